Source: an optimization exercise on an open RTL-to-GDS flow (aim: small area). Production flows keep margins and buffers that such runs may drop. Where RTL was checked, it was by simulation tests only, not by an equivalence proof against the original. Order is by start time. A run may have started before the one above it ended, and the first run may already hold edits. Some runs may be left out. An edit can pass the tests and still lose a function that they never use. Only the layout flow was run in runs 3 and 4; the RTL was not checked for function there. The clock port is modelled as an ideal driver, which makes a skipped or thinned clock tree look cheaper than it is; a real chip needs a root buffer or a tree. Power and IR drop assume default switching activity.

--- flow/design.v ---
`timescale 1ns / 1ps
module halfadder(
    input A,
    input B,
    output S,
    output C
    );
	xor x1(S,A,B);
	and a1(C,A,B);
endmodule
`timescale 1ns / 1ps
module fulladder(
    input A,
    input B,
    input Cin,
    output S,
    output Cout
    );
	wire s0, c0, c1;
	halfadder half1(
		.A(A),
		.B(B),
		.S(s0),
		.C(c0)
		);
	halfadder half2(
		s0,
		Cin,
		S,
		c1
		);
	or o1(Cout,c0,c1);
endmodule
`timescale 1ns / 1ps
module LCD_INIT(
	input CLK,
	input RST,
	output reg [11:8] SF_D,
	output reg LCD_E,
	output reg LCD_RS,
	output reg LCD_RW,
	output reg DONE
    );
	reg [3:0] init_stage_counter;
	reg [19:0] init_counter;
	always @(posedge CLK)
	begin
		if (RST)
		begin
			init_stage_counter = 0;
			init_counter = 0;
			LCD_E <= 0;
			SF_D <= 0;
			LCD_RS <= 0;
			LCD_RW <= 0;
			DONE <= 0;
		end
		else
		begin
			if (init_stage_counter == 0 && init_counter >= 750000)
			begin
				init_stage_counter = 1;
				init_counter = 0;
				LCD_E <= 1;
				SF_D <= 4'h3;
			end
			if (init_stage_counter == 1 && init_counter >= 12)
			begin
				init_stage_counter = 2;
				init_counter = 0;
				LCD_E <= 0;
				SF_D <= 4'h0;
			end
			if (init_stage_counter == 2 && init_counter >= 205000)
			begin
				init_stage_counter = 3;
				init_counter = 0;
				LCD_E <= 1;
				SF_D <= 4'h3;
			end
			if (init_stage_counter == 3 && init_counter >= 12)
			begin
				init_stage_counter = 4;
				init_counter = 0;
				LCD_E <= 0;
				SF_D <= 4'h0;
			end
			if (init_stage_counter == 4 && init_counter >= 5000)
			begin
				init_stage_counter = 5;
				init_counter = 0;
				LCD_E <= 1;
				SF_D <= 4'h3;
			end
			if (init_stage_counter == 5 && init_counter >= 12)
			begin
				init_stage_counter = 6;
				init_counter = 0;
				LCD_E <= 0;
				SF_D <= 4'h0;
			end
			if (init_stage_counter == 6 && init_counter >= 2000)
			begin
				init_stage_counter = 7;
				init_counter = 0;
				LCD_E <= 1;
				SF_D <= 4'h2;
			end
			if (init_stage_counter == 7 && init_counter >= 12)
			begin
				init_stage_counter = 8;
				init_counter = 0;
				LCD_E <= 0;
			end
			if (init_stage_counter == 8 && init_counter >= 2000)
			begin
				init_stage_counter = 9;
				init_counter = 0;
			end
			if (init_stage_counter == 9)
			begin
				if (init_counter == 1)
				begin
					LCD_E <= 0;
					SF_D <= 4'b0010;
				end
				if (init_counter == 6)
					LCD_E <= 1;
				if (init_counter == 26)
				begin
					LCD_E <= 0;
					SF_D <= 4'h8;
				end
				if (init_counter == 76)
				begin
					LCD_E <= 1;
				end
				if (init_counter == 101)
				begin
					LCD_E <= 0;
				end
				if (init_counter >= 3005)
				begin
					init_counter = 0;
					init_stage_counter = 10;
				end
			end
			if (init_stage_counter == 10)
			begin
				if (init_counter == 1)
				begin
					LCD_E <= 0;
					SF_D <= 4'h0;
				end
				if (init_counter == 6)
					LCD_E <= 1;
				if (init_counter == 26)
				begin
					LCD_E <= 0;
					SF_D <= 4'h6;
				end
				if (init_counter == 76)
				begin
					LCD_E <= 1;
				end
				if (init_counter == 101)
				begin
					LCD_E <= 0;
				end
				if (init_counter >= 3005)
				begin
					init_counter = 0;
					init_stage_counter = 11;
				end
			end
			if (init_stage_counter == 11)
			begin
				if (init_counter == 1)
				begin
					LCD_E <= 0;
					SF_D <= 4'h0;
				end
				if (init_counter == 6)
					LCD_E <= 1;
				if (init_counter == 26)
				begin
					LCD_E <= 0;
					SF_D <= 4'hc;
				end
				if (init_counter == 76)
				begin
					LCD_E <= 1;
				end
				if (init_counter == 101)
				begin
					LCD_E <= 0;
				end
				if (init_counter >= 3005)
				begin
					init_counter = 0;
					init_stage_counter = 12;
				end
			end
			if (init_stage_counter == 12)
			begin
				if (init_counter == 1)
				begin
					LCD_E <= 0;
					SF_D <= 4'h0;
				end
				if (init_counter == 6)
					LCD_E <= 1;
				if (init_counter == 26)
				begin
					LCD_E <= 0;
					SF_D <= 4'h1;
				end
				if (init_counter == 76)
				begin
					LCD_E <= 1;
				end
				if (init_counter == 101)
				begin
					LCD_E <= 0;
				end
				if (init_counter >= 100000)
				begin
					init_counter = 0;
					init_stage_counter = 15;
					DONE <= 1;
				end
			end
			if (init_stage_counter != 15)
				init_counter = init_counter + 1;
		end
	end	
endmodule
`timescale 1ns / 1ps
module lcd_vala(
	input [2:0] DATA,
	input CLK,
	input RST,
	output tri [11:8] SF_D,
	output tri LCD_E,
	output tri LCD_RS,
	output tri LCD_RW
	);
	reg [3:0] D;
	reg Enable, RS, RW;
	wire [3:0] init_D;
	wire init_E, init_RS, init_RW;
	wire init_done;
	LCD_INIT Init_Module(CLK, RST, init_D, init_E, init_RS, init_RW, init_done);
	assign SF_D[11:8] = (init_done) ? D[3:0] : init_D[3:0];
	assign LCD_E = (init_done) ? Enable : init_E;
	assign LCD_RS = (init_done) ? RS : init_RS;
	assign LCD_RW = (init_done) ? RW : init_RW;
	reg stage_counter;
	reg [11:0] counter;
	always @(posedge CLK)
	begin
		if (RST)
		begin
			D = 4'b0000;
			Enable = 1'b0;
			RS = 1'b0;
			RW = 1'b0;
			stage_counter = 0;
			counter = 0;
		end
		else if (init_done == 1)
		begin
			if (stage_counter == 1'b0)
			begin
				if (counter == 1)
				begin
					RS = 0;
					RW = 0;
					Enable = 0;
					D = 4'h8;
				end
				if (counter == 6)
					Enable = 1;
				if (counter == 26)
				begin
					Enable = 0;
					D = 4'h0;
				end
				if (counter == 76)
				begin
					Enable = 1;
				end
				if (counter == 101)
				begin
					Enable = 0;
				end
				if (counter >= 3005)
				begin
					counter = 0;
					stage_counter = 1'b1;
				end
			end
			if (stage_counter == 1'b1)
			begin
				if (counter == 1)
				begin
					RS = 1;
					RW = 0;
					Enable = 0;
					D = 4'b0011;
				end
				if (counter == 6)
					Enable = 1;
				if (counter == 26)
				begin
					Enable = 0;
					D = {1'b0, DATA};
				end
				if (counter == 76)
				begin
					Enable = 1;
				end
				if (counter == 101)
				begin
					Enable = 0;
				end
				if (counter >= 3005)
				begin
					counter = 0;
					stage_counter = 1'b0;
				end
			end
		counter = counter + 1;
		end
	end
endmodule
`timescale 1ns / 1ps
module main(
    input [1:0] A,
    input [1:0] B,
    output [1:0] S,
    input Cin,
    output Cout,
	 input CLK,
	 input RST,
	 output [11:8] SF_D,
	 output LCD_E,
	 output LCD_RS,
	 output LCD_RW,
	 output LCD_Enable
    );
	assign LCD_Enable = 1'b1;
	wire c0;
	fulladder full1(
		A[0],
		B[0],
		Cin,
		S[0],
		c0
		);
	fulladder full2(
		A[1],
		B[1],
		c0,
		S[1],
		Cout
		);
	lcd_vala yup(
		.DATA({Cout, S[1:0]}),
		.CLK(CLK),
		.RST(RST),
		.SF_D(SF_D),
		.LCD_E(LCD_E),
		.LCD_RS(LCD_RS),
		.LCD_RW(LCD_RW)
	);
endmodule
--- flow/run.sh ---
#!/bin/bash
# synth_recipe.tcl (not shown) runs the flow's synth.tcl, then flattens the netlist and writes it again
# the make line also repeats each setting of config.mk as NAME=value (left out here)
make -C /OpenROAD-flow-scripts/flow DESIGN_CONFIG=/design/flow/config.mk WORK_HOME=/design/flow/orfs CLKGATE_MAP_FILE= SYNTH_SCRIPT=/design/flow/synth_recipe.tcl finish
--- flow/config.mk ---
export PLATFORM = sky130hd
export DESIGN_NAME = main
export DESIGN_NICKNAME = main
export VERILOG_FILES = /design/flow/design.v
export SDC_FILE = /design/flow/constraint.sdc
export NUM_CORES = 4
export LEC_CHECK = 0
export CAP_MARGIN = 20
export CORE_MARGIN = 2
export CORE_UTILIZATION = 35
export SLEW_MARGIN = 20
--- flow/constraint.sdc ---
create_clock -name core_clock -period 20.0 [get_ports {CLK}]
set_input_delay 4.0000 -clock core_clock [delete_from_list [all_inputs] [get_ports {CLK}]]
set_output_delay 4.0000 -clock core_clock [all_outputs]
set_load 0.01 [all_outputs]
==> results of run 1 <==
## cells in the final DEF (no fill, tap or decap), drive strengths merged, types with 4 or more instances in the layout
master         instances
or4                    7
nand2b                 5
clkbuf                 6
inv                   22
or3                   17
nor4b                  5
a31oi                  6
o31ai                  5
nand3                 24
a211oi                 7
o211ai                 4
mux2i                  4
nor4                  20
a31o                   5
o21ai                 30
a21o                   7
nor2                  76
and3                  13
mux2                   5
nand4                 17
xnor2                 11
nor3b                  5
clkdlybuf4s50         16
nor3                  27
o21a                   7
dfxtp                 50
nand2                 63
a21oi                 44
and2                   9
## power by group through the flow
stage | logic (mW) | clock network (mW) | registers [mW]
detailed placement | 0.0144 | 0 | 0.104
floorplan | 0.0106 | 0 | 0.103
global placement | 0.0142 | 0 | 0.104
finish | 0.0145 | 0.0884 | 0.101
CTS | 0.0145 | 0.0910 | 0.101
global route | 0.0161 | 0.0952 | 0.101
## critical path, stage by stage
cell	delay (ns)
clkdlybuf4s50_1	0.45
inv_1	0.06
fa_1	0.43
fa_1	0.44
inv_1	0.08
clkdlybuf4s50_1	0.53
## state kept, by name (all words and copies together) (netlist names), 4 cells and up
signal	cells
yup.Init_Module.init_stage_counter	4
yup.D	4
yup.counter	12
yup.Init_Module.SF_D	4
yup.Init_Module.init_counter	20
## layout make-up
cell class / instances / share of cell area
inverters: 22 / 0.0179
multi-input cells: 488 / 0.651
clock inverters: 2 / 0.00381
well taps: 147 / 0.0400
clock buffers: 6 / 0.0302
repair buffers: 19 / 0.0397
flip-flops and latches: 50 / 0.217
## final timing paths
kind                                                       to  cells after the start                                  startpoint
setup / recovery                                         S[1]                      6                                        A[0]
hold / removal                            yup.RS$_SDFFE_PP0P_                      2                         yup.RS$_SDFFE_PP0P_
setup reg to reg  yup.Init_Module.init_counter[10]$_SDFF_PP0_                     15  yup.Init_Module.init_counter[5]$_SDFF_PP0_
hold reg to reg                           yup.RS$_SDFFE_PP0P_                      2                         yup.RS$_SDFFE_PP0P_
## kinds of logic (layout without fill, tap and decap cells)
family | count (synthesis) | count (layout) | synth area share
compound gates | 152 | 152 | 0.242
xor+xnor | 14 | 14 | 0.0286
fa+ha+maj | 4 | 4 | 0.0152
buf+inv | 61 | 49 | 0.0688
flops | 50 | 50 | 0.233
mux | 9 | 9 | 0.0224
other cells | 1 | 1 | 0.000874
simple gates | 308 | 308 | 0.389
## through the flow
step / power, mW / instances
3_3_place_gp: 0.118 / 726
3_5_place_dp: 0.118 / 726
6_report: 0.204 / 734
5_1_grt: 0.213 / 734
2_1_floorplan: 0.113 / 599
4_1_cts: 0.207 / 734
## per-layer routing
layer  vias to the layer above  share of wire
met2                       173           0.44
met4                         0          0.022
met3                        21          0.067
met5                         -              0
li1                       2186              -
met1                      2142           0.47
==> reports/metrics.yaml, run 1 <==
placement:
  placed_cell_area_sq_um: 4450
  post-dp-hpwl_microns: 9740
  port_buffers: 16
  gp_congestion: 0.940
  dp_worst_setup_slack_ns: 10.00
die:
  io-pin-count: 18
  die_w_microns: 115
  initial_utilization: 0.357
  rows: 40
  die-area_sq_um: 13200
  die_h_microns: 115
  coreArea_sq_um: 12000
global_route:
  grt_pass1_vias: 4219
  grt_max_degree: 38
  grt_use_met3: 0.0316
  met1_usage: 0.287
  track_usage: 0.204
  globalRouteMet2Util: 0.318
  overflow: 0
  grt_pass1_wl_microns: 21900
  top_usage_layer: "met2"
  antenna_found_initial: 0
synthesis:
  yosys.area.top_type_share: 0.233
  synth_top_flop_cell: "dfxtp_1"
  synth-edff-count: 0
  yosysMostFrequentCell: "nor2_1"
  synth_top_area_cell: "dfxtp_1"
  ys_top_cells_by_area: "dfxtp_1 (23%), nor2_1 (6.6%), nand2_1 (5.2%), a21oi_1 (5.0%), nor3_1 (3.0%)"
  syn-cell-area_sq_um: 4290
  syn_area_per_cell_sq_um: 7.17
  syn_inst: 599
  ys_seq_area_frac: 0.233
  async_flop_share: 0
  synth_cell_types: 79
  yosysWarningCount: 2
  synth-seq-cells: 50
  synth_common_cells: "nor2_1 (75), nand2_1 (60), dfxtp_1 (50)"
timing:
  setup_ws_ns: 10.01
  rsz0062_at_grt: "no"
  whs_ns: 0.455
  finalSetupViolations: 0
  tns_ns: 0
  hold_viol_final: 0
  fin_crit_ns: 9.99
  drv_slew: 0
  fin_crit_sh: 0.500
  fmax_mhz: 100
  finClkSkew_ns: 0.00277
  tightest_slew_ns: 0.969
  relSlewSlack: 0.348
final_layout:
  final.fill_count: 1273
  design_area_sq_um: 4600
  final_nets: 597
  final_core_util: 0.383
  antennaDiodeCount: 0
  seq_area_sq_um: 1000
  syn_to_final_growth_pct: 7.23
  layout-drive-gt1-share: 0.0818
  multi_input_area_sq_um: 3000
cts:
  clk_pin_slew_ns: 0.07
  cts_setup_buffers: 0
  clk_latency_ns: 0.29
  cts-resized-gates: 0
  cts_buffer_depth: 2
  clockRootBuffer: "clkbuf_16"
  cts.htree.levels: 2
  cts_made_buffers: 5
  clkSinkCount: 50
  hold_buffers: 0
  cts_tree: "built"
power_and_ir_drop:
  p_int_mw: 0.157
  p_clk_frac: 0.433
  peakVddDrop_v: 0.0000349
  p_sw_mw: 0.0477
  switching_share: 0.234
  p_per_area_nw_per_um2: 44.4
  power_frac_comb: 0.071
  p_seq_frac: 0.496
  leakage_nw: 1.63
setup_path:
  critical_path_class: "in2out"
  arrival_ns: 5.99
  cp-start-kind: "input port"
  endpoint_kind: "output port"
  path_max_fanout: 2
  required_ns: 16.00
  reg2reg_slack_ns: 13.98
detailed_routing:
  firstDrtPassIters: 6
  drc: 0
  via_count: 4522
  ant_nets: 0
  post_drt_wl_per_cell_microns: 18.0
  viasPerCell: 6.16
  drt-total-wl_microns: 13200
  drt_iter0_markers: 334
outcome:
  status: "finished clean"
flow_run:
  drv_cap: 0
worst_hold_path:
  hp-class: "reg2reg"
==> run 2: changes to the inputs <==
==> flow/design.v (replaced) <==
module main(
    input [1:0] A,
    input [1:0] B,
    output [1:0] S,
    input Cin,
    output Cout,
    input CLK,
    input RST,
    output [11:8] SF_D,
    output LCD_E,
    output LCD_RS,
    output LCD_RW,
    output LCD_Enable
    );
  assign LCD_Enable = 1'b1;
  assign LCD_RW = 1'b0;
  assign {Cout, S} = A + B + Cin;
  reg [11:0] h;
  reg [8:0] U;
  reg [2:0] dat;
  wire done = U[8] & U[7];
  wire hw = &h;
  always @(posedge CLK) begin
    if (RST) begin
      h <= 12'd3815;
      U <= 9'd26;
    end else begin
      h <= hw ? 12'd1091 : h + 12'd1;
      if (hw) begin
        U[0] <= ~U[0];
        if (!done) U[8:1] <= U[8:1] + {7'd0, U[0]};
      end
    end
    if (!(U[0] == 1'b1 && h >= 12'd1116)) dat <= {Cout, S};
  end
  assign SF_D[8] = (U >= 9'd351 && U < 9'd383) || (U == 9'd276 && h >= 12'd2566 && h < 12'd2578) || (U == 9'd344 && h >= 12'd3238 && h < 12'd3250) || (U == 9'd346 && h >= 12'd2240 && h < 12'd2252) || (U == 9'd350 && h >= 12'd3285 && h < 12'd3335) || (U == 9'd350 && h >= 12'd3335 && h < 12'd3360) || (U == 9'd350 && h >= 12'd3360) || (U == 9'd383 && h < 12'd4094) || (done && ((U[0] == 1'b1 && h < 12'd1096) || (U[0] == 1'b1 && h >= 12'd1096 && h < 12'd1116) || (U[0] == 1'b1 && h >= 12'd1116 && h < 12'd1166 && dat[0]) || (U[0] == 1'b1 && h >= 12'd1166 && h < 12'd1191 && dat[0]) || (U[0] == 1'b1 && h >= 12'd1191 && dat[0])));
  assign SF_D[9] = (U == 9'd276 && h >= 12'd2566 && h < 12'd2578) || (U == 9'd344 && h >= 12'd3238 && h < 12'd3250) || (U == 9'd346 && h >= 12'd2240 && h < 12'd2252) || (U == 9'd347 && h >= 12'd1247 && h < 12'd1259) || (U == 9'd347 && h >= 12'd1259 && h < 12'd3265) || (U == 9'd347 && h >= 12'd3265 && h < 12'd3285) || (U == 9'd348 && h >= 12'd3285 && h < 12'd3335) || (U == 9'd348 && h >= 12'd3335 && h < 12'd3360) || (U == 9'd348 && h >= 12'd3360) || (U == 9'd349 && h < 12'd3260) || (done && ((U[0] == 1'b1 && h < 12'd1096) || (U[0] == 1'b1 && h >= 12'd1096 && h < 12'd1116) || (U[0] == 1'b1 && h >= 12'd1116 && h < 12'd1166 && dat[1]) || (U[0] == 1'b1 && h >= 12'd1166 && h < 12'd1191 && dat[1]) || (U[0] == 1'b1 && h >= 12'd1191 && dat[1])));
  assign SF_D[10] = (U == 9'd348 && h >= 12'd3285 && h < 12'd3335) || (U == 9'd348 && h >= 12'd3335 && h < 12'd3360) || (U == 9'd348 && h >= 12'd3360) || (U == 9'd349 && h < 12'd3260) || (U == 9'd349 && h >= 12'd3285 && h < 12'd3335) || (U == 9'd349 && h >= 12'd3335 && h < 12'd3360) || (U == 9'd349 && h >= 12'd3360) || (U == 9'd350 && h < 12'd3260) || (done && ((U[0] == 1'b1 && h >= 12'd1116 && h < 12'd1166 && dat[2]) || (U[0] == 1'b1 && h >= 12'd1166 && h < 12'd1191 && dat[2]) || (U[0] == 1'b1 && h >= 12'd1191 && dat[2])));
  assign SF_D[11] = (U == 9'd347 && h >= 12'd3285 && h < 12'd3335) || (U == 9'd347 && h >= 12'd3335 && h < 12'd3360) || (U == 9'd347 && h >= 12'd3360) || (U == 9'd348 && h < 12'd3260) || (U == 9'd349 && h >= 12'd3285 && h < 12'd3335) || (U == 9'd349 && h >= 12'd3335 && h < 12'd3360) || (U == 9'd349 && h >= 12'd3360) || (U == 9'd350 && h < 12'd3260) || (done && ((U[0] == 1'b0 && h < 12'd1096) || (U[0] == 1'b0 && h >= 12'd1096 && h < 12'd1116)));
  assign LCD_E = (U == 9'd276 && h >= 12'd2566 && h < 12'd2578) || (U == 9'd344 && h >= 12'd3238 && h < 12'd3250) || (U == 9'd346 && h >= 12'd2240 && h < 12'd2252) || (U == 9'd347 && h >= 12'd1247 && h < 12'd1259) || (U == 9'd347 && h >= 12'd3265 && h < 12'd3285) || (U == 9'd347 && h >= 12'd3335 && h < 12'd3360) || (U == 9'd348 && h >= 12'd3265 && h < 12'd3285) || (U == 9'd348 && h >= 12'd3335 && h < 12'd3360) || (U == 9'd349 && h >= 12'd3265 && h < 12'd3285) || (U == 9'd349 && h >= 12'd3335 && h < 12'd3360) || (U == 9'd350 && h >= 12'd3265 && h < 12'd3285) || (U == 9'd350 && h >= 12'd3335 && h < 12'd3360) || (done && ((U[0] == 1'b0 && h >= 12'd1096 && h < 12'd1116) || (U[0] == 1'b0 && h >= 12'd1166 && h < 12'd1191) || (U[0] == 1'b1 && h >= 12'd1096 && h < 12'd1116) || (U[0] == 1'b1 && h >= 12'd1166 && h < 12'd1191)));
  assign LCD_RS = (done && ((U[0] == 1'b1 && h < 12'd1096) || (U[0] == 1'b1 && h >= 12'd1096 && h < 12'd1116) || (U[0] == 1'b1 && h >= 12'd1116 && h < 12'd1166) || (U[0] == 1'b1 && h >= 12'd1166 && h < 12'd1191) || (U[0] == 1'b1 && h >= 12'd1191)));
endmodule
==> run 2 against run 1 <==
Effect of this change: utilization up 1.7 points; fmax about the same; clock power down 67%; worst setup slack better by 0.00060 ns; critical path depth unchanged; global-route usage down 4.6 points; flip-flop and latch count down 26; non-clock buffer count down 4.
==> reports/metrics.yaml, run 2 <==
outcome:
  status: "finished clean"
timing:
  finalSetupViolations: 0
  relSlewSlack: 0.609
  fin_crit_sh: 0.499
  setup_ws_ns: 10.01
  fin_crit_ns: 9.99
  fmax_mhz: 100
  hold_viol_final: 0
  tightest_slew_ns: 0.586
  rsz0062_at_grt: "no"
  finClkSkew_ns: 0.00649
  tns_ns: 0
  drv_slew: 0
synthesis:
  synth_top_family_by_area: "simple AND/OR/NAND/NOR gates"
  syn-cell-area_sq_um: 1870
  synth_xor_area_frac: 0.0608
  syn_area_per_cell_sq_um: 7.61
  synth_compound_gate_area_share: 0.172
  ys_seq_area_frac: 0.273
  yosys.area_share.adder: 0.0815
  yosysWarningCount: 1
  ys_top_cells_by_area: "dfxtp_1 (22%), ha_1 (6.0%), nand3_1 (4.8%), o21ai_0 (4.8%), edfxtp_1 (4.8%)"
  synth-seq-cells: 24
  synth-simple-area-share: 0.317
  synth_top_flop_cell: "dfxtp_1"
  yosys.area.top_type_share: 0.224
  syn_inst: 246
  synth_mux_area_frac: 0.00534
  synth_cell_types: 55
  yosysMostFrequentCell: "nand2_1"
  synth-edff-count: 3
  async_flop_share: 0
  synth_common_cells: "nand2_1 (22), dfxtp_1 (21), nor2_1 (20)"
  synth_top_area_cell: "dfxtp_1"
detailed_routing:
  drt_iter0_markers: 93
  via_count: 1693
  firstDrtPassIters: 4
  ant_nets: 0
  drt-total-wl_microns: 4480
  drc: 0
  viasPerCell: 5.32
  post_drt_wl_per_cell_microns: 14.1
cts:
  cts_tree: "built"
  cts.htree.levels: 1
  clk_pin_slew_ns: 0.08
  clkSinkCount: 24
  cts-resized-gates: 0
  cts_made_buffers: 3
  cts_buffer_depth: 2
  clockRootBuffer: "clkbuf_8"
  cts_setup_buffers: 0
  clk_latency_ns: 0.27
  hold_buffers: 0
die:
  die_w_microns: 77.2
  coreArea_sq_um: 5140
  die-area_sq_um: 5950
  io-pin-count: 18
  initial_utilization: 0.364
  die_h_microns: 77.2
  rows: 26
global_route:
  antenna_found_initial: 0
  overflow: 0
  track_usage: 0.158
  grt_pass1_vias: 1556
  grt_max_degree: 18
  grt_pass1_wl_microns: 7620
setup_path:
  required_ns: 16.00
  cp-start-kind: "input port"
  endpoint_kind: "output port"
  arrival_ns: 5.99
  critical_path_class: "in2out"
  path_max_fanout: 2
final_layout:
  layout-drive-gt1-share: 0.0363
  final_core_util: 0.401
  final.fill_count: 565
  syn_to_final_growth_pct: 9.95
  multi_input_area_sq_um: 1200
  mostFrequentLayoutCells: "nand2_1 (22), dfxtp_1 (21), nor2_1 (20)"
  antennaDiodeCount: 0
  final_common_cell: "nand2_1"
  seq_area_sq_um: 510
  largest_reg_flops: 12
  final_nets: 267
  design_area_sq_um: 2060
worst_hold_path:
  hp-class: "reg2reg"
placement:
  dp_worst_setup_slack_ns: 10.0
  gp_congestion: 0.839
  placed_cell_area_sq_um: 2010
  post-dp-hpwl_microns: 3380
  port_buffers: 15
power_and_ir_drop:
  leakage_nw: 0.783
  p_per_area_nw_per_um2: 49.6
  peakVddDrop_v: 0.0000255
flow_run:
  drv_cap: 0
==> run 2: worst paths after layout <==
kind              startpoint                 to  slack (ns)  cells after the start
min reg2reg  h[0]$_SDFF_PP1_    h[0]$_SDFF_PP1_        0.46                      1
min          h[0]$_SDFF_PP1_    h[0]$_SDFF_PP1_        0.46                      1
max reg2reg  h[3]$_SDFF_PP0_  U[8]$_SDFFE_PP0P_       17.83                      6
max                     A[0]               S[1]       10.01                      6
==> run 2: final cells by class <==
class                      instances  share of cell area
tap                               70              0.0425
timing repair buffer              15              0.0729
clock buffer                       4              0.0219
inverter                          18              0.0328
sequential                        24               0.248
multi-input combinational        187               0.582
==> run 2: worst max-delay path, cell delays in order <==
cell and delay, ns:
clkdlybuf4s50_1 0.45, inv_1 0.05, fa_1 0.42, fa_1 0.43, inv_1 0.08, clkdlybuf4s50_1 0.55
==> run 2: metrics by stage <==
step | total power [mW] | cells | hold slack [ns]
6_report | 0.102 | 318 | 0.455
5_1_grt | 0.108 | 318 | 0.490
4_1_cts | 0.103 | 318 | 0.458
3_5_place_dp | 0.0735 | 314 | 0.439
3_3_place_gp | 0.0733 | 314 | 0.434
2_1_floorplan | 0.0687 | 246 | 0.403
==> run 2: power by group <==
| group | switching, mW | internal [mW] |
|---|---|---|
| logic | 0.00822 | 0.00763 |
| clock network | 0.0153 | 0.0142 |
| registers | 0.00551 | 0.0512 |
==> run 2: logic make-up after synthesis <==
| kind of cell | count (synthesis) |
|---|---|
| AND/OR/NAND/NOR | 111 |
| AO/OA/AOI/OAI | 49 |
| buffers and inverters | 35 |
| flip-flops | 24 |
| XOR/XNOR | 13 |
| adder cells (fa/ha/maj) | 11 |
| other | 2 |
| multiplexers | 1 |
==> run 2: per-layer routing <==
metal	vias up	wire (microns)	GRT usage
li1	858	-	-
met5	-	0	0
met4	0	58	0.0482
met2	32	2090	0.254
met3	5	136	0.0141
met1	798	2200	0.224
==> run 3: changes to the inputs <==
==> flow/design.v (replaced) <==
module main(
    input [1:0] A,
    input [1:0] B,
    output [1:0] S,
    input Cin,
    output Cout,
    input CLK,
    input RST,
    output [11:8] SF_D,
    output LCD_E,
    output LCD_RS,
    output LCD_RW,
    output LCD_Enable
    );
  assign LCD_Enable = 1'b1;
  assign LCD_RW = 1'b0;
  assign {Cout, S} = A + B + Cin;
  reg [11:0] h;
  reg [8:0] U;
  reg [2:0] dat;
  wire done = U[8] & U[7];
  wire [12:0] hcy;
  assign hcy[0] = 1'b1;
  genvar gi;
  generate for (gi = 0; gi < 12; gi = gi + 1) begin : hcg
    assign hcy[gi+1] = hcy[gi] & h[gi];
  end endgenerate
  wire [11:0] hc = hcy[11:0];
  wire hw = hcy[12];
  wire [9:0] ucy;
  assign ucy[0] = hw;
  assign ucy[1] = hw & U[0] & ~done;
  generate for (gi = 1; gi < 9; gi = gi + 1) begin : ucg
    assign ucy[gi+1] = ucy[gi] & U[gi];
  end endgenerate
  wire [8:0] uc = ucy[8:0];
  always @(posedge CLK) begin
    if (RST) begin
      h <= 12'd3815;
      U <= 9'd26;
    end else begin
      h <= hw ? 12'd1091 : h ^ hc;
      U <= U ^ uc;
    end
    if (!(U[0] == 1'b1 && (h[11] | (h[10] & (h[9] | (h[8] | (h[7] | (h[6] & (h[5] | (h[4] & (h[3] & (h[2] & (h[1] | 1'b1))))))))))))) dat <= {Cout, S};
  end
  assign SF_D[8] = ((U[8] & (U[7] | (U[6] & (U[5] | (U[4] & (U[3] & (U[2] & (U[1] & U[0])))))))) && ~(U[8] & (U[7] | (U[6] & (U[5] & (U[4] & (U[3] & (U[2] & (U[1] & U[0]))))))))) || ((~U[0] & ~U[1] & U[2] & ~U[3] & U[4] & ~U[5] & ~U[6] & ~U[7] & U[8]) && (h[11] & (h[10] | (h[9] & (h[8] | (h[7] | (h[6] | (h[5] | (h[4] | (h[3] | (h[2] & (h[1] & 1'b1))))))))))) && ~(h[11] & (h[10] | (h[9] & (h[8] | (h[7] | (h[6] | (h[5] | (h[4] & (h[3] | (h[2] | (h[1] & 1'b1)))))))))))) || ((~U[0] & ~U[1] & ~U[2] & U[3] & U[4] & ~U[5] & U[6] & ~U[7] & U[8]) && (h[11] & (h[10] & (h[9] | (h[8] | (h[7] & (h[6] | (h[5] & (h[4] | (h[3] | (h[2] & (h[1] & 1'b1))))))))))) && ~(h[11] & (h[10] & (h[9] | (h[8] | (h[7] & (h[6] | (h[5] & (h[4] & (h[3] | (h[2] | (h[1] & 1'b1)))))))))))) || ((~U[0] & U[1] & ~U[2] & U[3] & U[4] & ~U[5] & U[6] & ~U[7] & U[8]) && (h[11] & (h[10] | (h[9] | (h[8] | (h[7] & (h[6] & (h[5] | (h[4] | (h[3] | (h[2] | (h[1] | 1'b1))))))))))) && ~(h[11] & (h[10] | (h[9] | (h[8] | (h[7] & (h[6] & (h[5] | (h[4] | (h[3] & (h[2] & (h[1] | 1'b1)))))))))))) || ((~U[0] & U[1] & U[2] & U[3] & U[4] & ~U[5] & U[6] & ~U[7] & U[8]) && (h[11] & (h[10] & (h[9] | (h[8] | (h[7] & (h[6] & (h[5] | (h[4] & (h[3] | (h[2] & (h[1] | h[0]))))))))))) && ~(h[11] & (h[10] & (h[9] | (h[8] & (h[7] | (h[6] | (h[5] | (h[4] | (h[3] | (h[2] & (h[1] & h[0])))))))))))) || ((~U[0] & U[1] & U[2] & U[3] & U[4] & ~U[5] & U[6] & ~U[7] & U[8]) && (h[11] & (h[10] & (h[9] | (h[8] & (h[7] | (h[6] | (h[5] | (h[4] | (h[3] | (h[2] & (h[1] & h[0]))))))))))) && ~(h[11] & (h[10] & (h[9] | (h[8] & (h[7] | (h[6] | (h[5] & (h[4] | (h[3] | (h[2] | (h[1] | 1'b1)))))))))))) || ((~U[0] & U[1] & U[2] & U[3] & U[4] & ~U[5] & U[6] & ~U[7] & U[8]) && (h[11] & (h[10] & (h[9] | (h[8] & (h[7] | (h[6] | (h[5] & (h[4] | (h[3] | (h[2] | (h[1] | 1'b1)))))))))))) || ((U[0] & U[1] & U[2] & U[3] & U[4] & U[5] & U[6] & ~U[7] & U[8]) && ~(h[11] & (h[10] & (h[9] & (h[8] & (h[7] & (h[6] & (h[5] & (h[4] & (h[3] & (h[2] & (h[1] & 1'b1)))))))))))) || (done && ((U[0] == 1'b1 && ~(h[11] | (h[10] & (h[9] | (h[8] | (h[7] | (h[6] & (h[5] | (h[4] | (h[3] & (h[2] | (h[1] | 1'b1)))))))))))) || (U[0] == 1'b1 && (h[11] | (h[10] & (h[9] | (h[8] | (h[7] | (h[6] & (h[5] | (h[4] | (h[3] & (h[2] | (h[1] | 1'b1))))))))))) && ~(h[11] | (h[10] & (h[9] | (h[8] | (h[7] | (h[6] & (h[5] | (h[4] & (h[3] & (h[2] & (h[1] | 1'b1)))))))))))) || (U[0] == 1'b1 && (h[11] | (h[10] & (h[9] | (h[8] | (h[7] | (h[6] & (h[5] | (h[4] & (h[3] & (h[2] & (h[1] | 1'b1))))))))))) && ~(h[11] | (h[10] & (h[9] | (h[8] | (h[7] & (h[6] | (h[5] | (h[4] | (h[3] & (h[2] & (h[1] & 1'b1))))))))))) && dat[0]) || (U[0] == 1'b1 && (h[11] | (h[10] & (h[9] | (h[8] | (h[7] & (h[6] | (h[5] | (h[4] | (h[3] & (h[2] & (h[1] & 1'b1))))))))))) && ~(h[11] | (h[10] & (h[9] | (h[8] | (h[7] & (h[6] | (h[5] & (h[4] | (h[3] | (h[2] & (h[1] & h[0]))))))))))) && dat[0]) || (U[0] == 1'b1 && (h[11] | (h[10] & (h[9] | (h[8] | (h[7] & (h[6] | (h[5] & (h[4] | (h[3] | (h[2] & (h[1] & h[0]))))))))))) && dat[0])));
  assign SF_D[9] = ((~U[0] & ~U[1] & U[2] & ~U[3] & U[4] & ~U[5] & ~U[6] & ~U[7] & U[8]) && (h[11] & (h[10] | (h[9] & (h[8] | (h[7] | (h[6] | (h[5] | (h[4] | (h[3] | (h[2] & (h[1] & 1'b1))))))))))) && ~(h[11] & (h[10] | (h[9] & (h[8] | (h[7] | (h[6] | (h[5] | (h[4] & (h[3] | (h[2] | (h[1] & 1'b1)))))))))))) || ((~U[0] & ~U[1] & ~U[2] & U[3] & U[4] & ~U[5] & U[6] & ~U[7] & U[8]) && (h[11] & (h[10] & (h[9] | (h[8] | (h[7] & (h[6] | (h[5] & (h[4] | (h[3] | (h[2] & (h[1] & 1'b1))))))))))) && ~(h[11] & (h[10] & (h[9] | (h[8] | (h[7] & (h[6] | (h[5] & (h[4] & (h[3] | (h[2] | (h[1] & 1'b1)))))))))))) || ((~U[0] & U[1] & ~U[2] & U[3] & U[4] & ~U[5] & U[6] & ~U[7] & U[8]) && (h[11] & (h[10] | (h[9] | (h[8] | (h[7] & (h[6] & (h[5] | (h[4] | (h[3] | (h[2] | (h[1] | 1'b1))))))))))) && ~(h[11] & (h[10] | (h[9] | (h[8] | (h[7] & (h[6] & (h[5] | (h[4] | (h[3] & (h[2] & (h[1] | 1'b1)))))))))))) || ((U[0] & U[1] & ~U[2] & U[3] & U[4] & ~U[5] & U[6] & ~U[7] & U[8]) && (h[11] | (h[10] & (h[9] | (h[8] | (h[7] & (h[6] & (h[5] | (h[4] & (h[3] & (h[2] & (h[1] & h[0]))))))))))) && ~(h[11] | (h[10] & (h[9] | (h[8] | (h[7] & (h[6] & (h[5] & (h[4] | (h[3] & (h[2] | (h[1] & h[0])))))))))))) || ((U[0] & U[1] & ~U[2] & U[3] & U[4] & ~U[5] & U[6] & ~U[7] & U[8]) && (h[11] | (h[10] & (h[9] | (h[8] | (h[7] & (h[6] & (h[5] & (h[4] | (h[3] & (h[2] | (h[1] & h[0]))))))))))) && ~(h[11] & (h[10] & (h[9] | (h[8] | (h[7] & (h[6] & (h[5] | (h[4] | (h[3] | (h[2] | (h[1] | h[0])))))))))))) || ((U[0] & U[1] & ~U[2] & U[3] & U[4] & ~U[5] & U[6] & ~U[7] & U[8]) && (h[11] & (h[10] & (h[9] | (h[8] | (h[7] & (h[6] & (h[5] | (h[4] | (h[3] | (h[2] | (h[1] | h[0]))))))))))) && ~(h[11] & (h[10] & (h[9] | (h[8] | (h[7] & (h[6] & (h[5] | (h[4] & (h[3] | (h[2] & (h[1] | h[0])))))))))))) || ((~U[0] & ~U[1] & U[2] & U[3] & U[4] & ~U[5] & U[6] & ~U[7] & U[8]) && (h[11] & (h[10] & (h[9] | (h[8] | (h[7] & (h[6] & (h[5] | (h[4] & (h[3] | (h[2] & (h[1] | h[0]))))))))))) && ~(h[11] & (h[10] & (h[9] | (h[8] & (h[7] | (h[6] | (h[5] | (h[4] | (h[3] | (h[2] & (h[1] & h[0])))))))))))) || ((~U[0] & ~U[1] & U[2] & U[3] & U[4] & ~U[5] & U[6] & ~U[7] & U[8]) && (h[11] & (h[10] & (h[9] | (h[8] & (h[7] | (h[6] | (h[5] | (h[4] | (h[3] | (h[2] & (h[1] & h[0]))))))))))) && ~(h[11] & (h[10] & (h[9] | (h[8] & (h[7] | (h[6] | (h[5] & (h[4] | (h[3] | (h[2] | (h[1] | 1'b1)))))))))))) || ((~U[0] & ~U[1] & U[2] & U[3] & U[4] & ~U[5] & U[6] & ~U[7] & U[8]) && (h[11] & (h[10] & (h[9] | (h[8] & (h[7] | (h[6] | (h[5] & (h[4] | (h[3] | (h[2] | (h[1] | 1'b1)))))))))))) || ((U[0] & ~U[1] & U[2] & U[3] & U[4] & ~U[5] & U[6] & ~U[7] & U[8]) && ~(h[11] & (h[10] & (h[9] | (h[8] | (h[7] & (h[6] | (h[5] & (h[4] & (h[3] & (h[2] & (h[1] | 1'b1)))))))))))) || (done && ((U[0] == 1'b1 && ~(h[11] | (h[10] & (h[9] | (h[8] | (h[7] | (h[6] & (h[5] | (h[4] | (h[3] & (h[2] | (h[1] | 1'b1)))))))))))) || (U[0] == 1'b1 && (h[11] | (h[10] & (h[9] | (h[8] | (h[7] | (h[6] & (h[5] | (h[4] | (h[3] & (h[2] | (h[1] | 1'b1))))))))))) && ~(h[11] | (h[10] & (h[9] | (h[8] | (h[7] | (h[6] & (h[5] | (h[4] & (h[3] & (h[2] & (h[1] | 1'b1)))))))))))) || (U[0] == 1'b1 && (h[11] | (h[10] & (h[9] | (h[8] | (h[7] | (h[6] & (h[5] | (h[4] & (h[3] & (h[2] & (h[1] | 1'b1))))))))))) && ~(h[11] | (h[10] & (h[9] | (h[8] | (h[7] & (h[6] | (h[5] | (h[4] | (h[3] & (h[2] & (h[1] & 1'b1))))))))))) && dat[1]) || (U[0] == 1'b1 && (h[11] | (h[10] & (h[9] | (h[8] | (h[7] & (h[6] | (h[5] | (h[4] | (h[3] & (h[2] & (h[1] & 1'b1))))))))))) && ~(h[11] | (h[10] & (h[9] | (h[8] | (h[7] & (h[6] | (h[5] & (h[4] | (h[3] | (h[2] & (h[1] & h[0]))))))))))) && dat[1]) || (U[0] == 1'b1 && (h[11] | (h[10] & (h[9] | (h[8] | (h[7] & (h[6] | (h[5] & (h[4] | (h[3] | (h[2] & (h[1] & h[0]))))))))))) && dat[1])));
  assign SF_D[10] = ((~U[0] & ~U[1] & U[2] & U[3] & U[4] & ~U[5] & U[6] & ~U[7] & U[8]) && (h[11] & (h[10] & (h[9] | (h[8] | (h[7] & (h[6] & (h[5] | (h[4] & (h[3] | (h[2] & (h[1] | h[0]))))))))))) && ~(h[11] & (h[10] & (h[9] | (h[8] & (h[7] | (h[6] | (h[5] | (h[4] | (h[3] | (h[2] & (h[1] & h[0])))))))))))) || ((~U[0] & ~U[1] & U[2] & U[3] & U[4] & ~U[5] & U[6] & ~U[7] & U[8]) && (h[11] & (h[10] & (h[9] | (h[8] & (h[7] | (h[6] | (h[5] | (h[4] | (h[3] | (h[2] & (h[1] & h[0]))))))))))) && ~(h[11] & (h[10] & (h[9] | (h[8] & (h[7] | (h[6] | (h[5] & (h[4] | (h[3] | (h[2] | (h[1] | 1'b1)))))))))))) || ((~U[0] & ~U[1] & U[2] & U[3] & U[4] & ~U[5] & U[6] & ~U[7] & U[8]) && (h[11] & (h[10] & (h[9] | (h[8] & (h[7] | (h[6] | (h[5] & (h[4] | (h[3] | (h[2] | (h[1] | 1'b1)))))))))))) || ((U[0] & ~U[1] & U[2] & U[3] & U[4] & ~U[5] & U[6] & ~U[7] & U[8]) && ~(h[11] & (h[10] & (h[9] | (h[8] | (h[7] & (h[6] | (h[5] & (h[4] & (h[3] & (h[2] & (h[1] | 1'b1)))))))))))) || ((U[0] & ~U[1] & U[2] & U[3] & U[4] & ~U[5] & U[6] & ~U[7] & U[8]) && (h[11] & (h[10] & (h[9] | (h[8] | (h[7] & (h[6] & (h[5] | (h[4] & (h[3] | (h[2] & (h[1] | h[0]))))))))))) && ~(h[11] & (h[10] & (h[9] | (h[8] & (h[7] | (h[6] | (h[5] | (h[4] | (h[3] | (h[2] & (h[1] & h[0])))))))))))) || ((U[0] & ~U[1] & U[2] & U[3] & U[4] & ~U[5] & U[6] & ~U[7] & U[8]) && (h[11] & (h[10] & (h[9] | (h[8] & (h[7] | (h[6] | (h[5] | (h[4] | (h[3] | (h[2] & (h[1] & h[0]))))))))))) && ~(h[11] & (h[10] & (h[9] | (h[8] & (h[7] | (h[6] | (h[5] & (h[4] | (h[3] | (h[2] | (h[1] | 1'b1)))))))))))) || ((U[0] & ~U[1] & U[2] & U[3] & U[4] & ~U[5] & U[6] & ~U[7] & U[8]) && (h[11] & (h[10] & (h[9] | (h[8] & (h[7] | (h[6] | (h[5] & (h[4] | (h[3] | (h[2] | (h[1] | 1'b1)))))))))))) || ((~U[0] & U[1] & U[2] & U[3] & U[4] & ~U[5] & U[6] & ~U[7] & U[8]) && ~(h[11] & (h[10] & (h[9] | (h[8] | (h[7] & (h[6] | (h[5] & (h[4] & (h[3] & (h[2] & (h[1] | 1'b1)))))))))))) || (done && ((U[0] == 1'b1 && (h[11] | (h[10] & (h[9] | (h[8] | (h[7] | (h[6] & (h[5] | (h[4] & (h[3] & (h[2] & (h[1] | 1'b1))))))))))) && ~(h[11] | (h[10] & (h[9] | (h[8] | (h[7] & (h[6] | (h[5] | (h[4] | (h[3] & (h[2] & (h[1] & 1'b1))))))))))) && dat[2]) || (U[0] == 1'b1 && (h[11] | (h[10] & (h[9] | (h[8] | (h[7] & (h[6] | (h[5] | (h[4] | (h[3] & (h[2] & (h[1] & 1'b1))))))))))) && ~(h[11] | (h[10] & (h[9] | (h[8] | (h[7] & (h[6] | (h[5] & (h[4] | (h[3] | (h[2] & (h[1] & h[0]))))))))))) && dat[2]) || (U[0] == 1'b1 && (h[11] | (h[10] & (h[9] | (h[8] | (h[7] & (h[6] | (h[5] & (h[4] | (h[3] | (h[2] & (h[1] & h[0]))))))))))) && dat[2])));
  assign SF_D[11] = ((U[0] & U[1] & ~U[2] & U[3] & U[4] & ~U[5] & U[6] & ~U[7] & U[8]) && (h[11] & (h[10] & (h[9] | (h[8] | (h[7] & (h[6] & (h[5] | (h[4] & (h[3] | (h[2] & (h[1] | h[0]))))))))))) && ~(h[11] & (h[10] & (h[9] | (h[8] & (h[7] | (h[6] | (h[5] | (h[4] | (h[3] | (h[2] & (h[1] & h[0])))))))))))) || ((U[0] & U[1] & ~U[2] & U[3] & U[4] & ~U[5] & U[6] & ~U[7] & U[8]) && (h[11] & (h[10] & (h[9] | (h[8] & (h[7] | (h[6] | (h[5] | (h[4] | (h[3] | (h[2] & (h[1] & h[0]))))))))))) && ~(h[11] & (h[10] & (h[9] | (h[8] & (h[7] | (h[6] | (h[5] & (h[4] | (h[3] | (h[2] | (h[1] | 1'b1)))))))))))) || ((U[0] & U[1] & ~U[2] & U[3] & U[4] & ~U[5] & U[6] & ~U[7] & U[8]) && (h[11] & (h[10] & (h[9] | (h[8] & (h[7] | (h[6] | (h[5] & (h[4] | (h[3] | (h[2] | (h[1] | 1'b1)))))))))))) || ((~U[0] & ~U[1] & U[2] & U[3] & U[4] & ~U[5] & U[6] & ~U[7] & U[8]) && ~(h[11] & (h[10] & (h[9] | (h[8] | (h[7] & (h[6] | (h[5] & (h[4] & (h[3] & (h[2] & (h[1] | 1'b1)))))))))))) || ((U[0] & ~U[1] & U[2] & U[3] & U[4] & ~U[5] & U[6] & ~U[7] & U[8]) && (h[11] & (h[10] & (h[9] | (h[8] | (h[7] & (h[6] & (h[5] | (h[4] & (h[3] | (h[2] & (h[1] | h[0]))))))))))) && ~(h[11] & (h[10] & (h[9] | (h[8] & (h[7] | (h[6] | (h[5] | (h[4] | (h[3] | (h[2] & (h[1] & h[0])))))))))))) || ((U[0] & ~U[1] & U[2] & U[3] & U[4] & ~U[5] & U[6] & ~U[7] & U[8]) && (h[11] & (h[10] & (h[9] | (h[8] & (h[7] | (h[6] | (h[5] | (h[4] | (h[3] | (h[2] & (h[1] & h[0]))))))))))) && ~(h[11] & (h[10] & (h[9] | (h[8] & (h[7] | (h[6] | (h[5] & (h[4] | (h[3] | (h[2] | (h[1] | 1'b1)))))))))))) || ((U[0] & ~U[1] & U[2] & U[3] & U[4] & ~U[5] & U[6] & ~U[7] & U[8]) && (h[11] & (h[10] & (h[9] | (h[8] & (h[7] | (h[6] | (h[5] & (h[4] | (h[3] | (h[2] | (h[1] | 1'b1)))))))))))) || ((~U[0] & U[1] & U[2] & U[3] & U[4] & ~U[5] & U[6] & ~U[7] & U[8]) && ~(h[11] & (h[10] & (h[9] | (h[8] | (h[7] & (h[6] | (h[5] & (h[4] & (h[3] & (h[2] & (h[1] | 1'b1)))))))))))) || (done && ((U[0] == 1'b0 && ~(h[11] | (h[10] & (h[9] | (h[8] | (h[7] | (h[6] & (h[5] | (h[4] | (h[3] & (h[2] | (h[1] | 1'b1)))))))))))) || (U[0] == 1'b0 && (h[11] | (h[10] & (h[9] | (h[8] | (h[7] | (h[6] & (h[5] | (h[4] | (h[3] & (h[2] | (h[1] | 1'b1))))))))))) && ~(h[11] | (h[10] & (h[9] | (h[8] | (h[7] | (h[6] & (h[5] | (h[4] & (h[3] & (h[2] & (h[1] | 1'b1))))))))))))));
  assign LCD_E = ((~U[0] & ~U[1] & U[2] & ~U[3] & U[4] & ~U[5] & ~U[6] & ~U[7] & U[8]) && (h[11] & (h[10] | (h[9] & (h[8] | (h[7] | (h[6] | (h[5] | (h[4] | (h[3] | (h[2] & (h[1] & 1'b1))))))))))) && ~(h[11] & (h[10] | (h[9] & (h[8] | (h[7] | (h[6] | (h[5] | (h[4] & (h[3] | (h[2] | (h[1] & 1'b1)))))))))))) || ((~U[0] & ~U[1] & ~U[2] & U[3] & U[4] & ~U[5] & U[6] & ~U[7] & U[8]) && (h[11] & (h[10] & (h[9] | (h[8] | (h[7] & (h[6] | (h[5] & (h[4] | (h[3] | (h[2] & (h[1] & 1'b1))))))))))) && ~(h[11] & (h[10] & (h[9] | (h[8] | (h[7] & (h[6] | (h[5] & (h[4] & (h[3] | (h[2] | (h[1] & 1'b1)))))))))))) || ((~U[0] & U[1] & ~U[2] & U[3] & U[4] & ~U[5] & U[6] & ~U[7] & U[8]) && (h[11] & (h[10] | (h[9] | (h[8] | (h[7] & (h[6] & (h[5] | (h[4] | (h[3] | (h[2] | (h[1] | 1'b1))))))))))) && ~(h[11] & (h[10] | (h[9] | (h[8] | (h[7] & (h[6] & (h[5] | (h[4] | (h[3] & (h[2] & (h[1] | 1'b1)))))))))))) || ((U[0] & U[1] & ~U[2] & U[3] & U[4] & ~U[5] & U[6] & ~U[7] & U[8]) && (h[11] | (h[10] & (h[9] | (h[8] | (h[7] & (h[6] & (h[5] | (h[4] & (h[3] & (h[2] & (h[1] & h[0]))))))))))) && ~(h[11] | (h[10] & (h[9] | (h[8] | (h[7] & (h[6] & (h[5] & (h[4] | (h[3] & (h[2] | (h[1] & h[0])))))))))))) || ((U[0] & U[1] & ~U[2] & U[3] & U[4] & ~U[5] & U[6] & ~U[7] & U[8]) && (h[11] & (h[10] & (h[9] | (h[8] | (h[7] & (h[6] & (h[5] | (h[4] | (h[3] | (h[2] | (h[1] | h[0]))))))))))) && ~(h[11] & (h[10] & (h[9] | (h[8] | (h[7] & (h[6] & (h[5] | (h[4] & (h[3] | (h[2] & (h[1] | h[0])))))))))))) || ((U[0] & U[1] & ~U[2] & U[3] & U[4] & ~U[5] & U[6] & ~U[7] & U[8]) && (h[11] & (h[10] & (h[9] | (h[8] & (h[7] | (h[6] | (h[5] | (h[4] | (h[3] | (h[2] & (h[1] & h[0]))))))))))) && ~(h[11] & (h[10] & (h[9] | (h[8] & (h[7] | (h[6] | (h[5] & (h[4] | (h[3] | (h[2] | (h[1] | 1'b1)))))))))))) || ((~U[0] & ~U[1] & U[2] & U[3] & U[4] & ~U[5] & U[6] & ~U[7] & U[8]) && (h[11] & (h[10] & (h[9] | (h[8] | (h[7] & (h[6] & (h[5] | (h[4] | (h[3] | (h[2] | (h[1] | h[0]))))))))))) && ~(h[11] & (h[10] & (h[9] | (h[8] | (h[7] & (h[6] & (h[5] | (h[4] & (h[3] | (h[2] & (h[1] | h[0])))))))))))) || ((~U[0] & ~U[1] & U[2] & U[3] & U[4] & ~U[5] & U[6] & ~U[7] & U[8]) && (h[11] & (h[10] & (h[9] | (h[8] & (h[7] | (h[6] | (h[5] | (h[4] | (h[3] | (h[2] & (h[1] & h[0]))))))))))) && ~(h[11] & (h[10] & (h[9] | (h[8] & (h[7] | (h[6] | (h[5] & (h[4] | (h[3] | (h[2] | (h[1] | 1'b1)))))))))))) || ((U[0] & ~U[1] & U[2] & U[3] & U[4] & ~U[5] & U[6] & ~U[7] & U[8]) && (h[11] & (h[10] & (h[9] | (h[8] | (h[7] & (h[6] & (h[5] | (h[4] | (h[3] | (h[2] | (h[1] | h[0]))))))))))) && ~(h[11] & (h[10] & (h[9] | (h[8] | (h[7] & (h[6] & (h[5] | (h[4] & (h[3] | (h[2] & (h[1] | h[0])))))))))))) || ((U[0] & ~U[1] & U[2] & U[3] & U[4] & ~U[5] & U[6] & ~U[7] & U[8]) && (h[11] & (h[10] & (h[9] | (h[8] & (h[7] | (h[6] | (h[5] | (h[4] | (h[3] | (h[2] & (h[1] & h[0]))))))))))) && ~(h[11] & (h[10] & (h[9] | (h[8] & (h[7] | (h[6] | (h[5] & (h[4] | (h[3] | (h[2] | (h[1] | 1'b1)))))))))))) || ((~U[0] & U[1] & U[2] & U[3] & U[4] & ~U[5] & U[6] & ~U[7] & U[8]) && (h[11] & (h[10] & (h[9] | (h[8] | (h[7] & (h[6] & (h[5] | (h[4] | (h[3] | (h[2] | (h[1] | h[0]))))))))))) && ~(h[11] & (h[10] & (h[9] | (h[8] | (h[7] & (h[6] & (h[5] | (h[4] & (h[3] | (h[2] & (h[1] | h[0])))))))))))) || ((~U[0] & U[1] & U[2] & U[3] & U[4] & ~U[5] & U[6] & ~U[7] & U[8]) && (h[11] & (h[10] & (h[9] | (h[8] & (h[7] | (h[6] | (h[5] | (h[4] | (h[3] | (h[2] & (h[1] & h[0]))))))))))) && ~(h[11] & (h[10] & (h[9] | (h[8] & (h[7] | (h[6] | (h[5] & (h[4] | (h[3] | (h[2] | (h[1] | 1'b1)))))))))))) || (done && ((U[0] == 1'b0 && (h[11] | (h[10] & (h[9] | (h[8] | (h[7] | (h[6] & (h[5] | (h[4] | (h[3] & (h[2] | (h[1] | 1'b1))))))))))) && ~(h[11] | (h[10] & (h[9] | (h[8] | (h[7] | (h[6] & (h[5] | (h[4] & (h[3] & (h[2] & (h[1] | 1'b1)))))))))))) || (U[0] == 1'b0 && (h[11] | (h[10] & (h[9] | (h[8] | (h[7] & (h[6] | (h[5] | (h[4] | (h[3] & (h[2] & (h[1] & 1'b1))))))))))) && ~(h[11] | (h[10] & (h[9] | (h[8] | (h[7] & (h[6] | (h[5] & (h[4] | (h[3] | (h[2] & (h[1] & h[0])))))))))))) || (U[0] == 1'b1 && (h[11] | (h[10] & (h[9] | (h[8] | (h[7] | (h[6] & (h[5] | (h[4] | (h[3] & (h[2] | (h[1] | 1'b1))))))))))) && ~(h[11] | (h[10] & (h[9] | (h[8] | (h[7] | (h[6] & (h[5] | (h[4] & (h[3] & (h[2] & (h[1] | 1'b1)))))))))))) || (U[0] == 1'b1 && (h[11] | (h[10] & (h[9] | (h[8] | (h[7] & (h[6] | (h[5] | (h[4] | (h[3] & (h[2] & (h[1] & 1'b1))))))))))) && ~(h[11] | (h[10] & (h[9] | (h[8] | (h[7] & (h[6] | (h[5] & (h[4] | (h[3] | (h[2] & (h[1] & h[0]))))))))))))));
  assign LCD_RS = (done && ((U[0] == 1'b1 && ~(h[11] | (h[10] & (h[9] | (h[8] | (h[7] | (h[6] & (h[5] | (h[4] | (h[3] & (h[2] | (h[1] | 1'b1)))))))))))) || (U[0] == 1'b1 && (h[11] | (h[10] & (h[9] | (h[8] | (h[7] | (h[6] & (h[5] | (h[4] | (h[3] & (h[2] | (h[1] | 1'b1))))))))))) && ~(h[11] | (h[10] & (h[9] | (h[8] | (h[7] | (h[6] & (h[5] | (h[4] & (h[3] & (h[2] & (h[1] | 1'b1)))))))))))) || (U[0] == 1'b1 && (h[11] | (h[10] & (h[9] | (h[8] | (h[7] | (h[6] & (h[5] | (h[4] & (h[3] & (h[2] & (h[1] | 1'b1))))))))))) && ~(h[11] | (h[10] & (h[9] | (h[8] | (h[7] & (h[6] | (h[5] | (h[4] | (h[3] & (h[2] & (h[1] & 1'b1)))))))))))) || (U[0] == 1'b1 && (h[11] | (h[10] & (h[9] | (h[8] | (h[7] & (h[6] | (h[5] | (h[4] | (h[3] & (h[2] & (h[1] & 1'b1))))))))))) && ~(h[11] | (h[10] & (h[9] | (h[8] | (h[7] & (h[6] | (h[5] & (h[4] | (h[3] | (h[2] & (h[1] & h[0])))))))))))) || (U[0] == 1'b1 && (h[11] | (h[10] & (h[9] | (h[8] | (h[7] & (h[6] | (h[5] & (h[4] | (h[3] | (h[2] & (h[1] & h[0]))))))))))))));
endmodule
==> flow/flow/run.sh (new file) <==
#!/bin/bash
# Own layout flow: the standard flow (standard.sh) with three changes:
#  - synthesis maps logic with an area-oriented ABC script and without the adder-cell
#    pre-mapping (the rest of synth_recipe.tcl, register naming, flatten and rename, is unchanged);
#  - ports are buffered with sky130_fd_sc_hd__buf_1;
#  - clock tree synthesis uses small clock buffers.
set -euo pipefail
W=$PWD
F=$FLOW_HOME
sed "s#^source \$::env(SCRIPTS_DIR)/synth_preamble.tcl#&\nset abc_args [lreplace \$abc_args 1 1 $W/flow/area.abc]#" \
  "$F/scripts/synth.tcl" > "$W/area_synth.tcl"
grep -q "flow/area.abc" "$W/area_synth.tcl"
sed "s#\$::env(SCRIPTS_DIR)/synth.tcl#$W/area_synth.tcl#" "$W/synth_recipe.tcl" > "$W/area_synth_recipe.tcl"
grep -q "area_synth.tcl" "$W/area_synth_recipe.tcl"
bash "$W/standard.sh" \
  SYNTH_SCRIPT="$W/area_synth_recipe.tcl" \
  ADDER_MAP_FILE= \
  BUFFER_PORTS_ARGS="-buffer_cell sky130_fd_sc_hd__buf_1" \
  finish > "$W/make.log" 2>&1
==> flow/flow/area.abc (new file) <==
strash
&get -n
&st
&syn2
&dch -f
&nf -a -R 1000
&put
mfs2 -W 20 -M 10000
strash
&get -n
&st
&syn2
&dch -f
&nf -a -R 1000
&put
mfs2 -W 20 -M 10000
strash
&get -n
&st
&dch -f
&nf -a -R 1000
&put
==> flow/standard.sh (new file) <==
#!/bin/bash
# synth_recipe.tcl (not shown) runs the flow's synth.tcl, then flattens the netlist and writes it again
# the make line also repeats each setting of config.mk as NAME=value (left out here)
make -C /OpenROAD-flow-scripts/flow DESIGN_CONFIG=/design/flow/config.mk WORK_HOME=/design/flow/orfs CLKGATE_MAP_FILE= SYNTH_SCRIPT=/design/flow/synth_recipe.tcl "${@:-finish}"
removed: flow/run.sh
==> run 3 against run 2 <==
Effect of this change: still clean; critical path depth decreased by 1; flip-flop and latch count unchanged; routed wire length decreased by 23%; final cell count decreased by 19%; register-to-register slack got worse by 0.44 ns; first-iteration DRC count increased by 8.6%; sequential share of layout area increased by 7.6 points; global-route usage increased by 1.5 points; clock power about the same; non-clock buffer count unchanged; fmax increased by 7.2%; critical path type unchanged.
==> reports/metrics.yaml, run 3 <==
timing:
  fmax_mhz: 107
  setup_ws_ns: 10.68
  hold_viol_final: 0
  tightest_slew_ns: 0.791
  finalSetupViolations: 0
  tns_ns: 0
  fin_crit_sh: 0.466
  relSlewSlack: 0.473
  finClkSkew_ns: 0.00313
  rsz0062_at_grt: "no"
  fin_crit_ns: 9.32
  drv_slew: 0
synthesis:
  ys_top_cells_by_area: "dfxtp_1 (29%), nand2_1 (6.6%), edfxtp_1 (6.3%), a21oi_1 (6.0%), nor3_1 (5.6%)"
  yosysMostFrequentCell: "nand2_1"
  syn_inst: 189
  syn-cell-area_sq_um: 1430
  async_flop_share: 0
  synth_top_flop_cell: "dfxtp_1"
  ys_seq_area_frac: 0.358
  synth_top_area_cell: "dfxtp_1"
  synth_cell_types: 37
  syn_area_per_cell_sq_um: 7.54
  synth-seq-cells: 24
  yosysWarningCount: 1
  yosys.area.top_type_share: 0.295
  synth-edff-count: 3
  synth_common_cells: "nand2_1 (25), dfxtp_1 (21), a21oi_1 (17), nor2_1 (17), nor3_1 (16)"
final_layout:
  fin_cells: 256
  design_area_sq_um: 1570
  largest_reg_flops: 12
  final_nets: 214
  final.fill_count: 416
  layout-drive-gt1-share: 0.0146
  antennaDiodeCount: 0
  mostFrequentLayoutCells: "nand2_1 (25), dfxtp_1 (21), a21oi_1 (17), nor2_1 (17), nor3_1 (16)"
  syn_to_final_growth_pct: 10.4
  final_common_cell: "nand2_1"
  seq_area_sq_um: 510
  multi_input_area_sq_um: 900
setup_path:
  path_max_fanout: 4
  ff2ff_path_depth: 10
  required_ns: 16.00
  critical_path_class: "in2out"
  endpoint_kind: "output port"
  reg2reg_slack_ns: 17.39
  r2r_end: "U[4]$_SDFF_PP1_"
  cp-start-kind: "input port"
  worstReg2RegStart: "h[2]$_SDFF_PP1_"
  arrival_ns: 5.32
outcome:
  status: "finished clean"
die:
  rows: 23
  die-area_sq_um: 4600
  die_w_microns: 67.8
  coreArea_sq_um: 3970
  die_h_microns: 67.8
  initial_utilization: 0.359
  io-pin-count: 18
cts:
  clkSinkCount: 24
  cts_made_buffers: 3
  clockRootBuffer: "clkbuf_8"
  clk_pin_slew_ns: 0.08
  cts_tree: "built"
  hold_buffers: 0
  cts_setup_buffers: 0
  cts-resized-gates: 0
  cts_buffer_depth: 2
  clk_latency_ns: 0.26
  cts.htree.levels: 1
power_and_ir_drop:
  p_total_mw: 0.0929
  peakVddDrop_v: 0.0000418
  p_per_area_nw_per_um2: 59.0
  leakage_nw: 0.563
placement:
  port_buffers: 15
  post-dp-hpwl_microns: 2610
  post-place-cells: 252
  gp_congestion: 0.888
  dp_worst_setup_slack_ns: 10.69
  placed_cell_area_sq_um: 1530
detailed_routing:
  drc: 0
  drt-total-wl_microns: 3460
  ant_nets: 0
  via_count: 1449
  drt_iter0_markers: 101
  viasPerCell: 5.66
  post_drt_wl_per_cell_microns: 13.5
  firstDrtPassIters: 4
global_route:
  overflow: 0
  grt_pass1_wl_microns: 6090
  antenna_found_initial: 0
  grt_pass1_vias: 1312
  grt_max_degree: 19
  track_usage: 0.173
worst_hold_path:
  hp-class: "reg2reg"
  hold_start: "h[0]$_SDFF_PP1_"
  hold_end: "h[0]$_SDFF_PP1_"
  min_path_cells: 1
flow_run:
  drv_cap: 0
## run 3: cell count changes after synthesis, moves of 4 or more
cell / before / now
a21oi_1: 9 / 17
buf_2: 11 / 0
ha_1: 9 / 0
inv_1: 18 / 0
nor3_1: 8 / 16
o21ai_0: 18 / 9
or2_0: 0 / 4
xor2_1: 7 / 3
## run 3: kinds of logic (layout without fill, tap and decap cells)
| kind of cell | Yosys count | in the layout | share of synthesized area |
|---|---|---|---|
| AO/OA/AOI/OAI | 46 | 46 | 0.202 |
| XOR/XNOR | 6 | 6 | 0.0369 |
| AND/OR/NAND/NOR | 107 | 107 | 0.373 |
| flip-flops | 24 | 24 | 0.358 |
| other | 2 | 2 | 0.00527 |
| adder cells (fa/ha/maj) | 2 | 2 | 0.0140 |
| buffers and inverters | 2 | 19 | 0.0105 |
## run 3: through the flow
| stage | utilization | hold slack, ns |
|---|---|---|
| 2_1_floorplan | - | 0.423 |
| 3_3_place_gp | 0.385 | 0.471 |
| 3_5_place_dp | 0.385 | 0.474 |
| 4_1_cts | 0.396 | 0.495 |
| 5_1_grt | 0.396 | 0.519 |
| 6_report | 0.396 | 0.496 |
## run 3: worst max-delay path: stages
cell,delay (ns)
buf_1,0.10
maj3_1,0.41
maj3_1,0.41
o21ai_0,0.22
buf_1,0.18
## run 3: layer usage
metal / share of wire / track usage / vias to the layer above
met5: 0 / 0 / -
met4: 0.012 / 0.0650 / 0
met3: 0.050 / 0.0345 / 4
met2: 0.49 / 0.286 / 38
met1: 0.45 / 0.224 / 676
li1: - / - / 731
## run 3: worst max-delay path by stage
stage / startpoint / slack (ns) / to / cells after the start
floorplan: Cin / 10.83 / S[1] / 3
global placement: Cin / 10.71 / S[1] / 5
detailed placement: Cin / 10.69 / S[1] / 5
CTS: Cin / 10.68 / S[1] / 5
global route: Cin / 10.60 / S[1] / 5
finish: Cin / 10.68 / S[1] / 5
## run 3: report_power, final
part / switching, mW / internal, mW / leakage (nW) / total (mW)
combinational: 0.00578 / 0.00383 / 0.337 / 0.00961
clock: 0.0151 / 0.0142 / 0.0228 / 0.0293
sequential: 0.00324 / 0.0507 / 0.203 / 0.0540
total: 0.0241 / 0.0688 / 0.563 / 0.0929
## run 3: cell type report
cell class                      count  share of cell area
Tap cell                           50              0.0397
Timing Repair Buffer               15              0.0358
Multi-Input combinational cell    163               0.572
Clock buffer                        4              0.0286
Sequential cell                    24               0.324
==> run 4: changes to the inputs <==
==> flow/design.v (replaced) <==
module main(
    input [1:0] A,
    input [1:0] B,
    output [1:0] S,
    input Cin,
    output Cout,
    input CLK,
    input RST,
    output [11:8] SF_D,
    output LCD_E,
    output LCD_RS,
    output LCD_RW,
    output LCD_Enable
    );
  assign LCD_Enable = 1'b1;
  assign LCD_RW = 1'b0;
  assign {Cout, S} = A + B + Cin;
  reg [11:0] h;
  reg [8:0] U;
  wire done = U[8] & U[7];
  wire [12:0] hcy;
  assign hcy[0] = 1'b1;
  genvar gi;
  generate for (gi = 0; gi < 12; gi = gi + 1) begin : hcg
    assign hcy[gi+1] = hcy[gi] & h[gi];
  end endgenerate
  wire hw = hcy[12];                         
  wire irr = (U[0] & ~U[1] & U[2] & ~U[3] & U[4] & U[5] & U[6] & ~U[7] & U[8]);             
  wire [11:0] reload = irr ? 12'd255 : 12'd1091;
  wire [9:0] ucy;
  assign ucy[0] = hw;
  assign ucy[1] = hw & U[0] & ~done;
  generate for (gi = 1; gi < 9; gi = gi + 1) begin : ucg
    assign ucy[gi+1] = ucy[gi] & U[gi];
  end endgenerate
  wire lo = (h[11] | (h[10] & (h[9] | (h[8] | (h[7] | (h[6] & (h[5] | (h[4] & (h[3] & (h[2] & (h[1] | 1'b1)))))))))));
  wire eh = ((h[11] | (h[10] & (h[9] | (h[8] | (h[7] | (h[6] & (h[5] | (h[4] | (h[3] & (h[2] | (h[1] | 1'b1))))))))))) & ~lo) | ((h[11] | (h[10] & (h[9] | (h[8] | (h[7] & (h[6] | (h[5] | (h[4] | (h[3] & (h[2] & (h[1] & 1'b1))))))))))) & ~(h[11] | (h[10] & (h[9] | (h[8] | (h[7] & (h[6] | (h[5] & (h[4] | (h[3] | (h[2] & (h[1] & h[0]))))))))))));
  wire cmd = (U[8:2][0] & U[8:2][1] & U[8:2][2] & ~U[8:2][3] & U[8:2][4] & ~U[8:2][5] & U[8:2][6]);         
  wire clr = (U[8:5][0] & U[8:5][1] & ~U[8:5][2] & U[8:5][3]);      
  wire wr = done & U[0];                     
  wire hold = wr & lo;                       
  wire [2:0] dat = U[3:1];
  always @(posedge CLK) begin
    if (RST) begin
      h <= 12'd1646;
      U <= 9'd27;
    end else begin
      h <= hw ? reload : h ^ hcy[11:0];
      U[0] <= U[0] ^ ucy[0];
      U[8:4] <= U[8:4] ^ ucy[8:4];
      if (done & ~hold) U[3:1] <= {Cout, S};
      else U[3:1] <= U[3:1] ^ ucy[3:1];
    end
  end
  wire p123 = ((~U[0] & ~U[1] & U[2] & ~U[3] & U[4] & ~U[5] & ~U[6] & ~U[7] & U[8]) & ((h[11] & (h[10] & (h[9] | (h[8] & (h[7] | (h[6] & (h[5] | (h[4] | (h[3] & (h[2] | (h[1] & 1'b1))))))))))) & ~(h[11] & (h[10] & (h[9] | (h[8] & (h[7] | (h[6] & (h[5] | (h[4] & (h[3] | (h[2] & (h[1] & 1'b1))))))))))))) | ((~U[0] & ~U[1] & ~U[2] & U[3] & U[4] & ~U[5] & U[6] & ~U[7] & U[8]) & ((h[11] & (h[10] & (h[9] & (h[8] & (h[7] & (h[6] & (h[5] & (h[4] | (h[3] & (h[2] | (h[1] & 1'b1))))))))))) & ~(h[11] & (h[10] & (h[9] & (h[8] & (h[7] & (h[6] & (h[5] & (h[4] & (h[3] | (h[2] & (h[1] & 1'b1))))))))))))) | ((~U[0] & U[1] & ~U[2] & U[3] & U[4] & ~U[5] & U[6] & ~U[7] & U[8]) & ((h[11] & (h[10] & (h[9] | (h[8] | (h[7] | (h[6] | (h[5] | (h[4] | (h[3] | (h[2] & (h[1] | 1'b1))))))))))) & ~(h[11] & (h[10] & (h[9] | (h[8] | (h[7] | (h[6] | (h[5] | (h[4] & (h[3] | (h[2] | (h[1] | 1'b1)))))))))))));
  wire p4 = ((U[0] & U[1] & ~U[2] & U[3] & U[4] & ~U[5] & U[6] & ~U[7] & U[8]) & ((h[11] & (h[10] | (h[9] | (h[8] | (h[7] | (h[6] | (h[5] & (h[4] | (h[3] | (h[2] | (h[1] & h[0]))))))))))) & ~(h[11] & (h[10] | (h[9] | (h[8] | (h[7] | (h[6] | (h[5] & (h[4] | (h[3] & (h[2] & (h[1] & h[0])))))))))))));
  wire d2 = ((U[0] & U[1] & ~U[2] & U[3] & U[4] & ~U[5] & U[6] & ~U[7] & U[8]) & (h[11] & (h[10] | (h[9] | (h[8] | (h[7] | (h[6] | (h[5] & (h[4] | (h[3] | (h[2] | (h[1] & h[0])))))))))))) | ((~U[0] & ~U[1] & U[2] & U[3] & U[4] & ~U[5] & U[6] & ~U[7] & U[8]) & ~lo);    
  wire tail = (U[0] & U[1] & U[2] & U[3] & U[4] & U[5] & U[6] & ~U[7] & U[8]) & (h[11] & (h[10] & (h[9] & (h[8] & (h[7] & (h[6] & (h[5] & (h[4] & (h[3] & (h[2] & (h[1] & 1'b1)))))))))));
  assign LCD_E = p123 | p4 | ((cmd | done) & eh);
  assign LCD_RS = wr;
  assign SF_D[11] = (cmd & lo & ~U[0]) | (done & ~U[0] & ~lo);
  assign SF_D[10] = (cmd & lo & (U[1] ^ U[0])) | (hold & dat[2]);
  assign SF_D[9] = p123 | d2 | ((U[0] & ~U[1] & U[2] & U[3] & U[4] & ~U[5] & U[6] & ~U[7] & U[8]) & lo) | (wr & (~lo | dat[1]));
  assign SF_D[8] = p123 | ((U[0] & U[1] & U[2] & U[3] & U[4] & ~U[5] & U[6] & ~U[7] & U[8]) & lo) | (clr & ~tail) | (wr & (~lo | dat[0]));
endmodule
--- a/flow/config.mk
+++ b/flow/config.mk
@@ -9,3 +9,6 @@
 export CORE_MARGIN = 2
 export CORE_UTILIZATION = 35
+export CTS_BUF_LIST = sky130_fd_sc_hd__clkbuf_8
+export CTS_CLUSTER_DIAMETER = 200
+export CTS_CLUSTER_SIZE = 30
 export SLEW_MARGIN = 20
==> run 4 against run 3 <==
Effect of this change: hold slack got worse by 0.0036 ns; still clean; via count decreased by 12%; die area decreased by 13%; power decreased by 11%; combinational power decreased by 19%; critical path type unchanged; sequential share of layout area decreased by 2.0 points; critical endpoint unchanged.
==> reports/metrics.yaml, run 4 <==
synthesis:
  async_flop_share: 0
  synth_common_cells: "dfxtp_1 (21), nor2_1 (19), a21oi_1 (15), nand2_1 (15), nor3_1 (13)"
  synth_top_flop_cell: "dfxtp_1"
  syn_inst: 165
  yosysWarningCount: 1
  ys_top_cells_by_area: "dfxtp_1 (34%), a21oi_1 (6.1%), nor2_1 (5.8%), nor3_1 (5.3%), nand2_1 (4.6%)"
  syn_area_per_cell_sq_um: 7.45
  syn-cell-area_sq_um: 1230
  synth_top_area_cell: "dfxtp_1"
  yosysMostFrequentCell: "dfxtp_1"
  synth-edff-count: 0
  synth_cell_types: 34
  ys_seq_area_frac: 0.342
  synth-seq-cells: 21
  yosys.area.top_type_share: 0.342
cts:
  cts_tree: "built"
  hold_buffers: 0
  clkSinkCount: 21
  cts.htree.levels: 1
  clockRootBuffer: "clkbuf_8"
  cts_setup_buffers: 0
  cts_made_buffers: 3
  cts_buffer_depth: 2
  clk_latency_ns: 0.27
  clk_pin_slew_ns: 0.08
  cts-resized-gates: 0
die:
  die-area_sq_um: 4000
  io-pin-count: 18
  die_w_microns: 63.3
  coreArea_sq_um: 3360
  initial_utilization: 0.365
  die_h_microns: 63.3
  rows: 21
global_route:
  overflow: 0
  antenna_found_initial: 0
  grt_pass1_vias: 1123
  track_usage: 0.155
  grt_max_degree: 20
  grt_pass1_wl_microns: 5070
detailed_routing:
  post_drt_wl_per_cell_microns: 13.1
  drt-total-wl_microns: 3010
  firstDrtPassIters: 4
  viasPerCell: 5.58
  via_count: 1278
  drc: 0
  drt_iter0_markers: 77
  ant_nets: 0
timing:
  fin_crit_ns: 9.35
  tightest_slew_ns: 0.791
  setup_ws_ns: 10.65
  finalSetupViolations: 0
  drv_slew: 0
  relSlewSlack: 0.473
  finClkSkew_ns: 0.00427
  tns_ns: 0
  hold_viol_final: 0
  whs_ns: 0.493
  rsz0062_at_grt: "no"
  fin_crit_sh: 0.468
  fmax_mhz: 107
setup_path:
  cp-start-kind: "input port"
  arrival_ns: 5.35
  path_max_fanout: 4
  critical_path_class: "in2out"
  startpoint: "B[0]"
  endpoint_kind: "output port"
  worstReg2RegStart: "h[2]$_SDFF_PP1_"
  required_ns: 16.00
final_layout:
  final_nets: 191
  final_common_cell: "dfxtp_1"
  antennaDiodeCount: 0
  final.fill_count: 383
  mostFrequentLayoutCells: "dfxtp_1 (21), nor2_1 (19), a21oi_1 (15), nand2_1 (15), buf_1 (15)"
  syn_to_final_growth_pct: 12.4
  layout-drive-gt1-share: 0.0273
  largest_reg_flops: 12
worst_hold_path:
  hp-class: "reg2reg"
  hold_start: "h[0]$_SDFF_PP0_"
power_and_ir_drop:
  peakVddDrop_v: 0.0000293
  leakage_nw: 0.450
  p_per_area_nw_per_um2: 59.6
placement:
  dp_worst_setup_slack_ns: 10.66
  gp_congestion: 0.907
  post-dp-hpwl_microns: 2170
  port_buffers: 15
flow_run:
  drv_cap: 0
outcome:
  status: "finished clean"
## run 4: path summary, 6_finish.rpt
check,slack (ns),cells past startpoint,end
min,0.49,1,h[0]$_SDFF_PP0_
max,10.65,5,S[1]
min reg2reg,0.49,1,h[0]$_SDFF_PP0_
max reg2reg,17.52,10,U[7]$_SDFF_PP0_
## run 4: report_power, final
part | total (mW) | switching, mW | leakage [nW] | internal (mW)
combinational | 0.00782 | 0.00462 | 0.254 | 0.00320
clock | 0.0288 | 0.0149 | 0.0255 | 0.0139
sequential | 0.0456 | 0.00256 | 0.171 | 0.0431
total | 0.0823 | 0.0221 | 0.450 | 0.0602
## run 4: worst max-delay path: stages
cell and delay [ns]:
buf_1 0.11, maj3_1 0.41, maj3_1 0.41, o21ai_0 0.24
buf_1 0.18
## run 4: area by class of cell
type | count | area [sq um] | share of cell area
timing repair buffer | 16 | 63.8 | 0.0462
sequential | 21 | 420 | 0.304
clock inverter | 1 | 5.00 | 0.00362
tap | 46 | 57.6 | 0.0417
multi-input combinational | 139 | 782 | 0.566
clock buffer | 3 | 41.3 | 0.0299
inverter | 3 | 11.3 | 0.00815
## run 4: cell families (layout without fill, tap and decap cells)
group / count (synthesis) / count (layout) / share of synthesized area
flops: 21 / 21 / 0.342
compound gates: 41 / 41 / 0.204
xor+xnor: 8 / 8 / 0.0570
fa+ha+maj: 2 / 2 / 0.0163
simple gates: 86 / 86 / 0.353
buf+inv: 5 / 23 / 0.0214
other cells: 2 / 2 / 0.00611
## run 4: stage by stage
| stage | area [sq um] | cells | total power [mW] | util |
|---|---|---|---|---|
| 4_1_cts | 1380 | 229 | 0.0828 | 0.411 |
| 5_1_grt | 1380 | 229 | 0.0860 | 0.411 |
| 6_report | 1380 | 229 | 0.0823 | 0.411 |
| 2_1_floorplan | 1230 | 165 | 0.0515 | - |
| 3_3_place_gp | 1340 | 225 | 0.0541 | 0.397 |
| 3_5_place_dp | 1340 | 225 | 0.0543 | 0.397 |
## run 4: layer usage
| layer | global-route usage | wire length (microns) | up-vias |
|---|---|---|---|
| met5 | 0 | 0 | - |
| met4 | 0.0571 | 45 | 0 |
| met3 | 0.0286 | 185 | 5 |
| met2 | 0.241 | 1380 | 46 |
| met1 | 0.215 | 1400 | 580 |
| li1 | - | - | 647 |
==> run 5: changes to the inputs <==
--- a/flow/design.v
+++ b/flow/design.v
@@ -26,5 +26,5 @@
   end endgenerate
   wire hw = hcy[12];                         
-  wire irr = (U[0] & ~U[1] & U[2] & ~U[3] & U[4] & U[5] & U[6] & ~U[7] & U[8]);             
+  wire irr = (U[0] & ~U[1] & ~U[2] & ~U[3] & U[4] & U[5] & U[6] & ~U[7] & U[8]);             
   wire [11:0] reload = irr ? 12'd255 : 12'd1091;
   wire [9:0] ucy;
@@ -36,6 +36,6 @@
   wire lo = (h[11] | (h[10] & (h[9] | (h[8] | (h[7] | (h[6] & (h[5] | (h[4] & (h[3] & (h[2] & (h[1] | 1'b1)))))))))));
   wire eh = ((h[11] | (h[10] & (h[9] | (h[8] | (h[7] | (h[6] & (h[5] | (h[4] | (h[3] & (h[2] | (h[1] | 1'b1))))))))))) & ~lo) | ((h[11] | (h[10] & (h[9] | (h[8] | (h[7] & (h[6] | (h[5] | (h[4] | (h[3] & (h[2] & (h[1] & 1'b1))))))))))) & ~(h[11] | (h[10] & (h[9] | (h[8] | (h[7] & (h[6] | (h[5] & (h[4] | (h[3] | (h[2] & (h[1] & h[0]))))))))))));
-  wire cmd = (U[8:2][0] & U[8:2][1] & U[8:2][2] & ~U[8:2][3] & U[8:2][4] & ~U[8:2][5] & U[8:2][6]);         
-  wire clr = (U[8:5][0] & U[8:5][1] & ~U[8:5][2] & U[8:5][3]);      
+  wire cmd = (U[2] & U[3] & U[4] & ~U[5] & U[6] & ~U[7] & U[8]);         
+  wire clr = (U[5] & U[6] & ~U[7] & U[8]);      
   wire wr = done & U[0];                     
   wire hold = wr & lo;                       
--- a/flow/config.mk
+++ b/flow/config.mk
@@ -9,6 +9,3 @@
 export CORE_MARGIN = 2
 export CORE_UTILIZATION = 35
-export CTS_BUF_LIST = sky130_fd_sc_hd__clkbuf_8
-export CTS_CLUSTER_DIAMETER = 200
-export CTS_CLUSTER_SIZE = 30
 export SLEW_MARGIN = 20
==> run 5 against run 4 <==
Effect of this change: clock skew is essentially flat; first-iteration DRC count fell by 9.1%; area after synthesis increased by 1.1%; routed wire length rose by 1.4%; via count increased by 0.86%; non-clock buffer count decreased by 1; synthesized cell count grew 1.8%; worst setup slack gained 0.037 ns; utilization is 0.41 points lower; power down 6.9%; critical path type unchanged; critical endpoint unchanged.
==> reports/metrics.yaml, run 5 <==
outcome:
  status: "finished clean"
detailed_routing:
  firstDrtPassIters: 4
  drt_iter0_markers: 70
  via_count: 1289
  drt-total-wl_microns: 3050
  drc: 0
  ant_nets: 0
  viasPerCell: 5.58
  post_drt_wl_per_cell_microns: 13.2
die:
  coreArea_sq_um: 3360
  rows: 21
  io-pin-count: 18
  die_w_microns: 63.6
  initial_utilization: 0.369
  die-area_sq_um: 4040
  die_h_microns: 63.6
setup_path:
  path_max_fanout: 4
  slowest_delay_ns: 0.41
  critical_path_class: "in2out"
  reg2reg_slack_ns: 17.72
  crit_chain: "buf_1 -> maj3_1 -> maj3_1 -> o21ai_0 -> buf_1"
  timing.critical_path.buf_inv: 2
  arrival_ns: 5.32
  cp-start-kind: "input port"
  endpoint_kind: "output port"
  required_ns: 16.00
  crit_path_top_delay_cell: "maj3_1"
  critPathTopFamily: "adder cells"
final_layout:
  antennaDiodeCount: 0
  final_core_util: 0.407
  design_area_sq_um: 1370
  mostFrequentLayoutCells: "dfxtp_1 (21), nand2_1 (19), a21oi_1 (17), nor2_1 (17), buf_1 (15)"
  layout-drive-gt1-share: 0.0162
  syn_to_final_growth_pct: 10.1
  final_common_cell: "dfxtp_1"
  final_nets: 193
  final.fill_count: 387
  largest_reg_flops: 12
synthesis:
  yosys.area.top_type_share: 0.338
  synth_cell_types: 34
  syn_area_per_cell_sq_um: 7.40
  synth_compound_gate_area_share: 0.190
  synth_top_family_by_area: "simple AND/OR/NAND/NOR gates"
  synth-edff-count: 0
  ys_top_cells_by_area: "dfxtp_1 (34%), a21oi_1 (6.8%), nand2_1 (5.7%), xnor2_1 (5.6%), nor2_1 (5.1%)"
  synth-seq-cells: 21
  ys_seq_area_frac: 0.338
  synth_top_flop_cell: "dfxtp_1"
  async_flop_share: 0
  synth-simple-area-share: 0.355
  synth_mux_area_frac: 0.00806
  yosysWarningCount: 1
  synth_xor_area_frac: 0.0705
  yosysMostFrequentCell: "dfxtp_1"
  syn_inst: 168
  syn-cell-area_sq_um: 1240
  synth_common_cells: "dfxtp_1 (21), nand2_1 (19), a21oi_1 (17), nor2_1 (17), nor3_1 (12)"
  yosys.area_share.adder: 0.0161
  synth_top_area_cell: "dfxtp_1"
placement:
  gp_congestion: 0.936
  dp_worst_setup_slack_ns: 10.69
  placed_cell_area_sq_um: 1340
  post-dp-hpwl_microns: 2260
  port_buffers: 15
cts:
  clk_pin_slew_ns: 0.12
  cts.htree.levels: 1
  cts-resized-gates: 0
  hold_buffers: 0
  cts_buffer_depth: 2
  clkSinkCount: 21
  clk_latency_ns: 0.31
  cts_made_buffers: 3
  cts_tree: "built"
  cts_setup_buffers: 0
  clockRootBuffer: "clkbuf_4"
global_route:
  track_usage: 0.160
  grt_max_degree: 19
  antenna_found_initial: 0
  overflow: 0
  grt_pass1_vias: 1156
  grt_pass1_wl_microns: 5220
timing:
  whs_ns: 0.502
  rsz0062_at_grt: "no"
  relSlewSlack: 0.469
  fmax_mhz: 107
  drv_slew: 0
  finClkSkew_ns: 0.00439
  fin_crit_sh: 0.466
  tightest_slew_ns: 0.797
  hold_viol_final: 0
  finalSetupViolations: 0
  tns_ns: 0
  setup_ws_ns: 10.68
  fin_crit_ns: 9.32
power_and_ir_drop:
  p_per_area_nw_per_um2: 56.0
  peakVddDrop_v: 0.0000346
  leakage_nw: 0.441
worst_hold_path:
  hp-class: "reg2reg"
flow_run:
  drv_cap: 0
run 5: layout make-up:
cell class              instances  area [sq um]  share of cell area
repair buffers                 15          56.3              0.0412
well taps                      46          57.6              0.0421
flip-flops and latches         21           420               0.307
inverters                       1          3.75             0.00274
clock buffers                   4          26.3              0.0192
multi-input cells             144           803               0.587
run 5: path summary, 6_finish.rpt:
check | start | endpoint | cells past startpoint
max | Cin | S[1] | 5
min | h[0]$_SDFF_PP0_ | h[0]$_SDFF_PP0_ | 1
max reg2reg | h[6]$_SDFF_PP1_ | U[4]$_SDFF_PP1_ | 7
min reg2reg | h[0]$_SDFF_PP0_ | h[0]$_SDFF_PP0_ | 1
run 5: worst register-to-register path: cells and delay by family (launching register included):
kind	cells	cell delay (ns)
xor+xnor	1	0.12
flops	1	0.48
simple gates	6	1.59
run 5: cell families (layout without fill, tap and decap cells):
logic type,Yosys count,in the layout
buf+inv,3,20
flops,21,21
simple gates,89,89
mux,1,1
fa+ha+maj,2,2
xor+xnor,10,10
compound gates,40,40
other cells,2,2
run 5: where the power goes:
part           leakage [nW]  total [mW]  internal [mW]  switching, mW
logic                 0.255     0.00972        0.00390        0.00582
registers             0.171      0.0460         0.0434        0.00262
clock network        0.0150      0.0209        0.00779         0.0131
total                 0.441      0.0766         0.0550         0.0216
run 5: through the flow:
stage / instances / power (mW)
global placement: 227 / 0.0562
finish: 231 / 0.0766
detailed placement: 227 / 0.0564
CTS: 231 / 0.0768
global route: 231 / 0.0802
floorplan: 168 / 0.0533
run 5: per-layer routing:
metal  vias to the layer above  track usage  wire length (microns)
li1                        644            -                      -
met2                        41        0.236                   1340
met1                       602        0.228                   1500
met3                         2       0.0429                    185
met5                         -            0                      0
met4                         0       0.0435                     19
==> run 6: changes to the inputs <==
==> flow/design.v (replaced) <==
module main(
    input [1:0] A,
    input [1:0] B,
    output [1:0] S,
    input Cin,
    output Cout,
    input CLK,
    input RST,
    output [11:8] SF_D,
    output LCD_E,
    output LCD_RS,
    output LCD_RW,
    output LCD_Enable
    );
  assign LCD_Enable = 1'b1;
  assign LCD_RW = 1'b0;
  assign {Cout, S} = A + B + Cin;
  reg [11:0] h;
  reg [8:0] U;
  wire done = (U[8] & U[7]);
  wire [12:0] hcy;
  assign hcy[0] = 1'b1;
  genvar gi;
  generate for (gi = 0; gi < 12; gi = gi + 1) begin : hcg
    assign hcy[gi+1] = hcy[gi] & h[gi];
  end endgenerate
  wire hw = hcy[12];                         
  wire irr = (U[8] & U[6] & U[5] & U[4] & ~U[3] & ~U[2] & ~U[1] & U[0]);             
  wire [11:0] reload = irr ? 12'd255 : 12'd1091;
  wire [9:0] ucy;
  assign ucy[0] = hw;
  assign ucy[1] = hw & U[0] & ~done;
  generate for (gi = 1; gi < 9; gi = gi + 1) begin : ucg
    assign ucy[gi+1] = ucy[gi] & U[gi];
  end endgenerate
  wire lo = (h[11] | (h[9] | (h[8] | (h[7] | (h[5] | (h[4] & (h[3] & h[2])))))));
  wire eh = ((h[11] | (h[9] | (h[8] | (h[7] | (h[5] | (h[4] | h[3])))))) & ~lo) | ((h[11] | (h[9] | (h[8] | (h[7] & (h[6] | (h[5] | (h[4] | (h[3] & (h[2] & h[1]))))))))) & ~(h[11] | (h[9] | (h[8] | (h[7] & (h[6] | (h[5] & (h[4] | (h[3] | (h[2] & (h[1] & h[0])))))))))));
  wire cmd = (U[8] & U[6] & ~U[5] & U[4] & U[3] & U[2]);         
  wire clr = (U[8] & U[6] & U[5]);      
  wire wr = done & U[0];                     
  wire hold = wr & lo;                       
  wire [2:0] dat = U[3:1];
  always @(posedge CLK) begin
    if (RST) begin
      h <= 12'd1646;
      U <= 9'd27;
    end else begin
      h <= hw ? reload : h ^ hcy[11:0];
      U[0] <= U[0] ^ ucy[0];
      U[8:4] <= U[8:4] ^ ucy[8:4];
      if (done & ~hold) U[3:1] <= {Cout, S};
      else U[3:1] <= U[3:1] ^ ucy[3:1];
    end
  end
  wire p123 = ((~U[7] & ~U[6] & ~U[5] & U[4] & ~U[3] & U[2] & ~U[1] & ~U[0]) & ((h[11] & (h[10] & (h[9] | (h[8] & (h[7] | (h[6] & (h[5] | (h[4] | (h[3] & (h[2] | h[1])))))))))) & ~(h[11] & (h[10] & (h[9] | (h[8] & (h[7] | (h[6] & (h[5] | (h[4] & (h[3] | (h[2] & h[1])))))))))))) | ((U[8] & U[6] & ~U[5] & U[4] & U[3] & ~U[2] & ~U[1] & ~U[0]) & ((h[11] & (h[10] & (h[9] & (h[8] & (h[7] & (h[6] & (h[5] & (h[4] | (h[3] & (h[2] | h[1])))))))))) & ~(h[11] & (h[10] & (h[9] & (h[8] & (h[7] & (h[6] & (h[5] & (h[4] & (h[3] | (h[2] & h[1])))))))))))) | ((U[8] & U[6] & ~U[5] & U[4] & U[3] & ~U[2] & U[1] & ~U[0]) & ((h[11] & (h[10] & (h[9] | (h[8] | (h[7] | (h[6] | (h[5] | (h[4] | (h[3] | h[2]))))))))) & ~(h[11] & (h[10] & (h[9] | (h[8] | (h[7] | (h[6] | (h[5] | h[4])))))))));
  wire p4 = ((U[8] & U[6] & ~U[5] & U[4] & U[3] & ~U[2] & U[1] & U[0]) & ((h[11] & (h[10] | (h[9] | (h[8] | (h[7] | (h[6] | (h[5] & (h[4] | (h[3] | (h[2] | (h[1] & h[0]))))))))))) & ~(h[11] & (h[10] | (h[9] | (h[8] | (h[7] | (h[6] | (h[5] & (h[4] | (h[3] & (h[2] & (h[1] & h[0])))))))))))));
  wire d2 = ((U[8] & U[6] & ~U[5] & U[4] & U[3] & ~U[2] & U[1] & U[0]) & (h[11] & (h[10] | (h[9] | (h[8] | (h[7] | (h[6] | (h[5] & (h[4] | (h[3] | (h[2] | (h[1] & h[0])))))))))))) | ((U[8] & U[6] & ~U[5] & U[4] & U[3] & U[2] & ~U[1] & ~U[0]) & ~lo);    
  wire tail = (U[8] & U[6] & U[5] & U[4] & U[3] & U[2] & U[1] & U[0]) & (h[11] & (h[10] & (h[9] & (h[8] & (h[7] & (h[6] & (h[5] & (h[4] & (h[3] & (h[2] & h[1]))))))))));
  assign LCD_E = p123 | p4 | ((cmd | done) & eh);
  assign LCD_RS = wr;
  assign SF_D[11] = (cmd & lo & ~U[0]) | (done & ~U[0] & ~lo);
  assign SF_D[10] = (cmd & lo & (U[1] ^ U[0])) | (hold & dat[2]);
  assign SF_D[9] = p123 | d2 | ((U[8] & U[6] & ~U[5] & U[4] & U[3] & U[2] & ~U[1] & U[0]) & lo) | (wr & (~lo | dat[1]));
  assign SF_D[8] = p123 | ((U[8] & U[6] & ~U[5] & U[4] & U[3] & U[2] & U[1] & U[0]) & lo) | (clr & ~tail) | (wr & (~lo | dat[0]));
endmodule
==> flow/flow/run.sh (replaced) <==
#!/bin/bash
# Own layout flow: the standard flow (standard.sh) with these changes:
#  - synthesis maps the logic with several area-oriented ABC scripts (flow/abc_*.script) and keeps
#    the smallest result, without the adder-cell pre-mapping; the rest of synth_recipe.tcl
#    (register naming, flatten, rename) is unchanged;
#  - ports are buffered with sky130_fd_sc_hd__buf_1.
# make's full output goes to make.log here; ORFS's own per-step logs are under orfs/logs/.
set -euo pipefail
W=$PWD
F=$FLOW_HOME
sed 's#^  log_cmd abc {\*}\$abc_args$#  source '"$W"'/flow/portfolio.tcl#' \
  "$F/scripts/synth.tcl" > "$W/area_synth.tcl"
grep -q "flow/portfolio.tcl" "$W/area_synth.tcl"
sed "s#\$::env(SCRIPTS_DIR)/synth.tcl#$W/area_synth.tcl#" "$W/synth_recipe.tcl" > "$W/area_synth_recipe.tcl"
grep -q "area_synth.tcl" "$W/area_synth_recipe.tcl"
bash "$W/standard.sh" \
  SYNTH_SCRIPT="$W/area_synth_recipe.tcl" \
  ADDER_MAP_FILE= \
  BUFFER_PORTS_ARGS="-buffer_cell sky130_fd_sc_hd__buf_1" \
  finish > "$W/make.log" 2>&1
==> flow/flow/abc_01.script (new file) <==
strash
&get -n
&st
&syn2
&dch -f
&nf -a -R 1000
&put
mfs2 -W 20 -M 10000
strash
&get -n
&st
&syn2
&dch -f
&nf -a -R 1000
&put
mfs2 -W 20 -M 10000
strash
&get -n
&st
&dch -f
&nf -a -R 1000
&put
==> flow/flow/abc_02.script (new file) <==
strash
&get -n
&st
&syn2
&dch -f
&nf -a -R 1000
&put
mfs2
strash
&get -n
&st
&syn2
&dch -f
&nf -a -R 1000
&put
mfs2
strash
&get -n
&st
&syn2
&dch -f
&nf -a -R 1000
&put
mfs2
strash
&get -n
&st
&dch -f
&nf -a -R 1000
&put
==> flow/flow/abc_03.script (new file) <==
strash
&get -n
&st
&syn2
&dch
&nf -a
&st
&syn2
&dch
&nf -a
&put
==> flow/flow/abc_04.script (new file) <==
strash
&get -n
&st
&syn2
&dch
&nf -a
&st
&syn2
&dch
&nf -a
&st
&syn2
&dch
&nf -a
&put
==> flow/flow/abc_05.script (new file) <==
strash
&get -n
&st
&syn2
&dch -f
&nf -a -R 1000
&put
mfs2
strash
&get -n
&st
&syn2
&dch -f
&nf -a -R 1000
&put
==> flow/flow/abc_06.script (new file) <==
strash
dch
map -a
==> flow/flow/abc_07.script (new file) <==
strash
&get -n
&st
&if -K 6 -a
&mfs
&st
&syn2
&dch
&nf -a
&put
==> flow/flow/abc_08.script (new file) <==
strash
&get -n
&st
&dch -f
&nf -a -R 1000
&put
mfs2
strash
&get -n
&st
&syn2
&dch -f
&nf -a -R 1000
&put
mfs2
strash
&get -n
&st
&dch -f
&nf -a -R 1000
&put
==> flow/flow/abc_09.script (new file) <==
strash
&get -n
&st
&dch -f
&nf -a -R 1000
&put
&get -n
&st
&dch -f
&nf -a -R 1000
&put
==> flow/flow/abc_10.script (new file) <==
strash
&get -n
&st
&dch -f
&nf -a -R 1000
&put
mfs2
strash
&get -n
&st
&dch -f
&nf -a -R 1000
&put
==> flow/flow/abc_11.script (new file) <==
strash
&get -n
&st
&dch -f
&nf -a -R 1000
&put
mfs2 -W 20 -M 10000
strash
&get -n
&st
&syn2
&dch -f
&nf -a -R 1000
&put
mfs2 -W 20 -M 10000
strash
&get -n
&st
&dch -f
&nf -a -R 1000
&put
==> flow/flow/abc_12.script (new file) <==
strash
&get -n
&st
&syn2
&put
&get -n
&st
&dch -f
&nf -a -R 1000
&put
&get -n
&st
&dch -f
&nf -a -R 1000
&put
==> flow/flow/abc_13.script (new file) <==
strash
&get -n
&st
&syn2
&put
&get -n
&st
&dch -f
&nf -a -R 1000
&put
mfs2
strash
&get -n
&st
&dch -f
&nf -a -R 1000
&put
==> flow/flow/abc_14.script (new file) <==
strash
&get -n
&st
&syn2
&put
&get -n
&st
&dch -f
&nf -a -R 1000
&put
mfs2 -W 20 -M 10000
strash
&get -n
&st
&syn2
&dch -f
&nf -a -R 1000
&put
mfs2 -W 20 -M 10000
strash
&get -n
&st
&dch -f
&nf -a -R 1000
&put
==> flow/flow/abc_15.script (new file) <==
strash
dc2
&get -n
&st
&dch -f
&nf -a -R 1000
&put
&get -n
&st
&dch -f
&nf -a -R 1000
&put
==> flow/flow/abc_16.script (new file) <==
strash
dc2
&get -n
&st
&dch -f
&nf -a -R 1000
&put
mfs2
strash
&get -n
&st
&dch -f
&nf -a -R 1000
&put
==> flow/flow/abc_17.script (new file) <==
strash
dc2
&get -n
&st
&dch -f
&nf -a -R 1000
&put
mfs2 -W 20 -M 10000
strash
&get -n
&st
&syn2
&dch -f
&nf -a -R 1000
&put
mfs2 -W 20 -M 10000
strash
&get -n
&st
&dch -f
&nf -a -R 1000
&put
==> flow/flow/abc_18.script (new file) <==
strash
balance
rewrite
refactor
balance
rewrite
rewrite -z
balance
refactor -z
rewrite -z
balance
&get -n
&st
&dch -f
&nf -a -R 1000
&put
&get -n
&st
&dch -f
&nf -a -R 1000
&put
==> flow/flow/abc_19.script (new file) <==
strash
balance
rewrite
refactor
balance
rewrite
rewrite -z
balance
refactor -z
rewrite -z
balance
&get -n
&st
&dch -f
&nf -a -R 1000
&put
mfs2
strash
&get -n
&st
&dch -f
&nf -a -R 1000
&put
==> flow/flow/abc_20.script (new file) <==
strash
balance
rewrite
refactor
balance
rewrite
rewrite -z
balance
refactor -z
rewrite -z
balance
&get -n
&st
&dch -f
&nf -a -R 1000
&put
mfs2 -W 20 -M 10000
strash
&get -n
&st
&syn2
&dch -f
&nf -a -R 1000
&put
mfs2 -W 20 -M 10000
strash
&get -n
&st
&dch -f
&nf -a -R 1000
&put
==> flow/flow/abc_21.script (new file) <==
strash
&get -n
&st
&syn3
&put
&get -n
&st
&dch -f
&nf -a -R 1000
&put
&get -n
&st
&dch -f
&nf -a -R 1000
&put
==> flow/flow/abc_22.script (new file) <==
strash
&get -n
&st
&syn3
&put
&get -n
&st
&dch -f
&nf -a -R 1000
&put
mfs2
strash
&get -n
&st
&dch -f
&nf -a -R 1000
&put
==> flow/flow/abc_23.script (new file) <==
strash
&get -n
&st
&syn3
&put
&get -n
&st
&dch -f
&nf -a -R 1000
&put
mfs2 -W 20 -M 10000
strash
&get -n
&st
&syn2
&dch -f
&nf -a -R 1000
&put
mfs2 -W 20 -M 10000
strash
&get -n
&st
&dch -f
&nf -a -R 1000
&put
==> flow/flow/abc_24.script (new file) <==
strash
&get -n
&st
&dc2
&put
&get -n
&st
&dch -f
&nf -a -R 1000
&put
&get -n
&st
&dch -f
&nf -a -R 1000
&put
==> flow/flow/abc_25.script (new file) <==
strash
&get -n
&st
&dc2
&put
&get -n
&st
&dch -f
&nf -a -R 1000
&put
mfs2
strash
&get -n
&st
&dch -f
&nf -a -R 1000
&put
==> flow/flow/abc_26.script (new file) <==
strash
&get -n
&st
&dc2
&put
&get -n
&st
&dch -f
&nf -a -R 1000
&put
mfs2 -W 20 -M 10000
strash
&get -n
&st
&syn2
&dch -f
&nf -a -R 1000
&put
mfs2 -W 20 -M 10000
strash
&get -n
&st
&dch -f
&nf -a -R 1000
&put
==> flow/flow/portfolio.tcl (new file) <==
set pf_dir [file dirname [info script]]
set pf_scripts [lsort [glob $pf_dir/abc_*.script]]
design -save pf_pre
set pf_best ""
set pf_best_area 1e18
foreach pf_s $pf_scripts {
  design -load pf_pre
  log_cmd abc {*}[lreplace $abc_args 1 1 $pf_s]
  set pf_stat [tee -q -s result.string stat {*}$lib_args]
  if {![regexp {Chip area for module[^:]*:\s+([0-9.]+)} $pf_stat -> pf_area]} { error "portfolio: no area for $pf_s" }
  puts "portfolio: $pf_s area $pf_area"
  if {$pf_area < $pf_best_area} {
    set pf_best_area $pf_area
    set pf_best $pf_s
    design -save pf_best
  }
}
design -load pf_best
puts "portfolio: chose $pf_best (area $pf_best_area)"
removed: flow/flow/area.abc
==> run 6 against run 5 <==
Effect of this change: count of clock-buffer cells in the layout did not move; final cell count fell by 1.7%; highest routed layer unchanged; critical path type unchanged; global-route usage fell by 0.42 points; worst setup slack got worse by 0.0010 ns; clock skew rose by 0.0019 ns; via count fell by 0.23%; cell area fell by 2.4%.
==> reports/metrics.yaml, run 6 <==
outcome:
  status: "finished clean"
die:
  coreArea_sq_um: 3310
  rows: 21
  io-pin-count: 18
  die-area_sq_um: 3920
  die_h_microns: 62.6
  die_w_microns: 62.6
  initial_utilization: 0.364
setup_path:
  worstReg2RegStart: "h[5]$_SDFF_PP1_"
  ff2ff_path_depth: 8
  critical_path_class: "in2out"
  required_ns: 16.00
  endpoint: "S[1]"
  reg2reg_slack_ns: 17.43
  cp-start-kind: "input port"
  r2r_end: "U[7]$_SDFF_PP0_"
  slowest_delay_ns: 0.41
  path_max_fanout: 4
  crit_chain: "buf_1 -> maj3_1 -> maj3_1 -> o21ai_0 -> buf_1"
  arrival_ns: 5.32
  endpoint_kind: "output port"
  startpoint: "Cin"
  crit_path_top_delay_cell: "maj3_1"
cts:
  hold_buffers: 0
  cts_tree: "built"
  clk_latency_ns: 0.30
  cts_setup_buffers: 0
  cts-resized-gates: 0
  clockRootBuffer: "clkbuf_4"
  cts.htree.levels: 1
  clkSinkCount: 21
  cts_made_buffers: 3
  clk_pin_slew_ns: 0.12
  cts_buffer_depth: 2
synthesis:
  syn_inst: 164
  synth-edff-count: 0
  synth_cell_types: 32
  synth-seq-cells: 21
  async_flop_share: 0
  syn-cell-area_sq_um: 1200
  synth_top_flop_cell: "dfxtp_1"
  ys_seq_area_frac: 0.349
  yosys.area.top_type_share: 0.349
  synth_top_area_cell: "dfxtp_1"
  syn_area_per_cell_sq_um: 7.34
  synth_common_cells: "a21oi_1 (22), dfxtp_1 (21), nor2_1 (20)"
  ys_top_cells_by_area: "dfxtp_1 (35%), a21oi_1 (9.1%), nor2_1 (6.2%), nor3_1 (5.8%), xnor2_1 (5.1%)"
  yosysWarningCount: 1
  yosysMostFrequentCell: "a21oi_1"
final_layout:
  syn_to_final_growth_pct: 10.9
  final_nets: 189
  largest_reg_flops: 12
  antennaDiodeCount: 0
  design_area_sq_um: 1340
  final_common_cell: "a21oi_1"
  fin_cells: 227
  layout-drive-gt1-share: 0.0221
  mostFrequentLayoutCells: "a21oi_1 (22), dfxtp_1 (21), nor2_1 (20)"
power_and_ir_drop:
  p_per_area_nw_per_um2: 56.8
  leakage_nw: 0.466
  peakVddDrop_v: 0.0000195
placement:
  placed_cell_area_sq_um: 1310
  gp_congestion: 0.899
  port_buffers: 15
  post-place-cells: 223
  post-dp-hpwl_microns: 2170
worst_hold_path:
  min_path_cells: 1
  hp-class: "reg2reg"
detailed_routing:
  via_count: 1286
  drt_iter0_markers: 81
  post_drt_wl_per_cell_microns: 13.2
  highest_layer: "met4"
  wl_met2_microns: 1480
  viasPerCell: 5.67
  dr_wl_met3_microns: 115
  firstDrtPassIters: 6
  drt-total-wl_microns: 3000
  wl_met1_microns: 1350
  ant_nets: 0
  drc: 0
timing:
  relSlewSlack: 0.486
  fmax_mhz: 107
  hold_viol_final: 0
  rsz0062_at_grt: "no"
  tightest_slew_ns: 0.765
  fin_crit_ns: 9.32
  finClkSkew_ns: 0.00625
  fin_crit_sh: 0.466
  tns_ns: 0
  finalSetupViolations: 0
  drv_slew: 0
global_route:
  grt_max_degree: 18
  track_usage: 0.156
  grt_pass1_wl_microns: 5140
  overflow: 0
  grt_pass1_vias: 1190
  antenna_found_initial: 0
flow_run:
  drv_cap: 0
-- run 6: changes by cell type in the layout (fill, tap and decap cells not counted), sizes merged, moves of 3 or more --
cell   delta
nand2     -3
nand4     -5
a21oi     +5
nor2      +3
-- run 6: cell families after synthesis --
kind of cell | share of synthesized area
and+or+nand+nor | 0.336
AOI/OAI and AO/OA | 0.226
DFF | 0.349
xor gates and xnor gates | 0.0509
buffers and inverters | 0.0156
adders and majority gates | 0.0166
other | 0.00624
-- run 6: layout make-up --
cell class,instances,area [sq um]
multi-input combinational,140,771
clock buffer,4,26.3
fill,364,1980
tap,46,57.6
sequential,21,420
inverter,1,3.75
timing repair buffer,15,56.3
-- run 6: report_power, final --
part	leakage (nW)	switching, mW	internal (mW)
clock	0.0150	0.0129	0.00776
combinational	0.280	0.00536	0.00383
sequential	0.171	0.00289	0.0432
-- run 6: worst min-delay path by stage --
stage	start	slack, ns	end
floorplan	h[0]$_SDFF_PP0_	0.47	h[0]$_SDFF_PP0_
global placement	h[0]$_SDFF_PP0_	0.50	h[0]$_SDFF_PP0_
detailed placement	h[0]$_SDFF_PP0_	0.52	h[0]$_SDFF_PP0_
CTS	h[0]$_SDFF_PP0_	0.55	h[0]$_SDFF_PP0_
global route	h[0]$_SDFF_PP0_	0.57	h[0]$_SDFF_PP0_
finish	h[0]$_SDFF_PP0_	0.54	h[0]$_SDFF_PP0_
-- run 6: per-stage QoR --
step | setup slack, ns | total power [mW] | hold WS (ns) | utilization
4_1_cts | 10.66 | 0.0766 | 0.545 | 0.403
6_report | 10.68 | 0.0759 | 0.538 | 0.403
5_1_grt | 10.57 | 0.0800 | 0.571 | 0.403
2_1_floorplan | 10.82 | 0.0528 | 0.465 | -
3_3_place_gp | 10.73 | 0.0557 | 0.499 | 0.393
3_5_place_dp | 10.66 | 0.0559 | 0.517 | 0.395
-- run 6: metal layers --
metal / global-route usage / vias up
li1: - / 638
met4: 0.0667 / 0
met1: 0.205 / 604
met5: 0 / -
met2: 0.262 / 40
met3: 0.0108 / 4
-- run 6: worst max-delay path: cells and delay by family --
family | cells | cell delay (ns)
AOI/OAI and AO/OA | 1 | 0.22
adders and majority gates | 2 | 0.82
buffers and inverters | 2 | 0.28
==> run 7: changes to the inputs <==
--- a/flow/flow/run.sh
+++ b/flow/flow/run.sh
@@ -4,5 +4,7 @@
 #    the smallest result, without the adder-cell pre-mapping; the rest of synth_recipe.tcl
 #    (register naming, flatten, rename) is unchanged;
-#  - ports are buffered with sky130_fd_sc_hd__buf_1.
+#  - ports are buffered with sky130_fd_sc_hd__buf_1;
+#  - after clock tree synthesis, flow/collapse.tcl replaces the tree with one clock buffer that
+#    drives every flip-flop (POST_CTS_TCL hook of ORFS's cts.tcl).
 # make's full output goes to make.log here; ORFS's own per-step logs are under orfs/logs/.
 set -euo pipefail
@@ -18,3 +20,4 @@
   ADDER_MAP_FILE= \
   BUFFER_PORTS_ARGS="-buffer_cell sky130_fd_sc_hd__buf_1" \
+  POST_CTS_TCL="$W/flow/collapse.tcl" \
   finish > "$W/make.log" 2>&1
==> flow/flow/collapse.tcl (new file) <==
# POST_CTS_TCL hook: collapse the clock tree that CTS built into a single buffer. The buffer the
# clock port drives (the tree's root) then drives every flip-flop clock pin itself; the other
# clock buffers and the tree's dummy loads are removed. All registers keep one common clock
# buffer, so no register's clock arrives earlier or later than another's.
set clk_port_net [get_nets CLK]
if {[llength $clk_port_net] != 1} { error "collapse: no net CLK" }
set root_pin ""
foreach p [get_pins -of_objects $clk_port_net] {
  if {[get_property $p direction] == "input"} { lappend root_pin $p }
}
if {[llength $root_pin] != 1} { error "collapse: clock port drives [llength $root_pin] pins" }
set root [get_cells -of_objects $root_pin]
set root_out [get_nets -of_objects [get_pins -of_objects $root -filter "direction==output"]]
puts "collapse: root [get_full_name $root] ([get_property $root ref_name]) net [get_full_name $root_out]"
set removed 0
set moved 0
while {1} {
  set again 0
  foreach p [get_pins -of_objects $root_out] {
    if {[get_property $p direction] != "input"} { continue }
    set c [get_cells -of_objects $p]
    set ref [get_property $c ref_name]
    if {[string match "sky130_fd_sc_hd__clkbuf_*" $ref] || [string match "sky130_fd_sc_hd__clkinv*" $ref]} {
      set outs [get_pins -of_objects $c -filter "direction==output"]
      if {[string match "*clkinv*" $ref]} {
        # a dummy load: an inverter whose output drives nothing
        if {[llength [get_pins -of_objects [get_nets -of_objects $outs] -filter "direction==input"]] != 0} { error "collapse: inverter $ref in the clock tree drives logic" }
        delete_instance $c
        incr removed
        set again 1
        continue
      }
      set n [get_nets -of_objects $outs]
      foreach q [get_pins -of_objects $n] {
        if {[get_property $q direction] != "input"} { continue }
        disconnect_pin $n $q
        connect_pin $root_out $q
        incr moved
      }
      disconnect_pin $root_out $p
      delete_instance $c
      delete_net $n
      incr removed
      set again 1
    }
  }
  if {!$again} { break }
}
puts "collapse: removed $removed clock-tree cells, moved $moved pins"
proc collapse_max_clk_slew {} {
  set w 0
  foreach p [get_pins -of_objects [get_cells *] -filter "is_clock==1"] {
    foreach e {rise fall} {
      set s [get_property $p slew_max_$e]
      if {$s > $w} { set w $s }
    }
  }
  return $w
}
foreach cell {sky130_fd_sc_hd__clkbuf_8 sky130_fd_sc_hd__clkbuf_16} {
  replace_cell $root $cell
  estimate_parasitics -placement
  set w [collapse_max_clk_slew]
  puts "collapse: $cell gives a clock-pin slew of $w"
  if {$w < 0.095} { break }
}
# The buffer may have grown: legalize the placement again.
detailed_placement
check_placement -verbose
estimate_parasitics -placement
puts "collapse: final clock-pin slew [collapse_max_clk_slew]"
==> run 7 against run 6 <==
Effect of this change: non-clock buffer count unchanged; largest power group unchanged; clock power about the same; cell area about the same; still clean; hold slack got worse by 0.0080 ns; fmax about the same; clock skew decreased by 0.0048 ns; critical path depth unchanged.
==> reports/metrics.yaml, run 7 <==
die:
  coreArea_sq_um: 3310
  die_w_microns: 62.6
  rows: 21
  die-area_sq_um: 3920
  io-pin-count: 18
  initial_utilization: 0.364
  die_h_microns: 62.6
global_route:
  overflow: 0
  track_usage: 0.175
  grt_max_degree: 22
  antenna_found_initial: 0
  grt_pass1_vias: 1170
  grt_pass1_wl_microns: 5090
setup_path:
  endpoint_kind: "output port"
  required_ns: 16.00
  cp-start-kind: "input port"
  path_max_fanout: 4
  critical_path_class: "in2out"
  arrival_ns: 5.32
worst_hold_path:
  hp-class: "reg2reg"
synthesis:
  synth_top_family_by_area: "simple AND/OR/NAND/NOR gates"
  syn_inst: 164
  synth_top_flop_cell: "dfxtp_1"
  synth_mux_area_frac: 0
  synth-edff-count: 0
  yosysMostFrequentCell: "a21oi_1"
  ys_top_cells_by_area: "dfxtp_1 (35%), a21oi_1 (9.1%), nor2_1 (6.2%), nor3_1 (5.8%), xnor2_1 (5.1%)"
  synth_compound_gate_area_share: 0.226
  yosys.area_share.adder: 0.0166
  yosys.area.top_type_share: 0.349
  syn_area_per_cell_sq_um: 7.34
  synth_common_cells: "a21oi_1 (22), dfxtp_1 (21), nor2_1 (20)"
  synth_xor_area_frac: 0.0509
  async_flop_share: 0
  synth-seq-cells: 21
  synth_top_area_cell: "dfxtp_1"
  synth_cell_types: 32
  yosysWarningCount: 1
  ys_seq_area_frac: 0.349
  syn-cell-area_sq_um: 1200
  synth-simple-area-share: 0.336
timing:
  drv_slew: 0
  hold_viol_final: 0
  whs_ns: 0.530
  fmax_mhz: 107
  relSlewSlack: 0.487
  tightest_slew_ns: 0.763
  fin_crit_ns: 9.32
  tns_ns: 0
  finalSetupViolations: 0
  fin_crit_sh: 0.466
  rsz0062_at_grt: "no"
  finClkSkew_ns: 0.00147
final_layout:
  antennaDiodeCount: 0
  largest_reg_flops: 12
  final.fill_count: 364
  final_nets: 187
  mostFrequentLayoutCells: "a21oi_1 (22), dfxtp_1 (21), nor2_1 (20)"
  layout-drive-gt1-share: 0.0112
  syn_to_final_growth_pct: 10.8
  final_common_cell: "a21oi_1"
placement:
  post-dp-hpwl_microns: 2170
  gp_congestion: 0.899
  port_buffers: 15
power_and_ir_drop:
  leakage_nw: 0.463
  peakVddDrop_v: 0.0000304
  p_total_mw: 0.0759
  p_per_area_nw_per_um2: 56.9
detailed_routing:
  drc: 0
  drt-total-wl_microns: 3020
  ant_nets: 0
  drt_iter0_markers: 100
  post_drt_wl_per_cell_microns: 13.5
  firstDrtPassIters: 7
  viasPerCell: 5.72
  via_count: 1281
cts:
  clk_latency_ns: 0.15
  clk_pin_slew_ns: 0.09
  clkSinkCount: 21
flow_run:
  drv_cap: 0
outcome:
  status: "finished clean"
-- run 7: where the power goes --
| part | switching (mW) | internal, mW |
|---|---|---|
| clock | 0.0115 | 0.00916 |
| combinational | 0.00538 | 0.00383 |
| sequential | 0.00284 | 0.0431 |
| total | 0.0197 | 0.0561 |
-- run 7: layout make-up --
cell class / count / area, sq um / share of cell area
Timing Repair Buffer: 15 / 56.3 / 0.0422
Tap cell: 46 / 57.6 / 0.0432
Multi-Input combinational cell: 140 / 771 / 0.578
Inverter: 1 / 3.75 / 0.00281
Clock buffer: 1 / 25.0 / 0.0188
Sequential cell: 21 / 420 / 0.315
-- run 7: through the flow --
step           instance area, sq um  setup slack [ns]   util  instances
2_1_floorplan                  1200             10.82      -        164
3_3_place_gp                   1300             10.73  0.393        223
3_5_place_dp                   1310             10.66  0.395        223
5_1_grt                        1330             10.57  0.403        224
6_report                       1330             10.68  0.403        224
-- run 7: worst max-delay path, cell delays in order --
cell and delay [ns]:
buf_1 0.10, maj3_1 0.41, maj3_1 0.41, o21ai_0 0.22, buf_1 0.18
-- run 7: routing by layer --
metal / track usage / wire (microns) / vias up
li1: - / - / 630
met1: 0.238 / 1320 / 594
met2: 0.297 / 1420 / 47
met3: 0.0162 / 198 / 10
met4: 0.0472 / 76 / 0
met5: 0 / 0 / -
-- run 7: worst paths after layout --
| check | start | to | slack [ns] | cells after the start |
|---|---|---|---|---|
| hold reg to reg | h[0]$_SDFF_PP0_ | h[0]$_SDFF_PP0_ | 0.53 | 1 |
| setup / recovery | Cin | S[1] | 10.68 | 5 |
| hold / removal | h[0]$_SDFF_PP0_ | h[0]$_SDFF_PP0_ | 0.53 | 1 |
| setup reg to reg | h[5]$_SDFF_PP1_ | U[7]$_SDFF_PP0_ | 17.42 | 8 |
-- run 7: cells by family (layout without fill, tap and decap cells) --
kind of cell    count (synthesis)  in the layout
compound gates                 47             47
simple gates                   82             82
other cells                     2              2
fa+ha+maj                       2              2
buf+inv                         3             17
flops                          21             21
xor+xnor                        7              7
==> run 8: changes to the inputs <==
--- a/flow/design.v
+++ b/flow/design.v
@@ -26,5 +26,5 @@
   end endgenerate
   wire hw = hcy[12];                         
-  wire irr = (U[8] & U[6] & U[5] & U[4] & ~U[3] & ~U[2] & ~U[1] & U[0]);             
+  wire irr = (U[8] & U[6] & ~U[5] & U[4] & U[3] & U[2] & U[1] & U[0]);             
   wire [11:0] reload = irr ? 12'd255 : 12'd1091;
   wire [9:0] ucy;
==> run 8 against run 7 <==
Effect of this change: combinational power decreased by 15%; hold slack got worse by 0.030 ns; via count decreased by 3.0%; clock power decreased by 4%; still clean on timing, DRC and antenna; largest power group unchanged; final cell count unchanged; utilization decreased by 0.30 points.
==> reports/metrics.yaml, run 8 <==
flow_run:
  drv_cap: 0
final_layout:
  fin_cells: 224
  seq_area_sq_um: 420
  final_common_cell: "dfxtp_1"
  design_area_sq_um: 1320
  antennaDiodeCount: 0
  final.fill_count: 378
  final_nets: 187
  layout-drive-gt1-share: 0.0112
  syn_to_final_growth_pct: 11.0
  mostFrequentLayoutCells: "dfxtp_1 (21), nand2_1 (19), nor2_1 (18)"
  multi_input_area_sq_um: 746
  largest_reg_flops: 12
timing:
  hold_viol_final: 0
  fin_crit_sh: 0.467
  finClkSkew_ns: 0.00188
  setup_ws_ns: 10.65
  relSlewSlack: 0.502
  fmax_mhz: 107
  drv_slew: 0
  finalSetupViolations: 0
  fin_crit_ns: 9.35
  rsz0062_at_grt: "no"
  tns_ns: 0
  tightest_slew_ns: 0.747
setup_path:
  endpoint_kind: "output port"
  crit_chain: "buf_1 -> maj3_1 -> maj3_1 -> o21ai_0 -> buf_1"
  path_max_fanout: 4
  slowest_delay_ns: 0.41
  arrival_ns: 5.35
  crit_path_top_delay_cell: "maj3_1"
  critical_path_class: "in2out"
  cp-start-kind: "input port"
  required_ns: 16.00
die:
  die_w_microns: 62.4
  io-pin-count: 18
  die_h_microns: 62.4
  initial_utilization: 0.360
  rows: 21
  die-area_sq_um: 3890
  coreArea_sq_um: 3310
detailed_routing:
  drt-total-wl_microns: 2720
  drt_iter0_markers: 120
  via_count: 1243
  ant_nets: 0
  post_drt_wl_per_cell_microns: 12.1
  viasPerCell: 5.55
  firstDrtPassIters: 4
  drc: 0
global_route:
  track_usage: 0.163
  antenna_found_initial: 0
  overflow: 0
  grt_pass1_vias: 1078
  grt_pass1_wl_microns: 4730
  grt_max_degree: 22
synthesis:
  yosys.area.top_type_share: 0.353
  synth_top_flop_cell: "dfxtp_1"
  ys_top_cells_by_area: "dfxtp_1 (35%), a21oi_1 (7.1%), nand2_1 (6.0%), nor2_1 (5.7%), nand3_1 (5.5%)"
  synth_cell_types: 34
  ys_seq_area_frac: 0.353
  syn_inst: 163
  synth-seq-cells: 21
  yosysWarningCount: 1
  synth-edff-count: 0
  syn-cell-area_sq_um: 1190
  syn_area_per_cell_sq_um: 7.32
  synth_top_area_cell: "dfxtp_1"
  synth_common_cells: "dfxtp_1 (21), nand2_1 (19), nor2_1 (18)"
  yosysMostFrequentCell: "dfxtp_1"
  async_flop_share: 0
power_and_ir_drop:
  leakage_nw: 0.435
  p_per_area_nw_per_um2: 55.7
  peakVddDrop_v: 0.0000291
worst_hold_path:
  hp-class: "reg2reg"
placement:
  placed_cell_area_sq_um: 1300
  dp_worst_setup_slack_ns: 10.66
  post-place-cells: 223
  gp_congestion: 0.851
  port_buffers: 15
  post-dp-hpwl_microns: 2070
cts:
  clk_pin_slew_ns: 0.08
  clkSinkCount: 21
  clk_latency_ns: 0.15
outcome:
  status: "finished clean"
## run 8: power breakdown
group	total [mW]	internal, mW	switching (mW)	leakage [nW]
clock network	0.0199	0.00912	0.0107	0.0123
logic	0.00787	0.00326	0.00461	0.252
registers	0.0459	0.0431	0.00281	0.171
total	0.0737	0.0555	0.0182	0.435
## run 8: critical path: cells and delay by family
| kind | cells | cell delay (ns) |
|---|---|---|
| adder cells (fa/ha/maj) | 2 | 0.82 |
| buffers and inverters | 2 | 0.28 |
| AO/OA/AOI/OAI | 1 | 0.25 |
## run 8: path summary, 6_finish.rpt
path,slack (ns),from,endpoint,cells after the start
hold reg to reg,0.50,h[0]$_SDFF_PP0_,h[0]$_SDFF_PP0_,1
setup / recovery,10.65,Cin,S[1],5
setup reg to reg,17.79,h[2]$_SDFF_PP1_,U[7]$_SDFF_PP0_,7
hold / removal,0.50,h[0]$_SDFF_PP0_,h[0]$_SDFF_PP0_,1
## run 8: per-layer routing
layer | vias up | share of wire | GRT usage | wire [microns]
met5 | - | 0 | 0 | 0
met4 | 0 | 0.0070 | 0.0361 | 19
met3 | 2 | 0.082 | 0.0252 | 224
met2 | 54 | 0.45 | 0.260 | 1220
met1 | 556 | 0.46 | 0.235 | 1260
li1 | 631 | - | - | -
## run 8: final cells by class
cell class	instances	share of cell area
inverter	3	0.00851
tap	46	0.0435
timing repair buffer	16	0.0482
sequential	21	0.318
clock buffer	1	0.0189
multi-input combinational	137	0.563
## run 8: stage by stage
| step | hold slack, ns | total power, mW | utilization |
|---|---|---|---|
| global placement | 0.481 | 0.0546 | 0.392 |
| floorplan | 0.454 | 0.0519 | - |
| detailed placement | 0.485 | 0.0547 | 0.392 |
| global route | 0.544 | 0.0777 | 0.400 |
| finish | 0.500 | 0.0737 | 0.400 |
## run 8: cells by family after synthesis
logic type | share of synthesized area
AO/OA/AOI/OAI | 0.201
other | 0.00630
XOR/XNOR | 0.0661
AND/OR/NAND/NOR | 0.335
buffers and inverters | 0.0220
flip-flops | 0.353
adder cells (fa/ha/maj) | 0.0168
==> run 9: changes to the inputs <==
--- a/flow/config.mk
+++ b/flow/config.mk
@@ -8,4 +8,5 @@
 export CAP_MARGIN = 20
 export CORE_MARGIN = 2
-export CORE_UTILIZATION = 35
+export CORE_UTILIZATION = 65
+export PLACE_DENSITY = 0.8
 export SLEW_MARGIN = 20
==> run 9 against run 8 <==
Effect of this change: count of clock-buffer cells in the layout unchanged; still clean on timing, DRC and antenna; die area down 44%; global-route usage grew 14 points; fmax is 0.49% higher; critical path depth is the same; clock skew hardly changed; register-to-register slack worse by 0.12 ns; largest power group unchanged; highest routed layer unchanged; critical endpoint unchanged; flip-flop and latch count did not move.
==> reports/metrics.yaml, run 9 <==
outcome:
  status: "finished clean"
synthesis:
  ys_seq_area_frac: 0.353
  synth-simple-area-share: 0.335
  yosysMostFrequentCell: "dfxtp_1"
  synth_mux_area_frac: 0
  synth_top_area_cell: "dfxtp_1"
  yosysWarningCount: 1
  synth_cell_types: 34
  synth-edff-count: 0
  synth-seq-cells: 21
  synth_xor_area_frac: 0.0661
  yosys.area.top_type_share: 0.353
  yosys.area_share.adder: 0.0168
  syn-cell-area_sq_um: 1190
  synth_top_family_by_area: "simple AND/OR/NAND/NOR gates"
  async_flop_share: 0
  syn_inst: 163
  ys_top_cells_by_area: "dfxtp_1 (35%), a21oi_1 (7.1%), nand2_1 (6.0%), nor2_1 (5.7%), nand3_1 (5.5%)"
  synth_common_cells: "dfxtp_1 (21), nand2_1 (19), nor2_1 (18)"
  synth_top_flop_cell: "dfxtp_1"
  synth_compound_gate_area_share: 0.201
  syn_area_per_cell_sq_um: 7.32
placement:
  placed_cell_area_sq_um: 1270
  port_buffers: 15
  gp_congestion: 0.911
  dp_worst_setup_slack_ns: 10.71
  post-dp-hpwl_microns: 1990
global_route:
  antenna_found_initial: 0
  overflow: 0
  grt_pass1_wl_microns: 4420
  grt_pass1_vias: 1048
  grt_max_degree: 22
  track_usage: 0.307
timing:
  hold_viol_final: 0
  setup_ws_ns: 10.70
  finalSetupViolations: 0
  fin_crit_ns: 9.30
  fin_crit_sh: 0.465
  finClkSkew_ns: 0.00151
  rsz0062_at_grt: "no"
  relSlewSlack: 0.506
  fmax_mhz: 107
  tns_ns: 0
  tightest_slew_ns: 0.740
  drv_slew: 0
power_and_ir_drop:
  p_total_mw: 0.0735
  p_sw_mw: 0.0180
  peakVddDrop_v: 0.0000646
  p_per_area_nw_per_um2: 56.6
  power_frac_comb: 0.109
  p_seq_frac: 0.627
  p_int_mw: 0.0555
  leakage_nw: 0.435
  switching_share: 0.245
  p_clk_frac: 0.264
detailed_routing:
  highest_layer: "met4"
  drc: 0
  dr_wl_met3_microns: 234
  ant_nets: 0
  wl_met2_microns: 1280
  wl_met1_microns: 1210
  via_count: 1299
  viasPerCell: 6.40
  drt_iter0_markers: 123
  firstDrtPassIters: 6
  drt-total-wl_microns: 2820
  post_drt_wl_per_cell_microns: 13.9
flow_run:
  drv_cap: 0
final_layout:
  syn_to_final_growth_pct: 8.81
  mostFrequentLayoutCells: "dfxtp_1 (21), nand2_1 (19), nor2_1 (18)"
  antennaDiodeCount: 0
  final_nets: 187
  layout-drive-gt1-share: 0.0112
  design_area_sq_um: 1300
  final_common_cell: "dfxtp_1"
  largest_reg_flops: 12
die:
  rows: 15
  die_w_microns: 46.8
  die-area_sq_um: 2190
  io-pin-count: 18
  coreArea_sq_um: 1730
  initial_utilization: 0.691
  die_h_microns: 46.8
setup_path:
  required_ns: 16.00
  path_max_fanout: 4
  critical_path_class: "in2out"
  endpoint_kind: "output port"
  cp-start-kind: "input port"
  arrival_ns: 5.30
cts:
  clk_pin_slew_ns: 0.08
  clkSinkCount: 21
  clk_latency_ns: 0.15
worst_hold_path:
  hp-class: "reg2reg"
-- run 9: cell counts after synthesis --
Identical to the previous run, type by type.
-- run 9: kinds of logic (layout without fill, tap and decap cells) --
family | after synthesis | after routing
and+or+nand+nor | 83 | 83
AOI/OAI and AO/OA | 41 | 41
DFF | 21 | 21
xor gates and xnor gates | 9 | 9
buffers and inverters | 5 | 20
adders and majority gates | 2 | 2
other | 2 | 2
-- run 9: routing by layer --
metal,track usage,up-vias
li1,-,625
met1,0.434,594
met2,0.482,65
met3,0.0269,15
met4,0.128,0
met5,0,-
-- run 9: cell type report --
cell class / count / area [sq um]
Clock buffer: 1 / 25.0
Fill cell: 160 / 429
Inverter: 3 / 11.3
Multi-Input combinational cell: 137 / 746
Sequential cell: 21 / 420
Tap cell: 25 / 31.3
Timing Repair Buffer: 16 / 63.8
-- run 9: path summary, 6_finish.rpt --
check,startpoint,to,slack [ns],depth (start not counted)
max reg2reg,h[2]$_SDFF_PP1_,U[2]$_SDFF_PP0_,17.67,6
max,Cin,S[1],10.70,5
min,U[5]$_SDFF_PP0_,U[5]$_SDFF_PP0_,0.55,2
min reg2reg,U[5]$_SDFF_PP0_,U[5]$_SDFF_PP0_,0.55,2
-- run 9: power by group through the flow --
stage / Clock (mW) / Combinational, mW / Sequential [mW]
floorplan: 0 / 0.00575 / 0.0461
global placement: 0 / 0.00740 / 0.0468
detailed placement: 0 / 0.00778 / 0.0469
global route: 0.0209 / 0.00901 / 0.0463
finish: 0.0194 / 0.00798 / 0.0460
-- run 9: critical path: stages --
cell     delay (ns)
buf_1          0.10
maj3_1         0.41
maj3_1         0.40
o21ai_0        0.22
buf_1          0.18
-- run 9: through the flow --
stage                     std cells  hold WS, ns   util
after detailed placement        202        0.487  0.737
final                           203        0.550  0.751
after global routing            203        0.583  0.751
after global placement          202        0.472  0.737
after floorplan                 163        0.454      -
==> run 10: changes to the inputs <==
--- a/flow/config.mk
+++ b/flow/config.mk
@@ -8,5 +8,5 @@
 export CAP_MARGIN = 20
 export CORE_MARGIN = 2
-export CORE_UTILIZATION = 65
-export PLACE_DENSITY = 0.8
+export CORE_UTILIZATION = 50
+export PLACE_DENSITY = 0.7
 export SLEW_MARGIN = 20
==> run 10 against run 9 <==
Effect of this change: still clean on timing, DRC and antenna; fmax down 0.13%; non-clock buffer count unchanged; sequential power about the same; flip-flop and latch count unchanged.
==> reports/metrics.yaml, run 10 <==
outcome:
  status: "finished clean"
global_route:
  antenna_found_initial: 0
  grt_pass1_wl_microns: 4370
  overflow: 0
  grt_max_degree: 22
  track_usage: 0.234
  grt_pass1_vias: 966
setup_path:
  endpoint_kind: "output port"
  r2r_end: "U[7]$_SDFF_PP0_"
  path_max_fanout: 4
  arrival_ns: 5.32
  critical_path_class: "in2out"
  required_ns: 16.00
  ff2ff_path_depth: 7
  reg2reg_slack_ns: 17.78
  worstReg2RegStart: "h[1]$_SDFF_PP1_"
  cp-start-kind: "input port"
timing:
  rsz0062_at_grt: "no"
  hold_viol_final: 0
  finClkSkew_ns: 0.00461
  fin_crit_sh: 0.466
  whs_ns: 0.513
  finalSetupViolations: 0
  relSlewSlack: 0.510
  drv_slew: 0
  tightest_slew_ns: 0.735
  tns_ns: 0
  fin_crit_ns: 9.32
  fmax_mhz: 107
synthesis:
  synth-seq-cells: 21
  syn-cell-area_sq_um: 1190
  yosysWarningCount: 1
  yosys.area.top_type_share: 0.353
  syn_area_per_cell_sq_um: 7.32
  yosysMostFrequentCell: "dfxtp_1"
  synth-edff-count: 0
  syn_inst: 163
  ys_seq_area_frac: 0.353
  synth_common_cells: "dfxtp_1 (21), nand2_1 (19), nor2_1 (18)"
  ys_top_cells_by_area: "dfxtp_1 (35%), a21oi_1 (7.1%), nand2_1 (6.0%), nor2_1 (5.7%), nand3_1 (5.5%)"
  synth_cell_types: 34
  async_flop_share: 0
  synth_top_flop_cell: "dfxtp_1"
  synth_top_area_cell: "dfxtp_1"
cts:
  clk_pin_slew_ns: 0.08
  clkSinkCount: 21
  clk_latency_ns: 0.15
final_layout:
  final.fill_count: 222
  design_area_sq_um: 1300
  largest_reg_flops: 12
  antennaDiodeCount: 0
  final_core_util: 0.583
  mostFrequentLayoutCells: "dfxtp_1 (21), nand2_1 (19), nor2_1 (18)"
  final_nets: 187
  syn_to_final_growth_pct: 9.13
  final_common_cell: "dfxtp_1"
  layout-drive-gt1-share: 0.0112
placement:
  placed_cell_area_sq_um: 1280
  gp_congestion: 0.876
  post-dp-hpwl_microns: 1950
  port_buffers: 15
die:
  die_h_microns: 52.8
  io-pin-count: 18
  initial_utilization: 0.534
  die-area_sq_um: 2790
  rows: 17
  coreArea_sq_um: 2230
  die_w_microns: 52.8
detailed_routing:
  via_count: 1256
  drt-total-wl_microns: 2770
  drt_iter0_markers: 68
  post_drt_wl_per_cell_microns: 13.5
  drc: 0
  viasPerCell: 6.10
  firstDrtPassIters: 5
  ant_nets: 0
worst_hold_path:
  hp-class: "reg2reg"
  min_path_cells: 1
  hold_start: "h[0]$_SDFF_PP0_"
  hold_end: "h[0]$_SDFF_PP0_"
power_and_ir_drop:
  leakage_nw: 0.435
  p_total_mw: 0.0737
  peakVddDrop_v: 0.0000421
  p_per_area_nw_per_um2: 56.7
flow_run:
  drv_cap: 0
## run 10: cell counts in the layout (fill, tap and decap cells not counted)
No cell type changed its count.
## run 10: through the flow
| step | instances | worst slack [ns] |
|---|---|---|
| 2_1_floorplan | 163 | 10.82 |
| 3_3_place_gp | 205 | 10.73 |
| 3_5_place_dp | 205 | 10.69 |
| 5_1_grt | 206 | 10.61 |
| 6_report | 206 | 10.68 |
## run 10: worst max path at each step
stage,to,start,depth (start not counted)
2_1_floorplan,S[1],Cin,3
3_3_place_gp,S[1],Cin,5
3_5_place_dp,S[1],Cin,5
5_1_grt,S[1],Cin,5
6_report,S[1],Cin,5
## run 10: layout make-up
class                      instances  area [sq um]  area share
tap                               28          35.0      0.0269
clock buffer                       1          25.0      0.0192
sequential                        21           420       0.323
multi-input combinational        137           746       0.573
timing repair buffer              16          63.8      0.0490
inverter                           3          11.3     0.00865
## run 10: critical path, cell delays in order
cell and delay, ns:
buf_1 0.10, maj3_1 0.41, maj3_1 0.40, o21ai_0 0.22
buf_1 0.18
## run 10: metal layers
| layer | GRT usage | share of wire | wire (microns) | vias to the layer above |
|---|---|---|---|---|
| met4 | 0.0598 | 0.014 | 40 | 0 |
| met3 | 0.0286 | 0.065 | 179 | 6 |
| met1 | 0.338 | 0.48 | 1320 | 576 |
| met5 | 0 | 0 | 0 | - |
| li1 | - | - | - | 624 |
| met2 | 0.365 | 0.44 | 1230 | 50 |
## run 10: power breakdown
part	switching (mW)	internal [mW]	leakage, nW
clock network	0.0107	0.00912	0.0123
logic	0.00463	0.00326	0.252
registers	0.00286	0.0431	0.171
total	0.0182	0.0555	0.435
## run 10: logic make-up (layout without fill, tap and decap cells)
group,Yosys count,in the layout,synth area share
fa+ha+maj,2,2,0.0168
compound gates,41,41,0.201
simple gates,83,83,0.335
other cells,2,2,0.00630
xor+xnor,9,9,0.0661
buf+inv,5,20,0.0220
flops,21,21,0.353
==> run 11: changes to the inputs <==
--- a/flow/config.mk
+++ b/flow/config.mk
@@ -6,7 +6,6 @@
 export NUM_CORES = 4
 export LEC_CHECK = 0
-export CAP_MARGIN = 20
+export CAP_MARGIN = 0
 export CORE_MARGIN = 2
-export CORE_UTILIZATION = 50
-export PLACE_DENSITY = 0.7
-export SLEW_MARGIN = 20
+export CORE_UTILIZATION = 35
+export SLEW_MARGIN = 0
==> run 11 against run 10 <==
Effect of this change: clock power about the same; still clean; sequential power barely moved; flip-flop and latch count is the same; highest routed layer unchanged; die area up 39%; non-clock buffer count unchanged; fmax is 0.35% lower; cell area rose by 1.7%.
==> reports/metrics.yaml, run 11 <==
global_route:
  grt_pass1_wl_microns: 4730
  overflow: 0
  track_usage: 0.163
  antenna_found_initial: 0
  grt_pass1_vias: 1078
  grt_max_degree: 22
timing:
  tns_ns: 0
  tightest_slew_ns: 0.747
  finalSetupViolations: 0
  drv_slew: 0
  finClkSkew_ns: 0.00188
  setup_ws_ns: 10.65
  rsz0062_at_grt: "no"
  fmax_mhz: 107
  whs_ns: 0.500
  fin_crit_sh: 0.467
  relSlewSlack: 0.502
  hold_viol_final: 0
  fin_crit_ns: 9.35
power_and_ir_drop:
  peakVddDrop_v: 0.0000291
  power_frac_comb: 0.107
  p_int_mw: 0.0555
  leakage_nw: 0.435
  p_per_area_nw_per_um2: 55.7
  switching_share: 0.246
  p_sw_mw: 0.0182
  p_clk_frac: 0.270
  p_seq_frac: 0.624
final_layout:
  largest_reg_flops: 12
  syn_to_final_growth_pct: 11.0
  final_nets: 187
  mostFrequentLayoutCells: "dfxtp_1 (21), nand2_1 (19), nor2_1 (18)"
  design_area_sq_um: 1320
  final_common_cell: "dfxtp_1"
  layout-drive-gt1-share: 0.0112
  antennaDiodeCount: 0
setup_path:
  timing.critical_path.buf_inv: 2
  arrival_ns: 5.35
  worstReg2RegStart: "h[2]$_SDFF_PP1_"
  critPathTopFamily: "adder cells"
  reg2reg_slack_ns: 17.79
  crit_chain: "buf_1 -> maj3_1 -> maj3_1 -> o21ai_0 -> buf_1"
  slowest_delay_ns: 0.41
  r2r_end: "U[7]$_SDFF_PP0_"
  endpoint_kind: "output port"
  ff2ff_path_depth: 7
  cp-start-kind: "input port"
  required_ns: 16.00
  path_depth: 5
  crit_path_top_delay_cell: "maj3_1"
  path_max_fanout: 4
  critical_path_class: "in2out"
detailed_routing:
  highest_layer: "met4"
  wl_met1_microns: 1260
  post_drt_wl_per_cell_microns: 12.1
  via_count: 1243
  ant_nets: 0
  drc: 0
  firstDrtPassIters: 4
  dr_wl_met3_microns: 224
  drt-total-wl_microns: 2720
  drt_iter0_markers: 120
  viasPerCell: 5.55
  wl_met2_microns: 1220
placement:
  placed_cell_area_sq_um: 1300
  dp_worst_setup_slack_ns: 10.66
  gp_congestion: 0.851
  port_buffers: 15
  post-dp-hpwl_microns: 2070
synthesis:
  synth_top_area_cell: "dfxtp_1"
  syn_area_per_cell_sq_um: 7.32
  yosys.area.top_type_share: 0.353
  synth_top_flop_cell: "dfxtp_1"
  ys_seq_area_frac: 0.353
  yosysWarningCount: 1
  syn-cell-area_sq_um: 1190
  synth-edff-count: 0
  syn_inst: 163
  async_flop_share: 0
  synth_common_cells: "dfxtp_1 (21), nand2_1 (19), nor2_1 (18)"
  synth-seq-cells: 21
  synth_cell_types: 34
  ys_top_cells_by_area: "dfxtp_1 (35%), a21oi_1 (7.1%), nand2_1 (6.0%), nor2_1 (5.7%), nand3_1 (5.5%)"
  yosysMostFrequentCell: "dfxtp_1"
die:
  coreArea_sq_um: 3310
  die_w_microns: 62.4
  die-area_sq_um: 3890
  rows: 21
  initial_utilization: 0.360
  die_h_microns: 62.4
  io-pin-count: 18
worst_hold_path:
  min_path_cells: 1
  hold_start: "h[0]$_SDFF_PP0_"
  hp-class: "reg2reg"
  hold_end: "h[0]$_SDFF_PP0_"
cts:
  clkSinkCount: 21
  clk_latency_ns: 0.15
  clk_pin_slew_ns: 0.08
flow_run:
  drv_cap: 0
outcome:
  status: "finished clean"
## run 11: cell counts after synthesis
Identical to the previous run, type by type.
## run 11: worst max path at each step
stage	startpoint	to	slack, ns
after global placement	Cin	S[1]	10.73
after detailed placement	Cin	S[1]	10.66
after global routing	Cin	S[1]	10.58
final	Cin	S[1]	10.65
after floorplan	Cin	S[1]	10.82
## run 11: final cells by class
cell class / instances / area, sq um
clock buffers: 1 / 25.0
fillers: 378 / 1990
inverters: 3 / 11.3
multi-input cells: 137 / 746
flip-flops and latches: 21 / 420
well taps: 46 / 57.6
repair buffers: 16 / 63.8
## run 11: metrics by stage
step | instances | util | power, mW
after floorplan | 163 | - | 0.0519
after global placement | 223 | 0.392 | 0.0546
after detailed placement | 223 | 0.392 | 0.0547
after global routing | 224 | 0.400 | 0.0777
final | 224 | 0.400 | 0.0737
## run 11: per-layer routing
| layer | track usage | vias to the layer above |
|---|---|---|
| met4 | 0.0361 | 0 |
| met1 | 0.235 | 556 |
| li1 | - | 631 |
| met5 | 0 | - |
| met3 | 0.0252 | 2 |
| met2 | 0.260 | 54 |
## run 11: worst reg2reg max path, cell delays in order (launching register included)
cell and delay [ns]:
dfxtp_1 0.46, and3_1 0.28, and3_1 0.28, and2_0 0.34
nand3_1 0.16, nor3_1 0.34, xnor2_1 0.17, nor2_1 0.05
## run 11: power by group through the flow
stage | Clock (mW) | Combinational, mW | Sequential [mW]
after floorplan | 0 | 0.00575 | 0.0461
after global placement | 0 | 0.00762 | 0.0469
after detailed placement | 0 | 0.00784 | 0.0469
after global routing | 0.0224 | 0.00899 | 0.0463
final | 0.0199 | 0.00787 | 0.0459
## run 11: cells by family after synthesis
family	count (synthesis)	share of synthesized area
AND/OR/NAND/NOR	83	0.335
buffers and inverters	5	0.0220
AO/OA/AOI/OAI	41	0.201
adder cells (fa/ha/maj)	2	0.0168
other	2	0.00630
XOR/XNOR	9	0.0661
flip-flops	21	0.353
==> run 12: changes to the inputs <==
--- a/flow/config.mk
+++ b/flow/config.mk
@@ -6,6 +6,7 @@
 export NUM_CORES = 4
 export LEC_CHECK = 0
-export CAP_MARGIN = 0
+export CAP_MARGIN = 20
 export CORE_MARGIN = 2
 export CORE_UTILIZATION = 35
-export SLEW_MARGIN = 0
+export GPL_TIMING_DRIVEN = 0
+export SLEW_MARGIN = 20
==> run 12 against run 11 <==
Effect of this change: highest routed layer unchanged; sequential power hardly changed; worst setup slack better by 0.017 ns; first-iteration DRC count is 64% higher.
==> reports/metrics.yaml, run 12 <==
timing:
  rsz0062_at_grt: "no"
  fin_crit_ns: 9.33
  drv_slew: 0
  tightest_slew_ns: 1.02
  relSlewSlack: 0.311
  fmax_mhz: 107
  finClkSkew_ns: 0.000504
  hold_viol_final: 0
  finalSetupViolations: 0
  tns_ns: 0
  fin_crit_sh: 0.467
  setup_ws_ns: 10.67
die:
  die_w_microns: 62.4
  io-pin-count: 18
  initial_utilization: 0.360
  die-area_sq_um: 3890
  rows: 21
  die_h_microns: 62.4
  coreArea_sq_um: 3310
synthesis:
  synth_cell_types: 34
  ys_seq_area_frac: 0.353
  synth-edff-count: 0
  yosys.area.top_type_share: 0.353
  yosysWarningCount: 1
  synth_common_cells: "dfxtp_1 (21), nand2_1 (19), nor2_1 (18)"
  yosysMostFrequentCell: "dfxtp_1"
  synth_top_area_cell: "dfxtp_1"
  synth-seq-cells: 21
  syn-cell-area_sq_um: 1190
  syn_area_per_cell_sq_um: 7.32
  ys_top_cells_by_area: "dfxtp_1 (35%), a21oi_1 (7.1%), nand2_1 (6.0%), nor2_1 (5.7%), nand3_1 (5.5%)"
  async_flop_share: 0
  synth_top_flop_cell: "dfxtp_1"
  syn_inst: 163
final_layout:
  final_common_cell: "dfxtp_1"
  layout-drive-gt1-share: 0.0168
  final_nets: 188
  largest_reg_flops: 12
  mostFrequentLayoutCells: "dfxtp_1 (21), nand2_1 (19), nor2_1 (18)"
  syn_to_final_growth_pct: 11.6
  antennaDiodeCount: 0
detailed_routing:
  drc: 0
  viasPerCell: 5.66
  drt-total-wl_microns: 2830
  ant_nets: 0
  drt_iter0_markers: 197
  via_count: 1273
  post_drt_wl_per_cell_microns: 12.6
  firstDrtPassIters: 5
placement:
  port_buffers: 15
  gp_congestion: 0.831
  dp_worst_setup_slack_ns: 10.67
  post-dp-hpwl_microns: 2050
setup_path:
  arrival_ns: 5.33
  critPathTopFamily: "adder cells"
  timing.critical_path.buf_inv: 2
  cp-start-kind: "input port"
  reg2reg_slack_ns: 17.37
  worstReg2RegStart: "h[3]$_SDFF_PP1_"
  critical_path_class: "in2out"
  ff2ff_path_depth: 7
  r2r_end: "U[2]$_SDFF_PP0_"
  path_max_fanout: 4
  slowest_delay_ns: 0.41
  crit_chain: "buf_1 -> maj3_1 -> maj3_1 -> o21ai_0 -> buf_1"
  endpoint_kind: "output port"
  required_ns: 16.00
  crit_path_top_delay_cell: "maj3_1"
power_and_ir_drop:
  p_per_area_nw_per_um2: 55.9
  leakage_nw: 0.439
  peakVddDrop_v: 0.0000272
cts:
  clk_pin_slew_ns: 0.09
  clkSinkCount: 21
  clk_latency_ns: 0.15
worst_hold_path:
  hold_end: "h[0]$_SDFF_PP0_"
  hold_start: "h[0]$_SDFF_PP0_"
  min_path_cells: 1
  hp-class: "reg2reg"
global_route:
  track_usage: 0.164
  grt_pass1_vias: 1093
  grt_pass1_wl_microns: 4860
  overflow: 0
  grt_max_degree: 22
  antenna_found_initial: 0
flow_run:
  drv_cap: 0
outcome:
  status: "finished clean"
run 12: final cells by class:
| cell class | instances | area, sq um |
|---|---|---|
| flip-flops and latches | 21 | 420 |
| multi-input cells | 137 | 746 |
| repair buffers | 15 | 56.3 |
| fillers | 349 | 1980 |
| inverters | 3 | 11.3 |
| plain buffers | 2 | 15.0 |
| well taps | 46 | 57.6 |
| clock buffers | 1 | 25.0 |
run 12: power breakdown:
group	switching [mW]	leakage, nW	internal [mW]
logic	0.00467	0.256	0.00351
clock network	0.0110	0.0123	0.00913
registers	0.00296	0.171	0.0431
run 12: routing by layer:
layer	vias up	part of all wire	track usage
met4	0	0.016	0.0389
met5	-	0	0
met2	72	0.43	0.268
met3	6	0.090	0.0252
met1	568	0.46	0.230
li1	627	-	-
run 12: logic make-up (layout without fill, tap and decap cells):
| logic type | after synthesis | in the layout | share of synthesized area |
|---|---|---|---|
| buf+inv | 5 | 21 | 0.0220 |
| flops | 21 | 21 | 0.353 |
| other cells | 2 | 2 | 0.00630 |
| xor+xnor | 9 | 9 | 0.0661 |
| simple gates | 83 | 83 | 0.335 |
| fa+ha+maj | 2 | 2 | 0.0168 |
| compound gates | 41 | 41 | 0.201 |
run 12: through the flow:
step                std cells  hold slack [ns]  power (mW)  cell area (sq um)   util
global placement          224            0.480      0.0548               1310  0.395
finish                    225            0.517      0.0744               1330  0.402
global route              225            0.552      0.0776               1330  0.402
detailed placement        224            0.501      0.0550               1310  0.395
floorplan                 163            0.454      0.0519               1190      -
run 12: worst max-delay path by stage:
stage	startpoint	endpoint	slack [ns]	cells past startpoint
2_1_floorplan	Cin	S[1]	10.82	3
3_3_place_gp	Cin	S[1]	10.69	5
3_5_place_dp	Cin	S[1]	10.67	5
5_1_grt	Cin	S[1]	10.59	5
6_report	Cin	S[1]	10.67	5
run 12: worst reg2reg max path: stages, from the launching register on:
cell,delay (ns)
dfxtp_1,0.43
nand3_1,0.15
nand2_1,0.06
nor4_1,0.78
clkinv_1,0.24
a21oi_1,0.37
a21oi_1,0.09
a2111oi_0,0.41
==> run 13: changes to the inputs <==
--- a/flow/flow/run.sh
+++ b/flow/flow/run.sh
@@ -19,4 +19,5 @@
   SYNTH_SCRIPT="$W/area_synth_recipe.tcl" \
   ADDER_MAP_FILE= \
+  REMOVE_ABC_BUFFERS=1 \
   BUFFER_PORTS_ARGS="-buffer_cell sky130_fd_sc_hd__buf_1" \
   POST_CTS_TCL="$W/flow/collapse.tcl" \
==> run 13 against run 12 <==
Effect of this change: sequential power hardly changed; clock skew is 0.0025 ns higher; utilization is 0.26 points lower; global-route usage is 0.26 points higher; area after synthesis stayed put; routed wire length is 2.2% higher; clock power is 4% lower.
==> reports/metrics.yaml, run 13 <==
setup_path:
  endpoint_kind: "output port"
  slowest_delay_ns: 0.41
  critical_path_class: "in2out"
  arrival_ns: 5.36
  timing.critical_path.buf_inv: 2
  crit_chain: "buf_1 -> maj3_1 -> maj3_1 -> o21ai_0 -> buf_1"
  required_ns: 16.00
  path_max_fanout: 4
  crit_path_top_delay_cell: "maj3_1"
  path_depth: 5
  critPathTopFamily: "adder cells"
  cp-start-kind: "input port"
  ff2ff_path_depth: 7
synthesis:
  syn_inst: 163
  yosys.area.top_type_share: 0.353
  syn-cell-area_sq_um: 1190
  ys_top_cells_by_area: "dfxtp_1 (35%), a21oi_1 (7.1%), nand2_1 (6.0%), nor2_1 (5.7%), nand3_1 (5.5%)"
  synth-edff-count: 0
  yosysWarningCount: 1
  synth_top_flop_cell: "dfxtp_1"
  synth_common_cells: "dfxtp_1 (21), nand2_1 (19), nor2_1 (18)"
  ys_seq_area_frac: 0.353
  synth-seq-cells: 21
  async_flop_share: 0
  synth_top_area_cell: "dfxtp_1"
  synth_cell_types: 34
  syn_area_per_cell_sq_um: 7.32
  yosysMostFrequentCell: "dfxtp_1"
final_layout:
  layout-drive-gt1-share: 0.0113
  syn_to_final_growth_pct: 10.9
  mostFrequentLayoutCells: "dfxtp_1 (21), nand2_1 (19), nor2_1 (18)"
  seq_area_sq_um: 420
  multi_input_area_sq_um: 752
  antennaDiodeCount: 0
  design_area_sq_um: 1320
  largest_reg_flops: 12
  final_common_cell: "dfxtp_1"
  final.fill_count: 354
  final_nets: 186
  final_core_util: 0.399
worst_hold_path:
  min_path_cells: 1
  hp-class: "reg2reg"
detailed_routing:
  post_drt_wl_per_cell_microns: 13.0
  firstDrtPassIters: 4
  via_count: 1269
  drt_iter0_markers: 104
  ant_nets: 0
  drt-total-wl_microns: 2890
  viasPerCell: 5.69
  drc: 0
global_route:
  antenna_found_initial: 0
  grt_max_degree: 22
  grt_pass1_vias: 1083
  track_usage: 0.167
  overflow: 0
  grt_pass1_wl_microns: 4960
die:
  io-pin-count: 18
  die_h_microns: 62.4
  rows: 21
  coreArea_sq_um: 3310
  die_w_microns: 62.4
  die-area_sq_um: 3890
  initial_utilization: 0.360
timing:
  fin_crit_sh: 0.468
  rsz0062_at_grt: "no"
  relSlewSlack: 0.507
  finalSetupViolations: 0
  fmax_mhz: 107
  finClkSkew_ns: 0.00304
  tns_ns: 0
  hold_viol_final: 0
  drv_slew: 0
  tightest_slew_ns: 0.740
  fin_crit_ns: 9.36
placement:
  gp_congestion: 0.851
  placed_cell_area_sq_um: 1290
  port_buffers: 15
  post-dp-hpwl_microns: 2100
cts:
  clkSinkCount: 21
  clk_pin_slew_ns: 0.08
  clk_latency_ns: 0.15
power_and_ir_drop:
  p_per_area_nw_per_um2: 55.4
  leakage_nw: 0.430
  peakVddDrop_v: 0.0000324
flow_run:
  drv_cap: 0
outcome:
  status: "finished clean"
## run 13: changes by cell type in the layout (fill, tap and decap cells not counted), sizes merged
cell	delta
buf	-2
## run 13: area by class of cell
type | count | area share
Multi-Input combinational cell | 137 | 0.569
Sequential cell | 21 | 0.318
Tap cell | 46 | 0.0435
Timing Repair Buffer | 15 | 0.0426
Clock buffer | 1 | 0.0189
Inverter | 3 | 0.00851
## run 13: final timing paths
| check | from | endpoint | slack, ns |
|---|---|---|---|
| min reg2reg | h[0]$_SDFF_PP0_ | h[0]$_SDFF_PP0_ | 0.51 |
| min | h[0]$_SDFF_PP0_ | h[0]$_SDFF_PP0_ | 0.51 |
| max | Cin | S[1] | 10.64 |
| max reg2reg | h[5]$_SDFF_PP1_ | U[2]$_SDFF_PP0_ | 17.66 |
## run 13: logic make-up after synthesis
family          share of synthesized area
simple gates                        0.335
compound gates                      0.201
flops                               0.353
xor+xnor                           0.0661
buf+inv                            0.0220
fa+ha+maj                          0.0168
other cells                       0.00630
## run 13: layer usage
layer	up-vias	global-route usage	routed length [microns]
li1	626	-	-
met1	587	0.238	1350
met2	54	0.276	1310
met3	2	0.0216	210
met4	0	0.0278	20
met5	-	0	0
## run 13: worst reg2reg max path, stage by stage (launching register included)
cell       delay [ns]
dfxtp_1          0.40
nor2_1           0.16
nand2_1          0.08
nor4_2           0.53
clkinv_1         0.19
a21oi_1          0.36
a21oi_1          0.09
a2111oi_0        0.40
## run 13: per-stage QoR
| step | cells | power, mW | hold WS [ns] | setup WS, ns |
|---|---|---|---|---|
| floorplan | 161 | 0.0516 | 0.454 | 10.82 |
| global placement | 222 | 0.0546 | 0.484 | 10.68 |
| detailed placement | 222 | 0.0548 | 0.499 | 10.64 |
| global route | 223 | 0.0774 | 0.550 | 10.54 |
| finish | 223 | 0.0732 | 0.514 | 10.64 |
## run 13: report_power, final
| group | switching [mW] | internal, mW |
|---|---|---|
| Combinational | 0.00463 | 0.00326 |
| Sequential | 0.00290 | 0.0431 |
| Clock | 0.0102 | 0.00910 |
| Total | 0.0178 | 0.0555 |

-- static timing again, ports no longer ideal --
In the flow no input, the clock included, has a driving cell. The finished layouts below were timed again as built, in two steps. Step 1 sets driving cells, clkbuf_16 on the clock port and buf_2 on the other inputs (assumed; they add their load-dependent delay and slew). Step 2 times the ports against the registers' clock, not the clock port: input delays grow and output delays shrink by t, the midpoint of the rising clock arrivals with the driver on. a / b / c = ideal ports / drivers / drivers and shift; a / b = the first two.
run	t, ns	setup slack, ns	worst hold slack (ns)
run 1	0.331	10.010 / 9.980 / 9.980	0.455 / 0.455 / 0.455
run 2	0.291	10.011 / 9.987 / 9.987	0.455 / 0.455 / 0.455
run 3	0.289	10.681 / 10.660 / 10.660	0.496 / 0.496 / 0.496
run 4	0.288	10.648 / 10.626 / 10.626	0.493 / 0.493 / 0.493
run 5	0.328	10.685 / 10.665 / 10.665	0.502 / 0.502 / 0.502
run 6	0.317	10.683 / 10.663 / 10.663	0.538 / 0.538 / 0.538
run 7	0.180	10.684 / 10.663 / 10.663	0.530 / 0.530 / 0.530
run 8	0.178	10.650 / 10.628 / 10.628	0.500 / 0.500 / 0.500
run 9	0.172	10.696 / 10.676 / 10.676	0.550 / 0.550 / 0.550
run 10	0.174	10.683 / 10.663 / 10.663	0.513 / 0.513 / 0.513
run 11	0.178	10.650 / 10.628 / 10.628	0.500 / 0.500 / 0.500
run 12	0.179	10.667 / 10.647 / 10.647	0.517 / 0.517 / 0.517
run 13	0.173	10.641 / 10.618 / 10.618	0.514 / 0.514 / 0.514
After both steps setup and hold are still met in every run listed. The setup slack of run 1, which loses most, moves by -0.030 ns with the drivers and by -0.030 ns with both steps.
